Context: an optimization exercise on an open-source flow, tuned for small area, a short achievable clock period and few clock cycles. The choices shown serve that exercise and are no tape-out recipe.
Where RTL was checked, it was by simulation tests only, not by an equivalence proof against the original.
Order is by start time. A run may have started before the one above it ended, and the first run may already hold edits.
Some runs may be left out. An edit can pass the tests and still lose a function that they never use.
Only the layout flow was run in runs 2 and 3; the RTL was not checked for function there.
Power and IR drop assume default switching activity.

==> design/flow/design.v <==
module fixed_point_mult(
     input wire signed [15:0] a,
     input wire signed [15:0] b,
     output wire signed [31:0] result
 );
     assign result = (a * b) >>> 6;
endmodule
module boundingbox(
    input wire signed [15:0] v0x, 
    input wire signed [15:0] v1x,
    input wire signed [15:0] v2x,
    input wire signed [15:0] v0y,
    input wire signed [15:0] v1y,
    input wire signed [15:0] v2y,
    output wire signed [15:0] XMIN,
    output wire signed [15:0] XMAX,
    output wire signed [15:0] YMIN,
    output wire signed [15:0] YMAX
);
    wire signed [15:0] xmax_unrounded, xmin_unrounded, ymax_unrounded, ymin_unrounded;
    maximum xmax_mod (.p1(v0x), .p2(v1x), .p3(v2x), .max(xmax_unrounded));
    minimum xmin_mod (.p1(v0x), .p2(v1x), .p3(v2x), .min(xmin_unrounded));
    maximum ymax_mod (.p1(v0y), .p2(v1y), .p3(v2y), .max(ymax_unrounded));
    minimum ymin_mod (.p1(v0y), .p2(v1y), .p3(v2y), .min(ymin_unrounded));
    round_fixed_point rounded_xmax (
        .unrounded(xmax_unrounded),
        .rounded(XMAX)
    );
    round_fixed_point rounded_xmin (
        .unrounded(xmin_unrounded),
        .rounded(XMIN)
    );
    round_fixed_point rounded_ymax (
        .unrounded(ymax_unrounded),
        .rounded(YMAX)
    );
    round_fixed_point rounded_ymin (
        .unrounded(ymin_unrounded),
        .rounded(YMIN)
    );
endmodule
module round_fixed_point(  
    input wire [15:0] unrounded,
    output wire [15:0] rounded
); 
    assign rounded = {unrounded[15:6], 6'b0} + 64*unrounded[5];
endmodule
    module maximum(
        input [15:0] p1,
        input [15:0] p2,
        input [15:0] p3,
        output reg [15:0] max
        );
        always @(*) begin
                if(p1[15:0] > p2[15:0]) begin
                    if(p1[15:0] > p3[15:0]) begin
                        max = p1;
                    end 
                    else begin
                        max = p3;
                    end 
                end
                else begin 
                    if(p2[15:0] > p3[15:0]) begin
                        max = p2;
                    end
                    else begin  
                        max = p3;
                    end
                end
            end
    endmodule
    module minimum(
        input [15:0] p1,
        input [15:0] p2,
        input [15:0] p3,
        output reg [15:0] min
        );
        always @(*) begin
                if(p1[15:0] < p2[15:0]) begin
                    if(p1[15:0] < p3[15:0]) begin
                        min = p1;
                    end 
                    else begin
                        min = p3;
                    end 
                end
                else begin 
                    if(p2[15:0] < p3[15:0]) begin
                        min = p2;
                    end
                    else begin  
                        min = p3;
                    end
                end
            end
    endmodule
module edge_function(
    input wire clk,
    input wire rst,
    input wire valid_data,
    input wire signed [15:0] v0x,
    input wire signed [15:0] v0y,
    input wire signed [15:0] v1x,
    input wire signed [15:0] v1y,
    input wire signed [15:0] v2x,
    input wire signed [15:0] v2y,
    input wire signed [15:0] px,
    input wire signed [15:0] py,
    input wire signed [15:0] a1,
    input wire signed [15:0] a2,
    input wire signed [15:0] a3,
    input wire signed [15:0] b1,
    input wire signed [15:0] b2,
    input wire signed [15:0] b3,
    output reg signed [31:0] e1,
    output reg signed [31:0] e2,
    output reg signed [31:0] e3,
    output reg edge_done
);
reg [2:0] count;
reg busy;
reg signed [15:0] A, B;
wire signed [31:0] mult_result;
reg signed [31:0] m1, m2;
fixed_point_mult mult (
    .a(A),
    .b(B),
    .result(mult_result)
);
always @(posedge clk) begin
    edge_done <= 0;
    if (rst) begin
        e1 <= 32'sd0;
        e2 <= 32'sd0;
        e3 <= 32'sd0;
        m1 <= 32'sd0;
        m2 <= 32'sd0;
        A <= 16'sd0;
        B <= 16'sd0;
        count <= 3'd0;
        busy <= 0;
    end else begin
        if (valid_data && !busy) begin
            count <= 3'd0;
            busy <= 1;
            A <= px - v0x;
            B <= a1;
        end
        else if (busy) begin
            if (count == 0) begin
                m1 <= mult_result;
                A <= py - v0y;
                B <= b1;
            end else if (count == 1) begin
                m2 <= mult_result;
                A <= px - v1x;
                B <= a2;
            end else if (count == 2) begin
                e1 <= m1 + m2;
                m1 <= mult_result;
                A <= py - v1y;
                B <= b2;
            end else if (count == 3) begin
                m2 <= mult_result;
                A <= px - v2x;
                B <= a3;
            end else if (count == 4) begin
                e2 <= m1 + m2;
                m1 <= mult_result;
                A <= py - v2y;
                B <= b3;
            end else if (count == 5) begin
                m2 <= mult_result;
            end else if (count == 6) begin
                e3 <= m1 + m2;
                count <= 3'd0;
                edge_done <= 1;
                busy <= 0;
            end 
            count <= count + 1;
        end  
    end
end
endmodule
module area(
    input wire clk,
    input wire rst,
    input wire valid_data,
    input [15:0] xspan_pix,
    input [15:0] yspan_pix,
    output reg [15:0] area_012,
    output wire area_done
 );
    wire [3:0] msbx, msby;
    wire [15:0] area_012_temp;
    wire x_done;
    wire y_done;
findMSB x(.valid_data(valid_data), .rst(rst), .span(xspan_pix[8:0]), .msb(msbx), .done(x_done));
findMSB y(.valid_data(valid_data), .rst(rst), .span(yspan_pix[8:0]), .msb(msby), .done(y_done));
findArea a(.rst(rst), .x_done(x_done), .y_done(y_done), .msbx(msbx), .msby(msby), .area_012(area_012_temp), .area_done(area_done));
always @(posedge clk) begin 
    if(area_done) begin
        area_012 <= area_012_temp;
    end
end
endmodule
module findArea(
input wire rst,
input wire x_done,
input wire y_done,
input [3:0] msbx,
input [3:0] msby,
output reg area_done,
output reg [15:0] area_012
);
always @(*) begin
    area_012 = msbx + msby;
    area_done = 0;
    if(rst) begin 
        area_012 = 1;
        area_done = 0;
    end else 
    if(x_done && y_done) begin 
        area_012 = msbx + msby;
        area_done = 1;
    end else begin 
        area_done = 0;
    end
end
endmodule
module findMSB(
    input wire valid_data,
    input wire rst,
    input wire [8:0] span,
    output reg [3:0] msb,
    output reg done
);
reg [8:0] temp;
always @(*) begin
    temp = span;
    done = 0;
    msb = 0;
    if(rst) begin 
        done = 0;
        msb = 0;
    end else if(valid_data) begin 
            temp = temp >> 1;  
            if(temp != 0) begin 
                msb = msb + 1;
            end else begin
                done = 1;
            end
            temp = temp >> 1;  
            if(temp != 0) begin 
                msb = msb + 1;
            end else begin
                done = 1;
            end
            temp = temp >> 1;  
            if(temp != 0) begin 
                msb = msb + 1;
            end else begin
                done = 1;
            end
            temp = temp >> 1;  
            if(temp != 0) begin 
                msb = msb + 1;
            end else begin
                done = 1;
            end
            temp = temp >> 1;  
            if(temp != 0) begin 
                msb = msb + 1;
            end else begin
                done = 1;
            end
            temp = temp >> 1;  
            if(temp != 0) begin 
                msb = msb + 1;
            end else begin
                done = 1;
            end
            temp = temp >> 1;  
            if(temp != 0) begin 
                msb = msb + 1;
            end else begin
                done = 1;
            end
            temp = temp >> 1;  
            if(temp != 0) begin 
                msb = msb + 1;
            end else begin
                done = 1;
            end
           temp = temp >> 1;  
            if(temp != 0) begin 
                msb = msb + 1;
            end
                done = 1;
    end 
end
endmodule
module interpolation_weights_old(
    input wire clk,
    input wire rst,
    input wire valid_data,
    input wire [15:0] area_012,
    input wire [15:0] area_p12,
    input wire [15:0] area_0p2,
    input wire [15:0] area_01p,
    output reg [31:0] w0,
    output reg [31:0] w1,
    output reg [31:0] w2,
    output reg interp_done
);
wire [15:0] divisor;
assign divisor = area_012;
always @(posedge clk) begin
    if(interp_done) begin 
        interp_done <= 0;
    end 
    else if (rst) begin
        w0 <= 32'sd0;
        w1 <= 32'sd0;
        w2 <= 32'sd0;
    end 
    else if (valid_data) begin
            w0 <= (area_p12 << 6) >> divisor;
            w1 <= (area_0p2 << 6) >> divisor;
            w2 <= (area_01p << 6) >> divisor;
            interp_done <= 1;
    end
end
endmodule
module rasterizer(
        input wire CLK,
        input wire RST,
        input wire START,        
        output wire READY,       
        input wire [15:0] V0X,   
        input wire [15:0] V0Y,
        input wire [15:0] C0,    
        input wire [15:0] V1X,
        input wire [15:0] V1Y,
        input wire [15:0] C1,
        input wire [15:0] V2X,
        input wire [15:0] V2Y,
        input wire [15:0] C2,
        output wire [15:0] COLOR,  
        output wire [9:0] PX,      
        output wire [7:0] PY,      
        output reg VALID,  
        output reg DONE  
);
    parameter FRAC = 6;  
    wire signed [15:0] v0x, v0y;  
    reg signed [15:0] v0x_reg, v0y_reg;
    wire signed [15:0] v1x, v1y;
    reg signed [15:0] v1x_reg, v1y_reg;
    wire signed [15:0] v2x, v2y;
    reg signed [15:0] v2x_reg, v2y_reg;
    wire [15:0] c0, c1, c2;
    reg [15:0] c0_reg, c1_reg, c2_reg;
        reg [15:0] v0x_reg_temp;  
        reg [15:0] v0y_reg_temp;
        reg [15:0] v1x_reg_temp;
        reg [15:0] v1y_reg_temp;
        reg [15:0] v2x_reg_temp;
        reg [15:0] v2y_reg_temp;
        reg [15:0] c0_reg_temp;  
        reg [15:0] c1_reg_temp;
        reg [15:0] c2_reg_temp;
        reg firstTriangle;
        reg siposFinished;
    reg [15:0] xspan_pix;   
    reg [15:0] yspan_pix;   
    reg [15:0] xrem;
    reg [15:0] yrem;
    wire [15:0] xmax;
    reg [8:0] xmax_reg;
    wire [15:0] xmin;
    reg [8:0] xmin_reg;
    wire [15:0] ymax;
    reg [7:0] ymax_reg;
    wire [15:0] ymin;
    reg [7:0] ymin_reg;
    reg signed [15:0] A1, A2, A3;
    reg signed [15:0] B1, B2, B3;
    wire signed [31:0] e1, e2, e3;
    reg signed [31:0] edge1, edge2, edge3;
    reg signed [31:0] e1_row0, e2_row0, e3_row0;  
    wire signed [15:0] area_012;
    wire signed [31:0] w0, w1, w2;
    wire [4:0] R0 = c0_reg[15:11];
    wire [4:0] G0 = c0_reg[10:6];
    wire [4:0] BL0 = c0_reg[5:1];
    wire       AL0 = c0_reg[0];
    wire [4:0] R1 = c1_reg[15:11];
    wire [4:0] G1 = c1_reg[10:6];
    wire [4:0] BL1 = c1_reg[5:1];
    wire       AL1 = c1_reg[0];
    wire [4:0] R2 = c2_reg[15:11];
    wire [4:0] G2 = c2_reg[10:6];
    wire [4:0] BL2 = c2_reg[5:1];
    wire       AL2 = c2_reg[0];
    wire [21:0] r0p = R0 * w0[15:0];
    wire [21:0] r1p = R1 * w1[15:0];
    wire [21:0] r2p = R2 * w2[15:0];
    wire [21:0] g0p = G0 * w0[15:0];
    wire [21:0] g1p = G1 * w1[15:0];
    wire [21:0] g2p = G2 * w2[15:0];
    wire [21:0] b0p = BL0 * w0[15:0];
    wire [21:0] b1p = BL1 * w1[15:0];
    wire [21:0] b2p = BL2 * w2[15:0];
    wire [22:0] Racc_full = r0p + r1p + r2p;
    wire [22:0] Gacc_full = g0p + g1p + g2p;
    wire [22:0] BLacc_full = b0p + b1p + b2p;
    wire [15:0] Racc_hi = Racc_full[22:6];
    wire [15:0] Gacc_hi = Gacc_full[22:6];
    wire [15:0] BLacc_hi = BLacc_full[22:6];
    wire [4:0] Rout = (Racc_hi > 16'd31) ? 5'd31 : Racc_hi[4:0];
    wire [4:0] Gout = (Gacc_hi > 16'd31) ? 5'd31 : Gacc_hi[4:0];
    wire [4:0] BLout = (BLacc_hi > 16'd31) ? 5'd31 : BLacc_hi[4:0];
    wire [15:0] ALacc = (AL0 ? w0[15:0] : 16'd0)
                    + (AL1 ? w1[15:0] : 16'd0)
                    + (AL2 ? w2[15:0] : 16'd0);
    wire        ALout = (ALacc >= 16'd32);
    wire sipos_done;
    reg area_start;
    wire area_done;
    reg ef_start;
    wire edge_done;
    reg iw_start;
    wire interp_done;
    reg coloring_ready;
    reg pixel_done;
    wire pisos_done;
    reg signed [15:0] xpos, ypos;  
    reg signed [15:0] xpos_out, ypos_out;
    reg [15:0] color;
assign v0x = V0X;
assign v0y = V0Y;
assign c0 = C0;
assign v1x = V1X;
assign v1y = V1Y;
assign c1 = C1;
assign v2x = V2X;
assign v2y = V2Y;
assign c2 = C2;
assign READY = !siposFinished;
assign sipos_done = START && !siposFinished;
boundingbox bb (
    .v0x(v0x_reg),
    .v0y(v0y_reg),
    .v1x(v1x_reg),
    .v1y(v1y_reg),
    .v2x(v2x_reg),
    .v2y(v2y_reg),
    .XMIN(xmin),
    .XMAX(xmax),
    .YMIN(ymin),
    .YMAX(ymax)
);
edge_function ef (
    .clk(CLK),
    .rst(RST),
    .valid_data(ef_start),
    .v0x(v0x_reg),
    .v0y(v0y_reg),
    .v1x(v1x_reg),
    .v1y(v1y_reg),
    .v2x(v2x_reg),
    .v2y(v2y_reg),
    .px(xpos + 16'd32),  
    .py(ypos + 16'd32),
    .a1(A1),
    .a2(A2),
    .a3(A3),
    .b1(B1),
    .b2(B2),
    .b3(B3),
    .e1(e1),
    .e2(e2),
    .e3(e3),
    .edge_done(edge_done)
);
area ar (
    .clk(CLK),
    .rst(RST),
    .valid_data(edge_done),
    .xspan_pix(xspan_pix),
    .yspan_pix(yspan_pix),
    .area_012(area_012),
    .area_done(area_done)
);
wire [15:0] area_p12 = (edge1 >>> FRAC);
wire [15:0] area_0p2 = (edge2 >>> FRAC);
wire [15:0] area_01p = (edge3 >>> FRAC);
interpolation_weights_old iw (
    .clk(CLK),
    .rst(RST),
    .valid_data(iw_start),
    .area_012(area_012),
    .area_p12(area_p12[15:0]),
    .area_0p2(area_0p2[15:0]),
    .area_01p(area_01p[15:0]),
    .w0(w0),
    .w1(w1),
    .w2(w2),
    .interp_done(interp_done)
);  
reg valid_d1, valid_d2;
always @(posedge CLK) begin
    if (RST) begin
        valid_d1 <= 0;
        valid_d2 <= 0;
    end else begin
        valid_d1 <= VALID;
        valid_d2 <= valid_d1;
    end
end
assign pisos_done = valid_d2;
assign PX = xpos_out[15:6];
assign PY = ypos_out[13:6];
assign COLOR = color;
always @(posedge CLK) begin
    VALID <= 0;  
    iw_start <= 0;
    if(RST) begin
        DONE <= 0;
        xspan_pix <= 0;
        yspan_pix <= 0;
        xrem <= 0;
        yrem <= 0;
        xpos <= 0;
        ypos <= 0;
        color <= 0;
        edge1 <= 0;
        edge2 <= 0;
        edge3 <= 0;
        e1_row0 <= 0;
        e2_row0 <= 0;
        e3_row0 <= 0;
        v0x_reg <= 0;
        v0y_reg <= 0;
        v1x_reg <= 0;  
        v1y_reg <= 0;
        v2x_reg <= 0;
        v2y_reg <= 0;
        c0_reg <= 0;
        c1_reg <= 0;
        c2_reg <= 0;
        A1 <= 0;
        A2 <= 0;
        A3 <= 0;
        B1 <= 0;
        B2 <= 0;
        B3 <= 0;
        area_start <= 0;
        ef_start <= 0;
        iw_start <= 0;
        coloring_ready <= 0;
        pixel_done <= 0;
        siposFinished <= 0;
        firstTriangle <= 1;
    end else if(sipos_done) begin
        v0x_reg_temp <= v0x;  
        v0y_reg_temp <= v0y;
        v1x_reg_temp <= v1x;
        v1y_reg_temp <= v1y;
        v2x_reg_temp <= v2x;
        v2y_reg_temp <= v2y;
        c0_reg_temp <= c0;  
        c1_reg_temp <= c1;
        c2_reg_temp <= c2;
        siposFinished <= 1;
    end 
    if((DONE || firstTriangle) && siposFinished) begin  
        DONE <= 0;
        v0x_reg <= v0x_reg_temp;  
        v0y_reg <= v0y_reg_temp;
        v1x_reg <= v1x_reg_temp;
        v1y_reg <= v1y_reg_temp;
        v2x_reg <= v2x_reg_temp;
        v2y_reg <= v2y_reg_temp;
        c0_reg <= c0_reg_temp;  
        c1_reg <= c1_reg_temp;
        c2_reg <= c2_reg_temp;
        siposFinished <= 0;
        firstTriangle <= 0;
        area_start <= 1;
    end else if(area_start) begin 
        A1 <= v0y_reg - v1y_reg;  
        A2 <= v1y_reg - v2y_reg;  
        A3 <= v2y_reg - v0y_reg;
        B1 <= v1x_reg - v0x_reg;
        B2 <= v2x_reg - v1x_reg;
        B3 <= v0x_reg - v2x_reg;
        xspan_pix <= ( (xmax - xmin) >>> FRAC ) + 10'd1;  
        yspan_pix <= ( (ymax - ymin) >>> FRAC ) + 9'd1;
        xrem <= ( (xmax - xmin) >>> FRAC );
        yrem <= ( (ymax - ymin) >>> FRAC );
        xpos <= xmin;
        ypos <= ymin;
        area_start <= 0;
        ef_start <= 1;
    end
    else if(edge_done) begin  
        edge1 <= e1;
        edge2 <= e2;
        edge3 <= e3;
        e1_row0 <= e1;
        e2_row0 <= e2;
        e3_row0 <= e3;
        ef_start <= 0;
        coloring_ready <= 1;
    end
    else if(VALID) begin 
        iw_start <= 1;
    end
    else if(coloring_ready && (pisos_done || !pixel_done || interp_done)) begin  
        if(yrem != 0) begin
            xpos_out <= xpos;
            ypos_out <= ypos;
            if(xrem != 0) begin
                if(edge1 >= 0 && edge2 >= 0 && edge3 >= 0) begin  
                    if(!pixel_done) begin
                    iw_start <= 1;
                    pixel_done <= 1;
                    end
                    if(interp_done) begin  
                        color <= {Rout, Gout, BLout, ALout};  
                        VALID <= 1;  
                        xpos <= xpos + 16'd64;
                        xrem <= xrem - 1;  
                        edge1 <= edge1 + A1;  
                        edge2 <= edge2 + A2;
                        edge3 <= edge3 + A3;
                    end
                end
                else begin
                    VALID <= 0;  
                    pixel_done <= 0;
                    xpos <= xpos + 16'd64;
                    xrem <= xrem - 1;  
                    edge1 <= edge1 + A1;  
                    edge2 <= edge2 + A2;
                    edge3 <= edge3 + A3;
                end
            end 
            else begin
                xpos <= xmin;
                pixel_done <= 0;
                ypos <= ypos + 16'd64;
                xrem <= xspan_pix;  
                yrem <= yrem - 1;  
                e1_row0 <= e1_row0 + B1;  
                e2_row0 <= e2_row0 + B2;
                e3_row0 <= e3_row0 + B3;
                edge1 <= e1_row0 + B1;  
                edge2 <= e2_row0 + B2;
                edge3 <= e3_row0 + B3;
            end
        end 
        else begin
            VALID <= 0;
            coloring_ready <= 0;
            DONE <= 1;
        end
    end
    else begin
        VALID <= 0;
        area_start <= 0;
        ef_start <= 0;
        iw_start <= 0;
    end
end
endmodule
==> design/flow/run.sh <==
#!/bin/bash
# synth_recipe.tcl (not shown) runs the flow's synth.tcl, then flattens the netlist and writes it again
# the make line also repeats each setting of config.mk as NAME=value (left out here)
make -C /OpenROAD-flow-scripts/flow DESIGN_CONFIG=/design/flow/config.mk WORK_HOME=/design/flow/orfs CLKGATE_MAP_FILE= SYNTH_SCRIPT=/design/flow/synth_recipe.tcl finish
==> design/flow/config.mk <==
export PLATFORM = sky130hd
export DESIGN_NAME = rasterizer
export DESIGN_NICKNAME = rasterizer
export VERILOG_FILES = /design/flow/design.v
export SDC_FILE = /design/flow/constraint.sdc
export NUM_CORES = 4
export LEC_CHECK = 0
export CAP_MARGIN = 20
export CORE_MARGIN = 2
export CORE_UTILIZATION = 40
export SLEW_MARGIN = 20
==> design/flow/constraint.sdc <==
create_clock -name core_clock -period 12.0 [get_ports {CLK}]
set_input_delay 2.4000 -clock core_clock [delete_from_list [all_inputs] [get_ports {CLK}]]
set_output_delay 2.4000 -clock core_clock [all_outputs]
set_load 0.01 [all_outputs]
==> results of run 1 <==
[layout make-up]
type                    count  area, um2  share of cell area
flip-flops and latches    948      22700               0.217
diodes                      2       5.00           0.0000479
clock inverters            69        753             0.00721
multi-input cells        8356      66400               0.636
well taps                3167       3960              0.0379
repair buffers            309       2840              0.0272
clock buffers             144       3140              0.0301
inverters                1236       4650              0.0445
[logic make-up (layout without fill, tap and decap cells)]
family	count (synthesis)	in the layout	synth area share
compound gates	2516	2516	0.167
xor+xnor	476	476	0.0438
fa+ha+maj	1651	1651	0.287
buf+inv	1740	1758	0.0686
flops	948	948	0.238
mux	138	138	0.0149
other cells	0	2	0
simple gates	3575	3575	0.181
[worst register-to-register path: stages (launching register included)]
cell       delay [ns]
edfxtp_1         0.42
inv_1            0.33
ha_1             0.37
nand4_1          0.17
a211oi_1         0.09
nor3_1           0.53
o21ba_1          0.28
nand4_1          0.49
and2_4           0.46
a21oi_1          0.19
ha_1             0.25
inv_1            0.06
a211oi_1         0.71
nand2_1          0.15
xor2_1           0.41
ha_1             0.32
ha_1             0.32
o21a_1           0.22
a2111oi_0        0.40
or3_1            0.21
xor2_1           0.32
nor3_1           0.13
and3_1           0.24
nand3_1          0.11
nor2_1           0.05
a2111oi_0        0.43
nand3_1          0.11
[cell usage after synthesis, types with 63 or more instances]
cell      count  share of area
nand2_1    1296          0.051
inv_1      1228          0.048
fa_1        892           0.19
ha_1        759          0.099
a21oi_1     720          0.038
and2_1      696          0.046
nor2_1      597          0.023
o21ai_0     589          0.031
dfxtp_1     577           0.12
clkbuf_1    459          0.018
edfxtp_1    371           0.12
xnor2_1     273          0.025
nand3_1     266          0.014
xor2_1      202          0.019
nor3_1      158         0.0083
a21o_1      145          0.011
nor2b_1     141         0.0092
a211oi_1    137          0.011
o22ai_1     128         0.0084
mux2i_1     116          0.012
nand2b_1     83         0.0054
a22oi_1      73         0.0057
and3_1       73         0.0048
a31oi_1      72         0.0047
a221oi_1     66         0.0061
o21a_1       65         0.0051
o211ai_1     63         0.0050
[power by group through the flow]
stage / clock, mW / sequential [mW] / combinational [mW]
after floorplan: 0 / 3.89 / 6.75
final: 3.71 / 4.22 / 9.39
after detailed placement: 0 / 4.25 / 9.31
after global routing: 3.88 / 4.23 / 10.5
after CTS: 3.76 / 4.19 / 9.37
after global placement: 0 / 4.25 / 9.12
[through the flow]
| stage | instance area [um2] | total power, mW |
|---|---|---|
| 2_1_floorplan | 95500 | 10.6 |
| 3_3_place_gp | 101000 | 13.4 |
| 3_5_place_dp | 101000 | 13.6 |
| 4_1_cts | 104000 | 17.3 |
| 5_1_grt | 104000 | 18.6 |
| 6_report | 104000 | 17.3 |
[layer usage]
layer / up-vias / part of all wire / track usage
met5: - / 0.00013 / 0
met4: 8 / 0.078 / 0.190
met3: 896 / 0.072 / 0.0437
met2: 3432 / 0.46 / 0.481
met1: 40600 / 0.39 / 0.360
li1: 37500 / - / -
[path summary, 6_finish.rpt]
path	startpoint	to	slack [ns]	depth (start not counted)
hold reg to reg	valid_d1$_SDFF_PP0_	valid_d2$_SDFF_PP0_	0.44	1
hold / removal	valid_d1$_SDFF_PP0_	valid_d2$_SDFF_PP0_	0.44	1
setup / recovery	v2x_reg[6]$_SDFFCE_PN0P_	xspan_pix[9]$_DFF_P_	4.13	26
setup reg to reg	v2x_reg[6]$_SDFFCE_PN0P_	xspan_pix[9]$_DFF_P_	4.13	26
==> results.json, run 1 <==
{
  "utilization": 0.440,
  "dr_total_vias": 82500,
  "dpl.hpwl_um": 279000,
  "final_cell_mix": "nand2_1 (1292), inv_1 (1226), fa_1 (892)",
  "clk-insertion-delay-late_ns": 0.81,
  "yosysSeqAreaShare": 0.238,
  "die_area_mm2": 0.243,
  "port_buffers": 183,
  "dp_slack_ns": 3.84,
  "area_growth_pct": 9.42,
  "wl_per_cell_um": 25.4,
  "clock_sinks": 948,
  "cts_max_level": 3,
  "finClkSkew_ns": 0.0510,
  "critPathTopFamily": "simple AND/OR/NAND/NOR gates",
  "ant_nets": 0,
  "status": "timing/DRC/antenna clean",
  "drc": 0,
  "clk_pin_slew_ns": 0.06,
  "place_congestion": 0.994,
  "grt_usage": 0.293,
  "critPathBufInv": 2,
  "synth_edf_count": 371,
  "netlist_area_mm2": 0.0955,
  "row_count": 179,
  "crit_type": "reg -> reg",
  "fmax_ghz": 0.127,
  "avgViaCountPerCell": 5.80,
  "syn_area_per_cell_um2": 8.64,
  "cts_max_path_buffers": 3,
  "cts_hold_buf": 0,
  "final_common_cell": "nand2_1",
  "drtPass1Iterations": 6,
  "combPwrFrac": 0.542,
  "cts_tree": "done",
  "cts_setup_buffers": 0,
  "n_fill_cell": 23300,
  "fin_ws_ns": 4.13,
  "cpMostUsedCell": "ha_1",
  "die_y_um": 493,
  "drtIter0Drc": 7383,
  "fin_nets": 12800,
  "timing_hold_violations_final": 0,
  "p_seq_frac": 0.244,
  "post-route-period-util": 0.656,
  "synth-async-reset-ratio": 0,
  "tns_ns": 0,
  "grt_pass1_wl_um": 536000,
  "whs_ns": 0.439,
  "arrival_ns": 8.55,
  "p_clk_frac": 0.214,
  "hold_class": "reg -> reg",
  "critPathSlowestCell": "a211oi_1",
  "p_int_mw": 9.35,
  "dp_cells": 14000,
  "grt-ovfl-total": 0,
  "io_pins": 184,
  "syn-num-nets": 12800,
  "drv_cap": 0,
  "max_slew_margin": 0.128,
  "worstMarginPinSlew_ns": 1.31,
  "grt_pass1_vias": 83200,
  "critPathRequiredTime_ns": 12.68,
  "netSwitchingPower_mw": 7.97,
  "p_leak_nw": 44.6,
  "wl_um": 361000,
  "cts_buffers": 113,
  "antenna_found_initial": 17,
  "power_density_mw_per_mm2": 166,
  "yosysWarnings": 8,
  "grt_setup_unrepaired": "no",
  "fp.dieW_um": 493,
  "synth_cell_types": 97,
  "core_mm2": 0.238,
  "cts_root_buf": "clkbuf_16",
  "layout.cells.non_filler": 14200,
  "min_period_ns": 7.87,
  "grt_max_degree": 185,
  "start_util": 0.402,
  "ys.flop_type": "dfxtp_1",
  "setup_viol": 0,
  "swShare": 0.460,
  "synth-seq-cells": 948,
  "finalMaxSlewViolations": 0,
  "cp-end-kind": "flop",
  "slowest_delay_ns": 0.71,
  "peakVddDrop_mv": 0.187,
  "drive_gt1_frac": 0.0405,
  "path_max_fanout": 12,
  "cp-start-kind": "flop",
  "syn_inst": 11000,
  "cts_resized": 0
}
Testbench counts, summed over its fixed seeds: cycles 104,207.
==> inputs of run 2 (changes only) <==
==> design/flow/design.v (replaced) <==
module rasterizer(
        input wire CLK,
        input wire RST,
        input wire START,
        output wire READY,
        input wire [15:0] V0X,
        input wire [15:0] V0Y,
        input wire [15:0] C0,
        input wire [15:0] V1X,
        input wire [15:0] V1Y,
        input wire [15:0] C1,
        input wire [15:0] V2X,
        input wire [15:0] V2Y,
        input wire [15:0] C2,
        output reg [15:0] COLOR,
        output reg [9:0] PX,
        output reg [7:0] PY,
        output reg VALID,
        output reg DONE
);
    reg full;
    reg [15:0] v0x, v0y, v1x, v1y, v2x, v2y, c0, c1, c2;
    assign READY = !full;
    localparam S_IDLE = 3'd0, S_BOX = 3'd1, S_MUL = 3'd2, S_WAIT = 3'd3, S_WALK = 3'd4;
    reg [2:0] state;
    reg [2:0] mcnt;         
    function [15:0] max3(input [15:0] a, input [15:0] b, input [15:0] c);
        max3 = (a > b) ? ((a > c) ? a : c) : ((b > c) ? b : c);
    endfunction
    function [15:0] min3(input [15:0] a, input [15:0] b, input [15:0] c);
        min3 = (a < b) ? ((a < c) ? a : c) : ((b < c) ? b : c);
    endfunction
    function [3:0] msb9(input [8:0] v);
        msb9 = v[8] ? 4'd8 : v[7] ? 4'd7 : v[6] ? 4'd6 : v[5] ? 4'd5 :
               v[4] ? 4'd4 : v[3] ? 4'd3 : v[2] ? 4'd2 : v[1] ? 4'd1 : 4'd0;
    endfunction
    wire [15:0] xmax_u = max3(v0x, v1x, v2x);
    wire [15:0] xmin_u = min3(v0x, v1x, v2x);
    wire [15:0] ymax_u = max3(v0y, v1y, v2y);
    wire [15:0] ymin_u = min3(v0y, v1y, v2y);
    wire [9:0] xmax_p = xmax_u[15:6] + xmax_u[5];
    wire [9:0] xmin_p = xmin_u[15:6] + xmin_u[5];
    wire [9:0] ymax_p = ymax_u[15:6] + ymax_u[5];
    wire [9:0] ymin_p = ymin_u[15:6] + ymin_u[5];
    reg [9:0] xmin_i;       
    reg [7:0] ymin_i;       
    reg [8:0] wbox;         
    reg [7:0] hbox;         
    reg [4:0] dsh;          
    reg signed [15:0] A1, A2, A3, B1, B2, B3;
    reg signed [17:0] A1x3, A2x3, A3x3;
    wire [15:0] X0 = {xmin_i, 6'd32};
    wire [15:0] Y0 = {ymin_i[7:0], 6'd32};
    reg signed [15:0] opa, opb;
    reg op_v;               
    reg [2:0] op_n;         
    always @(*) begin
        case (mcnt)
            3'd0: begin opa = X0 - v0x; opb = A1; end
            3'd1: begin opa = Y0 - v0y; opb = B1; end
            3'd2: begin opa = X0 - v1x; opb = A2; end
            3'd3: begin opa = Y0 - v1y; opb = B2; end
            3'd4: begin opa = X0 - v2x; opb = A3; end
            default: begin opa = Y0 - v2y; opb = B3; end
        endcase
    end
    reg signed [15:0] ma, mb;
    reg signed [23:0] plo, phi;
    reg m1_v;
    reg [2:0] m1_n;
    always @(posedge CLK) begin
        plo <= ma * $signed({1'b0, mb[7:0]});
        phi <= ma * $signed(mb[15:8]);
    end
    wire signed [24:0] pterm = (plo >>> 6) + (phi <<< 2);
    reg signed [24:0] e1, e2, e3;         
    reg signed [24:0] r1, r2, r3;         
    reg [8:0] rem;                        
    reg [7:0] rows;                       
    reg seen;                             
    reg [9:0] cx;                         
    reg [7:0] cy;                         
    reg [15:0] k0, k1, k2;                
    wire signed [24:0] e1a = e1 + A1, e1b = e1 + (A1 <<< 1), e1c = e1 + A1x3, e1d = e1 + (A1 <<< 2);
    wire signed [24:0] e2a = e2 + A2, e2b = e2 + (A2 <<< 1), e2c = e2 + A2x3, e2d = e2 + (A2 <<< 2);
    wire signed [24:0] e3a = e3 + A3, e3b = e3 + (A3 <<< 1), e3c = e3 + A3x3, e3d = e3 + (A3 <<< 2);
    wire in0 = (rem > 9'd0) && !e1[24] && !e2[24] && !e3[24];
    wire in1 = (rem > 9'd1) && !e1a[24] && !e2a[24] && !e3a[24];
    wire in2 = (rem > 9'd2) && !e1b[24] && !e2b[24] && !e3b[24];
    wire in3 = (rem > 9'd3) && !e1c[24] && !e2c[24] && !e3c[24];
    wire any_in = in0 | in1 | in2 | in3;
    wire [1:0] kf = in0 ? 2'd0 : in1 ? 2'd1 : in2 ? 2'd2 : 2'd3;
    wire span_end = kf == 2'd0 ? !in1 : kf == 2'd1 ? !in2 : kf == 2'd2 ? !in3 : (rem == 9'd4);
    wire leave_row = seen ? (!in0 || span_end) : (any_in ? span_end : (rem <= 9'd4));
    wire last_row = rows == 8'd1;
    reg pa_v, pa_done;
    reg [9:0] pa_x;
    reg [7:0] pa_y;
    reg [15:0] pa_e1, pa_e2, pa_e3;
    reg pb_v, pb_done;
    reg [9:0] pb_x;
    reg [7:0] pb_y;
    reg [7:0] w0, w1, w2;
    always @(posedge CLK) begin
        if (!full) begin
            v0x <= V0X; v0y <= V0Y; v1x <= V1X; v1y <= V1Y; v2x <= V2X; v2y <= V2Y;
            c0 <= C0; c1 <= C1; c2 <= C2;
        end
        pa_v <= 1'b0;
        pa_done <= 1'b0;
        ma <= opa;
        mb <= opb;
        m1_v <= op_v; m1_n <= op_n;
        op_v <= 1'b0;
        case (state)
            S_IDLE: if (full) state <= S_BOX;
            S_BOX: begin
                xmin_i <= xmin_p;
                ymin_i <= ymin_p[7:0];
                wbox <= xmax_p[8:0] - xmin_p[8:0];
                hbox <= ymax_p[7:0] - ymin_p[7:0];
                A1 <= v0y - v1y; A2 <= v1y - v2y; A3 <= v2y - v0y;
                B1 <= v1x - v0x; B2 <= v2x - v1x; B3 <= v0x - v2x;
                mcnt <= 3'd0;
                state <= S_MUL;
            end
            S_MUL: begin
                if (mcnt == 3'd0) begin
                    k0 <= c0; k1 <= c1; k2 <= c2;
                    dsh <= msb9(wbox + 9'd1) + msb9({1'b0, hbox} + 9'd1);
                    A1x3 <= A1 + (A1 <<< 1); A2x3 <= A2 + (A2 <<< 1); A3x3 <= A3 + (A3 <<< 1);
                    rows <= hbox;
                end
                if (hbox == 8'd0) begin
                    pa_done <= 1'b1;
                    state <= S_IDLE;
                end else begin
                    op_v <= 1'b1;
                    op_n <= mcnt;
                    mcnt <= mcnt + 3'd1;
                    if (mcnt == 3'd5) state <= S_WAIT;
                end
            end
            S_WAIT: if (m1_v && m1_n == 3'd5) begin
                state <= S_WALK;
                rem <= wbox;
                seen <= 1'b0;
                cx <= xmin_i;
                cy <= ymin_i;
            end
            S_WALK: begin
                if (!(seen && !in0) && any_in) begin
                    pa_v <= 1'b1;
                    pa_x <= cx + kf;
                    pa_y <= cy;
                    case (kf)
                        2'd0: begin pa_e1 <= e1[21:6];  pa_e2 <= e2[21:6];  pa_e3 <= e3[21:6];  end
                        2'd1: begin pa_e1 <= e1a[21:6]; pa_e2 <= e2a[21:6]; pa_e3 <= e3a[21:6]; end
                        2'd2: begin pa_e1 <= e1b[21:6]; pa_e2 <= e2b[21:6]; pa_e3 <= e3b[21:6]; end
                        default: begin pa_e1 <= e1c[21:6]; pa_e2 <= e2c[21:6]; pa_e3 <= e3c[21:6]; end
                    endcase
                end
                if (leave_row) begin
                    if (last_row) begin
                        pa_done <= 1'b1;
                        state <= full ? S_BOX : S_IDLE;
                    end
                    rows <= rows - 8'd1;
                    e1 <= r1 + B1; e2 <= r2 + B2; e3 <= r3 + B3;
                    r1 <= r1 + B1; r2 <= r2 + B2; r3 <= r3 + B3;
                    cx <= xmin_i;
                    cy <= cy + 8'd1;
                    rem <= wbox + 9'd1;
                    seen <= 1'b0;
                end else if (any_in) begin
                    seen <= 1'b1;
                    case (kf)
                        2'd0: begin e1 <= e1a; e2 <= e2a; e3 <= e3a; end
                        2'd1: begin e1 <= e1b; e2 <= e2b; e3 <= e3b; end
                        2'd2: begin e1 <= e1c; e2 <= e2c; e3 <= e3c; end
                        default: begin e1 <= e1d; e2 <= e2d; e3 <= e3d; end
                    endcase
                    cx <= cx + kf + 10'd1;
                    rem <= rem - kf - 9'd1;
                end else begin
                    e1 <= e1d; e2 <= e2d; e3 <= e3d;
                    cx <= cx + 10'd4;
                    rem <= rem - 9'd4;
                end
            end
            default: state <= S_IDLE;
        endcase
        if (m1_v) begin
            case (m1_n)
                3'd0: begin e1 <= pterm; r1 <= pterm; end
                3'd1: begin e1 <= e1 + pterm; r1 <= r1 + pterm; end
                3'd2: begin e2 <= pterm; r2 <= pterm; end
                3'd3: begin e2 <= e2 + pterm; r2 <= r2 + pterm; end
                3'd4: begin e3 <= pterm; r3 <= pterm; end
                default: begin e3 <= e3 + pterm; r3 <= r3 + pterm; end
            endcase
        end
        if (state == S_MUL && (mcnt == 3'd5 || hbox == 8'd0)) full <= 1'b0;
        else if (!full && START) full <= 1'b1;
        if (RST) begin
            full <= 1'b0;
            state <= S_IDLE;
            op_v <= 1'b0;
            m1_v <= 1'b0;
            pa_v <= 1'b0;
            pa_done <= 1'b0;
        end
    end
    function [7:0] wsh(input [15:0] a, input [4:0] d);
        reg [21:0] t;
        begin
            t = {a, 6'd0} >> d;
            wsh = t[7:0];
        end
    endfunction
    wire [4:0] R0 = k0[15:11], G0 = k0[10:6], L0 = k0[5:1];
    wire [4:0] R1 = k1[15:11], G1 = k1[10:6], L1 = k1[5:1];
    wire [4:0] R2 = k2[15:11], G2 = k2[10:6], L2 = k2[5:1];
    wire [14:0] racc = R0 * w0 + R1 * w1 + R2 * w2;
    wire [14:0] gacc = G0 * w0 + G1 * w1 + G2 * w2;
    wire [14:0] lacc = L0 * w0 + L1 * w1 + L2 * w2;
    wire [9:0] aacc = (k0[0] ? w0 : 8'd0) + (k1[0] ? w1 : 8'd0) + (k2[0] ? w2 : 8'd0);
    wire [4:0] rout = (racc[14:11] != 4'd0) ? 5'd31 : racc[10:6];
    wire [4:0] gout = (gacc[14:11] != 4'd0) ? 5'd31 : gacc[10:6];
    wire [4:0] lout = (lacc[14:11] != 4'd0) ? 5'd31 : lacc[10:6];
    always @(posedge CLK) begin
        pb_v <= pa_v;
        pb_done <= pa_done;
        pb_x <= pa_x;
        pb_y <= pa_y;
        w0 <= wsh(pa_e1, dsh);
        w1 <= wsh(pa_e2, dsh);
        w2 <= wsh(pa_e3, dsh);
        VALID <= pb_v;
        DONE <= pb_done;
        PX <= pb_x;
        PY <= pb_y;
        COLOR <= {rout, gout, lout, aacc >= 10'd32};
        if (RST) begin
            pb_v <= 1'b0;
            pb_done <= 1'b0;
            VALID <= 1'b0;
            DONE <= 1'b0;
        end
    end
endmodule
==> run 2 against run 1 <==
Area after synthesis down 10%. Fmax up 9.8%. Still clean. Setup slack better by 0.71 ns. Via count down 9.2%. Critical path type unchanged. Global-route usage down 0.61 points. Sequential cell count down 144. Non-clock buffer count up 2. Count of clock-buffer cells in the layout down 30. Register-to-register slack better by 0.71 ns.
==> results.json, run 2 <==
{
  "status": "timing/DRC/antenna clean",
  "drtIter0Drc": 7257,
  "cts_max_path_buffers": 3,
  "hold_class": "reg -> reg",
  "path_max_fanout": 55,
  "clk_pin_slew_ns": 0.06,
  "fin_nets": 11400,
  "timing_hold_violations_final": 0,
  "dp_slack_ns": 4.98,
  "synth_mux_area_frac": 0.0242,
  "synth_commonest_cells": "inv_1 (980), ha_1 (917), nand2_1 (887)",
  "synth_top_family_by_area": "adder cells",
  "setup_viol": 0,
  "ant_nets": 0,
  "synth_compound_gate_area_share": 0.198,
  "ys.flop_type": "edfxtp_1",
  "cts_max_level": 3,
  "top_layer_used": "met4",
  "critPathRequiredTime_ns": 12.51,
  "netlist_area_mm2": 0.0857,
  "synth_edf_count": 490,
  "wl_met3_um": 22900,
  "place_congestion": 1.01,
  "cts_root_buf": "clkbuf_16",
  "final_cell_mix": "inv_1 (979), ha_1 (917), nand2_1 (883)",
  "yosysWarnings": 1,
  "max_slew_margin": 0.137,
  "synth_top_area_cell": "edfxtp_1",
  "grt_setup_unrepaired": "no",
  "post-route-period-util": 0.597,
  "worstMarginPinSlew_ns": 1.29,
  "die_area_mm2": 0.218,
  "tns_ns": 0,
  "drtPass1Iterations": 6,
  "area_growth_pct": 10.1,
  "fp.dieW_um": 467,
  "wl_met1_um": 131000,
  "synth-seq-cells": 804,
  "clk-insertion-delay-late_ns": 0.82,
  "cp-start-kind": "flop",
  "port_buffers": 183,
  "synth_top_area_share": 0.172,
  "row_count": 169,
  "grt_max_degree": 82,
  "arrival_ns": 7.67,
  "cts_setup_buffers": 0,
  "syn_inst": 9725,
  "die_y_um": 467,
  "finalMaxSlewViolations": 0,
  "routed-wl-met2_um": 144000,
  "yosysSeqAreaShare": 0.245,
  "wl_per_cell_um": 25.1,
  "drv_cap": 0,
  "min_period_ns": 7.16,
  "finClkSkew_ns": 0.103,
  "drive_gt1_frac": 0.0479,
  "whs_ns": 0.325,
  "syn-num-nets": 11300,
  "synth-xor-area-share": 0.0677,
  "dpl.hpwl_um": 253000,
  "core_mm2": 0.213,
  "yosysMostFrequentCell": "inv_1",
  "grt-ovfl-total": 0,
  "dr_total_vias": 74900,
  "crit_type": "reg -> reg",
  "drc": 0,
  "synth-async-reset-ratio": 0,
  "cts_tree": "done",
  "yosys.area_share.simple": 0.151,
  "avgViaCountPerCell": 5.89,
  "grt_pass1_wl_um": 471000,
  "start_util": 0.403,
  "synthAdderAreaFrac": 0.256,
  "cp-end-kind": "flop",
  "fmax_ghz": 0.140,
  "fin_ws_ns": 4.84,
  "cts_hold_buf": 0,
  "cts_resized": 0,
  "synth.area.top_cells": "edfxtp_1 (17%), ha_1 (13%), fa_1 (12%)",
  "syn_area_per_cell_um2": 8.81,
  "clock_sinks": 804,
  "grt_usage": 0.287,
  "io_pins": 184,
  "cts_buffers": 97,
  "wl_um": 320000,
  "grt_pass1_vias": 73300,
  "final_common_cell": "inv_1",
  "antenna_found_initial": 14,
  "synth_cell_types": 103
}
run 2: cell types whose count changed in the layout (fill, tap and decap cells not counted), sizes merged, moves of 46 or more:
cell / change
a21o: +63
a31oi: +72
and2: -266
dfxtp: -263
edfxtp: +119
fa: -369
ha: +158
inv: -243
nand2: -408
nand3: -123
nor2b: -46
o21ai: -48
xnor2: +160
run 2: final timing paths:
| path | slack [ns] | start | cells past startpoint | end |
|---|---|---|---|---|
| max | 4.84 | A1[1]$_DFFE_PP_ | 16 | rows[2]$_DFFE_PP_ |
| min | 0.33 | pb_y[0]$_DFF_P_ | 0 | PY[0]$_DFF_P_ |
| max reg2reg | 4.84 | A1[1]$_DFFE_PP_ | 16 | rows[2]$_DFFE_PP_ |
| min reg2reg | 0.33 | pb_y[0]$_DFF_P_ | 0 | PY[0]$_DFF_P_ |
run 2: cells by family after synthesis:
group / count (synthesis)
buffers and inverters: 1313
muxes: 197
xor gates and xnor gates: 662
AOI/OAI and AO/OA: 2617
adders and majority gates: 1440
and+or+nand+nor: 2692
DFF: 804
run 2: area by class of cell:
class | instances | area, um2
Tap cell | 2821 | 3530
Antenna cell | 13 | 32.5
Multi-Input combinational cell | 7608 | 59900
Sequential cell | 804 | 21000
Clock buffer | 114 | 2620
Timing Repair Buffer | 311 | 2790
Clock inverter | 70 | 757
Fill cell | 20600 | 118000
Inverter | 982 | 3690
run 2: stage by stage:
step	utilization	area (um2)	std cells
floorplan	-	85700	9725
global placement	0.428	90900	12500
detailed placement	0.428	90900	12500
CTS	0.444	94300	12700
global route	0.444	94300	12700
finish	0.444	94300	12700
run 2: per-layer routing:
| metal | vias up | global-route usage |
|---|---|---|
| met5 | - | 0 |
| met4 | 0 | 0.171 |
| met1 | 36300 | 0.363 |
| li1 | 34600 | - |
| met3 | 779 | 0.0456 |
| met2 | 3193 | 0.461 |
run 2: critical path: stages, from the launching register on:
cell and delay [ns]:
edfxtp_1 0.54, inv_1 0.23, fa_1 0.50, nor2b_1 0.19, o31a_1 0.25, o22ai_1 0.21, o21ai_0 0.51, nand4_1 0.22
a21bo_2 0.24, nand4_1 0.46, buf_4 0.44, o2111ai_2 0.13, buf_4 0.27, or2_1 0.38, a31oi_4 0.83, buf_4 0.96
or2_2 0.37
Power of run 2 is not shown: default switching activity piles up to over one toggle a cycle in this logic, so the estimate is an artifact.
==> inputs of run 3 (changes only) <==
--- a/design/flow/design.v
+++ b/design/flow/design.v
@@ -24,20 +24,21 @@
     localparam S_IDLE = 3'd0, S_BOX = 3'd1, S_MUL = 3'd2, S_WAIT = 3'd3, S_WALK = 3'd4;
     reg [2:0] state;
     reg [2:0] mcnt;         
-    function [15:0] max3(input [15:0] a, input [15:0] b, input [15:0] c);
-        max3 = (a > b) ? ((a > c) ? a : c) : ((b > c) ? b : c);
-    endfunction
-    function [15:0] min3(input [15:0] a, input [15:0] b, input [15:0] c);
-        min3 = (a < b) ? ((a < c) ? a : c) : ((b < c) ? b : c);
+    function [31:0] maxmin3(input [15:0] a, input [15:0] b, input [15:0] c);
+        reg gab, gac, gbc;
+        begin
+            gab = a > b; gac = a > c; gbc = b > c;
+            maxmin3[31:16] = gab ? (gac ? a : c) : (gbc ? b : c);
+            maxmin3[15:0]  = gab ? (gbc ? c : b) : (gac ? c : a);
+        end
     endfunction
     function [3:0] msb9(input [8:0] v);
         msb9 = v[8] ? 4'd8 : v[7] ? 4'd7 : v[6] ? 4'd6 : v[5] ? 4'd5 :
                v[4] ? 4'd4 : v[3] ? 4'd3 : v[2] ? 4'd2 : v[1] ? 4'd1 : 4'd0;
     endfunction
-    wire [15:0] xmax_u = max3(v0x, v1x, v2x);
-    wire [15:0] xmin_u = min3(v0x, v1x, v2x);
-    wire [15:0] ymax_u = max3(v0y, v1y, v2y);
-    wire [15:0] ymin_u = min3(v0y, v1y, v2y);
+    wire [15:0] xmax_u, xmin_u, ymax_u, ymin_u;
+    assign {xmax_u, xmin_u} = maxmin3(v0x, v1x, v2x);
+    assign {ymax_u, ymin_u} = maxmin3(v0y, v1y, v2y);
     wire [9:0] xmax_p = xmax_u[15:6] + xmax_u[5];
     wire [9:0] xmin_p = xmin_u[15:6] + xmin_u[5];
     wire [9:0] ymax_p = ymax_u[15:6] + ymax_u[5];
@@ -73,6 +74,8 @@
         phi <= ma * $signed(mb[15:8]);
     end
     wire signed [24:0] pterm = (plo >>> 6) + (phi <<< 2);
+    reg signed [24:0] acc_in;
+    wire signed [24:0] acc_sum = acc_in + pterm;
     reg signed [24:0] e1, e2, e3;         
     reg signed [24:0] r1, r2, r3;         
     reg [8:0] rem;                        
@@ -93,6 +96,14 @@
     wire span_end = kf == 2'd0 ? !in1 : kf == 2'd1 ? !in2 : kf == 2'd2 ? !in3 : (rem == 9'd4);
     wire leave_row = seen ? (!in0 || span_end) : (any_in ? span_end : (rem <= 9'd4));
     wire last_row = rows == 8'd1;
+    always @(*) begin
+        case (m1_n)
+            3'd1: acc_in = e1;
+            3'd3: acc_in = e2;
+            3'd5: acc_in = e3;
+            default: acc_in = 25'sd0;
+        endcase
+    end
     reg pa_v, pa_done;
     reg [9:0] pa_x;
     reg [7:0] pa_y;
@@ -191,13 +202,10 @@
             default: state <= S_IDLE;
         endcase
         if (m1_v) begin
-            case (m1_n)
-                3'd0: begin e1 <= pterm; r1 <= pterm; end
-                3'd1: begin e1 <= e1 + pterm; r1 <= r1 + pterm; end
-                3'd2: begin e2 <= pterm; r2 <= pterm; end
-                3'd3: begin e2 <= e2 + pterm; r2 <= r2 + pterm; end
-                3'd4: begin e3 <= pterm; r3 <= pterm; end
-                default: begin e3 <= e3 + pterm; r3 <= r3 + pterm; end
+            case (m1_n[2:1])
+                2'd0: begin e1 <= acc_sum; r1 <= acc_sum; end
+                2'd1: begin e2 <= acc_sum; r2 <= acc_sum; end
+                default: begin e3 <= acc_sum; r3 <= acc_sum; end
             endcase
         end
         if (state == S_MUL && (mcnt == 3'd5 || hbox == 8'd0)) full <= 1'b0;
==> design/flow/flow/run.sh (new file) <==
#!/bin/bash
# Standard layout, with repair_timing aiming well below the 12 ns clock
# (the SDC is unchanged; only the optimisation target margin is raised).
set -euo pipefail
bash standard.sh SETUP_SLACK_MARGIN=8 finish > standard.log 2>&1
==> design/flow/standard.sh (new file) <==
#!/bin/bash
# synth_recipe.tcl (not shown) runs the flow's synth.tcl, then flattens the netlist and writes it again
# the make line also repeats each setting of config.mk as NAME=value (left out here)
make -C /OpenROAD-flow-scripts/flow DESIGN_CONFIG=/design/flow/config.mk WORK_HOME=/design/flow/orfs CLKGATE_MAP_FILE= SYNTH_SCRIPT=/design/flow/synth_recipe.tcl "${@:-finish}"
--- a/design/flow/config.mk
+++ b/design/flow/config.mk
@@ -5,6 +5,7 @@
 export SDC_FILE = /design/flow/constraint.sdc
 export NUM_CORES = 4
 export LEC_CHECK = 0
+export ABC_CLOCK_PERIOD_IN_PS = 4000
 export CAP_MARGIN = 20
 export CORE_MARGIN = 2
 export CORE_UTILIZATION = 40
removed: design/flow/run.sh
==> run 3 against run 2 <==
Critical path depth is 6 higher. Clock skew shrank 0.021 ns. Highest routed layer is now met5. Global-route usage grew 2.9 points. Still clean.
==> results.json, run 3 <==
{
  "drtPass1Iterations": 8,
  "ys.flop_type": "edfxtp_1",
  "die_y_um": 449,
  "post-route-period-util": 0.506,
  "avgViaCountPerCell": 5.98,
  "crit_type": "reg -> reg",
  "final_cell_mix": "inv_1 (843), nand2_1 (725), ha_1 (678)",
  "hold_depth": 0,
  "worstMarginPinSlew_ns": 1.23,
  "min_period_ns": 6.07,
  "clk-insertion-delay-late_ns": 0.83,
  "synth_edf_count": 490,
  "syn_inst": 8825,
  "layout.cells.non_filler": 12400,
  "cp-end-kind": "flop",
  "wl_um": 333000,
  "tns_ns": 0,
  "timing_hold_violations_final": 0,
  "critPathRequiredTime_ns": 12.62,
  "netlist_area_mm2": 0.0793,
  "cp-start-kind": "flop",
  "cts_max_path_buffers": 3,
  "drv_cap": 0,
  "clock_sinks": 804,
  "area_growth_pct": 30.1,
  "startpoint": "k0[2]$_DFFE_PP_",
  "core_mm2": 0.197,
  "die_area_mm2": 0.202,
  "whs_ns": 0.324,
  "cts_tree": "done",
  "fp.dieW_um": 449,
  "synth_commonest_cells": "inv_1 (901), nand2_1 (806), ha_1 (776)",
  "reg2reg_depth": 22,
  "synth_top_area_cell": "edfxtp_1",
  "hold_class": "reg -> reg",
  "port_buffers": 183,
  "syn-num-nets": 10300,
  "grt-ovfl-total": 0,
  "place_congestion": 1.00,
  "synth.area.top_cells": "edfxtp_1 (19%), fa_1 (14%), ha_1 (12%)",
  "r2r_slack_ns": 5.93,
  "grt_pass1_wl_um": 477000,
  "fin_nets": 11100,
  "finClkSkew_ns": 0.0819,
  "cts_buffers": 99,
  "grt_usage": 0.316,
  "io_pins": 184,
  "dp_cells": 11400,
  "fmax_ghz": 0.165,
  "grt_pass1_vias": 73000,
  "drtIter0Drc": 8423,
  "grt_setup_unrepaired": "yes",
  "dr_total_vias": 74100,
  "hold_start": "pb_x[1]$_DFF_P_",
  "synth_top_area_share": 0.186,
  "cts_hold_buf": 0,
  "cts_root_buf": "clkbuf_16",
  "max_slew_margin": 0.179,
  "drive_gt1_frac": 0.222,
  "ant_nets": 0,
  "synth-seq-cells": 804,
  "dpl.hpwl_um": 228000,
  "reg2reg_from": "k0[2]$_DFFE_PP_",
  "cts_max_level": 3,
  "regArea_mm2": 0.0212,
  "yosysMostFrequentCell": "inv_1",
  "arrival_ns": 6.69,
  "drc": 0,
  "multi_input_area_mm2": 0.0601,
  "synth-async-reset-ratio": 0,
  "clk_pin_slew_ns": 0.06,
  "path_max_fanout": 7,
  "finalMaxSlewViolations": 0,
  "n_fill_cell": 17600,
  "grt_max_degree": 121,
  "status": "timing/DRC/antenna clean",
  "synth_cell_types": 99,
  "start_util": 0.402,
  "row_count": 163,
  "syn_area_per_cell_um2": 8.98,
  "setup_viol": 0,
  "yosysSeqAreaShare": 0.265,
  "final_common_cell": "inv_1",
  "yosysWarnings": 1,
  "antenna_found_initial": 28,
  "wl_per_cell_um": 26.9,
  "utilization": 0.523
}
[run 3: cell types whose count changed after synthesis, sizes merged, moves of 45 or more]
cell and change:
a21o -59, nand2 -82, ha -141, xnor2 -69
xor2 -55, inv -80, o21ai -113, o221ai -45
[run 3: cell type report]
cell class                 instances  share of cell area
antenna                            8            0.000194
clock buffer                     138              0.0291
clock inverter                    50             0.00646
inverter                         902              0.0332
multi-input combinational       6804               0.583
sequential                       804               0.206
tap                             2640              0.0320
timing repair buffer            1044               0.110
[run 3: cells by family after synthesis]
family / share of synthesized area
flip-flops: 0.265
adder cells (fa/ha/maj): 0.259
XOR/XNOR: 0.0600
multiplexers: 0.0238
AO/OA/AOI/OAI: 0.180
AND/OR/NAND/NOR: 0.154
buffers and inverters: 0.0587
[run 3: path summary, 6_finish.rpt]
check | endpoint
worst min-delay path | PX[1]$_DFF_P_
worst max register to register | COLOR[3]$_SDFF_PP1_
worst max-delay path | COLOR[3]$_SDFF_PP1_
worst min register to register | PX[1]$_DFF_P_
[run 3: metal layers]
metal	vias up	share of wire	global-route usage
li1	32700	-	-
met1	36100	0.37	0.379
met2	4089	0.44	0.495
met3	1287	0.093	0.0693
met4	14	0.097	0.241
met5	-	0.00027	0
[run 3: stage by stage]
| stage | setup slack, ns | cell area (um2) |
|---|---|---|
| after floorplan | 6.17 | 80800 |
| after global placement | 5.37 | 85000 |
| after detailed placement | 5.34 | 85000 |
| after CTS | 5.95 | 99200 |
| after global routing | 5.62 | 103000 |
| final | 5.93 | 103000 |
[run 3: critical path: stages, from the launching register on]
cell and delay [ns]:
edfxtp_1 0.41, buf_4 0.16, buf_4 0.15, and2_1 0.17, fa_1 0.50, fa_1 0.59, fa_1 0.46, fa_1 0.50
fa_1 0.49, inv_1 0.05, fa_1 0.47, inv_1 0.04, ha_1 0.27, a21oi_2 0.15, nor2b_2 0.06, o21a_1 0.19
o21a_1 0.18, o21a_1 0.19, o21a_1 0.21, a2111oi_2 0.22, a21oi_1 0.09, a31oi_2 0.25, o21ai_1 0.11
[run 3: timing repair]
item / CTS / global route
buffers inserted: 512 / 209
resized for setup: 1168 / 470
endpoints found under the setup margin: 441 / 402
pin swaps: 394 / 357
gates cloned: 55 / 8
Power of run 3 is left out for the same reason.
==> inputs of run 4 (changes only) <==
--- a/design/flow/design.v
+++ b/design/flow/design.v
@@ -18,12 +18,9 @@
         output reg VALID,
         output reg DONE
 );
-    reg full;
+    reg full, full_d;
     reg [15:0] v0x, v0y, v1x, v1y, v2x, v2y, c0, c1, c2;
     assign READY = !full;
-    localparam S_IDLE = 3'd0, S_BOX = 3'd1, S_MUL = 3'd2, S_WAIT = 3'd3, S_WALK = 3'd4;
-    reg [2:0] state;
-    reg [2:0] mcnt;         
     function [31:0] maxmin3(input [15:0] a, input [15:0] b, input [15:0] c);
         reg gab, gac, gbc;
         begin
@@ -39,39 +36,67 @@
     wire [15:0] xmax_u, xmin_u, ymax_u, ymin_u;
     assign {xmax_u, xmin_u} = maxmin3(v0x, v1x, v2x);
     assign {ymax_u, ymin_u} = maxmin3(v0y, v1y, v2y);
-    wire [9:0] xmax_p = xmax_u[15:6] + xmax_u[5];
-    wire [9:0] xmin_p = xmin_u[15:6] + xmin_u[5];
-    wire [9:0] ymax_p = ymax_u[15:6] + ymax_u[5];
-    wire [9:0] ymin_p = ymin_u[15:6] + ymin_u[5];
-    reg [9:0] xmin_i;       
-    reg [7:0] ymin_i;       
-    reg [8:0] wbox;         
-    reg [7:0] hbox;         
-    reg [4:0] dsh;          
+    reg [9:0] bx_xmax, bx_xmin, bx_ymax, bx_ymin;
+    wire [8:0] bx_w = bx_xmax[8:0] - bx_xmin[8:0];
+    wire [7:0] bx_h = bx_ymax[7:0] - bx_ymin[7:0];
+    reg [9:0] bb_xmin;
+    reg [7:0] bb_ymin;
+    reg [8:0] bb_w;
+    reg [7:0] bb_h;
+    reg [4:0] bb_d;
+    always @(posedge CLK) begin
+        bx_xmax <= xmax_u[15:6] + xmax_u[5];
+        bx_xmin <= xmin_u[15:6] + xmin_u[5];
+        bx_ymax <= ymax_u[15:6] + ymax_u[5];
+        bx_ymin <= ymin_u[15:6] + ymin_u[5];
+        bb_xmin <= bx_xmin;
+        bb_ymin <= bx_ymin[7:0];
+        bb_w <= bx_w;
+        bb_h <= bx_h;
+        bb_d <= msb9(bx_w + 9'd1) + msb9({1'b0, bx_h} + 9'd1);
+    end
+    localparam S_IDLE = 2'd0, S_MUL = 2'd1, S_WAIT = 2'd2, S_WALK = 2'd3;
+    reg [1:0] state;
+    reg [2:0] mcnt;         
+    wire go = full && full_d;    
+    reg [9:0] xmin_i;
+    reg [7:0] ymin_i;
+    reg [8:0] wbox;
+    reg [4:0] dsh;
     reg signed [15:0] A1, A2, A3, B1, B2, B3;
     reg signed [17:0] A1x3, A2x3, A3x3;
-    wire [15:0] X0 = {xmin_i, 6'd32};
-    wire [15:0] Y0 = {ymin_i[7:0], 6'd32};
-    reg signed [15:0] opa, opb;
-    reg op_v;               
-    reg [2:0] op_n;         
+    reg [15:0] vsel, cp, cq;
     always @(*) begin
         case (mcnt)
-            3'd0: begin opa = X0 - v0x; opb = A1; end
-            3'd1: begin opa = Y0 - v0y; opb = B1; end
-            3'd2: begin opa = X0 - v1x; opb = A2; end
-            3'd3: begin opa = Y0 - v1y; opb = B2; end
-            3'd4: begin opa = X0 - v2x; opb = A3; end
-            default: begin opa = Y0 - v2y; opb = B3; end
+            3'd0: begin vsel = v0x; cp = v0y; cq = v1y; end    
+            3'd1: begin vsel = v0y; cp = v1x; cq = v0x; end    
+            3'd2: begin vsel = v1x; cp = v1y; cq = v2y; end    
+            3'd3: begin vsel = v1y; cp = v2x; cq = v1x; end    
+            3'd4: begin vsel = v2x; cp = v2y; cq = v0y; end    
+            default: begin vsel = v2y; cp = v0x; cq = v2x; end    
         endcase
     end
+    wire [15:0] corner = mcnt[0] ? {bb_ymin, 6'd32} : {bb_xmin, 6'd32};
+    wire signed [15:0] opa = corner - vsel;
+    wire signed [15:0] coef = cp - cq;
+    reg signed [15:0] a3sel;
+    always @(*) begin
+        case (mcnt[2:1])
+            2'd0: a3sel = A1;
+            2'd1: a3sel = A2;
+            default: a3sel = A3;
+        endcase
+    end
+    wire signed [17:0] a3sum = a3sel + (a3sel <<< 1);
     reg signed [15:0] ma, mb;
     reg signed [23:0] plo, phi;
-    reg m1_v;
-    reg [2:0] m1_n;
+    reg op_v, m1_v;
+    reg [2:0] op_n, m1_n;
+    wire signed [8:0] mb_lo = {1'b0, mb[7:0]};
+    wire signed [7:0] mb_hi = mb[15:8];
     always @(posedge CLK) begin
-        plo <= ma * $signed({1'b0, mb[7:0]});
-        phi <= ma * $signed(mb[15:8]);
+        plo <= ma * mb_lo;
+        phi <= ma * mb_hi;
     end
     wire signed [24:0] pterm = (plo >>> 6) + (phi <<< 2);
     reg signed [24:0] acc_in;
@@ -84,6 +109,14 @@
     reg [9:0] cx;                         
     reg [7:0] cy;                         
     reg [15:0] k0, k1, k2;                
+    always @(*) begin
+        case (m1_n)
+            3'd1: acc_in = e1;
+            3'd3: acc_in = e2;
+            3'd5: acc_in = e3;
+            default: acc_in = 25'sd0;
+        endcase
+    end
     wire signed [24:0] e1a = e1 + A1, e1b = e1 + (A1 <<< 1), e1c = e1 + A1x3, e1d = e1 + (A1 <<< 2);
     wire signed [24:0] e2a = e2 + A2, e2b = e2 + (A2 <<< 1), e2c = e2 + A2x3, e2d = e2 + (A2 <<< 2);
     wire signed [24:0] e3a = e3 + A3, e3b = e3 + (A3 <<< 1), e3c = e3 + A3x3, e3d = e3 + (A3 <<< 2);
@@ -96,53 +129,63 @@
     wire span_end = kf == 2'd0 ? !in1 : kf == 2'd1 ? !in2 : kf == 2'd2 ? !in3 : (rem == 9'd4);
     wire leave_row = seen ? (!in0 || span_end) : (any_in ? span_end : (rem <= 9'd4));
     wire last_row = rows == 8'd1;
-    always @(*) begin
-        case (m1_n)
-            3'd1: acc_in = e1;
-            3'd3: acc_in = e2;
-            3'd5: acc_in = e3;
-            default: acc_in = 25'sd0;
-        endcase
-    end
-    reg pa_v, pa_done;
+    reg pa_v, pa_done;                    
     reg [9:0] pa_x;
     reg [7:0] pa_y;
     reg [15:0] pa_e1, pa_e2, pa_e3;
-    reg pb_v, pb_done;
+    reg pb_v, pb_done;                    
     reg [9:0] pb_x;
     reg [7:0] pb_y;
     reg [7:0] w0, w1, w2;
+    reg pc_v, pc_done;                    
+    reg [9:0] pc_x;
+    reg [7:0] pc_y;
+    reg [13:0] rs01, gs01, ls01;
+    reg [12:0] rs2, gs2, ls2;
+    reg pc_al;
     always @(posedge CLK) begin
         if (!full) begin
             v0x <= V0X; v0y <= V0Y; v1x <= V1X; v1y <= V1Y; v2x <= V2X; v2y <= V2Y;
             c0 <= C0; c1 <= C1; c2 <= C2;
         end
+        full_d <= full;
         pa_v <= 1'b0;
         pa_done <= 1'b0;
         ma <= opa;
-        mb <= opb;
+        mb <= coef;
         m1_v <= op_v; m1_n <= op_n;
         op_v <= 1'b0;
         case (state)
-            S_IDLE: if (full) state <= S_BOX;
-            S_BOX: begin
-                xmin_i <= xmin_p;
-                ymin_i <= ymin_p[7:0];
-                wbox <= xmax_p[8:0] - xmin_p[8:0];
-                hbox <= ymax_p[7:0] - ymin_p[7:0];
-                A1 <= v0y - v1y; A2 <= v1y - v2y; A3 <= v2y - v0y;
-                B1 <= v1x - v0x; B2 <= v2x - v1x; B3 <= v0x - v2x;
+            S_IDLE: if (go) begin
                 mcnt <= 3'd0;
                 state <= S_MUL;
             end
             S_MUL: begin
+                case (mcnt)
+                    3'd0: A1 <= coef;
+                    3'd1: B1 <= coef;
+                    3'd2: A2 <= coef;
+                    3'd3: B2 <= coef;
+                    3'd4: A3 <= coef;
+                    default: B3 <= coef;
+                endcase
+                case (mcnt)
+                    3'd1: A1x3 <= a3sum;
+                    3'd3: A2x3 <= a3sum;
+                    3'd5: A3x3 <= a3sum;
+                    default: ;
+                endcase
                 if (mcnt == 3'd0) begin
+                    xmin_i <= bb_xmin;
+                    ymin_i <= bb_ymin;
+                    wbox <= bb_w;
+                    rows <= bb_h;
+                    dsh <= bb_d;
+                end
+                if (mcnt == 3'd1) begin
                     k0 <= c0; k1 <= c1; k2 <= c2;
-                    dsh <= msb9(wbox + 9'd1) + msb9({1'b0, hbox} + 9'd1);
-                    A1x3 <= A1 + (A1 <<< 1); A2x3 <= A2 + (A2 <<< 1); A3x3 <= A3 + (A3 <<< 1);
-                    rows <= hbox;
-                end
-                if (hbox == 8'd0) begin
+                end
+                if (mcnt == 3'd1 && bb_h == 8'd0) begin
                     pa_done <= 1'b1;
                     state <= S_IDLE;
                 end else begin
@@ -159,7 +202,7 @@
                 cx <= xmin_i;
                 cy <= ymin_i;
             end
-            S_WALK: begin
+            default: begin   
                 if (!(seen && !in0) && any_in) begin
                     pa_v <= 1'b1;
                     pa_x <= cx + kf;
@@ -174,7 +217,12 @@
                 if (leave_row) begin
                     if (last_row) begin
                         pa_done <= 1'b1;
-                        state <= full ? S_BOX : S_IDLE;
+                        if (go) begin
+                            mcnt <= 3'd0;
+                            state <= S_MUL;
+                        end else begin
+                            state <= S_IDLE;
+                        end
                     end
                     rows <= rows - 8'd1;
                     e1 <= r1 + B1; e2 <= r2 + B2; e3 <= r3 + B3;
@@ -199,7 +247,6 @@
                     rem <= rem - 9'd4;
                 end
             end
-            default: state <= S_IDLE;
         endcase
         if (m1_v) begin
             case (m1_n[2:1])
@@ -208,10 +255,11 @@
                 default: begin e3 <= acc_sum; r3 <= acc_sum; end
             endcase
         end
-        if (state == S_MUL && (mcnt == 3'd5 || hbox == 8'd0)) full <= 1'b0;
+        if (state == S_MUL && (mcnt == 3'd5 || (mcnt == 3'd1 && bb_h == 8'd0))) full <= 1'b0;
         else if (!full && START) full <= 1'b1;
         if (RST) begin
             full <= 1'b0;
+            full_d <= 1'b0;
             state <= S_IDLE;
             op_v <= 1'b0;
             m1_v <= 1'b0;
@@ -229,10 +277,10 @@
     wire [4:0] R0 = k0[15:11], G0 = k0[10:6], L0 = k0[5:1];
     wire [4:0] R1 = k1[15:11], G1 = k1[10:6], L1 = k1[5:1];
     wire [4:0] R2 = k2[15:11], G2 = k2[10:6], L2 = k2[5:1];
-    wire [14:0] racc = R0 * w0 + R1 * w1 + R2 * w2;
-    wire [14:0] gacc = G0 * w0 + G1 * w1 + G2 * w2;
-    wire [14:0] lacc = L0 * w0 + L1 * w1 + L2 * w2;
     wire [9:0] aacc = (k0[0] ? w0 : 8'd0) + (k1[0] ? w1 : 8'd0) + (k2[0] ? w2 : 8'd0);
+    wire [14:0] racc = rs01 + rs2;
+    wire [14:0] gacc = gs01 + gs2;
+    wire [14:0] lacc = ls01 + ls2;
     wire [4:0] rout = (racc[14:11] != 4'd0) ? 5'd31 : racc[10:6];
     wire [4:0] gout = (gacc[14:11] != 4'd0) ? 5'd31 : gacc[10:6];
     wire [4:0] lout = (lacc[14:11] != 4'd0) ? 5'd31 : lacc[10:6];
@@ -244,14 +292,27 @@
         w0 <= wsh(pa_e1, dsh);
         w1 <= wsh(pa_e2, dsh);
         w2 <= wsh(pa_e3, dsh);
-        VALID <= pb_v;
-        DONE <= pb_done;
-        PX <= pb_x;
-        PY <= pb_y;
-        COLOR <= {rout, gout, lout, aacc >= 10'd32};
+        pc_v <= pb_v;
+        pc_done <= pb_done;
+        pc_x <= pb_x;
+        pc_y <= pb_y;
+        rs01 <= R0 * w0 + R1 * w1;
+        gs01 <= G0 * w0 + G1 * w1;
+        ls01 <= L0 * w0 + L1 * w1;
+        rs2 <= R2 * w2;
+        gs2 <= G2 * w2;
+        ls2 <= L2 * w2;
+        pc_al <= aacc >= 10'd32;
+        VALID <= pc_v;
+        DONE <= pc_done;
+        PX <= pc_x;
+        PY <= pc_y;
+        COLOR <= {rout, gout, lout, pc_al};
         if (RST) begin
             pb_v <= 1'b0;
             pb_done <= 1'b0;
+            pc_v <= 1'b0;
+            pc_done <= 1'b0;
             VALID <= 1'b0;
             DONE <= 1'b0;
         end
==> design/flow/run.sh (new file) <==
#!/bin/bash
# synth_recipe.tcl (not shown) runs the flow's synth.tcl, then flattens the netlist and writes it again
# the make line also repeats each setting of config.mk as NAME=value (left out here)
make -C /OpenROAD-flow-scripts/flow DESIGN_CONFIG=/design/flow/config.mk WORK_HOME=/design/flow/orfs CLKGATE_MAP_FILE= SYNTH_SCRIPT=/design/flow/synth_recipe.tcl finish
--- a/design/flow/config.mk
+++ b/design/flow/config.mk
@@ -5,7 +5,6 @@
 export SDC_FILE = /design/flow/constraint.sdc
 export NUM_CORES = 4
 export LEC_CHECK = 0
-export ABC_CLOCK_PERIOD_IN_PS = 4000
 export CAP_MARGIN = 20
 export CORE_MARGIN = 2
 export CORE_UTILIZATION = 40
removed: design/flow/flow/run.sh
removed: design/flow/standard.sh
==> run 4 against run 3 <==
Still clean. Non-clock buffer count down 773. Sequential cell count is 169 higher. Global-route usage shrank 5.3 points. Core utilization decreased by 7.8 points. Routed wire length fell by 18%. Final cell count decreased by 8.0%. Worst hold slack got worse by 0.0026 ns. Setup slack lost 1.0 ns. Area after synthesis up 1.1%. Via count down 10%. First-iteration DRC count shrank 27%. Cell area is 14% lower. Largest cell class unchanged. Highest routed layer unchanged.
==> results.json, run 4 <==
{
  "status": "timing/DRC/antenna clean",
  "crit_type": "reg -> reg",
  "drtPass1Iterations": 7,
  "fin_nets": 10100,
  "cts_resized": 0,
  "cts_max_path_buffers": 3,
  "grt-ovfl-total": 0,
  "grt_max_degree": 84,
  "drc": 0,
  "avgViaCountPerCell": 5.82,
  "synth_cell_types": 110,
  "drive_gt1_frac": 0.0483,
  "row_count": 164,
  "wl_per_cell_um": 24.0,
  "cp-end-kind": "flop",
  "cp-start-kind": "flop",
  "cts_root_buf": "clkbuf_16",
  "synth.area.top_cells": "edfxtp_1 (18%), ha_1 (13%), dfxtp_1 (12%)",
  "cts_hold_buf": 0,
  "synth-seq-cells": 973,
  "die_y_um": 452,
  "synth_commonest_cells": "ha_1 (809), nand2_1 (791), inv_1 (740)",
  "cts_max_level": 3,
  "wl_um": 274000,
  "yosysWarnings": 1,
  "area_growth_pct": 10.7,
  "drv_cap": 0,
  "antenna_found_initial": 13,
  "synth-async-reset-ratio": 0,
  "arrival_ns": 7.74,
  "port_buffers": 183,
  "dpl.hpwl_um": 210000,
  "dr_total_vias": 66400,
  "max_slew_margin": 0.128,
  "io_pins": 184,
  "path_max_fanout": 15,
  "fmax_ghz": 0.141,
  "cts_buffers": 110,
  "ant_nets": 0,
  "tns_ns": 0,
  "finalMaxSlewViolations": 0,
  "yosysSeqAreaShare": 0.303,
  "setup_viol": 0,
  "worstMarginPinSlew_ns": 1.29,
  "grt_pass1_wl_um": 410000,
  "clk_pin_slew_ns": 0.06,
  "start_util": 0.402,
  "clock_sinks": 973,
  "netlist_area_mm2": 0.0801,
  "final_common_cell": "ha_1",
  "timing_hold_violations_final": 0,
  "final_cell_mix": "ha_1 (807), nand2_1 (789), inv_1 (739)",
  "fp.dieW_um": 452,
  "yosysMostFrequentCell": "ha_1",
  "place_congestion": 0.989,
  "synth_top_area_cell": "edfxtp_1",
  "clk-insertion-delay-late_ns": 0.81,
  "finClkSkew_ns": 0.0581,
  "ys.flop_type": "dfxtp_1",
  "drtIter0Drc": 6167,
  "post-route-period-util": 0.593,
  "syn_inst": 8588,
  "grt_usage": 0.263,
  "cts_tree": "done",
  "synth_edf_count": 482,
  "die_area_mm2": 0.204,
  "synth_top_area_share": 0.181,
  "core_mm2": 0.199,
  "syn_area_per_cell_um2": 9.33,
  "critPathRequiredTime_ns": 12.62,
  "hold_class": "reg -> reg",
  "grt_pass1_vias": 65600,
  "syn-num-nets": 10000,
  "grt_setup_unrepaired": "no",
  "min_period_ns": 7.11,
  "cts_setup_buffers": 0
}
run 4: cell types whose count changed after synthesis, sizes merged, moves of 27 or more:
cell | previous run | this run
buf | 58 | 96
a22oi | 61 | 107
fa | 539 | 472
inv | 901 | 742
a21oi | 650 | 601
a31oi | 135 | 106
ha | 776 | 809
dfxtp | 314 | 491
or3 | 58 | 31
nor3 | 158 | 131
clkbuf | 266 | 229
o21bai | 57 | 84
nor2 | 573 | 506
run 4: path summary, 6_finish.rpt:
kind / from / endpoint / slack, ns / cells past startpoint
max: A2[0]$_DFFE_PP_ / cx[9]$_DFFE_PP_ / 4.89 / 25
min reg2reg: pb_y[6]$_DFF_P_ / pc_y[6]$_DFF_P_ / 0.32 / 0
min: pb_y[6]$_DFF_P_ / pc_y[6]$_DFF_P_ / 0.32 / 0
max reg2reg: A2[0]$_DFFE_PP_ / cx[9]$_DFFE_PP_ / 4.89 / 25
run 4: stage by stage:
stage | hold slack (ns) | util | instance area (um2) | worst slack [ns] | std cells
after floorplan | 0.310 | - | 80100 | 3.53 | 8588
after global placement | 0.315 | 0.425 | 84800 | 5.08 | 11200
after detailed placement | 0.312 | 0.425 | 84800 | 5.13 | 11200
after CTS | 0.315 | 0.444 | 88600 | 5.11 | 11400
after global routing | 0.325 | 0.444 | 88600 | 4.54 | 11400
final | 0.322 | 0.444 | 88700 | 4.89 | 11400
run 4: critical path: stages, from the launching register on:
cell	delay (ns)
edfxtp_1	0.43
ha_1	0.23
inv_1	0.07
fa_1	0.41
nand2b_1	0.19
a21oi_1	0.29
o21ai_1	0.25
a211oi_1	0.58
o21ai_0	0.15
a221oi_1	0.93
o211ai_4	0.25
buf_4	0.32
nor2_4	0.11
buf_4	0.32
nor2_1	0.13
inv_1	0.12
ha_1	0.20
fa_1	0.32
xor2_1	0.28
and3_1	0.25
nand3_1	0.13
nor3_1	0.26
and3_1	0.22
xnor2_1	0.07
mux2_2	0.26
o21ai_0	0.15
run 4: routing by layer:
| layer | global-route usage | share of wire | up-vias |
|---|---|---|---|
| met5 | 0 | 0.00035 | - |
| met4 | 0.150 | 0.067 | 14 |
| met3 | 0.0517 | 0.081 | 724 |
| met2 | 0.418 | 0.44 | 2842 |
| met1 | 0.335 | 0.41 | 32300 |
| li1 | - | - | 30500 |
run 4: cell families (layout without fill, tap and decap cells):
kind of cell	after synthesis	count (layout)	synth area share
other	0	4	0
buffers and inverters	1067	1223	0.0515
flip-flops	973	973	0.303
multiplexers	136	136	0.0180
adder cells (fa/ha/maj)	1281	1281	0.244
AND/OR/NAND/NOR	2356	2356	0.142
AO/OA/AOI/OAI	2242	2242	0.183
XOR/XNOR	533	533	0.0584
run 4: area by class of cell:
cell class / count / area (um2)
fillers: 19200 / 111000
diodes: 4 / 10.0
well taps: 2656 / 3320
flip-flops and latches: 973 / 24300
inverters: 742 / 2790
clock inverters: 61 / 627
multi-input cells: 6548 / 51900
clock buffers: 149 / 3210
repair buffers: 271 / 2510
Testbench counts for the RTL of run 4, summed over its fixed seeds: cycles 25,516.
Power of run 4 is not shown: the default activity estimate is doubtful for this run.
==> inputs of run 5 (changes only) <==
--- a/design/flow/design.v
+++ b/design/flow/design.v
@@ -89,18 +89,27 @@
     end
     wire signed [17:0] a3sum = a3sel + (a3sel <<< 1);
     reg signed [15:0] ma, mb;
-    reg signed [23:0] plo, phi;
-    reg op_v, m1_v;
-    reg [2:0] op_n, m1_n;
-    wire signed [8:0] mb_lo = {1'b0, mb[7:0]};
-    wire signed [7:0] mb_hi = mb[15:8];
+    reg signed [19:0] q0, q1, q2, q3;
+    reg op_v, m1_v, m2_v;
+    reg [2:0] op_n, m1_n, m2_n;
+    wire signed [4:0] mb0 = {1'b0, mb[3:0]};
+    wire signed [4:0] mb1 = {1'b0, mb[7:4]};
+    wire signed [4:0] mb2 = {1'b0, mb[11:8]};
+    wire signed [3:0] mb3 = mb[15:12];
     always @(posedge CLK) begin
-        plo <= ma * mb_lo;
-        phi <= ma * mb_hi;
+        q0 <= ma * mb0;
+        q1 <= ma * mb1;
+        q2 <= ma * mb2;
+        q3 <= ma * mb3;
     end
-    wire signed [24:0] pterm = (plo >>> 6) + (phi <<< 2);
-    reg signed [24:0] acc_in;
-    wire signed [24:0] acc_sum = acc_in + pterm;
+    wire [6:0] low6 = q0[5:0] + {q1[1:0], 4'd0};
+    wire signed [24:0] t0 = q0 >>> 6;
+    wire signed [24:0] t1 = q1 >>> 2;
+    wire signed [24:0] t2 = q2 <<< 2;
+    wire signed [24:0] t3 = q3 <<< 6;
+    wire signed [24:0] t4 = {24'd0, low6[6]};
+    reg signed [24:0] pt;                 
+    always @(posedge CLK) pt <= t0 + t1 + t2 + t3 + t4;
     reg signed [24:0] e1, e2, e3;         
     reg signed [24:0] r1, r2, r3;         
     reg [8:0] rem;                        
@@ -109,14 +118,10 @@
     reg [9:0] cx;                         
     reg [7:0] cy;                         
     reg [15:0] k0, k1, k2;                
-    always @(*) begin
-        case (m1_n)
-            3'd1: acc_in = e1;
-            3'd3: acc_in = e2;
-            3'd5: acc_in = e3;
-            default: acc_in = 25'sd0;
-        endcase
-    end
+    wire walking = state == S_WALK;
+    wire signed [24:0] rs1 = r1 + (walking ? {{9{B1[15]}}, B1} : pt);
+    wire signed [24:0] rs2 = r2 + (walking ? {{9{B2[15]}}, B2} : pt);
+    wire signed [24:0] rs3 = r3 + (walking ? {{9{B3[15]}}, B3} : pt);
     wire signed [24:0] e1a = e1 + A1, e1b = e1 + (A1 <<< 1), e1c = e1 + A1x3, e1d = e1 + (A1 <<< 2);
     wire signed [24:0] e2a = e2 + A2, e2b = e2 + (A2 <<< 1), e2c = e2 + A2x3, e2d = e2 + (A2 <<< 2);
     wire signed [24:0] e3a = e3 + A3, e3b = e3 + (A3 <<< 1), e3c = e3 + A3x3, e3d = e3 + (A3 <<< 2);
@@ -129,6 +134,8 @@
     wire span_end = kf == 2'd0 ? !in1 : kf == 2'd1 ? !in2 : kf == 2'd2 ? !in3 : (rem == 9'd4);
     wire leave_row = seen ? (!in0 || span_end) : (any_in ? span_end : (rem <= 9'd4));
     wire last_row = rows == 8'd1;
+    wire [9:0] cx1 = cx + 10'd1, cx2 = cx + 10'd2, cx3 = cx + 10'd3, cx4 = cx + 10'd4;
+    wire [8:0] rm1 = rem - 9'd1, rm2 = rem - 9'd2, rm3 = rem - 9'd3, rm4 = rem - 9'd4;
     reg pa_v, pa_done;                    
     reg [9:0] pa_x;
     reg [7:0] pa_y;
@@ -140,8 +147,7 @@
     reg pc_v, pc_done;                    
     reg [9:0] pc_x;
     reg [7:0] pc_y;
-    reg [13:0] rs01, gs01, ls01;
-    reg [12:0] rs2, gs2, ls2;
+    reg [12:0] rp0, rp1, rp2, gp0, gp1, gp2, lp0, lp1, lp2;
     reg pc_al;
     always @(posedge CLK) begin
         if (!full) begin
@@ -154,6 +160,7 @@
         ma <= opa;
         mb <= coef;
         m1_v <= op_v; m1_n <= op_n;
+        m2_v <= m1_v; m2_n <= m1_n;
         op_v <= 1'b0;
         case (state)
             S_IDLE: if (go) begin
@@ -195,7 +202,7 @@
                     if (mcnt == 3'd5) state <= S_WAIT;
                 end
             end
-            S_WAIT: if (m1_v && m1_n == 3'd5) begin
+            S_WAIT: if (m2_v && m2_n == 3'd5) begin
                 state <= S_WALK;
                 rem <= wbox;
                 seen <= 1'b0;
@@ -205,7 +212,12 @@
             default: begin   
                 if (!(seen && !in0) && any_in) begin
                     pa_v <= 1'b1;
-                    pa_x <= cx + kf;
+                    case (kf)
+                        2'd0: pa_x <= cx;
+                        2'd1: pa_x <= cx1;
+                        2'd2: pa_x <= cx2;
+                        default: pa_x <= cx3;
+                    endcase
                     pa_y <= cy;
                     case (kf)
                         2'd0: begin pa_e1 <= e1[21:6];  pa_e2 <= e2[21:6];  pa_e3 <= e3[21:6];  end
@@ -225,8 +237,8 @@
                         end
                     end
                     rows <= rows - 8'd1;
-                    e1 <= r1 + B1; e2 <= r2 + B2; e3 <= r3 + B3;
-                    r1 <= r1 + B1; r2 <= r2 + B2; r3 <= r3 + B3;
+                    e1 <= rs1; e2 <= rs2; e3 <= rs3;
+                    r1 <= rs1; r2 <= rs2; r3 <= rs3;
                     cx <= xmin_i;
                     cy <= cy + 8'd1;
                     rem <= wbox + 9'd1;
@@ -239,20 +251,27 @@
                         2'd2: begin e1 <= e1c; e2 <= e2c; e3 <= e3c; end
                         default: begin e1 <= e1d; e2 <= e2d; e3 <= e3d; end
                     endcase
-                    cx <= cx + kf + 10'd1;
-                    rem <= rem - kf - 9'd1;
+                    case (kf)
+                        2'd0: begin cx <= cx1; rem <= rm1; end
+                        2'd1: begin cx <= cx2; rem <= rm2; end
+                        2'd2: begin cx <= cx3; rem <= rm3; end
+                        default: begin cx <= cx4; rem <= rm4; end
+                    endcase
                 end else begin
                     e1 <= e1d; e2 <= e2d; e3 <= e3d;
-                    cx <= cx + 10'd4;
-                    rem <= rem - 9'd4;
+                    cx <= cx4;
+                    rem <= rm4;
                 end
             end
         endcase
-        if (m1_v) begin
-            case (m1_n[2:1])
-                2'd0: begin e1 <= acc_sum; r1 <= acc_sum; end
-                2'd1: begin e2 <= acc_sum; r2 <= acc_sum; end
-                default: begin e3 <= acc_sum; r3 <= acc_sum; end
+        if (state == S_MUL && mcnt == 3'd0) begin
+            r1 <= 25'sd0; r2 <= 25'sd0; r3 <= 25'sd0;
+        end
+        if (m2_v) begin
+            case (m2_n[2:1])
+                2'd0: begin e1 <= rs1; r1 <= rs1; end
+                2'd1: begin e2 <= rs2; r2 <= rs2; end
+                default: begin e3 <= rs3; r3 <= rs3; end
             endcase
         end
         if (state == S_MUL && (mcnt == 3'd5 || (mcnt == 3'd1 && bb_h == 8'd0))) full <= 1'b0;
@@ -263,6 +282,7 @@
             state <= S_IDLE;
             op_v <= 1'b0;
             m1_v <= 1'b0;
+            m2_v <= 1'b0;
             pa_v <= 1'b0;
             pa_done <= 1'b0;
         end
@@ -278,9 +298,9 @@
     wire [4:0] R1 = k1[15:11], G1 = k1[10:6], L1 = k1[5:1];
     wire [4:0] R2 = k2[15:11], G2 = k2[10:6], L2 = k2[5:1];
     wire [9:0] aacc = (k0[0] ? w0 : 8'd0) + (k1[0] ? w1 : 8'd0) + (k2[0] ? w2 : 8'd0);
-    wire [14:0] racc = rs01 + rs2;
-    wire [14:0] gacc = gs01 + gs2;
-    wire [14:0] lacc = ls01 + ls2;
+    wire [14:0] racc = rp0 + rp1 + rp2;
+    wire [14:0] gacc = gp0 + gp1 + gp2;
+    wire [14:0] lacc = lp0 + lp1 + lp2;
     wire [4:0] rout = (racc[14:11] != 4'd0) ? 5'd31 : racc[10:6];
     wire [4:0] gout = (gacc[14:11] != 4'd0) ? 5'd31 : gacc[10:6];
     wire [4:0] lout = (lacc[14:11] != 4'd0) ? 5'd31 : lacc[10:6];
@@ -296,12 +316,9 @@
         pc_done <= pb_done;
         pc_x <= pb_x;
         pc_y <= pb_y;
-        rs01 <= R0 * w0 + R1 * w1;
-        gs01 <= G0 * w0 + G1 * w1;
-        ls01 <= L0 * w0 + L1 * w1;
-        rs2 <= R2 * w2;
-        gs2 <= G2 * w2;
-        ls2 <= L2 * w2;
+        rp0 <= R0 * w0; rp1 <= R1 * w1; rp2 <= R2 * w2;
+        gp0 <= G0 * w0; gp1 <= G1 * w1; gp2 <= G2 * w2;
+        lp0 <= L0 * w0; lp1 <= L1 * w1; lp2 <= L2 * w2;
         pc_al <= aacc >= 10'd32;
         VALID <= pc_v;
         DONE <= pc_done;
==> design/flow/flow/run.sh (new file) <==
#!/bin/bash
set -euo pipefail
bash standard.sh SETUP_SLACK_MARGIN=7.5 finish > standard.log 2>&1
==> design/flow/standard.sh (new file) <==
#!/bin/bash
# synth_recipe.tcl (not shown) runs the flow's synth.tcl, then flattens the netlist and writes it again
# the make line also repeats each setting of config.mk as NAME=value (left out here)
make -C /OpenROAD-flow-scripts/flow DESIGN_CONFIG=/design/flow/config.mk WORK_HOME=/design/flow/orfs CLKGATE_MAP_FILE= SYNTH_SCRIPT=/design/flow/synth_recipe.tcl "${@:-finish}"
removed: design/flow/run.sh
==> run 5 against run 4 <==
Final cell count grew 6.3%. Count of clock-buffer cells in the layout increased by 31. Clock skew is 0.019 ns lower. Fmax increased by 36%. Die area grew 3.2%. Critical path type unchanged. Still clean. Critical path depth shrank 3. Core utilization increased by 5.0 points. Cell area up 14%.
==> results.json, run 5 <==
{
  "clk-insertion-delay-late_ns": 0.82,
  "wl_um": 286000,
  "p_int_mw": 14.1,
  "syn-num-nets": 10300,
  "grt_usage": 0.264,
  "fp.dieW_um": 459,
  "finClkSkew_ns": 0.0387,
  "critPathRequiredTime_ns": 12.55,
  "tns_ns": 0,
  "syn_inst": 8833,
  "avgViaCountPerCell": 5.78,
  "power_density_mw_per_mm2": 253,
  "combPwrFrac": 0.629,
  "synth_top_area_cell": "edfxtp_1",
  "area_growth_pct": 22.5,
  "netlist_area_mm2": 0.0827,
  "core_mm2": 0.205,
  "ys.flop_type": "dfxtp_1",
  "cp-start-kind": "flop",
  "cts_max_path_buffers": 3,
  "p_seq_frac": 0.206,
  "synth_commonest_cells": "ha_1 (903), nand2_1 (847), inv_1 (770)",
  "yosysMostFrequentCell": "ha_1",
  "post-route-period-util": 0.436,
  "cts_tree": "done",
  "r2r_end": "rem[6]$_DFFE_PP_",
  "synth_cell_types": 105,
  "synth_edf_count": 482,
  "synth_top_area_share": 0.175,
  "path_max_fanout": 5,
  "row_count": 166,
  "dpl.hpwl_um": 197000,
  "cts_buffers": 130,
  "grt_max_degree": 63,
  "fmax_ghz": 0.191,
  "grt-ovfl-total": 0,
  "drtPass1Iterations": 8,
  "worstPathCellList": "ha_4, o211ai_1, o211ai_2, a311oi_4, o41ai_4, buf_4, mux2i_4, or4_4, nor4_4, a21oi_4, ha_4, buf_16, nor4_4, nor2_2, o21ai_2, a32o_4, o22ai_4, buf_12, nand2_8, inv_8, or3_4, o211a_1",
  "dr_total_vias": 70100,
  "die_y_um": 459,
  "swShare": 0.450,
  "clock_sinks": 1072,
  "hold_class": "reg -> reg",
  "netSwitchingPower_mw": 11.5,
  "grt_setup_unrepaired": "yes",
  "status": "timing/DRC/antenna clean",
  "peakVddDrop_mv": 0.402,
  "slowest_delay_ns": 0.50,
  "p_clk_frac": 0.165,
  "min_period_ns": 5.24,
  "die_area_mm2": 0.210,
  "fin_nets": 10800,
  "start_util": 0.404,
  "place_congestion": 0.966,
  "setup_viol": 0,
  "grt_pass1_wl_um": 424000,
  "yosysWarnings": 1,
  "cp-end-kind": "flop",
  "final_cell_mix": "ha_1 (868), nand2_1 (832), inv_1 (757)",
  "synth-seq-cells": 1072,
  "wl_per_cell_um": 23.6,
  "ant_nets": 0,
  "hold_start": "pc_y[3]$_DFF_P_",
  "port_buffers": 183,
  "drv_cap": 0,
  "drive_gt1_frac": 0.138,
  "final_common_cell": "ha_1",
  "synth-async-reset-ratio": 0,
  "grt_pass1_vias": 68600,
  "crit_type": "reg -> reg",
  "finalMaxSlewViolations": 0,
  "drc": 0,
  "worstMarginPinSlew_ns": 1.19,
  "critPathSlowestCell": "or4_4",
  "r2r_slack_ns": 6.76,
  "timing_hold_violations_final": 0,
  "reg2reg_from": "A1[2]$_DFFE_PP_",
  "syn_area_per_cell_um2": 9.37,
  "hold_depth": 0,
  "drtIter0Drc": 6847,
  "antenna_found_initial": 14,
  "reg2reg_depth": 22,
  "cts_max_level": 4,
  "clk_pin_slew_ns": 0.06,
  "arrival_ns": 5.79,
  "cts_hold_buf": 0,
  "max_slew_margin": 0.210,
  "synth.area.top_cells": "edfxtp_1 (17%), dfxtp_1 (14%), ha_1 (14%)",
  "cts_root_buf": "clkbuf_16",
  "hold_end": "PY[3]$_DFF_P_",
  "whs_ns": 0.324,
  "io_pins": 184,
  "p_leak_nw": 44.3,
  "yosysSeqAreaShare": 0.318
}
## run 5: changes by cell type in the layout (fill, tap and decap cells not counted), sizes merged, moves of 42 or more
cell	delta
fa	-78
nand2	+58
dfxtp	+99
xnor2	+69
nor2	-67
a31oi	-52
ha	+94
a222oi	+42
buf	+388
## run 5: what timing repair did
action	4_1_cts	5_1_grt
gates cloned	69	6
endpoints found under the setup margin	477	464
pin swaps	233	159
buffers inserted	262	90
gates resized for setup	725	271
## run 5: critical path, delay by kind of cell, from the launching register on
kind	cells	cell delay, ns
AND/OR/NAND/NOR	6	1.59
multiplexers	1	0.19
adder cells (fa/ha/maj)	2	0.53
buffers and inverters	4	0.54
AO/OA/AOI/OAI	9	1.64
flip-flops	1	0.47
## run 5: cell families (layout without fill, tap and decap cells)
family | Yosys count | in the layout | synth area share
simple gates | 2368 | 2374 | 0.138
xor+xnor | 586 | 586 | 0.0620
buf+inv | 1106 | 1698 | 0.0509
flops | 1072 | 1072 | 0.318
other cells | 0 | 3 | 0
compound gates | 2291 | 2294 | 0.185
fa+ha+maj | 1297 | 1297 | 0.232
mux | 113 | 113 | 0.0146
## run 5: routing by layer
layer  global-route usage  part of all wire
met5                    0           0.00020
met4                0.139             0.062
met3               0.0496             0.078
met2                0.427              0.46
met1                0.333              0.40
## run 5: per-stage QoR
step	setup WS [ns]	util	instances	cell area (um2)	power [mW]
4_1_cts	6.90	0.485	12000	99400	24.9
2_1_floorplan	7.35	-	8833	83100	15.2
6_report	6.76	0.494	12100	101000	25.6
3_5_place_dp	4.48	0.427	11500	87600	18.8
3_3_place_gp	4.61	0.427	11500	87600	18.6
5_1_grt	6.64	0.494	12100	101000	27.5
## run 5: worst max-delay path by stage
stage                      from          endpoint  slack [ns]
2_1_floorplan   A1[3]$_DFFE_PP_  rem[6]$_DFFE_PP_        7.35
3_3_place_gp   A2[15]$_DFFE_PP_    e1[18]$_DFF_P_        4.61
3_5_place_dp   A2[15]$_DFFE_PP_    e1[18]$_DFF_P_        4.48
4_1_cts         A1[1]$_DFFE_PP_  rem[6]$_DFFE_PP_        6.90
5_1_grt         A1[2]$_DFFE_PP_     r2[2]$_DFF_P_        6.64
6_report        A1[2]$_DFFE_PP_  rem[6]$_DFFE_PP_        6.76
## run 5: power by group through the flow
stage                     Sequential (mW)  Clock, mW  Combinational [mW]
final                                5.26       4.23                16.1
after global routing                 5.33       4.45                17.7
after CTS                            5.26       4.31                15.3
after detailed placement             5.35          0                13.4
after global placement               5.34          0                13.2
after floorplan                      4.97          0                10.2
## run 5: layout make-up
type | count | area (um2)
Fill cell | 18600 | 104000
Clock inverter | 62 | 857
Multi-Input combinational cell | 6664 | 55500
Inverter | 773 | 2980
Clock buffer | 180 | 3800
Antenna cell | 3 | 7.51
Timing Repair Buffer | 682 | 8420
Sequential cell | 1072 | 26400
Timing Repair inverter | 1 | 11.3
Tap cell | 2688 | 3360
Testbench counts for the RTL of run 5, summed over its fixed seeds: cycles 25,990.
==> inputs of run 6 (changes only) <==
--- a/design/flow/design.v
+++ b/design/flow/design.v
@@ -1,3 +1,37 @@
+module edge_step(
+    input wire signed [24:0] e,
+    input wire signed [15:0] a,
+    input wire signed [17:0] a3,
+    output wire [24:0] s1,
+    output wire [24:0] s2,
+    output wire [24:0] s3,
+    output wire [24:0] s4,
+    output wire n1,
+    output wire n2,
+    output wire n3
+);
+    wire [17:0] k1 = {{2{a[15]}}, a};
+    wire [17:0] k2 = {a[15], a, 1'b0};
+    wire [17:0] k3 = a3;
+    wire [17:0] k4 = {a, 2'b00};
+    wire [8:0] h0 = e[24:16];
+    wire [8:0] hm = h0 - 9'd1;
+    wire [8:0] hp = h0 + 9'd1;
+    wire n0 = e[24];
+    wire nm = e[24] | (h0 == 9'd0);         
+    wire np = e[24] & (h0 != 9'h1ff);       
+    wire [16:0] l1 = {1'b0, e[15:0]} + {1'b0, k1[15:0]};
+    wire [16:0] l2 = {1'b0, e[15:0]} + {1'b0, k2[15:0]};
+    wire [16:0] l3 = {1'b0, e[15:0]} + {1'b0, k3[15:0]};
+    wire [16:0] l4 = {1'b0, e[15:0]} + {1'b0, k4[15:0]};
+    assign s1 = {k1[17] ? (l1[16] ? h0 : hm) : (l1[16] ? hp : h0), l1[15:0]};
+    assign s2 = {k2[17] ? (l2[16] ? h0 : hm) : (l2[16] ? hp : h0), l2[15:0]};
+    assign s3 = {k3[17] ? (l3[16] ? h0 : hm) : (l3[16] ? hp : h0), l3[15:0]};
+    assign s4 = {k4[17] ? (l4[16] ? h0 : hm) : (l4[16] ? hp : h0), l4[15:0]};
+    assign n1 = k1[17] ? (l1[16] ? n0 : nm) : (l1[16] ? np : n0);
+    assign n2 = k2[17] ? (l2[16] ? n0 : nm) : (l2[16] ? np : n0);
+    assign n3 = k3[17] ? (l3[16] ? n0 : nm) : (l3[16] ? np : n0);
+endmodule
 module rasterizer(
         input wire CLK,
         input wire RST,
@@ -65,18 +99,14 @@
     reg [4:0] dsh;
     reg signed [15:0] A1, A2, A3, B1, B2, B3;
     reg signed [17:0] A1x3, A2x3, A3x3;
-    reg [15:0] vsel, cp, cq;
-    always @(*) begin
-        case (mcnt)
-            3'd0: begin vsel = v0x; cp = v0y; cq = v1y; end    
-            3'd1: begin vsel = v0y; cp = v1x; cq = v0x; end    
-            3'd2: begin vsel = v1x; cp = v1y; cq = v2y; end    
-            3'd3: begin vsel = v1y; cp = v2x; cq = v1x; end    
-            3'd4: begin vsel = v2x; cp = v2y; cq = v0y; end    
-            default: begin vsel = v2y; cp = v0x; cq = v2x; end    
-        endcase
-    end
-    wire [15:0] corner = mcnt[0] ? {bb_ymin, 6'd32} : {bb_xmin, 6'd32};
+    reg [5:0] msel;         
+    wire [15:0] vsel = ({16{msel[0]}} & v0x) | ({16{msel[1]}} & v0y) | ({16{msel[2]}} & v1x)
+                     | ({16{msel[3]}} & v1y) | ({16{msel[4]}} & v2x) | ({16{msel[5]}} & v2y);
+    wire [15:0] cp = ({16{msel[0]}} & v0y) | ({16{msel[1]}} & v1x) | ({16{msel[2]}} & v1y)
+                   | ({16{msel[3]}} & v2x) | ({16{msel[4]}} & v2y) | ({16{msel[5]}} & v0x);
+    wire [15:0] cq = ({16{msel[0]}} & v1y) | ({16{msel[1]}} & v0x) | ({16{msel[2]}} & v2y)
+                   | ({16{msel[3]}} & v1x) | ({16{msel[4]}} & v0y) | ({16{msel[5]}} & v2x);
+    wire [15:0] corner = (msel[1] | msel[3] | msel[5]) ? {bb_ymin, 6'd32} : {bb_xmin, 6'd32};
     wire signed [15:0] opa = corner - vsel;
     wire signed [15:0] coef = cp - cq;
     reg signed [15:0] a3sel;
@@ -122,17 +152,38 @@
     wire signed [24:0] rs1 = r1 + (walking ? {{9{B1[15]}}, B1} : pt);
     wire signed [24:0] rs2 = r2 + (walking ? {{9{B2[15]}}, B2} : pt);
     wire signed [24:0] rs3 = r3 + (walking ? {{9{B3[15]}}, B3} : pt);
-    wire signed [24:0] e1a = e1 + A1, e1b = e1 + (A1 <<< 1), e1c = e1 + A1x3, e1d = e1 + (A1 <<< 2);
-    wire signed [24:0] e2a = e2 + A2, e2b = e2 + (A2 <<< 1), e2c = e2 + A2x3, e2d = e2 + (A2 <<< 2);
-    wire signed [24:0] e3a = e3 + A3, e3b = e3 + (A3 <<< 1), e3c = e3 + A3x3, e3d = e3 + (A3 <<< 2);
+    wire signed [24:0] e1a, e1b, e1c, e1d, e2a, e2b, e2c, e2d, e3a, e3b, e3c, e3d;
+    wire n1a, n1b, n1c, n2a, n2b, n2c, n3a, n3b, n3c;
+    edge_step es1(.e(e1), .a(A1), .a3(A1x3), .s1(e1a), .s2(e1b), .s3(e1c), .s4(e1d), .n1(n1a), .n2(n1b), .n3(n1c));
+    edge_step es2(.e(e2), .a(A2), .a3(A2x3), .s1(e2a), .s2(e2b), .s3(e2c), .s4(e2d), .n1(n2a), .n2(n2b), .n3(n2c));
+    edge_step es3(.e(e3), .a(A3), .a3(A3x3), .s1(e3a), .s2(e3b), .s3(e3c), .s4(e3d), .n1(n3a), .n2(n3b), .n3(n3c));
     wire in0 = (rem > 9'd0) && !e1[24] && !e2[24] && !e3[24];
-    wire in1 = (rem > 9'd1) && !e1a[24] && !e2a[24] && !e3a[24];
-    wire in2 = (rem > 9'd2) && !e1b[24] && !e2b[24] && !e3b[24];
-    wire in3 = (rem > 9'd3) && !e1c[24] && !e2c[24] && !e3c[24];
-    wire any_in = in0 | in1 | in2 | in3;
-    wire [1:0] kf = in0 ? 2'd0 : in1 ? 2'd1 : in2 ? 2'd2 : 2'd3;
-    wire span_end = kf == 2'd0 ? !in1 : kf == 2'd1 ? !in2 : kf == 2'd2 ? !in3 : (rem == 9'd4);
-    wire leave_row = seen ? (!in0 || span_end) : (any_in ? span_end : (rem <= 9'd4));
+    wire in1 = (rem > 9'd1) && !n1a && !n2a && !n3a;
+    wire in2 = (rem > 9'd2) && !n1b && !n2b && !n3b;
+    wire in3 = (rem > 9'd3) && !n1c && !n2c && !n3c;
+    wire p0 = in0;
+    wire p1 = !in0 & in1;
+    wire p2 = !in0 & !in1 & in2;
+    wire p3 = !in0 & !in1 & !in2 & in3;
+    wire pn = !in0 & !in1 & !in2 & !in3;
+    wire v4 = rem > 9'd4;
+    wire leave_row = seen ? !(in0 & in1)
+                          : (p0 & !in1) | (p1 & !in2) | (p2 & !in3) | ((p3 | pn) & !v4);
+    wire emit = walking & (seen ? in0 : !pn);
+    wire st1 = walking & !leave_row & p0;
+    wire st2 = walking & !leave_row & !seen & p1;
+    wire st3 = walking & !leave_row & !seen & p2;
+    wire st4 = walking & !leave_row & !seen & (p3 | pn);
+    wire acc1 = m2_v & (m2_n[2:1] == 2'd0);
+    wire acc2 = m2_v & (m2_n[2:1] == 2'd1);
+    wire acc3 = m2_v & (m2_n[2:1] == 2'd2);
+    wire strow = walking & leave_row;
+    wire [24:0] e1n = ({25{strow | acc1}} & rs1) | ({25{st1}} & e1a) | ({25{st2}} & e1b)
+                    | ({25{st3}} & e1c) | ({25{st4}} & e1d);
+    wire [24:0] e2n = ({25{strow | acc2}} & rs2) | ({25{st1}} & e2a) | ({25{st2}} & e2b)
+                    | ({25{st3}} & e2c) | ({25{st4}} & e2d);
+    wire [24:0] e3n = ({25{strow | acc3}} & rs3) | ({25{st1}} & e3a) | ({25{st2}} & e3b)
+                    | ({25{st3}} & e3c) | ({25{st4}} & e3d);
     wire last_row = rows == 8'd1;
     wire [9:0] cx1 = cx + 10'd1, cx2 = cx + 10'd2, cx3 = cx + 10'd3, cx4 = cx + 10'd4;
     wire [8:0] rm1 = rem - 9'd1, rm2 = rem - 9'd2, rm3 = rem - 9'd3, rm4 = rem - 9'd4;
@@ -165,17 +216,16 @@
         case (state)
             S_IDLE: if (go) begin
                 mcnt <= 3'd0;
+                msel <= 6'd1;
                 state <= S_MUL;
             end
             S_MUL: begin
-                case (mcnt)
-                    3'd0: A1 <= coef;
-                    3'd1: B1 <= coef;
-                    3'd2: A2 <= coef;
-                    3'd3: B2 <= coef;
-                    3'd4: A3 <= coef;
-                    default: B3 <= coef;
-                endcase
+                if (msel[0]) A1 <= coef;
+                if (msel[1]) B1 <= coef;
+                if (msel[2]) A2 <= coef;
+                if (msel[3]) B2 <= coef;
+                if (msel[4]) A3 <= coef;
+                if (msel[5]) B3 <= coef;
                 case (mcnt)
                     3'd1: A1x3 <= a3sum;
                     3'd3: A2x3 <= a3sum;
@@ -199,6 +249,7 @@
                     op_v <= 1'b1;
                     op_n <= mcnt;
                     mcnt <= mcnt + 3'd1;
+                    msel <= {msel[4:0], 1'b0};
                     if (mcnt == 3'd5) state <= S_WAIT;
                 end
             end
@@ -210,70 +261,46 @@
                 cy <= ymin_i;
             end
             default: begin   
-                if (!(seen && !in0) && any_in) begin
+                if (emit) begin
                     pa_v <= 1'b1;
-                    case (kf)
-                        2'd0: pa_x <= cx;
-                        2'd1: pa_x <= cx1;
-                        2'd2: pa_x <= cx2;
-                        default: pa_x <= cx3;
-                    endcase
+                    pa_x <= ({10{p0}} & cx) | ({10{p1}} & cx1) | ({10{p2}} & cx2) | ({10{p3}} & cx3);
                     pa_y <= cy;
-                    case (kf)
-                        2'd0: begin pa_e1 <= e1[21:6];  pa_e2 <= e2[21:6];  pa_e3 <= e3[21:6];  end
-                        2'd1: begin pa_e1 <= e1a[21:6]; pa_e2 <= e2a[21:6]; pa_e3 <= e3a[21:6]; end
-                        2'd2: begin pa_e1 <= e1b[21:6]; pa_e2 <= e2b[21:6]; pa_e3 <= e3b[21:6]; end
-                        default: begin pa_e1 <= e1c[21:6]; pa_e2 <= e2c[21:6]; pa_e3 <= e3c[21:6]; end
-                    endcase
+                    pa_e1 <= ({16{p0}} & e1[21:6]) | ({16{p1}} & e1a[21:6]) | ({16{p2}} & e1b[21:6]) | ({16{p3}} & e1c[21:6]);
+                    pa_e2 <= ({16{p0}} & e2[21:6]) | ({16{p1}} & e2a[21:6]) | ({16{p2}} & e2b[21:6]) | ({16{p3}} & e2c[21:6]);
+                    pa_e3 <= ({16{p0}} & e3[21:6]) | ({16{p1}} & e3a[21:6]) | ({16{p2}} & e3b[21:6]) | ({16{p3}} & e3c[21:6]);
                 end
                 if (leave_row) begin
                     if (last_row) begin
                         pa_done <= 1'b1;
                         if (go) begin
                             mcnt <= 3'd0;
+                            msel <= 6'd1;
                             state <= S_MUL;
                         end else begin
                             state <= S_IDLE;
                         end
                     end
                     rows <= rows - 8'd1;
-                    e1 <= rs1; e2 <= rs2; e3 <= rs3;
-                    r1 <= rs1; r2 <= rs2; r3 <= rs3;
                     cx <= xmin_i;
                     cy <= cy + 8'd1;
                     rem <= wbox + 9'd1;
                     seen <= 1'b0;
-                end else if (any_in) begin
-                    seen <= 1'b1;
-                    case (kf)
-                        2'd0: begin e1 <= e1a; e2 <= e2a; e3 <= e3a; end
-                        2'd1: begin e1 <= e1b; e2 <= e2b; e3 <= e3b; end
-                        2'd2: begin e1 <= e1c; e2 <= e2c; e3 <= e3c; end
-                        default: begin e1 <= e1d; e2 <= e2d; e3 <= e3d; end
-                    endcase
-                    case (kf)
-                        2'd0: begin cx <= cx1; rem <= rm1; end
-                        2'd1: begin cx <= cx2; rem <= rm2; end
-                        2'd2: begin cx <= cx3; rem <= rm3; end
-                        default: begin cx <= cx4; rem <= rm4; end
-                    endcase
                 end else begin
-                    e1 <= e1d; e2 <= e2d; e3 <= e3d;
-                    cx <= cx4;
-                    rem <= rm4;
+                    if (!pn) seen <= 1'b1;
+                    cx <= ({10{st1}} & cx1) | ({10{st2}} & cx2) | ({10{st3}} & cx3) | ({10{st4}} & cx4);
+                    rem <= ({9{st1}} & rm1) | ({9{st2}} & rm2) | ({9{st3}} & rm3) | ({9{st4}} & rm4);
                 end
             end
         endcase
+        if (walking | acc1) e1 <= e1n;
+        if (walking | acc2) e2 <= e2n;
+        if (walking | acc3) e3 <= e3n;
+        if (strow | acc1) r1 <= rs1;
+        if (strow | acc2) r2 <= rs2;
+        if (strow | acc3) r3 <= rs3;
         if (state == S_MUL && mcnt == 3'd0) begin
             r1 <= 25'sd0; r2 <= 25'sd0; r3 <= 25'sd0;
         end
-        if (m2_v) begin
-            case (m2_n[2:1])
-                2'd0: begin e1 <= rs1; r1 <= rs1; end
-                2'd1: begin e2 <= rs2; r2 <= rs2; end
-                default: begin e3 <= rs3; r3 <= rs3; end
-            endcase
-        end
         if (state == S_MUL && (mcnt == 3'd5 || (mcnt == 3'd1 && bb_h == 8'd0))) full <= 1'b0;
         else if (!full && START) full <= 1'b1;
         if (RST) begin
==> run 6 against run 5 <==
Largest cell class unchanged. Global-route usage fell by 1.7 points. Total power fell by 22%. Cell area fell by 5.3%.
==> results.json, run 6 <==
{
  "worstMarginPinSlew_ns": 1.11,
  "whs_ns": 0.306,
  "synth-seq-cells": 1075,
  "min_period_ns": 4.72,
  "grt_max_degree": 80,
  "syn_area_per_cell_um2": 9.47,
  "fmax_ghz": 0.212,
  "status": "timing/DRC/antenna clean",
  "yosys.area_share.simple": 0.144,
  "wl_per_cell_um": 22.7,
  "hold_class": "reg -> reg",
  "syn-num-nets": 9931,
  "ant_nets": 0,
  "synth_compound_gate_area_share": 0.162,
  "synth_top_family_by_area": "adder cells",
  "netlist_area_mm2": 0.0808,
  "drc": 0,
  "synth_commonest_cells": "nand2_1 (992), ha_1 (854), inv_1 (745)",
  "syn_inst": 8536,
  "critPathRequiredTime_ns": 12.52,
  "cts_max_level": 4,
  "grt_setup_unrepaired": "yes",
  "grt_pass1_wl_um": 390000,
  "wl_met1_um": 108000,
  "core_mm2": 0.200,
  "synth_edf_count": 560,
  "die_area_mm2": 0.206,
  "synthAdderAreaFrac": 0.231,
  "top_layer_used": "met5",
  "grt_pass1_vias": 64900,
  "dpl.hpwl_um": 187000,
  "max_slew_margin": 0.255,
  "wl_met3_um": 19300,
  "cts_root_buf": "clkbuf_16",
  "finalPower_mw": 20.0,
  "avgViaCountPerCell": 5.70,
  "yosysSeqAreaShare": 0.336,
  "area_growth_pct": 18.7,
  "start_util": 0.403,
  "power_density_mw_per_mm2": 209,
  "timing_hold_violations_final": 0,
  "finClkSkew_ns": 0.0566,
  "drv_cap": 0,
  "ys.flop_type": "edfxtp_1",
  "cts_hold_buf": 0,
  "row_count": 164,
  "synth_cell_types": 95,
  "utilization": 0.479,
  "fp.dieW_um": 453,
  "peakVddDrop_mv": 0.390,
  "clk_pin_slew_ns": 0.08,
  "cp-start-kind": "flop",
  "cts_tree": "done",
  "synth-async-reset-ratio": 0,
  "place_congestion": 0.945,
  "io_pins": 184,
  "fin_nets": 10300,
  "drtPass1Iterations": 9,
  "synth_top_area_share": 0.208,
  "grt_usage": 0.246,
  "post-route-period-util": 0.393,
  "arrival_ns": 5.24,
  "cp-end-kind": "flop",
  "p_leak_nw": 42.0,
  "synth-xor-area-share": 0.0606,
  "clk-insertion-delay-late_ns": 0.83,
  "grt-ovfl-total": 0,
  "crit_type": "reg -> reg",
  "drive_gt1_frac": 0.122,
  "synth_mux_area_frac": 0.0179,
  "antenna_found_initial": 8,
  "die_y_um": 453,
  "final_common_cell": "nand2_1",
  "cts_max_path_buffers": 3,
  "yosysMostFrequentCell": "nand2_1",
  "synth.area.top_cells": "edfxtp_1 (21%), ha_1 (13%), dfxtp_1 (13%)",
  "synth_top_area_cell": "edfxtp_1",
  "setup_viol": 0,
  "tns_ns": 0,
  "dr_total_vias": 66500,
  "port_buffers": 183,
  "final_cell_mix": "nand2_1 (868), ha_1 (841), inv_1 (735)",
  "yosysWarnings": 1,
  "drtIter0Drc": 6170,
  "finalMaxSlewViolations": 0,
  "wl_um": 265000,
  "cts_buffers": 131,
  "clock_sinks": 1075,
  "routed-wl-met2_um": 126000,
  "path_max_fanout": 8
}
run 6: changes by cell type in the layout (fill, tap and decap cells not counted), moves of 41 or more:
cell | before | now
a22oi_1 | 99 | 199
edfxtp_1 | 482 | 560
nand2_4 | 5 | 72
dfxtp_1 | 559 | 493
a222oi_1 | 76 | 11
a21o_1 | 195 | 134
o21ai_0 | 319 | 270
o211ai_1 | 102 | 59
nand2_2 | 7 | 48
run 6: final timing paths:
kind	startpoint	end	slack (ns)	cells after the start
max reg2reg	e1[17]$_DFFE_PP_	mcnt[0]$_SDFFCE_PN0P_	7.28	19
min reg2reg	op_n[0]$_DFFE_PP_	m1_n[0]$_DFF_P_	0.31	0
max	e1[17]$_DFFE_PP_	mcnt[0]$_SDFFCE_PN0P_	7.28	19
min	op_n[0]$_DFFE_PP_	m1_n[0]$_DFF_P_	0.31	0
run 6: stage by stage:
stage | worst slack, ns | cells | cell area, um2
6_report | 7.28 | 11700 | 95900
5_1_grt | 7.21 | 11700 | 95900
3_3_place_gp | 5.58 | 11200 | 85600
2_1_floorplan | 7.50 | 8536 | 80800
4_1_cts | 7.37 | 11500 | 92900
3_5_place_dp | 5.36 | 11200 | 85600
run 6: layout make-up:
type | instances | area (um2)
diodes | 6 | 15.0
clock buffers | 183 | 3790
clock inverters | 58 | 717
fillers | 18700 | 104000
inverters | 748 | 2820
multi-input cells | 6405 | 52100
flip-flops and latches | 1075 | 27200
well taps | 2656 | 3320
repair buffers | 551 | 5970
run 6: kinds of logic after synthesis:
group | Yosys count
AND/OR/NAND/NOR | 2467
AO/OA/AOI/OAI | 1983
adder cells (fa/ha/maj) | 1255
flip-flops | 1075
buffers and inverters | 1060
XOR/XNOR | 559
multiplexers | 137
run 6: critical path, cell delays in order (launching register included):
cell and delay, ns:
edfxtp_1 0.41, ha_4 0.18, nand3_4 0.08, or2_4 0.26, inv_2 0.06, nand3_2 0.09
ha_4 0.20, nor2b_4 0.13, a222oi_1 0.63, o31ai_1 0.22, nand3b_1 0.21, and4bb_4 0.45
and2_4 0.21, nor3_4 0.06, o211ai_4 0.33, buf_6 0.16, and4b_2 0.24, a21o_1 0.16
a21boi_4 0.20, buf_12 0.14
run 6: metal layers:
layer / up-vias / global-route usage
li1: 30900 / -
met1: 32600 / 0.317
met2: 2538 / 0.411
met3: 577 / 0.0419
met4: 2 / 0.0950
met5: - / 0
run 6: repair_timing:
item / CTS / global route
endpoints found under the setup margin: 381 / 410
cloned: 20 / 17
pin swaps: 82 / 192
gates resized for setup: 311 / 465
buffers inserted: 126 / 115
run 6: power by group:
part           switching, mW  internal (mW)
logic                   6.22           4.67
clock network           1.70           2.48
registers              0.415           4.55
total                   8.34           11.7
Testbench counts for the RTL of run 6, summed over its fixed seeds: cycles 25,990.
==> inputs of run 7 (changes only) <==
==> design/flow/flow/run.sh (replaced) <==
#!/bin/bash
set -euo pipefail
bash standard.sh SETUP_SLACK_MARGIN=8 finish > standard.log 2>&1
--- a/design/flow/config.mk
+++ b/design/flow/config.mk
@@ -7,5 +7,5 @@
 export LEC_CHECK = 0
 export CAP_MARGIN = 20
 export CORE_MARGIN = 2
-export CORE_UTILIZATION = 40
+export CORE_UTILIZATION = 60
 export SLEW_MARGIN = 20
==> run 7 against run 6 <==
Routed wire length grew 3.9%. Setup slack better by 0.18 ns. First-iteration DRC count increased by 29%. Sequential share of layout area decreased by 0.91 points. Non-clock buffer count increased by 227. Clock power decreased by 7.6%. Worst hold slack better by 0.017 ns. Critical path depth is 6 lower. Fmax increased by 3.9%. Core utilization rose by 26 points. Area after synthesis is the same. Critical endpoint is now rem[4]$_DFFE_PP_. Largest power group unchanged.
==> results.json, run 7 <==
{
  "status": "timing/DRC/antenna clean",
  "finClkSkew_ns": 0.0305,
  "die_y_um": 371,
  "drive_gt1_frac": 0.185,
  "final_common_cell": "ha_1",
  "cts_hold_buf": 0,
  "dp_slack_ns": 5.73,
  "fin_nets": 10500,
  "synth_commonest_cells": "nand2_1 (992), ha_1 (854), inv_1 (745)",
  "p_leak_nw": 43.6,
  "syn_area_per_cell_um2": 9.47,
  "synth_edf_count": 560,
  "top_layer_used": "met5",
  "io_pins": 184,
  "row_count": 134,
  "yosysSeqAreaShare": 0.336,
  "synth_top_area_share": 0.208,
  "grt_pass1_vias": 66500,
  "grt_usage": 0.384,
  "cp-start-kind": "flop",
  "dr_total_vias": 69900,
  "port_buffers": 183,
  "synth_top_area_cell": "edfxtp_1",
  "wl_met1_um": 106000,
  "grt_setup_unrepaired": "yes",
  "whs_ns": 0.323,
  "wl_per_cell_um": 25.0,
  "hold_class": "reg -> reg",
  "max_slew_margin": 0.154,
  "cp-end-kind": "flop",
  "critPathRequiredTime_ns": 12.62,
  "final_cell_mix": "ha_1 (823), nand2_1 (820), inv_1 (726)",
  "slowest_delay_ns": 0.93,
  "core_mm2": 0.134,
  "utilization": 0.743,
  "worstMarginPinSlew_ns": 1.26,
  "worstPathCellList": "inv_1, ha_1, nor2b_2, nand2_1, nor3b_2, or4_1, buf_4, nor2_2, nand2_8, nor2_2, o221ai_1, nand4_1, a21boi_2",
  "n_fill_cell": 9443,
  "fin_ws_ns": 7.45,
  "drv_cap": 0,
  "post-route-period-util": 0.379,
  "r2r_slack_ns": 7.45,
  "grt_pass1_wl_um": 400000,
  "syn-num-nets": 9931,
  "path_max_fanout": 18,
  "yosysMostFrequentCell": "nand2_1",
  "tns_ns": 0,
  "yosysWarnings": 1,
  "critPathTopFamily": "simple AND/OR/NAND/NOR gates",
  "cts_max_level": 3,
  "place_area_mm2": 0.0848,
  "synth.area.top_cells": "edfxtp_1 (21%), ha_1 (13%), dfxtp_1 (13%)",
  "synth_cell_types": 95,
  "clk_pin_slew_ns": 0.06,
  "place_congestion": 1.00,
  "wl_met3_um": 31600,
  "synth-async-reset-ratio": 0,
  "die_area_mm2": 0.138,
  "arrival_ns": 5.17,
  "syn_inst": 8536,
  "start_util": 0.605,
  "synth-seq-cells": 1075,
  "dpl.hpwl_um": 186000,
  "routed-wl-met2_um": 120000,
  "avgViaCountPerCell": 6.35,
  "ys.flop_type": "edfxtp_1",
  "power_density_mw_per_mm2": 208,
  "netlist_area_mm2": 0.0808,
  "drc": 0,
  "ant_nets": 0,
  "peakVddDrop_mv": 0.408,
  "stdcell_area_mm2": 0.0992,
  "cts_max_path_buffers": 3,
  "setup_viol": 0,
  "timing_hold_violations_final": 0,
  "drtPass1Iterations": 14,
  "drtIter0Drc": 7949,
  "antenna_found_initial": 13,
  "area_growth_pct": 22.8,
  "cts_tree": "done",
  "grt_max_degree": 145,
  "wl_um": 275000,
  "clk-insertion-delay-late_ns": 0.79,
  "cpMostUsedCell": "nor2_2",
  "critPathBufInv": 2,
  "clock_sinks": 1075,
  "fmax_ghz": 0.220,
  "cts_buffers": 115,
  "min_period_ns": 4.55,
  "grt-ovfl-total": 0,
  "cts_root_buf": "clkbuf_16",
  "finalMaxSlewViolations": 0,
  "crit_type": "reg -> reg",
  "critPathSlowestCell": "nor2_2",
  "fp.dieW_um": 371
}
run 7: cell type report:
class	instances	area, um2	area share
Clock inverter	69	782	0.00788
Sequential cell	1075	27200	0.274
Antenna cell	5	12.5	0.000126
Timing Repair Buffer	778	8330	0.0840
Tap cell	1768	2210	0.0223
Multi-Input combinational cell	6410	54500	0.549
Inverter	748	2820	0.0284
Clock buffer	150	3370	0.0340
run 7: kinds of logic (layout without fill, tap and decap cells):
kind of cell,after synthesis,in the layout,share of synthesized area
flops,1075,1075,0.336
fa+ha+maj,1255,1255,0.231
compound gates,1983,1987,0.162
buf+inv,1060,1745,0.0497
mux,137,137,0.0179
xor+xnor,559,559,0.0606
other cells,0,5,0
simple gates,2467,2472,0.144
run 7: per-layer routing:
layer / up-vias / global-route usage
met3: 990 / 0.105
met2: 3806 / 0.586
li1: 31300 / -
met1: 33800 / 0.501
met5: - / 0
met4: 10 / 0.193
run 7: metrics by stage:
stage / power (mW) / std cells
after floorplan: 12.3 / 8536
after global placement: 14.8 / 10300
after detailed placement: 15.0 / 10300
after CTS: 19.8 / 10800
after global routing: 22.0 / 11000
final: 20.6 / 11000
run 7: worst register-to-register path: stages (launching register included):
cell      delay, ns
edfxtp_1       0.55
inv_1          0.23
ha_1           0.30
nor2b_2        0.21
nand2_1        0.18
nor3b_2        0.11
or4_1          0.43
buf_4          0.27
nor2_2         0.94
nand2_8        0.35
nor2_2         0.26
o221ai_1       0.20
nand4_1        0.20
a21boi_2       0.19
run 7: worst paths after layout:
path,cells after the start,startpoint,to
setup / recovery,13,rem[2]$_DFFE_PP_,rem[4]$_DFFE_PP_
hold / removal,0,pb_y[6]$_DFF_P_,pc_y[6]$_DFF_P_
setup reg to reg,13,rem[2]$_DFFE_PP_,rem[4]$_DFFE_PP_
hold reg to reg,0,pb_y[6]$_DFF_P_,pc_y[6]$_DFF_P_
run 7: timing repair:
item / 4_1_cts / 5_1_grt
pin swaps: 283 / 278
setup endpoints to repair: 511 / 455
cloned: 40 / 9
setup buffers: 279 / 180
resized for setup: 851 / 552
run 7: power by group:
| group | switching (mW) | internal [mW] | leakage [nW] |
|---|---|---|---|
| Sequential | 0.409 | 4.55 | 9.62 |
| Combinational | 6.68 | 5.09 | 32.0 |
| Clock | 1.64 | 2.22 | 2.03 |
| Total | 8.74 | 11.9 | 43.6 |
==> inputs of run 8 (changes only) <==
--- a/design/flow/design.v
+++ b/design/flow/design.v
@@ -167,8 +167,10 @@
     wire p3 = !in0 & !in1 & !in2 & in3;
     wire pn = !in0 & !in1 & !in2 & !in3;
     wire v4 = rem > 9'd4;
+    wire past = (n1c & (A1[15] | (A1 == 16'sd0))) | (n2c & (A2[15] | (A2 == 16'sd0)))
+              | (n3c & (A3[15] | (A3 == 16'sd0)));
     wire leave_row = seen ? !(in0 & in1)
-                          : (p0 & !in1) | (p1 & !in2) | (p2 & !in3) | ((p3 | pn) & !v4);
+                          : (p0 & !in1) | (p1 & !in2) | (p2 & !in3) | (p3 & !v4) | (pn & (!v4 | past));
     wire emit = walking & (seen ? in0 : !pn);
     wire st1 = walking & !leave_row & p0;
     wire st2 = walking & !leave_row & !seen & p1;
@@ -261,8 +263,8 @@
                 cy <= ymin_i;
             end
             default: begin   
-                if (emit) begin
-                    pa_v <= 1'b1;
+                pa_v <= emit;
+                begin
                     pa_x <= ({10{p0}} & cx) | ({10{p1}} & cx1) | ({10{p2}} & cx2) | ({10{p3}} & cx3);
                     pa_y <= cy;
                     pa_e1 <= ({16{p0}} & e1[21:6]) | ({16{p1}} & e1a[21:6]) | ({16{p2}} & e1b[21:6]) | ({16{p3}} & e1c[21:6]);
==> design/flow/flow/run.sh (replaced) <==
#!/bin/bash
set -euo pipefail
bash standard.sh SETUP_SLACK_MARGIN=7.5 finish > standard.log 2>&1
--- a/design/flow/config.mk
+++ b/design/flow/config.mk
@@ -7,5 +7,5 @@
 export LEC_CHECK = 0
 export CAP_MARGIN = 20
 export CORE_MARGIN = 2
-export CORE_UTILIZATION = 60
+export CORE_UTILIZATION = 40
 export SLEW_MARGIN = 20
==> run 8 against run 7 <==
Combinational power decreased by 5%. Cell area decreased by 3.8%. Setup slack got worse by 0.075 ns. Critical path type unchanged. Sequential power increased by 3%.
==> results.json, run 8 <==
{
  "status": "timing/DRC/antenna clean",
  "clk_pin_slew_ns": 0.06,
  "drtIter0Drc": 5984,
  "final_common_cell": "nand2_1",
  "io_pins": 184,
  "multi_input_area_mm2": 0.0520,
  "dpl.hpwl_um": 193000,
  "syn-num-nets": 10000,
  "critPathRequiredTime_ns": 12.72,
  "grt_usage": 0.254,
  "synth_top_area_share": 0.207,
  "reg2reg_depth": 21,
  "synth_cell_types": 94,
  "timing_hold_violations_final": 0,
  "cp-start-kind": "flop",
  "area_growth_pct": 17.5,
  "worstPathCellList": "and2_4, fa_1, inv_1, fa_1, fa_2, inv_2, ha_4, inv_2, fa_2, nor2b_1, o21ai_1, a21boi_1, o21ai_1, a21boi_1, o21ai_1, a21boi_1, o21ai_1, a21boi_1, o21ai_1, a211o_1, o211ai_1",
  "yosysWarnings": 1,
  "synth_top_area_cell": "edfxtp_1",
  "drc": 0,
  "whs_ns": 0.318,
  "drive_gt1_frac": 0.106,
  "arrival_ns": 5.34,
  "setup_viol": 0,
  "netlist_area_mm2": 0.0813,
  "wl_um": 270000,
  "yosysSeqAreaShare": 0.334,
  "worstMarginPinSlew_ns": 1.18,
  "peakVddDrop_mv": 0.258,
  "drv_cap": 0,
  "clock_sinks": 1075,
  "finClkSkew_ns": 0.0422,
  "grt-ovfl-total": 0,
  "synth_edf_count": 560,
  "antenna_found_initial": 22,
  "syn_area_per_cell_um2": 9.45,
  "yosysMostFrequentCell": "nand2_1",
  "critPathSlowestCell": "fa_1",
  "finalPower_mw": 20.5,
  "crit_cells": 21,
  "hold_depth": 0,
  "cpMostUsedCell": "o21ai_1",
  "utilization": 0.472,
  "critPathBufInv": 3,
  "start_util": 0.402,
  "slowest_delay_ns": 0.53,
  "cts_max_level": 4,
  "synth_commonest_cells": "nand2_1 (988), ha_1 (854), inv_1 (755)",
  "regArea_mm2": 0.0272,
  "grt_setup_unrepaired": "yes",
  "fmax_ghz": 0.216,
  "cts_buffers": 132,
  "reg2reg_from": "ma[2]$_DFF_P_",
  "max_slew_margin": 0.213,
  "grt_pass1_wl_um": 403000,
  "p_leak_nw": 41.1,
  "grt_pass1_vias": 67100,
  "path_max_fanout": 7,
  "layout.cells.non_filler": 11800,
  "synth-seq-cells": 1075,
  "hold_start": "m1_n[0]$_DFF_P_",
  "avgViaCountPerCell": 5.73,
  "ys.flop_type": "edfxtp_1",
  "min_period_ns": 4.62,
  "dp_slack_ns": 5.00,
  "tns_ns": 0,
  "die_area_mm2": 0.207,
  "place_congestion": 0.955,
  "cts_max_path_buffers": 3,
  "dr_total_vias": 67300,
  "place_area_mm2": 0.0862,
  "fin_nets": 10400,
  "grt_max_degree": 67,
  "synth.area.top_cells": "edfxtp_1 (21%), ha_1 (13%), dfxtp_1 (13%)",
  "syn_inst": 8606,
  "post-route-period-util": 0.385,
  "critPathTopFamily": "adder cells",
  "final_cell_mix": "nand2_1 (967), ha_1 (838), inv_1 (747)",
  "drtPass1Iterations": 7,
  "stdcell_area_mm2": 0.0955,
  "hold_class": "reg -> reg",
  "crit_type": "reg -> reg",
  "port_buffers": 183,
  "cts_tree": "done",
  "synth-async-reset-ratio": 0,
  "cts_root_buf": "clkbuf_16",
  "startpoint": "ma[2]$_DFF_P_",
  "n_fill_cell": 18800,
  "ant_nets": 0,
  "fp.dieW_um": 455,
  "clk-insertion-delay-late_ns": 0.83,
  "power_density_mw_per_mm2": 215,
  "dp_cells": 11300,
  "finalMaxSlewViolations": 0,
  "row_count": 165,
  "die_y_um": 455,
  "core_mm2": 0.202,
  "wl_per_cell_um": 23.0,
  "fin_ws_ns": 7.38,
  "cp-end-kind": "flop"
}
==> run 8: cell count changes in the layout (fill, tap and decap cells not counted), moves of 22 or more <==
cell / previous run / this run
o211ai_1: 59 / 83
nand2_1: 820 / 967
a21oi_2: 156 / 42
a21oi_1: 387 / 496
clkdlybuf4s50_1: 146 / 182
buf_6: 113 / 39
o21ai_2: 39 / 17
nor2_1: 392 / 427
nand2_4: 91 / 8
buf_12: 61 / 33
nand2_2: 65 / 8
buf_4: 365 / 243
a22oi_2: 29 / 0
dlygate4sd2_1: 36 / 1
==> run 8: metal layers <==
| layer | wire (um) | part of all wire | track usage | vias up |
|---|---|---|---|---|
| met5 | 45 | 0.00017 | 0 | - |
| met4 | 15000 | 0.055 | 0.121 | 6 |
| met3 | 20300 | 0.075 | 0.0460 | 790 |
| met2 | 128000 | 0.47 | 0.431 | 2680 |
| met1 | 107000 | 0.40 | 0.311 | 32700 |
| li1 | - | - | - | 31100 |
==> run 8: kinds of logic after synthesis <==
family | Yosys count | share of synthesized area
and+or+nand+nor | 2507 | 0.145
AOI/OAI and AO/OA | 1990 | 0.163
adders and majority gates | 1248 | 0.228
buffers and inverters | 1075 | 0.0502
DFF | 1075 | 0.334
xor gates and xnor gates | 561 | 0.0604
muxes | 150 | 0.0195
==> run 8: cell type report <==
cell class,count,area share
tap,2672,0.0350
clock buffer,183,0.0406
antenna,8,0.000210
clock inverter,62,0.00697
timing repair buffer,529,0.0575
inverter,760,0.0301
multi-input combinational,6461,0.545
sequential,1075,0.285
==> run 8: path summary, 6_finish.rpt <==
| check | slack (ns) | endpoint |
|---|---|---|
| min | 0.32 | m2_n[0]$_DFF_P_ |
| min reg2reg | 0.32 | m2_n[0]$_DFF_P_ |
| max | 7.38 | q3[17]$_DFF_P_ |
| max reg2reg | 7.38 | q3[17]$_DFF_P_ |
==> run 8: report_power, final <==
part	switching [mW]	leakage [nW]	total, mW	internal (mW)
clock	1.76	2.23	4.19	2.43
sequential	0.510	9.42	5.10	4.59
combinational	6.23	29.5	11.2	4.97
total	8.50	41.1	20.5	12.0
==> run 8: repair_timing <==
item                       CTS  global route
setup endpoints to repair  358           282
cloned                      12             8
resized for setup          318           255
hold buffers                 0             0
buffers inserted           121           106
pin swaps                   70           105
Testbench counts for the RTL of run 8, summed over its fixed seeds: cycles 25,312.
==> inputs of run 9 (changes only) <==
--- a/design/flow/config.mk
+++ b/design/flow/config.mk
@@ -7,5 +7,7 @@
 export LEC_CHECK = 0
 export CAP_MARGIN = 20
 export CORE_MARGIN = 2
-export CORE_UTILIZATION = 40
+export CORE_UTILIZATION = 55
+export CTS_BUF_LIST = sky130_fd_sc_hd__clkbuf_8
+export CTS_CLUSTER_SIZE = 24
 export SLEW_MARGIN = 20
==> run 9 against run 8 <==
Clock power decreased by 12%. Critical path depth fell by 4. Count of clock-buffer cells in the layout grew 43. Worst hold slack better by 0.0024 ns. Setup slack worse by 0.047 ns. Final cell count shrank 5.5%. Critical path type unchanged. Critical endpoint is now e3[23]$_DFFE_PP_. Highest routed layer unchanged.
==> results.json, run 9 <==
{
  "status": "timing/DRC/antenna clean",
  "synth_top_area_cell": "edfxtp_1",
  "io_pins": 184,
  "clock_sinks": 1075,
  "multi_input_area_mm2": 0.0526,
  "core_mm2": 0.147,
  "fin_nets": 10400,
  "final_common_cell": "nand2_1",
  "antenna_found_initial": 15,
  "finalPower_mw": 20.1,
  "yosysSeqAreaShare": 0.334,
  "area_growth_pct": 16.4,
  "peakVddDrop_mv": 0.268,
  "hold_class": "reg -> reg",
  "reg2reg_depth": 17,
  "path_max_fanout": 7,
  "start_util": 0.552,
  "grt_max_degree": 60,
  "setup_viol": 0,
  "worstMarginPinSlew_ns": 1.23,
  "dr_total_vias": 68000,
  "wl_per_cell_um": 25.1,
  "n_fill_cell": 12200,
  "grt_setup_unrepaired": "yes",
  "crit_type": "reg -> reg",
  "wl_met1_um": 109000,
  "yosysMostFrequentCell": "nand2_1",
  "syn_inst": 8606,
  "ys.flop_type": "edfxtp_1",
  "regArea_mm2": 0.0272,
  "fp.dieW_um": 388,
  "synth-seq-cells": 1075,
  "cts_tree": "done",
  "cts_buffers": 191,
  "wl_met3_um": 26600,
  "final_cell_mix": "nand2_1 (930), ha_1 (844), inv_1 (793)",
  "drive_gt1_frac": 0.124,
  "grt_pass1_vias": 66300,
  "p_leak_nw": 41.2,
  "avgViaCountPerCell": 6.12,
  "drc": 0,
  "cp-end-kind": "flop",
  "routed-wl-met2_um": 123000,
  "place_congestion": 0.980,
  "die_area_mm2": 0.151,
  "stdcell_area_mm2": 0.0946,
  "cts_hold_buf": 0,
  "wl_um": 278000,
  "arrival_ns": 5.41,
  "synth_cell_types": 94,
  "ant_nets": 0,
  "synth.area.top_cells": "edfxtp_1 (21%), ha_1 (13%), dfxtp_1 (13%)",
  "dpl.hpwl_um": 198000,
  "fin_ws_ns": 7.33,
  "power_density_mw_per_mm2": 213,
  "cp-start-kind": "flop",
  "syn-num-nets": 10000,
  "top_layer_used": "met5",
  "finalMaxSlewViolations": 0,
  "synth_top_area_share": 0.207,
  "timing_hold_violations_final": 0,
  "cts_max_level": 4,
  "post-route-period-util": 0.389,
  "grt_pass1_wl_um": 406000,
  "die_y_um": 388,
  "clk_pin_slew_ns": 0.06,
  "synth_edf_count": 560,
  "yosysWarnings": 1,
  "synth_commonest_cells": "nand2_1 (988), ha_1 (854), inv_1 (755)",
  "max_slew_margin": 0.179,
  "cts_max_path_buffers": 3,
  "drtIter0Drc": 6182,
  "drv_cap": 0,
  "syn_area_per_cell_um2": 9.45,
  "netlist_area_mm2": 0.0813,
  "tns_ns": 0,
  "clk-insertion-delay-late_ns": 0.95,
  "port_buffers": 183,
  "grt-ovfl-total": 0,
  "finClkSkew_ns": 0.0596,
  "drtPass1Iterations": 7,
  "cts_root_buf": "clkbuf_8",
  "row_count": 141,
  "place_area_mm2": 0.0851,
  "dp_slack_ns": 5.71,
  "min_period_ns": 4.67,
  "grt_usage": 0.356,
  "fmax_ghz": 0.214,
  "synth-async-reset-ratio": 0,
  "hold_depth": 0,
  "critPathRequiredTime_ns": 12.74
}
==> run 9: metal layers <==
metal,vias to the layer above,global-route usage
met5,-,0
met3,853,0.0816
met4,16,0.211
met2,3145,0.559
li1,31200,-
met1,32700,0.449
==> run 9: kinds of logic after synthesis <==
| group | count (synthesis) | share of synthesized area |
|---|---|---|
| flops | 1075 | 0.334 |
| buf+inv | 1075 | 0.0502 |
| simple gates | 2507 | 0.145 |
| xor+xnor | 561 | 0.0604 |
| mux | 150 | 0.0195 |
| fa+ha+maj | 1248 | 0.228 |
| compound gates | 1990 | 0.163 |
==> run 9: report_power, final <==
part	internal [mW]	switching, mW	total, mW
combinational	5.00	6.32	11.3
sequential	4.59	0.539	5.13
clock	1.94	1.72	3.67
total	11.5	8.58	20.1
==> run 9: final cells by class <==
type                    instances  area share
well taps                    1930      0.0255
clock buffers                 226      0.0329
multi-input cells            6461       0.556
repair buffers                503      0.0567
flip-flops and latches       1075       0.288
diodes                          8    0.000212
inverters                     760      0.0303
clock inverters               135      0.0104
==> run 9: final timing paths <==
kind	slack (ns)	start	end
setup reg to reg	7.33	e3[0]$_DFFE_PP_	e3[23]$_DFFE_PP_
hold reg to reg	0.32	pb_x[4]$_DFF_P_	pc_x[4]$_DFF_P_
hold / removal	0.32	pb_x[4]$_DFF_P_	pc_x[4]$_DFF_P_
setup / recovery	7.33	e3[0]$_DFFE_PP_	e3[23]$_DFFE_PP_
==> run 9: timing repair <==
action,CTS,global route
gates cloned,15,11
setup buffers,129,89
pin swaps,80,239
endpoints found under the setup margin,364,323
resized for setup,318,393
==> run 9: worst max-delay path, stage by stage (launching register included) <==
cell and delay [ns]:
edfxtp_1 0.39, ha_2 0.21, inv_2 0.04, fa_2 0.36, nor2b_4 0.18, o2111ai_4 0.14
o211a_1 0.19, o31ai_4 0.36, a221o_1 0.30, buf_12 0.14, mux2_4 0.31, and3_4 0.21
or4_4 0.52, or3_4 0.45, buf_12 0.19, o2111ai_4 0.19, mux2i_1 0.10, o221ai_1 0.17
==> run 9: metrics by stage <==
step | util | hold WS [ns] | std cells
final | 0.642 | 0.321 | 11100
after global routing | 0.642 | 0.330 | 11100
after global placement | 0.578 | 0.310 | 10500
after CTS | 0.624 | 0.323 | 11000
after floorplan | - | 0.310 | 8606
after detailed placement | 0.578 | 0.312 | 10500
==> inputs of run 10 (changes only) <==
--- a/design/flow/design.v
+++ b/design/flow/design.v
@@ -52,7 +52,7 @@
         output reg VALID,
         output reg DONE
 );
-    reg full, full_d;
+    reg full, full_d, full_d2, taken;
     reg [15:0] v0x, v0y, v1x, v1y, v2x, v2y, c0, c1, c2;
     assign READY = !full;
     function [31:0] maxmin3(input [15:0] a, input [15:0] b, input [15:0] c);
@@ -89,35 +89,22 @@
         bb_h <= bx_h;
         bb_d <= msb9(bx_w + 9'd1) + msb9({1'b0, bx_h} + 9'd1);
     end
-    localparam S_IDLE = 2'd0, S_MUL = 2'd1, S_WAIT = 2'd2, S_WALK = 2'd3;
-    reg [1:0] state;
-    reg [2:0] mcnt;         
-    wire go = full && full_d;    
-    reg [9:0] xmin_i;
-    reg [7:0] ymin_i;
-    reg [8:0] wbox;
-    reg [4:0] dsh;
-    reg signed [15:0] A1, A2, A3, B1, B2, B3;
-    reg signed [17:0] A1x3, A2x3, A3x3;
+    wire signed [15:0] cA1 = v0y - v1y, cA2 = v1y - v2y, cA3 = v2y - v0y;
+    wire signed [15:0] cB1 = v1x - v0x, cB2 = v2x - v1x, cB3 = v0x - v2x;
+    localparam U_IDLE = 2'd0, U_MUL = 2'd1, U_WAIT = 2'd2, U_RDY = 2'd3;
+    reg [1:0] ustate;
     reg [5:0] msel;         
+    reg empty;              
+    wire go = full && !taken && ustate == U_IDLE;
     wire [15:0] vsel = ({16{msel[0]}} & v0x) | ({16{msel[1]}} & v0y) | ({16{msel[2]}} & v1x)
                      | ({16{msel[3]}} & v1y) | ({16{msel[4]}} & v2x) | ({16{msel[5]}} & v2y);
     wire [15:0] cp = ({16{msel[0]}} & v0y) | ({16{msel[1]}} & v1x) | ({16{msel[2]}} & v1y)
                    | ({16{msel[3]}} & v2x) | ({16{msel[4]}} & v2y) | ({16{msel[5]}} & v0x);
     wire [15:0] cq = ({16{msel[0]}} & v1y) | ({16{msel[1]}} & v0x) | ({16{msel[2]}} & v2y)
                    | ({16{msel[3]}} & v1x) | ({16{msel[4]}} & v0y) | ({16{msel[5]}} & v2x);
-    wire [15:0] corner = (msel[1] | msel[3] | msel[5]) ? {bb_ymin, 6'd32} : {bb_xmin, 6'd32};
+    wire [15:0] corner = (msel[1] | msel[3] | msel[5]) ? {bx_ymin[7:0], 6'd32} : {bx_xmin, 6'd32};
     wire signed [15:0] opa = corner - vsel;
     wire signed [15:0] coef = cp - cq;
-    reg signed [15:0] a3sel;
-    always @(*) begin
-        case (mcnt[2:1])
-            2'd0: a3sel = A1;
-            2'd1: a3sel = A2;
-            default: a3sel = A3;
-        endcase
-    end
-    wire signed [17:0] a3sum = a3sel + (a3sel <<< 1);
     reg signed [15:0] ma, mb;
     reg signed [19:0] q0, q1, q2, q3;
     reg op_v, m1_v, m2_v;
@@ -140,6 +127,25 @@
     wire signed [24:0] t4 = {24'd0, low6[6]};
     reg signed [24:0] pt;                 
     always @(posedge CLK) pt <= t0 + t1 + t2 + t3 + t4;
+    reg signed [24:0] se1, se2, se3;      
+    reg signed [24:0] acc_in;
+    always @(*) begin
+        case (m2_n)
+            3'd1: acc_in = se1;
+            3'd3: acc_in = se2;
+            3'd5: acc_in = se3;
+            default: acc_in = 25'sd0;
+        endcase
+    end
+    wire signed [24:0] acc_sum = acc_in + pt;
+    localparam W_IDLE = 2'd0, W_WALK = 2'd1, W_EMPTY = 2'd2;
+    reg [1:0] wstate;
+    reg [1:0] rel;                        
+    reg signed [15:0] A1, A2, A3, B1, B2, B3;
+    reg signed [17:0] A1x3, A2x3, A3x3;
+    reg [9:0] xmin_i;
+    reg [8:0] wbox;
+    reg [4:0] dsh;
     reg signed [24:0] e1, e2, e3;         
     reg signed [24:0] r1, r2, r3;         
     reg [8:0] rem;                        
@@ -148,10 +154,12 @@
     reg [9:0] cx;                         
     reg [7:0] cy;                         
     reg [15:0] k0, k1, k2;                
-    wire walking = state == S_WALK;
-    wire signed [24:0] rs1 = r1 + (walking ? {{9{B1[15]}}, B1} : pt);
-    wire signed [24:0] rs2 = r2 + (walking ? {{9{B2[15]}}, B2} : pt);
-    wire signed [24:0] rs3 = r3 + (walking ? {{9{B3[15]}}, B3} : pt);
+    reg [15:0] sk0, sk1, sk2;             
+    wire walking = wstate == W_WALK;
+    wire take = wstate == W_IDLE && ustate == U_RDY;
+    wire signed [24:0] rs1 = r1 + B1;
+    wire signed [24:0] rs2 = r2 + B2;
+    wire signed [24:0] rs3 = r3 + B3;
     wire signed [24:0] e1a, e1b, e1c, e1d, e2a, e2b, e2c, e2d, e3a, e3b, e3c, e3d;
     wire n1a, n1b, n1c, n2a, n2b, n2c, n3a, n3b, n3c;
     edge_step es1(.e(e1), .a(A1), .a3(A1x3), .s1(e1a), .s2(e1b), .s3(e1c), .s4(e1d), .n1(n1a), .n2(n1b), .n3(n1c));
@@ -171,22 +179,19 @@
               | (n3c & (A3[15] | (A3 == 16'sd0)));
     wire leave_row = seen ? !(in0 & in1)
                           : (p0 & !in1) | (p1 & !in2) | (p2 & !in3) | (p3 & !v4) | (pn & (!v4 | past));
+    wire last_row = rows == 8'd1;
     wire emit = walking & (seen ? in0 : !pn);
     wire st1 = walking & !leave_row & p0;
     wire st2 = walking & !leave_row & !seen & p1;
     wire st3 = walking & !leave_row & !seen & p2;
     wire st4 = walking & !leave_row & !seen & (p3 | pn);
-    wire acc1 = m2_v & (m2_n[2:1] == 2'd0);
-    wire acc2 = m2_v & (m2_n[2:1] == 2'd1);
-    wire acc3 = m2_v & (m2_n[2:1] == 2'd2);
     wire strow = walking & leave_row;
-    wire [24:0] e1n = ({25{strow | acc1}} & rs1) | ({25{st1}} & e1a) | ({25{st2}} & e1b)
-                    | ({25{st3}} & e1c) | ({25{st4}} & e1d);
-    wire [24:0] e2n = ({25{strow | acc2}} & rs2) | ({25{st1}} & e2a) | ({25{st2}} & e2b)
-                    | ({25{st3}} & e2c) | ({25{st4}} & e2d);
-    wire [24:0] e3n = ({25{strow | acc3}} & rs3) | ({25{st1}} & e3a) | ({25{st2}} & e3b)
-                    | ({25{st3}} & e3c) | ({25{st4}} & e3d);
-    wire last_row = rows == 8'd1;
+    wire [24:0] e1n = ({25{strow}} & rs1) | ({25{st1}} & e1a) | ({25{st2}} & e1b)
+                    | ({25{st3}} & e1c) | ({25{st4}} & e1d) | ({25{take}} & se1);
+    wire [24:0] e2n = ({25{strow}} & rs2) | ({25{st1}} & e2a) | ({25{st2}} & e2b)
+                    | ({25{st3}} & e2c) | ({25{st4}} & e2d) | ({25{take}} & se2);
+    wire [24:0] e3n = ({25{strow}} & rs3) | ({25{st1}} & e3a) | ({25{st2}} & e3b)
+                    | ({25{st3}} & e3c) | ({25{st4}} & e3d) | ({25{take}} & se3);
     wire [9:0] cx1 = cx + 10'd1, cx2 = cx + 10'd2, cx3 = cx + 10'd3, cx4 = cx + 10'd4;
     wire [8:0] rm1 = rem - 9'd1, rm2 = rem - 9'd2, rm3 = rem - 9'd3, rm4 = rem - 9'd4;
     reg pa_v, pa_done;                    
@@ -208,6 +213,7 @@
             c0 <= C0; c1 <= C1; c2 <= C2;
         end
         full_d <= full;
+        full_d2 <= full_d & full;
         pa_v <= 1'b0;
         pa_done <= 1'b0;
         ma <= opa;
@@ -215,100 +221,102 @@
         m1_v <= op_v; m1_n <= op_n;
         m2_v <= m1_v; m2_n <= m1_n;
         op_v <= 1'b0;
-        case (state)
-            S_IDLE: if (go) begin
-                mcnt <= 3'd0;
+        case (ustate)
+            U_IDLE: if (go) begin
                 msel <= 6'd1;
-                state <= S_MUL;
+                taken <= 1'b1;
+                ustate <= U_MUL;
             end
-            S_MUL: begin
-                if (msel[0]) A1 <= coef;
-                if (msel[1]) B1 <= coef;
-                if (msel[2]) A2 <= coef;
-                if (msel[3]) B2 <= coef;
-                if (msel[4]) A3 <= coef;
-                if (msel[5]) B3 <= coef;
-                case (mcnt)
-                    3'd1: A1x3 <= a3sum;
-                    3'd3: A2x3 <= a3sum;
-                    3'd5: A3x3 <= a3sum;
-                    default: ;
-                endcase
-                if (mcnt == 3'd0) begin
-                    xmin_i <= bb_xmin;
-                    ymin_i <= bb_ymin;
-                    wbox <= bb_w;
-                    rows <= bb_h;
-                    dsh <= bb_d;
+            U_MUL: begin
+                if (msel[1]) begin
+                    empty <= bb_h == 8'd0;
+                    if (bb_h == 8'd0) ustate <= U_RDY;
                 end
-                if (mcnt == 3'd1) begin
-                    k0 <= c0; k1 <= c1; k2 <= c2;
-                end
-                if (mcnt == 3'd1 && bb_h == 8'd0) begin
+                op_v <= 1'b1;
+                op_n <= msel[0] ? 3'd0 : msel[1] ? 3'd1 : msel[2] ? 3'd2 :
+                        msel[3] ? 3'd3 : msel[4] ? 3'd4 : 3'd5;
+                msel <= {msel[4:0], 1'b0};
+                if (msel[5]) ustate <= U_WAIT;
+                if (msel[1] && bb_h == 8'd0) ustate <= U_RDY;
+            end
+            U_WAIT: if (m2_v && m2_n == 3'd5) ustate <= U_RDY;
+            default: if (take) ustate <= U_IDLE;    
+        endcase
+        if (m2_v) begin
+            case (m2_n[2:1])
+                2'd0: se1 <= acc_sum;
+                2'd1: se2 <= acc_sum;
+                default: se3 <= acc_sum;
+            endcase
+        end
+        if (take) begin
+            A1 <= cA1; A2 <= cA2; A3 <= cA3;
+            B1 <= cB1; B2 <= cB2; B3 <= cB3;
+            A1x3 <= cA1 + (cA1 <<< 1); A2x3 <= cA2 + (cA2 <<< 1); A3x3 <= cA3 + (cA3 <<< 1);
+            xmin_i <= bb_xmin;
+            wbox <= bb_w;
+            rows <= bb_h;
+            dsh <= bb_d;
+            rem <= bb_w;
+            seen <= 1'b0;
+            cx <= bb_xmin;
+            cy <= bb_ymin;
+            rel <= 2'd1;
+            sk0 <= c0; sk1 <= c1; sk2 <= c2;
+            wstate <= empty ? W_EMPTY : W_WALK;
+        end
+        if (rel == 2'd1) rel <= 2'd2;
+        if (rel == 2'd2) begin
+            k0 <= sk0; k1 <= sk1; k2 <= sk2;
+            rel <= 2'd0;
+        end
+        if (wstate == W_EMPTY) begin
+            pa_done <= 1'b1;
+            wstate <= W_IDLE;
+        end
+        if (walking) begin
+            pa_v <= emit;
+            pa_x <= ({10{p0}} & cx) | ({10{p1}} & cx1) | ({10{p2}} & cx2) | ({10{p3}} & cx3);
+            pa_y <= cy;
+            pa_e1 <= ({16{p0}} & e1[21:6]) | ({16{p1}} & e1a[21:6]) | ({16{p2}} & e1b[21:6]) | ({16{p3}} & e1c[21:6]);
+            pa_e2 <= ({16{p0}} & e2[21:6]) | ({16{p1}} & e2a[21:6]) | ({16{p2}} & e2b[21:6]) | ({16{p3}} & e2c[21:6]);
+            pa_e3 <= ({16{p0}} & e3[21:6]) | ({16{p1}} & e3a[21:6]) | ({16{p2}} & e3b[21:6]) | ({16{p3}} & e3c[21:6]);
+            if (leave_row) begin
+                if (last_row) begin
                     pa_done <= 1'b1;
-                    state <= S_IDLE;
-                end else begin
-                    op_v <= 1'b1;
-                    op_n <= mcnt;
-                    mcnt <= mcnt + 3'd1;
-                    msel <= {msel[4:0], 1'b0};
-                    if (mcnt == 3'd5) state <= S_WAIT;
+                    wstate <= W_IDLE;
                 end
-            end
-            S_WAIT: if (m2_v && m2_n == 3'd5) begin
-                state <= S_WALK;
-                rem <= wbox;
-                seen <= 1'b0;
+                rows <= rows - 8'd1;
                 cx <= xmin_i;
-                cy <= ymin_i;
-            end
-            default: begin   
-                pa_v <= emit;
-                begin
-                    pa_x <= ({10{p0}} & cx) | ({10{p1}} & cx1) | ({10{p2}} & cx2) | ({10{p3}} & cx3);
-                    pa_y <= cy;
-                    pa_e1 <= ({16{p0}} & e1[21:6]) | ({16{p1}} & e1a[21:6]) | ({16{p2}} & e1b[21:6]) | ({16{p3}} & e1c[21:6]);
-                    pa_e2 <= ({16{p0}} & e2[21:6]) | ({16{p1}} & e2a[21:6]) | ({16{p2}} & e2b[21:6]) | ({16{p3}} & e2c[21:6]);
-                    pa_e3 <= ({16{p0}} & e3[21:6]) | ({16{p1}} & e3a[21:6]) | ({16{p2}} & e3b[21:6]) | ({16{p3}} & e3c[21:6]);
-                end
-                if (leave_row) begin
-                    if (last_row) begin
-                        pa_done <= 1'b1;
-                        if (go) begin
-                            mcnt <= 3'd0;
-                            msel <= 6'd1;
-                            state <= S_MUL;
-                        end else begin
-                            state <= S_IDLE;
-                        end
-                    end
-                    rows <= rows - 8'd1;
-                    cx <= xmin_i;
-                    cy <= cy + 8'd1;
-                    rem <= wbox + 9'd1;
-                    seen <= 1'b0;
-                end else begin
-                    if (!pn) seen <= 1'b1;
-                    cx <= ({10{st1}} & cx1) | ({10{st2}} & cx2) | ({10{st3}} & cx3) | ({10{st4}} & cx4);
-                    rem <= ({9{st1}} & rm1) | ({9{st2}} & rm2) | ({9{st3}} & rm3) | ({9{st4}} & rm4);
-                end
+                cy <= cy + 8'd1;
+                rem <= wbox + 9'd1;
+                seen <= 1'b0;
+            end else begin
+                if (!pn) seen <= 1'b1;
+                cx <= ({10{st1}} & cx1) | ({10{st2}} & cx2) | ({10{st3}} & cx3) | ({10{st4}} & cx4);
+                rem <= ({9{st1}} & rm1) | ({9{st2}} & rm2) | ({9{st3}} & rm3) | ({9{st4}} & rm4);
             end
-        endcase
-        if (walking | acc1) e1 <= e1n;
-        if (walking | acc2) e2 <= e2n;
-        if (walking | acc3) e3 <= e3n;
-        if (strow | acc1) r1 <= rs1;
-        if (strow | acc2) r2 <= rs2;
-        if (strow | acc3) r3 <= rs3;
-        if (state == S_MUL && mcnt == 3'd0) begin
-            r1 <= 25'sd0; r2 <= 25'sd0; r3 <= 25'sd0;
         end
-        if (state == S_MUL && (mcnt == 3'd5 || (mcnt == 3'd1 && bb_h == 8'd0))) full <= 1'b0;
-        else if (!full && START) full <= 1'b1;
+        if (walking | take) begin
+            e1 <= e1n; e2 <= e2n; e3 <= e3n;
+        end
+        if (strow | take) begin
+            r1 <= take ? se1 : rs1;
+            r2 <= take ? se2 : rs2;
+            r3 <= take ? se3 : rs3;
+        end
+        if (take) begin
+            full <= 1'b0;
+            taken <= 1'b0;
+        end else if (!full && START) full <= 1'b1;
         if (RST) begin
             full <= 1'b0;
             full_d <= 1'b0;
-            state <= S_IDLE;
+            full_d2 <= 1'b0;
+            taken <= 1'b0;
+            ustate <= U_IDLE;
+            wstate <= W_IDLE;
+            rel <= 2'd0;
             op_v <= 1'b0;
             m1_v <= 1'b0;
             m2_v <= 1'b0;
--- a/design/flow/config.mk
+++ b/design/flow/config.mk
@@ -7,7 +7,5 @@
 export LEC_CHECK = 0
 export CAP_MARGIN = 20
 export CORE_MARGIN = 2
-export CORE_UTILIZATION = 55
-export CTS_BUF_LIST = sky130_fd_sc_hd__clkbuf_8
-export CTS_CLUSTER_SIZE = 24
+export CORE_UTILIZATION = 40
 export SLEW_MARGIN = 20
==> run 10 against run 9 <==
Total power increased by 19%. Fmax grew 4.0%. Die area increased by 51%. Critical endpoint is now A2x3[14]$_DFFE_PP_. Via count increased by 7.6%. First-iteration DRC count rose by 9.0%. Count of clock-buffer cells in the layout is 38 lower. Global-route usage shrank 9.6 points.
==> results.json, run 10 <==
{
  "dr_total_vias": 73100,
  "dpl.hpwl_um": 228000,
  "drtPass1Iterations": 10,
  "cts_max_level": 4,
  "finalPower_mw": 23.9,
  "synthAdderAreaFrac": 0.217,
  "grt-ovfl-total": 0,
  "cp-start-kind": "flop",
  "drc": 0,
  "utilization": 0.465,
  "crit_type": "reg -> reg",
  "die_area_mm2": 0.228,
  "post-route-period-util": 0.374,
  "syn-num-nets": 10700,
  "synth.area.top_cells": "edfxtp_1 (24%), ha_1 (13%), dfxtp_1 (10%)",
  "worstMarginPinSlew_ns": 1.04,
  "yosysSeqAreaShare": 0.346,
  "cts_max_path_buffers": 3,
  "synth_compound_gate_area_share": 0.166,
  "final_cell_mix": "ha_1 (893), nand2_1 (877), inv_1 (818)",
  "start_util": 0.403,
  "path_max_fanout": 4,
  "status": "timing/DRC/antenna clean",
  "grt_setup_unrepaired": "yes",
  "ant_nets": 0,
  "drive_gt1_frac": 0.0899,
  "timing_hold_violations_final": 0,
  "cts_tree": "done",
  "power_density_mw_per_mm2": 231,
  "clk-insertion-delay-late_ns": 0.82,
  "finalMaxSlewViolations": 0,
  "area_growth_pct": 15.4,
  "drtIter0Drc": 6740,
  "grt_pass1_vias": 71700,
  "drv_cap": 0,
  "synth_top_family_by_area": "adder cells",
  "cts_hold_buf": 0,
  "synth_mux_area_frac": 0.0217,
  "finClkSkew_ns": 0.0457,
  "p_leak_nw": 43.9,
  "peakVddDrop_mv": 0.403,
  "arrival_ns": 5.02,
  "hold_class": "reg -> reg",
  "fin_nets": 11000,
  "tns_ns": 0,
  "ys.flop_type": "edfxtp_1",
  "synth-xor-area-share": 0.0671,
  "avgViaCountPerCell": 5.78,
  "synth_cell_types": 99,
  "n_fill_cell": 20800,
  "syn_area_per_cell_um2": 9.69,
  "synth-async-reset-ratio": 0,
  "grt_pass1_wl_um": 452000,
  "clk_pin_slew_ns": 0.07,
  "clock_sinks": 1186,
  "min_period_ns": 4.49,
  "synth_edf_count": 725,
  "grt_max_degree": 163,
  "synth-seq-cells": 1186,
  "critPathRequiredTime_ns": 12.53,
  "yosys.area_share.simple": 0.134,
  "hold_start": "pb_x[5]$_DFF_P_",
  "synth_top_area_cell": "edfxtp_1",
  "fp.dieW_um": 478,
  "netlist_area_mm2": 0.0897,
  "antenna_found_initial": 17,
  "grt_usage": 0.260,
  "port_buffers": 183,
  "io_pins": 184,
  "row_count": 173,
  "reg2reg_from": "v1y[1]$_DFFE_PN_",
  "syn_inst": 9253,
  "startpoint": "v1y[1]$_DFFE_PN_",
  "die_y_um": 478,
  "yosysMostFrequentCell": "ha_1",
  "final_common_cell": "ha_1",
  "setup_viol": 0,
  "synth_commonest_cells": "ha_1 (904), nand2_1 (885), inv_1 (825)",
  "wl_um": 305000,
  "core_mm2": 0.223,
  "synth_top_area_share": 0.243,
  "cts_root_buf": "clkbuf_16",
  "whs_ns": 0.325,
  "fmax_ghz": 0.223,
  "cts_buffers": 141,
  "wl_per_cell_um": 24.1,
  "max_slew_margin": 0.305,
  "yosysWarnings": 1,
  "cp-end-kind": "flop",
  "place_congestion": 0.951
}
[run 10: routing by layer]
metal  GRT usage  vias to the layer above  routed length [um]
met5           0                        -                  70
met3      0.0473                      648               23500
met1       0.340                    35900              128000
met4       0.112                       10               14600
met2       0.421                     2987              139000
li1            -                    33500                   -
[run 10: cells by family after synthesis]
group / after synthesis
flip-flops: 1186
buffers and inverters: 1143
AND/OR/NAND/NOR: 2524
adder cells (fa/ha/maj): 1313
multiplexers: 186
XOR/XNOR: 687
AO/OA/AOI/OAI: 2214
[run 10: repair_timing]
action,CTS,global route
pin swaps,40,75
endpoints found under the setup margin,336,289
resized for setup,236,191
setup buffers,91,83
cloned,9,4
[run 10: path summary, 6_finish.rpt]
path | to | slack, ns | cells past startpoint
hold / removal | pc_x[5]$_DFF_P_ | 0.33 | 0
setup / recovery | A2x3[14]$_DFFE_PP_ | 7.51 | 18
hold reg to reg | pc_x[5]$_DFF_P_ | 0.33 | 0
setup reg to reg | A2x3[14]$_DFFE_PP_ | 7.51 | 18
[run 10: per-stage QoR]
stage	cell area (um2)	cells	setup WS, ns
floorplan	89900	9253	7.29
global placement	95000	12200	5.83
detailed placement	95000	12200	5.69
CTS	102000	12600	7.50
global route	103000	12600	7.28
finish	103000	12600	7.51
[run 10: worst max-delay path: stages (launching register included)]
cell and delay (ns):
edfxtp_1 0.51, buf_4 0.20, ha_1 0.32, nor2b_1 0.16, o21ai_1 0.18, a21boi_1 0.13
o21ai_1 0.15, nand2b_1 0.15, a21o_1 0.23, a31o_2 0.28, o21ai_2 0.20, o21bai_1 0.10
a211oi_2 0.27, nor3_4 0.11, ha_1 0.35, inv_1 0.10, and3_1 0.17, a2111oi_1 0.38
o311ai_1 0.20
[run 10: power by group]
part | switching, mW | internal [mW]
Sequential | 0.676 | 5.23
Clock | 1.91 | 2.77
Combinational | 7.64 | 5.68
[run 10: area by class of cell]
cell class                 instances  area, um2  share of cell area
antenna                            4       10.0           0.0000967
clock buffer                     188       4060              0.0392
clock inverter                    74        966             0.00933
inverter                         826       3120              0.0301
multi-input combinational       6927      56000               0.541
sequential                      1186      31100               0.300
tap                             2975       3720              0.0360
timing repair buffer             467       4590              0.0444
Testbench counts for the RTL of run 10, summed over its fixed seeds: cycles 22,647.
==> inputs of run 11 (changes only) <==
==> design/flow/design.v: back to that of run 8 <==
==> design/flow/flow/run.sh (replaced) <==
#!/bin/bash
set -euo pipefail
bash standard.sh SETUP_SLACK_MARGIN=7 finish > standard.log 2>&1
==> run 11 against run 10 <==
Global-route usage down 0.77 points. Area after synthesis down 9.4%. Fmax down 9.0%. Final cell count down 8.6%. Sequential share of layout area down 0.68 points. Clock power down 7.1%. Non-clock buffer count down 121.
==> results.json, run 11 <==
{
  "status": "timing/DRC/antenna clean",
  "reg2reg_depth": 15,
  "synth-async-reset-ratio": 0,
  "cp-end-kind": "flop",
  "critPathTopFamily": "compound AO/OA/AOI/OAI gates",
  "multi_input_area_mm2": 0.0509,
  "grt_max_degree": 70,
  "fmax_ghz": 0.203,
  "slowest_delay_ns": 0.49,
  "die_y_um": 455,
  "ant_nets": 0,
  "finClkSkew_ns": 0.0524,
  "crit_type": "reg -> reg",
  "drtPass1Iterations": 6,
  "utilization": 0.458,
  "r2r_slack_ns": 7.07,
  "fin_nets": 10200,
  "dp_cells": 11200,
  "critPathSlowestCell": "edfxtp_1",
  "finalMaxSlewViolations": 0,
  "synth_top_area_cell": "edfxtp_1",
  "critPathBufInv": 2,
  "final_common_cell": "nand2_1",
  "clock_sinks": 1075,
  "synth_top_area_share": 0.207,
  "grt_usage": 0.252,
  "cts_max_level": 4,
  "startpoint": "e1[2]$_DFFE_PP_",
  "arrival_ns": 5.47,
  "syn_inst": 8606,
  "min_period_ns": 4.93,
  "dpl.hpwl_um": 195000,
  "wl_um": 266000,
  "area_growth_pct": 13.9,
  "synth.area.top_cells": "edfxtp_1 (21%), ha_1 (13%), dfxtp_1 (13%)",
  "regArea_mm2": 0.0272,
  "grt_pass1_wl_um": 399000,
  "cts_max_path_buffers": 3,
  "syn_area_per_cell_um2": 9.45,
  "drive_gt1_frac": 0.0675,
  "reg2reg_from": "e1[2]$_DFFE_PP_",
  "tns_ns": 0,
  "drc": 0,
  "antenna_found_initial": 17,
  "core_mm2": 0.202,
  "cts_tree": "done",
  "port_buffers": 183,
  "place_congestion": 0.957,
  "max_slew_margin": 0.215,
  "synth_commonest_cells": "nand2_1 (988), ha_1 (854), inv_1 (755)",
  "n_fill_cell": 19100,
  "die_area_mm2": 0.207,
  "cts_root_buf": "clkbuf_16",
  "row_count": 165,
  "ys.flop_type": "edfxtp_1",
  "post-route-period-util": 0.411,
  "worstSetupEndpoint": "msel[2]$_DFFE_PP_",
  "clk-insertion-delay-late_ns": 0.84,
  "r2r_end": "msel[2]$_DFFE_PP_",
  "netlist_area_mm2": 0.0813,
  "cp-start-kind": "flop",
  "synth_edf_count": 560,
  "drtIter0Drc": 5731,
  "critPathRequiredTime_ns": 12.54,
  "peakVddDrop_mv": 0.207,
  "worstPathCellList": "ha_1, a211oi_1, o21ai_1, o2111ai_2, nand4b_1, and2_4, a2111oi_4, a31o_2, a31oi_2, o21a_1, buf_6, or3_1, a21oi_2, a21boi_4, buf_4",
  "hold_class": "reg -> reg",
  "synth-seq-cells": 1075,
  "io_pins": 184,
  "setup_viol": 0,
  "synth_cell_types": 94,
  "fin_ws_ns": 7.07,
  "dp_slack_ns": 5.18,
  "grt-ovfl-total": 0,
  "layout.cells.non_filler": 11600,
  "final_cell_mix": "nand2_1 (977), ha_1 (853), inv_1 (753)",
  "crit_cells": 15,
  "cts_buffers": 132,
  "worstMarginPinSlew_ns": 1.17,
  "drv_cap": 0,
  "wl_per_cell_um": 23.0,
  "power_density_mw_per_mm2": 215,
  "yosysMostFrequentCell": "nand2_1",
  "fp.dieW_um": 455,
  "grt_pass1_vias": 65800,
  "timing_hold_violations_final": 0,
  "syn-num-nets": 10000,
  "dr_total_vias": 66100,
  "path_max_fanout": 18,
  "start_util": 0.402,
  "avgViaCountPerCell": 5.72,
  "clk_pin_slew_ns": 0.06,
  "p_leak_nw": 39.9,
  "yosysSeqAreaShare": 0.334,
  "yosysWarnings": 1,
  "grt_setup_unrepaired": "yes",
  "whs_ns": 0.321
}
run 11: stage by stage:
| stage | power, mW | instance area, um2 |
|---|---|---|
| final | 19.9 | 92600 |
| after global routing | 21.7 | 92500 |
| after CTS | 20.0 | 91900 |
| after detailed placement | 15.5 | 86200 |
| after global placement | 15.2 | 86200 |
| after floorplan | 12.8 | 81300 |
run 11: where the power goes:
group	internal [mW]	leakage (nW)	total, mW	switching [mW]
Clock	2.56	2.30	4.35	1.79
Combinational	4.55	28.2	10.5	5.92
Sequential	4.59	9.41	5.11	0.520
Total	11.7	39.9	19.9	8.23
run 11: worst min-delay path by stage:
stage                     from          endpoint  slack [ns]  depth (start not counted)
6_report       pc_y[1]$_DFF_P_     PY[1]$_DFF_P_        0.32                          0
5_1_grt        pc_y[1]$_DFF_P_     PY[1]$_DFF_P_        0.32                          0
4_1_cts        pc_y[1]$_DFF_P_     PY[1]$_DFF_P_        0.32                          0
3_5_place_dp   pc_x[8]$_DFF_P_     PX[8]$_DFF_P_        0.31                          0
3_3_place_gp   m1_n[2]$_DFF_P_   m2_n[2]$_DFF_P_        0.31                          0
2_1_floorplan    pc_al$_DFF_P_  COLOR[0]$_DFF_P_        0.31                          0
run 11: final cells by class:
cell class,instances,area share
timing repair buffer,346,0.0378
tap,2672,0.0361
sequential,1075,0.293
inverter,760,0.0311
antenna,6,0.000162
clock buffer,171,0.0394
clock inverter,75,0.0117
multi-input combinational,6459,0.550
run 11: cells by family after synthesis:
family,count (synthesis),synth area share
and+or+nand+nor,2507,0.145
AOI/OAI and AO/OA,1990,0.163
adders and majority gates,1248,0.228
buffers and inverters,1075,0.0502
DFF,1075,0.334
xor gates and xnor gates,561,0.0604
muxes,150,0.0195
run 11: per-layer routing:
| metal | share of wire | up-vias | global-route usage |
|---|---|---|---|
| met2 | 0.48 | 2536 | 0.432 |
| met1 | 0.40 | 32300 | 0.310 |
| met4 | 0.051 | 4 | 0.113 |
| met5 | 0.000087 | - | 0 |
| li1 | - | 30700 | - |
| met3 | 0.069 | 626 | 0.0428 |
run 11: what timing repair did:
| item | CTS | global route |
|---|---|---|
| gates cloned | 7 | 3 |
| setup endpoints to repair | 294 | 166 |
| hold endpoints to repair | 0 | 0 |
| pin swaps | 18 | 22 |
| gates resized for setup | 131 | 94 |
| buffers inserted | 27 | 28 |
| hold buffers | 0 | 0 |
Testbench counts for the RTL of run 11, summed over its fixed seeds: cycles 25,312.
==> inputs of run 12 (changes only) <==
==> design/flow/flow/run.sh (replaced) <==
#!/bin/bash
set -euo pipefail
bash standard.sh SETUP_SLACK_MARGIN=7.5 finish > standard.log 2>&1
--- a/design/flow/config.mk
+++ b/design/flow/config.mk
@@ -9,3 +9,4 @@
 export CORE_MARGIN = 2
 export CORE_UTILIZATION = 40
 export SLEW_MARGIN = 20
+export TNS_END_PERCENT = 10
==> run 12 against run 11 <==
Clock skew is 0.050 ns higher. Largest cell class unchanged. Still clean. Register-to-register slack better by 0.29 ns. Total power is 0.53% higher. Sequential share of layout area is 0.33 points lower. Critical path type unchanged.
==> results.json, run 12 <==
{
  "synth.area.top_cells": "edfxtp_1 (21%), ha_1 (13%), dfxtp_1 (13%)",
  "drtIter0Drc": 5685,
  "worstMarginPinSlew_ns": 1.22,
  "synth_commonest_cells": "nand2_1 (988), ha_1 (854), inv_1 (755)",
  "clk_pin_slew_ns": 0.07,
  "syn_inst": 8606,
  "power_density_mw_per_mm2": 214,
  "ys.flop_type": "edfxtp_1",
  "area_growth_pct": 15.3,
  "critPathBufInv": 7,
  "dr_total_vias": 66500,
  "timing_hold_violations_final": 0,
  "startpoint": "A3[0]$_DFFE_PP_",
  "n_fill_cell": 18900,
  "critPathRequiredTime_ns": 12.62,
  "yosysSeqAreaShare": 0.334,
  "crit_type": "reg -> reg",
  "grt_usage": 0.254,
  "whs_ns": 0.325,
  "syn-num-nets": 10000,
  "antenna_found_initial": 19,
  "dp_cells": 11200,
  "cts_hold_buf": 0,
  "cts_max_level": 3,
  "yosysMostFrequentCell": "nand2_1",
  "fin_ws_ns": 7.36,
  "grt_setup_unrepaired": "yes",
  "final_cell_mix": "nand2_1 (973), ha_1 (838), inv_1 (747)",
  "finalMaxSlewViolations": 0,
  "cts_root_buf": "clkbuf_16",
  "dpl.hpwl_um": 195000,
  "clk-insertion-delay-late_ns": 0.86,
  "synth_top_area_cell": "edfxtp_1",
  "clock_sinks": 1075,
  "row_count": 165,
  "r2r_slack_ns": 7.36,
  "grt-ovfl-total": 0,
  "reg2reg_from": "A3[0]$_DFFE_PP_",
  "yosysWarnings": 1,
  "status": "timing/DRC/antenna clean",
  "wl_um": 268000,
  "finClkSkew_ns": 0.103,
  "drv_cap": 0,
  "cp-end-kind": "flop",
  "routed-wl-met2_um": 127000,
  "hold_class": "reg -> reg",
  "netlist_area_mm2": 0.0813,
  "cts_tree": "done",
  "fmax_ghz": 0.215,
  "grt_pass1_vias": 66100,
  "arrival_ns": 5.26,
  "synth-seq-cells": 1075,
  "io_pins": 184,
  "core_mm2": 0.202,
  "drtPass1Iterations": 7,
  "wl_met1_um": 108000,
  "ant_nets": 0,
  "cp-start-kind": "flop",
  "wl_per_cell_um": 23.0,
  "max_slew_margin": 0.173,
  "p_leak_nw": 40.4,
  "avgViaCountPerCell": 5.71,
  "synth_cell_types": 94,
  "place_congestion": 0.930,
  "fp.dieW_um": 455,
  "layout.cells.non_filler": 11600,
  "critPathTopFamily": "buffers and inverters",
  "top_layer_used": "met5",
  "fin_nets": 10300,
  "post-route-period-util": 0.387,
  "min_period_ns": 4.64,
  "dp_slack_ns": 5.55,
  "setup_viol": 0,
  "finalPower_mw": 20.0,
  "tns_ns": 0,
  "worstPathCellList": "ha_2, inv_2, fa_2, nor2b_4, o2111ai_2, o211a_1, o31ai_4, a221o_1, buf_12, mux2_4, buf_4, nand3_4, buf_12, buf_16, nand2_8, buf_4, nor3_2, buf_6, a221o_1",
  "die_area_mm2": 0.207,
  "critPathSlowestCell": "buf_6",
  "slowest_delay_ns": 0.51,
  "drive_gt1_frac": 0.0898,
  "path_max_fanout": 46,
  "hold_start": "pc_y[0]$_DFF_P_",
  "die_y_um": 455,
  "place_area_mm2": 0.0862,
  "stdcell_area_mm2": 0.0937,
  "peakVddDrop_mv": 0.254,
  "cts_max_path_buffers": 3,
  "port_buffers": 183,
  "grt_pass1_wl_um": 402000,
  "drc": 0,
  "wl_met3_um": 18200,
  "synth_edf_count": 560,
  "final_common_cell": "nand2_1",
  "cts_buffers": 121,
  "utilization": 0.464,
  "synth-async-reset-ratio": 0,
  "start_util": 0.402,
  "grt_max_degree": 98,
  "syn_area_per_cell_um2": 9.45,
  "synth_top_area_share": 0.207
}
==> run 12: cell counts after synthesis <==
No cell type changed its count.
==> run 12: timing repair <==
item | 4_1_cts | 5_1_grt
gates resized for setup | 232 | 190
pin swaps | 53 | 88
setup endpoints to repair | 343 | 374
gates cloned | 11 | 2
setup buffers | 76 | 79
==> run 12: worst register-to-register path, cell delays in order (launching register included) <==
cell and delay, ns:
edfxtp_1 0.38, ha_2 0.21, inv_2 0.05, fa_2 0.37
nor2b_4 0.16, o2111ai_2 0.13, o211a_1 0.18, o31ai_4 0.30
a221o_1 0.24, buf_12 0.14, mux2_4 0.33, buf_4 0.16
nand3_4 0.10, buf_12 0.14, buf_16 0.20, nand2_8 0.12
buf_4 0.15, nor3_2 0.12, buf_6 0.51, a221o_1 0.45
==> run 12: worst paths after layout <==
path,to,cells after the start
worst max-delay path,pa_e2[8]$_DFFE_PP_,19
worst min-delay path,PY[0]$_DFF_P_,0
worst max register to register,pa_e2[8]$_DFFE_PP_,19
worst min register to register,PY[0]$_DFF_P_,0
==> run 12: per-layer routing <==
metal | vias to the layer above | track usage
met3 | 641 | 0.0404
li1 | 30900 | -
met1 | 32500 | 0.314
met5 | - | 0
met2 | 2459 | 0.433
met4 | 2 | 0.117
==> run 12: cell type report <==
| class | count | area, um2 | area share |
|---|---|---|---|
| repair buffers | 447 | 4480 | 0.0478 |
| clock buffers | 163 | 3530 | 0.0377 |
| diodes | 4 | 10.0 | 0.000107 |
| multi-input cells | 6458 | 51500 | 0.550 |
| flip-flops and latches | 1075 | 27200 | 0.290 |
| inverters | 760 | 2880 | 0.0307 |
| clock inverters | 69 | 788 | 0.00841 |
| well taps | 2672 | 3340 | 0.0357 |
==> run 12: cells by family after synthesis <==
kind of cell / after synthesis / share of synthesized area
muxes: 150 / 0.0195
xor gates and xnor gates: 561 / 0.0604
buffers and inverters: 1075 / 0.0502
adders and majority gates: 1248 / 0.228
and+or+nand+nor: 2507 / 0.145
AOI/OAI and AO/OA: 1990 / 0.163
DFF: 1075 / 0.334
==> run 12: report_power, final <==
| part | leakage [nW] | internal [mW] | switching [mW] | total, mW |
|---|---|---|---|---|
| clock | 2.12 | 2.27 | 1.71 | 3.98 |
| combinational | 28.9 | 4.81 | 6.15 | 11.0 |
| sequential | 9.42 | 4.59 | 0.497 | 5.09 |
==> inputs of run 13 (changes only) <==
--- a/design/flow/design.v
+++ b/design/flow/design.v
@@ -52,7 +52,7 @@
         output reg VALID,
         output reg DONE
 );
-    reg full, full_d;
+    reg full, full_d, full_d2, taken;
     reg [15:0] v0x, v0y, v1x, v1y, v2x, v2y, c0, c1, c2;
     assign READY = !full;
     function [31:0] maxmin3(input [15:0] a, input [15:0] b, input [15:0] c);
@@ -89,35 +89,19 @@
         bb_h <= bx_h;
         bb_d <= msb9(bx_w + 9'd1) + msb9({1'b0, bx_h} + 9'd1);
     end
-    localparam S_IDLE = 2'd0, S_MUL = 2'd1, S_WAIT = 2'd2, S_WALK = 2'd3;
-    reg [1:0] state;
-    reg [2:0] mcnt;         
-    wire go = full && full_d;    
-    reg [9:0] xmin_i;
-    reg [7:0] ymin_i;
-    reg [8:0] wbox;
-    reg [4:0] dsh;
-    reg signed [15:0] A1, A2, A3, B1, B2, B3;
-    reg signed [17:0] A1x3, A2x3, A3x3;
+    wire signed [15:0] cA1 = v0y - v1y, cA2 = v1y - v2y, cA3 = v2y - v0y;
+    wire signed [15:0] cB1 = v1x - v0x, cB2 = v2x - v1x, cB3 = v0x - v2x;
+    localparam U_IDLE = 2'd0, U_MUL = 2'd1, U_WAIT = 2'd2, U_RDY = 2'd3;
+    reg [1:0] ustate;
     reg [5:0] msel;         
+    reg empty;              
+    wire go = full && !taken && ustate == U_IDLE;
     wire [15:0] vsel = ({16{msel[0]}} & v0x) | ({16{msel[1]}} & v0y) | ({16{msel[2]}} & v1x)
                      | ({16{msel[3]}} & v1y) | ({16{msel[4]}} & v2x) | ({16{msel[5]}} & v2y);
-    wire [15:0] cp = ({16{msel[0]}} & v0y) | ({16{msel[1]}} & v1x) | ({16{msel[2]}} & v1y)
-                   | ({16{msel[3]}} & v2x) | ({16{msel[4]}} & v2y) | ({16{msel[5]}} & v0x);
-    wire [15:0] cq = ({16{msel[0]}} & v1y) | ({16{msel[1]}} & v0x) | ({16{msel[2]}} & v2y)
-                   | ({16{msel[3]}} & v1x) | ({16{msel[4]}} & v0y) | ({16{msel[5]}} & v2x);
-    wire [15:0] corner = (msel[1] | msel[3] | msel[5]) ? {bb_ymin, 6'd32} : {bb_xmin, 6'd32};
+    wire [15:0] corner = (msel[1] | msel[3] | msel[5]) ? {bx_ymin[7:0], 6'd32} : {bx_xmin, 6'd32};
     wire signed [15:0] opa = corner - vsel;
-    wire signed [15:0] coef = cp - cq;
-    reg signed [15:0] a3sel;
-    always @(*) begin
-        case (mcnt[2:1])
-            2'd0: a3sel = A1;
-            2'd1: a3sel = A2;
-            default: a3sel = A3;
-        endcase
-    end
-    wire signed [17:0] a3sum = a3sel + (a3sel <<< 1);
+    wire signed [15:0] coef = ({16{msel[0]}} & cA1) | ({16{msel[1]}} & cB1) | ({16{msel[2]}} & cA2)
+                            | ({16{msel[3]}} & cB2) | ({16{msel[4]}} & cA3) | ({16{msel[5]}} & cB3);
     reg signed [15:0] ma, mb;
     reg signed [19:0] q0, q1, q2, q3;
     reg op_v, m1_v, m2_v;
@@ -140,6 +124,25 @@
     wire signed [24:0] t4 = {24'd0, low6[6]};
     reg signed [24:0] pt;                 
     always @(posedge CLK) pt <= t0 + t1 + t2 + t3 + t4;
+    reg signed [24:0] se1, se2, se3;      
+    reg signed [24:0] acc_in;
+    always @(*) begin
+        case (m2_n)
+            3'd1: acc_in = se1;
+            3'd3: acc_in = se2;
+            3'd5: acc_in = se3;
+            default: acc_in = 25'sd0;
+        endcase
+    end
+    wire signed [24:0] acc_sum = acc_in + pt;
+    localparam W_IDLE = 2'd0, W_WALK = 2'd1, W_EMPTY = 2'd2;
+    reg [1:0] wstate;
+    reg [1:0] rel;                        
+    reg signed [15:0] A1, A2, A3, B1, B2, B3;
+    reg signed [17:0] A1x3, A2x3, A3x3;
+    reg [9:0] xmin_i;
+    reg [8:0] wbox;
+    reg [4:0] dsh;
     reg signed [24:0] e1, e2, e3;         
     reg signed [24:0] r1, r2, r3;         
     reg [8:0] rem;                        
@@ -148,10 +151,12 @@
     reg [9:0] cx;                         
     reg [7:0] cy;                         
     reg [15:0] k0, k1, k2;                
-    wire walking = state == S_WALK;
-    wire signed [24:0] rs1 = r1 + (walking ? {{9{B1[15]}}, B1} : pt);
-    wire signed [24:0] rs2 = r2 + (walking ? {{9{B2[15]}}, B2} : pt);
-    wire signed [24:0] rs3 = r3 + (walking ? {{9{B3[15]}}, B3} : pt);
+    reg [15:0] sk0, sk1, sk2;             
+    wire walking = wstate == W_WALK;
+    wire take = wstate == W_IDLE && ustate == U_RDY;
+    wire signed [24:0] rs1 = r1 + B1;
+    wire signed [24:0] rs2 = r2 + B2;
+    wire signed [24:0] rs3 = r3 + B3;
     wire signed [24:0] e1a, e1b, e1c, e1d, e2a, e2b, e2c, e2d, e3a, e3b, e3c, e3d;
     wire n1a, n1b, n1c, n2a, n2b, n2c, n3a, n3b, n3c;
     edge_step es1(.e(e1), .a(A1), .a3(A1x3), .s1(e1a), .s2(e1b), .s3(e1c), .s4(e1d), .n1(n1a), .n2(n1b), .n3(n1c));
@@ -171,22 +176,19 @@
               | (n3c & (A3[15] | (A3 == 16'sd0)));
     wire leave_row = seen ? !(in0 & in1)
                           : (p0 & !in1) | (p1 & !in2) | (p2 & !in3) | (p3 & !v4) | (pn & (!v4 | past));
+    wire last_row = rows == 8'd1;
     wire emit = walking & (seen ? in0 : !pn);
     wire st1 = walking & !leave_row & p0;
     wire st2 = walking & !leave_row & !seen & p1;
     wire st3 = walking & !leave_row & !seen & p2;
     wire st4 = walking & !leave_row & !seen & (p3 | pn);
-    wire acc1 = m2_v & (m2_n[2:1] == 2'd0);
-    wire acc2 = m2_v & (m2_n[2:1] == 2'd1);
-    wire acc3 = m2_v & (m2_n[2:1] == 2'd2);
     wire strow = walking & leave_row;
-    wire [24:0] e1n = ({25{strow | acc1}} & rs1) | ({25{st1}} & e1a) | ({25{st2}} & e1b)
-                    | ({25{st3}} & e1c) | ({25{st4}} & e1d);
-    wire [24:0] e2n = ({25{strow | acc2}} & rs2) | ({25{st1}} & e2a) | ({25{st2}} & e2b)
-                    | ({25{st3}} & e2c) | ({25{st4}} & e2d);
-    wire [24:0] e3n = ({25{strow | acc3}} & rs3) | ({25{st1}} & e3a) | ({25{st2}} & e3b)
-                    | ({25{st3}} & e3c) | ({25{st4}} & e3d);
-    wire last_row = rows == 8'd1;
+    wire [24:0] e1n = ({25{strow}} & rs1) | ({25{st1}} & e1a) | ({25{st2}} & e1b)
+                    | ({25{st3}} & e1c) | ({25{st4}} & e1d) | ({25{take}} & se1);
+    wire [24:0] e2n = ({25{strow}} & rs2) | ({25{st1}} & e2a) | ({25{st2}} & e2b)
+                    | ({25{st3}} & e2c) | ({25{st4}} & e2d) | ({25{take}} & se2);
+    wire [24:0] e3n = ({25{strow}} & rs3) | ({25{st1}} & e3a) | ({25{st2}} & e3b)
+                    | ({25{st3}} & e3c) | ({25{st4}} & e3d) | ({25{take}} & se3);
     wire [9:0] cx1 = cx + 10'd1, cx2 = cx + 10'd2, cx3 = cx + 10'd3, cx4 = cx + 10'd4;
     wire [8:0] rm1 = rem - 9'd1, rm2 = rem - 9'd2, rm3 = rem - 9'd3, rm4 = rem - 9'd4;
     reg pa_v, pa_done;                    
@@ -208,6 +210,7 @@
             c0 <= C0; c1 <= C1; c2 <= C2;
         end
         full_d <= full;
+        full_d2 <= full_d & full;
         pa_v <= 1'b0;
         pa_done <= 1'b0;
         ma <= opa;
@@ -215,100 +218,102 @@
         m1_v <= op_v; m1_n <= op_n;
         m2_v <= m1_v; m2_n <= m1_n;
         op_v <= 1'b0;
-        case (state)
-            S_IDLE: if (go) begin
-                mcnt <= 3'd0;
+        case (ustate)
+            U_IDLE: if (go) begin
                 msel <= 6'd1;
-                state <= S_MUL;
+                taken <= 1'b1;
+                ustate <= U_MUL;
             end
-            S_MUL: begin
-                if (msel[0]) A1 <= coef;
-                if (msel[1]) B1 <= coef;
-                if (msel[2]) A2 <= coef;
-                if (msel[3]) B2 <= coef;
-                if (msel[4]) A3 <= coef;
-                if (msel[5]) B3 <= coef;
-                case (mcnt)
-                    3'd1: A1x3 <= a3sum;
-                    3'd3: A2x3 <= a3sum;
-                    3'd5: A3x3 <= a3sum;
-                    default: ;
-                endcase
-                if (mcnt == 3'd0) begin
-                    xmin_i <= bb_xmin;
-                    ymin_i <= bb_ymin;
-                    wbox <= bb_w;
-                    rows <= bb_h;
-                    dsh <= bb_d;
+            U_MUL: begin
+                if (msel[1]) begin
+                    empty <= bb_h == 8'd0;
+                    if (bb_h == 8'd0) ustate <= U_RDY;
                 end
-                if (mcnt == 3'd1) begin
-                    k0 <= c0; k1 <= c1; k2 <= c2;
-                end
-                if (mcnt == 3'd1 && bb_h == 8'd0) begin
+                op_v <= 1'b1;
+                op_n <= msel[0] ? 3'd0 : msel[1] ? 3'd1 : msel[2] ? 3'd2 :
+                        msel[3] ? 3'd3 : msel[4] ? 3'd4 : 3'd5;
+                msel <= {msel[4:0], 1'b0};
+                if (msel[5]) ustate <= U_WAIT;
+                if (msel[1] && bb_h == 8'd0) ustate <= U_RDY;
+            end
+            U_WAIT: if (m2_v && m2_n == 3'd5) ustate <= U_RDY;
+            default: if (take) ustate <= U_IDLE;    
+        endcase
+        if (m2_v) begin
+            case (m2_n[2:1])
+                2'd0: se1 <= acc_sum;
+                2'd1: se2 <= acc_sum;
+                default: se3 <= acc_sum;
+            endcase
+        end
+        if (take) begin
+            A1 <= cA1; A2 <= cA2; A3 <= cA3;
+            B1 <= cB1; B2 <= cB2; B3 <= cB3;
+            A1x3 <= cA1 + (cA1 <<< 1); A2x3 <= cA2 + (cA2 <<< 1); A3x3 <= cA3 + (cA3 <<< 1);
+            xmin_i <= bb_xmin;
+            wbox <= bb_w;
+            rows <= bb_h;
+            dsh <= bb_d;
+            rem <= bb_w;
+            seen <= 1'b0;
+            cx <= bb_xmin;
+            cy <= bb_ymin;
+            rel <= 2'd1;
+            sk0 <= c0; sk1 <= c1; sk2 <= c2;
+            wstate <= empty ? W_EMPTY : W_WALK;
+        end
+        if (rel == 2'd1) rel <= 2'd2;
+        if (rel == 2'd2) begin
+            k0 <= sk0; k1 <= sk1; k2 <= sk2;
+            rel <= 2'd0;
+        end
+        if (wstate == W_EMPTY) begin
+            pa_done <= 1'b1;
+            wstate <= W_IDLE;
+        end
+        if (walking) begin
+            pa_v <= emit;
+            pa_x <= ({10{p0}} & cx) | ({10{p1}} & cx1) | ({10{p2}} & cx2) | ({10{p3}} & cx3);
+            pa_y <= cy;
+            pa_e1 <= ({16{p0}} & e1[21:6]) | ({16{p1}} & e1a[21:6]) | ({16{p2}} & e1b[21:6]) | ({16{p3}} & e1c[21:6]);
+            pa_e2 <= ({16{p0}} & e2[21:6]) | ({16{p1}} & e2a[21:6]) | ({16{p2}} & e2b[21:6]) | ({16{p3}} & e2c[21:6]);
+            pa_e3 <= ({16{p0}} & e3[21:6]) | ({16{p1}} & e3a[21:6]) | ({16{p2}} & e3b[21:6]) | ({16{p3}} & e3c[21:6]);
+            if (leave_row) begin
+                if (last_row) begin
                     pa_done <= 1'b1;
-                    state <= S_IDLE;
-                end else begin
-                    op_v <= 1'b1;
-                    op_n <= mcnt;
-                    mcnt <= mcnt + 3'd1;
-                    msel <= {msel[4:0], 1'b0};
-                    if (mcnt == 3'd5) state <= S_WAIT;
+                    wstate <= W_IDLE;
                 end
-            end
-            S_WAIT: if (m2_v && m2_n == 3'd5) begin
-                state <= S_WALK;
-                rem <= wbox;
-                seen <= 1'b0;
+                rows <= rows - 8'd1;
                 cx <= xmin_i;
-                cy <= ymin_i;
-            end
-            default: begin   
-                pa_v <= emit;
-                begin
-                    pa_x <= ({10{p0}} & cx) | ({10{p1}} & cx1) | ({10{p2}} & cx2) | ({10{p3}} & cx3);
-                    pa_y <= cy;
-                    pa_e1 <= ({16{p0}} & e1[21:6]) | ({16{p1}} & e1a[21:6]) | ({16{p2}} & e1b[21:6]) | ({16{p3}} & e1c[21:6]);
-                    pa_e2 <= ({16{p0}} & e2[21:6]) | ({16{p1}} & e2a[21:6]) | ({16{p2}} & e2b[21:6]) | ({16{p3}} & e2c[21:6]);
-                    pa_e3 <= ({16{p0}} & e3[21:6]) | ({16{p1}} & e3a[21:6]) | ({16{p2}} & e3b[21:6]) | ({16{p3}} & e3c[21:6]);
-                end
-                if (leave_row) begin
-                    if (last_row) begin
-                        pa_done <= 1'b1;
-                        if (go) begin
-                            mcnt <= 3'd0;
-                            msel <= 6'd1;
-                            state <= S_MUL;
-                        end else begin
-                            state <= S_IDLE;
-                        end
-                    end
-                    rows <= rows - 8'd1;
-                    cx <= xmin_i;
-                    cy <= cy + 8'd1;
-                    rem <= wbox + 9'd1;
-                    seen <= 1'b0;
-                end else begin
-                    if (!pn) seen <= 1'b1;
-                    cx <= ({10{st1}} & cx1) | ({10{st2}} & cx2) | ({10{st3}} & cx3) | ({10{st4}} & cx4);
-                    rem <= ({9{st1}} & rm1) | ({9{st2}} & rm2) | ({9{st3}} & rm3) | ({9{st4}} & rm4);
-                end
+                cy <= cy + 8'd1;
+                rem <= wbox + 9'd1;
+                seen <= 1'b0;
+            end else begin
+                if (!pn) seen <= 1'b1;
+                cx <= ({10{st1}} & cx1) | ({10{st2}} & cx2) | ({10{st3}} & cx3) | ({10{st4}} & cx4);
+                rem <= ({9{st1}} & rm1) | ({9{st2}} & rm2) | ({9{st3}} & rm3) | ({9{st4}} & rm4);
             end
-        endcase
-        if (walking | acc1) e1 <= e1n;
-        if (walking | acc2) e2 <= e2n;
-        if (walking | acc3) e3 <= e3n;
-        if (strow | acc1) r1 <= rs1;
-        if (strow | acc2) r2 <= rs2;
-        if (strow | acc3) r3 <= rs3;
-        if (state == S_MUL && mcnt == 3'd0) begin
-            r1 <= 25'sd0; r2 <= 25'sd0; r3 <= 25'sd0;
         end
-        if (state == S_MUL && (mcnt == 3'd5 || (mcnt == 3'd1 && bb_h == 8'd0))) full <= 1'b0;
-        else if (!full && START) full <= 1'b1;
+        if (walking | take) begin
+            e1 <= e1n; e2 <= e2n; e3 <= e3n;
+        end
+        if (strow | take) begin
+            r1 <= take ? se1 : rs1;
+            r2 <= take ? se2 : rs2;
+            r3 <= take ? se3 : rs3;
+        end
+        if (take) begin
+            full <= 1'b0;
+            taken <= 1'b0;
+        end else if (!full && START) full <= 1'b1;
         if (RST) begin
             full <= 1'b0;
             full_d <= 1'b0;
-            state <= S_IDLE;
+            full_d2 <= 1'b0;
+            taken <= 1'b0;
+            ustate <= U_IDLE;
+            wstate <= W_IDLE;
+            rel <= 2'd0;
             op_v <= 1'b0;
             m1_v <= 1'b0;
             m2_v <= 1'b0;
--- a/design/flow/config.mk
+++ b/design/flow/config.mk
@@ -9,4 +9,3 @@
 export CORE_MARGIN = 2
 export CORE_UTILIZATION = 40
 export SLEW_MARGIN = 20
-export TNS_END_PERCENT = 10
==> run 13 against run 12 <==
Critical endpoint is now r2[1]$_DFFE_PP_. Core utilization grew 0.75 points. Register-to-register slack gained 0.03 ns. Setup slack gained 0.027 ns. Clock power grew 16%. First-iteration DRC count grew 31%. Die area grew 8.3%. Largest cell class unchanged.
==> results.json, run 13 <==
{
  "cts_tree": "done",
  "drive_gt1_frac": 0.108,
  "finClkSkew_ns": 0.0473,
  "cts_buffers": 143,
  "grt_pass1_vias": 70700,
  "place_congestion": 1.01,
  "area_growth_pct": 17.3,
  "port_buffers": 183,
  "finalMaxSlewViolations": 0,
  "syn_area_per_cell_um2": 9.75,
  "grt_pass1_wl_um": 452000,
  "p_leak_nw": 43.9,
  "post-route-period-util": 0.385,
  "cts_max_level": 4,
  "timing_hold_violations_final": 0,
  "wl_um": 315000,
  "antenna_found_initial": 16,
  "cts_max_path_buffers": 3,
  "io_pins": 184,
  "hold_class": "reg -> reg",
  "syn_inst": 9037,
  "syn-num-nets": 10500,
  "max_slew_margin": 0.230,
  "yosysSeqAreaShare": 0.352,
  "yosysWarnings": 1,
  "synth_cell_types": 103,
  "drtIter0Drc": 7442,
  "status": "timing/DRC/antenna clean",
  "grt_usage": 0.269,
  "grt-ovfl-total": 0,
  "synth_mux_area_frac": 0.0209,
  "fp.dieW_um": 473,
  "fin_nets": 10900,
  "tns_ns": 0,
  "final_common_cell": "ha_1",
  "netlist_area_mm2": 0.0881,
  "synth-async-reset-ratio": 0,
  "dr_total_vias": 72100,
  "synth_top_area_share": 0.247,
  "arrival_ns": 5.19,
  "clk-insertion-delay-late_ns": 0.83,
  "yosys.area_share.simple": 0.132,
  "synth-xor-area-share": 0.0686,
  "wl_per_cell_um": 25.3,
  "min_period_ns": 4.62,
  "crit_type": "reg -> reg",
  "synth.area.top_cells": "edfxtp_1 (25%), ha_1 (13%), dfxtp_1 (10%)",
  "path_max_fanout": 6,
  "core_mm2": 0.219,
  "yosysMostFrequentCell": "ha_1",
  "start_util": 0.402,
  "cts_root_buf": "clkbuf_16",
  "row_count": 172,
  "die_area_mm2": 0.224,
  "clock_sinks": 1186,
  "synth_top_area_cell": "edfxtp_1",
  "dpl.hpwl_um": 226000,
  "avgViaCountPerCell": 5.79,
  "drtPass1Iterations": 10,
  "fmax_ghz": 0.217,
  "cp-start-kind": "flop",
  "peakVddDrop_mv": 0.495,
  "ys.flop_type": "edfxtp_1",
  "cp-end-kind": "flop",
  "synth_compound_gate_area_share": 0.160,
  "critPathRequiredTime_ns": 12.58,
  "grt_max_degree": 127,
  "synth-seq-cells": 1186,
  "drc": 0,
  "cts_hold_buf": 0,
  "synth_commonest_cells": "ha_1 (889), nand2_1 (852), inv_1 (799)",
  "whs_ns": 0.324,
  "worstMarginPinSlew_ns": 1.15,
  "clk_pin_slew_ns": 0.06,
  "synth_edf_count": 725,
  "die_y_um": 473,
  "drv_cap": 0,
  "ant_nets": 0,
  "grt_setup_unrepaired": "yes",
  "setup_viol": 0,
  "synth_top_family_by_area": "adder cells",
  "final_cell_mix": "ha_1 (865), nand2_1 (840), inv_1 (789)",
  "synthAdderAreaFrac": 0.218,
  "power_density_mw_per_mm2": 254
}
run 13: changes by cell type after synthesis, sizes merged, moves of 57 or more:
cell / previous run / this run
o21ai: 293 / 494
a22oi: 184 / 122
nand2: 988 / 852
xnor2: 399 / 471
edfxtp: 560 / 725
xor2: 162 / 219
run 13: area by class of cell:
class / instances / area [um2]
Fill cell: 20300 / 116000
Multi-Input combinational cell: 6741 / 54800
Sequential cell: 1186 / 31100
Timing Repair Buffer: 569 / 5890
Clock buffer: 182 / 3960
Tap cell: 2871 / 3590
Inverter: 802 / 3050
Clock inverter: 84 / 962
Timing Repair inverter: 4 / 38.8
Antenna cell: 5 / 12.5
run 13: what timing repair did:
item                       4_1_cts  5_1_grt
pin swaps                       51      157
buffers inserted                96      152
cloned                          16       22
gates resized for setup        233      284
setup endpoints to repair      337      277
run 13: per-stage QoR:
stage	power [mW]	instances	area [um2]	utilization	setup WS [ns]
CTS	25.2	12300	100000	0.457	7.38
detailed placement	19.9	11900	93200	0.425	5.69
finish	26.3	12400	103000	0.471	7.38
global route	28.4	12400	103000	0.471	7.22
floorplan	16.2	9037	88100	-	7.50
global placement	19.6	11900	93200	0.425	5.77
run 13: where the power goes:
part	internal, mW	leakage [nW]	switching [mW]
clock network	2.64	2.38	1.96
logic	7.04	31.0	8.71
registers	5.30	10.6	0.636
run 13: cells by family after synthesis:
group | count (synthesis)
AOI/OAI and AO/OA | 2158
xor gates and xnor gates | 690
adders and majority gates | 1291
buffers and inverters | 1115
DFF | 1186
muxes | 177
and+or+nand+nor | 2420
run 13: path summary, 6_finish.rpt:
path                          end  cells past startpoint             from  slack (ns)
setup / recovery  r2[1]$_DFFE_PP_                     17  e2[0]$_DFFE_PP_        7.38
hold reg to reg   pc_x[2]$_DFF_P_                      0  pb_x[2]$_DFF_P_        0.32
hold / removal    pc_x[2]$_DFF_P_                      0  pb_x[2]$_DFF_P_        0.32
setup reg to reg  r2[1]$_DFFE_PP_                     17  e2[0]$_DFFE_PP_        7.38
run 13: per-layer routing:
metal,track usage,part of all wire,up-vias
li1,-,-,32800
met1,0.346,0.40,35200
met2,0.426,0.44,3229
met3,0.0492,0.086,854
met4,0.147,0.069,4
met5,0,0.000086,-
run 13: critical path: stages (launching register included):
cell	delay (ns)
edfxtp_1	0.49
ha_4	0.23
fa_2	0.42
a211oi_2	0.25
o21ai_2	0.13
a2111oi_4	0.44
nor3_2	0.09
or3_4	0.43
a21o_4	0.27
nand4_4	0.15
buf_6	0.12
buf_6	0.09
a21oi_4	0.07
o31a_4	0.41
nor2_4	0.18
bufinv_16	0.23
buf_4	0.14
clkbuf_16	0.17
Testbench counts for the RTL of run 13, summed over its fixed seeds: cycles 22,647.
==> inputs of run 14 (changes only) <==
--- a/design/flow/design.v
+++ b/design/flow/design.v
@@ -153,7 +153,9 @@
     reg [15:0] k0, k1, k2;                
     reg [15:0] sk0, sk1, sk2;             
     wire walking = wstate == W_WALK;
-    wire take = wstate == W_IDLE && ustate == U_RDY;
+    wire last_acc = ustate == U_WAIT && m2_v && m2_n == 3'd5;
+    wire take = wstate == W_IDLE && (ustate == U_RDY || last_acc);
+    wire signed [24:0] se3_now = last_acc ? acc_sum : se3;
     wire signed [24:0] rs1 = r1 + B1;
     wire signed [24:0] rs2 = r2 + B2;
     wire signed [24:0] rs3 = r3 + B3;
@@ -188,7 +190,7 @@
     wire [24:0] e2n = ({25{strow}} & rs2) | ({25{st1}} & e2a) | ({25{st2}} & e2b)
                     | ({25{st3}} & e2c) | ({25{st4}} & e2d) | ({25{take}} & se2);
     wire [24:0] e3n = ({25{strow}} & rs3) | ({25{st1}} & e3a) | ({25{st2}} & e3b)
-                    | ({25{st3}} & e3c) | ({25{st4}} & e3d) | ({25{take}} & se3);
+                    | ({25{st3}} & e3c) | ({25{st4}} & e3d) | ({25{take}} & se3_now);
     wire [9:0] cx1 = cx + 10'd1, cx2 = cx + 10'd2, cx3 = cx + 10'd3, cx4 = cx + 10'd4;
     wire [8:0] rm1 = rem - 9'd1, rm2 = rem - 9'd2, rm3 = rem - 9'd3, rm4 = rem - 9'd4;
     reg pa_v, pa_done;                    
@@ -236,7 +238,7 @@
                 if (msel[5]) ustate <= U_WAIT;
                 if (msel[1] && bb_h == 8'd0) ustate <= U_RDY;
             end
-            U_WAIT: if (m2_v && m2_n == 3'd5) ustate <= U_RDY;
+            U_WAIT: if (m2_v && m2_n == 3'd5) ustate <= take ? U_IDLE : U_RDY;
             default: if (take) ustate <= U_IDLE;    
         endcase
         if (m2_v) begin
@@ -300,7 +302,7 @@
         if (strow | take) begin
             r1 <= take ? se1 : rs1;
             r2 <= take ? se2 : rs2;
-            r3 <= take ? se3 : rs3;
+            r3 <= take ? se3_now : rs3;
         end
         if (take) begin
             full <= 1'b0;
--- a/design/flow/config.mk
+++ b/design/flow/config.mk
@@ -9,3 +9,4 @@
 export CORE_MARGIN = 2
 export CORE_UTILIZATION = 40
 export SLEW_MARGIN = 20
+export TNS_END_PERCENT = 10
==> run 14 against run 13 <==
Still clean on timing, DRC and antenna. Area after synthesis grew 1.8%. Final cell count grew 1.9%. Sequential share of layout area down 0.28 points. Global-route usage fell by 0.26 points. Critical path type unchanged.
==> results.json, run 14 <==
{
  "status": "timing/DRC/antenna clean",
  "synth_top_area_cell": "edfxtp_1",
  "drtPass1Iterations": 8,
  "cp-start-kind": "flop",
  "syn_area_per_cell_um2": 9.73,
  "n_fill_cell": 21000,
  "drtIter0Drc": 7271,
  "start_util": 0.403,
  "ant_nets": 0,
  "synth_cell_types": 104,
  "synth_edf_count": 725,
  "syn-num-nets": 10700,
  "fp.dieW_um": 477,
  "fmax_ghz": 0.215,
  "hold_class": "reg -> reg",
  "cts_hold_buf": 0,
  "synth_compound_gate_area_share": 0.166,
  "tns_ns": 0,
  "die_area_mm2": 0.228,
  "yosysSeqAreaShare": 0.346,
  "setup_viol": 0,
  "port_buffers": 183,
  "synth-seq-cells": 1186,
  "dpl.hpwl_um": 229000,
  "area_growth_pct": 16.3,
  "crit_type": "reg -> reg",
  "worstMarginPinSlew_ns": 1.18,
  "die_y_um": 477,
  "drc": 0,
  "max_slew_margin": 0.213,
  "post-route-period-util": 0.387,
  "grt_max_degree": 108,
  "yosysWarnings": 1,
  "cts_buffers": 146,
  "startpoint": "e3[0]$_DFFE_PP_",
  "hold_start": "pc_y[4]$_DFF_P_",
  "grt_pass1_vias": 72200,
  "min_period_ns": 4.64,
  "synth_top_area_share": 0.243,
  "avgViaCountPerCell": 5.80,
  "synth_mux_area_frac": 0.0224,
  "place_congestion": 0.967,
  "netlist_area_mm2": 0.0897,
  "syn_inst": 9214,
  "synth_top_family_by_area": "adder cells",
  "fin_nets": 11000,
  "final_cell_mix": "ha_1 (873), nand2_1 (859), inv_1 (792)",
  "synth-async-reset-ratio": 0,
  "timing_hold_violations_final": 0,
  "ys.flop_type": "edfxtp_1",
  "grt_usage": 0.266,
  "synthAdderAreaFrac": 0.214,
  "dr_total_vias": 73600,
  "critPathRequiredTime_ns": 12.55,
  "grt_setup_unrepaired": "yes",
  "clock_sinks": 1186,
  "cts_root_buf": "clkbuf_16",
  "reg2reg_from": "e3[0]$_DFFE_PP_",
  "synth-xor-area-share": 0.0670,
  "wl_um": 316000,
  "core_mm2": 0.223,
  "path_max_fanout": 8,
  "clk-insertion-delay-late_ns": 0.83,
  "synth_commonest_cells": "ha_1 (889), nand2_1 (869), inv_1 (802)",
  "yosysMostFrequentCell": "ha_1",
  "finClkSkew_ns": 0.0489,
  "drive_gt1_frac": 0.102,
  "yosys.area_share.simple": 0.137,
  "grt_pass1_wl_um": 458000,
  "cts_max_level": 4,
  "finalMaxSlewViolations": 0,
  "wl_per_cell_um": 24.9,
  "cts_tree": "done",
  "row_count": 173,
  "cp-end-kind": "flop",
  "final_common_cell": "ha_1",
  "io_pins": 184,
  "drv_cap": 0,
  "arrival_ns": 5.19,
  "antenna_found_initial": 21,
  "grt-ovfl-total": 0,
  "clk_pin_slew_ns": 0.06,
  "synth.area.top_cells": "edfxtp_1 (24%), ha_1 (12%), dfxtp_1 (10%)",
  "cts_max_path_buffers": 3
}
## run 14: changes by cell type in the layout (fill, tap and decap cells not counted), moves of 16 or more
cell,previous run,this run
nor2_1,449,499
o21bai_1,114,98
nand3_1,151,175
o21ai_0,439,340
o22a_1,11,36
a211oi_1,59,76
o21a_1,64,88
nand2_1,840,859
buf_4,292,271
a21oi_1,499,478
a211o_1,19,45
xnor2_1,442,467
## run 14: area by class of cell
cell class | instances | area [um2] | share of cell area
clock buffers | 185 | 4090 | 0.0392
multi-input cells | 6903 | 56100 | 0.537
repair buffers | 538 | 5330 | 0.0511
diodes | 7 | 17.5 | 0.000168
inverters | 805 | 3050 | 0.0293
clock inverters | 87 | 987 | 0.00946
well taps | 2975 | 3720 | 0.0357
flip-flops and latches | 1186 | 31100 | 0.298
## run 14: stage by stage
| stage | area [um2] | std cells | setup WS, ns | util | hold WS, ns |
|---|---|---|---|---|---|
| 6_report | 104000 | 12700 | 7.36 | 0.469 | 0.307 |
| 2_1_floorplan | 89700 | 9214 | 6.62 | - | 0.310 |
| 5_1_grt | 104000 | 12700 | 7.27 | 0.469 | 0.323 |
| 4_1_cts | 102000 | 12500 | 7.37 | 0.458 | 0.309 |
| 3_5_place_dp | 95000 | 12200 | 5.22 | 0.427 | 0.312 |
| 3_3_place_gp | 95000 | 12200 | 5.25 | 0.427 | 0.313 |
## run 14: worst max-delay path, cell delays in order, from the launching register on
cell	delay, ns
edfxtp_1	0.46
ha_4	0.23
fa_2	0.41
a211oi_2	0.27
o21ai_2	0.13
o211ai_2	0.18
o211ai_1	0.26
o41ai_4	0.40
buf_6	0.17
mux2_4	0.31
nand4_1	0.15
buf_6	0.16
buf_8	0.12
or2_2	0.21
buf_12	0.17
buf_4	0.23
o32ai_1	0.12
a211oi_1	0.26
o211ai_1	0.12
## run 14: timing repair
item	CTS	global route
setup endpoints to repair	416	341
pin swaps	45	89
cloned	13	11
buffers inserted	87	130
gates resized for setup	222	257
## run 14: final timing paths
kind / end / slack (ns) / depth (start not counted)
hold / removal: PY[4]$_DFF_P_ / 0.31 / 0
setup reg to reg: e3[15]$_DFFE_PP_ / 7.36 / 18
hold reg to reg: PY[4]$_DFF_P_ / 0.31 / 0
setup / recovery: e3[15]$_DFFE_PP_ / 7.36 / 18
## run 14: metal layers
metal / vias up / share of wire / GRT usage
met4: 2 / 0.063 / 0.134
li1: 33600 / - / -
met2: 3251 / 0.44 / 0.423
met5: - / 0.000035 / 0
met1: 36000 / 0.41 / 0.344
met3: 789 / 0.088 / 0.0512
## run 14: cell families (layout without fill, tap and decap cells)
logic type | after synthesis | in the layout
buffers and inverters | 1133 | 1615
xor gates and xnor gates | 686 | 686
muxes | 191 | 191
adders and majority gates | 1291 | 1291
AOI/OAI and AO/OA | 2181 | 2182
DFF | 1186 | 1186
and+or+nand+nor | 2546 | 2553
other | 0 | 7
Testbench counts for the RTL of run 14, summed over its fixed seeds: cycles 22,438.
Power of run 14 is not shown: the default activity estimate is doubtful for this run.
==> inputs of run 15 (changes only) <==
--- a/design/flow/design.v
+++ b/design/flow/design.v
@@ -185,12 +185,16 @@
     wire st3 = walking & !leave_row & !seen & p2;
     wire st4 = walking & !leave_row & !seen & (p3 | pn);
     wire strow = walking & leave_row;
+    wire ehold = !walking & !take;
     wire [24:0] e1n = ({25{strow}} & rs1) | ({25{st1}} & e1a) | ({25{st2}} & e1b)
-                    | ({25{st3}} & e1c) | ({25{st4}} & e1d) | ({25{take}} & se1);
+                    | ({25{st3}} & e1c) | ({25{st4}} & e1d) | ({25{take}} & se1)
+                    | ({25{ehold}} & e1);
     wire [24:0] e2n = ({25{strow}} & rs2) | ({25{st1}} & e2a) | ({25{st2}} & e2b)
-                    | ({25{st3}} & e2c) | ({25{st4}} & e2d) | ({25{take}} & se2);
+                    | ({25{st3}} & e2c) | ({25{st4}} & e2d) | ({25{take}} & se2)
+                    | ({25{ehold}} & e2);
     wire [24:0] e3n = ({25{strow}} & rs3) | ({25{st1}} & e3a) | ({25{st2}} & e3b)
-                    | ({25{st3}} & e3c) | ({25{st4}} & e3d) | ({25{take}} & se3_now);
+                    | ({25{st3}} & e3c) | ({25{st4}} & e3d) | ({25{take}} & se3_now)
+                    | ({25{ehold}} & e3);
     wire [9:0] cx1 = cx + 10'd1, cx2 = cx + 10'd2, cx3 = cx + 10'd3, cx4 = cx + 10'd4;
     wire [8:0] rm1 = rem - 9'd1, rm2 = rem - 9'd2, rm3 = rem - 9'd3, rm4 = rem - 9'd4;
     reg pa_v, pa_done;                    
@@ -273,13 +277,15 @@
             pa_done <= 1'b1;
             wstate <= W_IDLE;
         end
-        if (walking) begin
-            pa_v <= emit;
+        pa_v <= emit;
+        begin
             pa_x <= ({10{p0}} & cx) | ({10{p1}} & cx1) | ({10{p2}} & cx2) | ({10{p3}} & cx3);
             pa_y <= cy;
             pa_e1 <= ({16{p0}} & e1[21:6]) | ({16{p1}} & e1a[21:6]) | ({16{p2}} & e1b[21:6]) | ({16{p3}} & e1c[21:6]);
             pa_e2 <= ({16{p0}} & e2[21:6]) | ({16{p1}} & e2a[21:6]) | ({16{p2}} & e2b[21:6]) | ({16{p3}} & e2c[21:6]);
             pa_e3 <= ({16{p0}} & e3[21:6]) | ({16{p1}} & e3a[21:6]) | ({16{p2}} & e3b[21:6]) | ({16{p3}} & e3c[21:6]);
+        end
+        if (walking) begin
             if (leave_row) begin
                 if (last_row) begin
                     pa_done <= 1'b1;
@@ -296,9 +302,7 @@
                 rem <= ({9{st1}} & rm1) | ({9{st2}} & rm2) | ({9{st3}} & rm3) | ({9{st4}} & rm4);
             end
         end
-        if (walking | take) begin
-            e1 <= e1n; e2 <= e2n; e3 <= e3n;
-        end
+        e1 <= e1n; e2 <= e2n; e3 <= e3n;
         if (strow | take) begin
             r1 <= take ? se1 : rs1;
             r2 <= take ? se2 : rs2;
==> run 15 against run 14 <==
Fmax is 1.7% lower. Highest routed layer unchanged. Sequential cell count unchanged. Sequential share of layout area fell by 0.30 points.
==> results.json, run 15 <==
{
  "status": "timing/DRC/antenna clean",
  "grt_max_degree": 83,
  "worstMarginPinSlew_ns": 1.14,
  "final_cell_mix": "nand2_1 (915), ha_1 (876), inv_1 (791)",
  "r2r_slack_ns": 7.28,
  "fmax_ghz": 0.212,
  "whs_ns": 0.323,
  "clock_sinks": 1186,
  "synth-seq-cells": 1186,
  "cts_max_path_buffers": 3,
  "min_period_ns": 4.72,
  "netlist_area_mm2": 0.0872,
  "crit_type": "reg -> reg",
  "hold_class": "reg -> reg",
  "fin_nets": 10900,
  "cts_root_buf": "clkbuf_16",
  "reg2reg_from": "A3[0]$_DFFE_PP_",
  "die_y_um": 471,
  "io_pins": 184,
  "dpl.hpwl_um": 220000,
  "arrival_ns": 5.42,
  "antenna_found_initial": 7,
  "start_util": 0.402,
  "utilization": 0.464,
  "yosysWarnings": 1,
  "ys.flop_type": "dfxtp_1",
  "max_slew_margin": 0.239,
  "ant_nets": 0,
  "critPathRequiredTime_ns": 12.70,
  "multi_input_area_mm2": 0.0547,
  "regArea_mm2": 0.0296,
  "finalMaxSlewViolations": 0,
  "n_fill_cell": 20400,
  "syn-num-nets": 10600,
  "synth_edf_count": 584,
  "cts_tree": "done",
  "hold_depth": 0,
  "tns_ns": 0,
  "core_mm2": 0.217,
  "grt-ovfl-total": 0,
  "wl_um": 295000,
  "port_buffers": 183,
  "drv_cap": 0,
  "syn_inst": 9123,
  "synth_top_area_share": 0.201,
  "grt_usage": 0.258,
  "wl_per_cell_um": 23.8,
  "synth_top_area_cell": "edfxtp_1",
  "synth.area.top_cells": "edfxtp_1 (20%), dfxtp_1 (14%), ha_1 (13%)",
  "clk-insertion-delay-late_ns": 0.84,
  "hold_end": "PX[5]$_DFF_P_",
  "place_congestion": 0.980,
  "row_count": 171,
  "grt_pass1_wl_um": 437000,
  "cp-end-kind": "flop",
  "synth_cell_types": 98,
  "dr_total_vias": 71600,
  "clk_pin_slew_ns": 0.07,
  "drive_gt1_frac": 0.0878,
  "die_area_mm2": 0.222,
  "cts_max_level": 4,
  "grt_pass1_vias": 70900,
  "cts_hold_buf": 0,
  "hold_start": "pc_x[5]$_DFF_P_",
  "drtPass1Iterations": 9,
  "drtIter0Drc": 6897,
  "final_common_cell": "nand2_1",
  "grt_setup_unrepaired": "yes",
  "yosysMostFrequentCell": "nand2_1",
  "syn_area_per_cell_um2": 9.56,
  "avgViaCountPerCell": 5.77,
  "synth-async-reset-ratio": 0,
  "cts_buffers": 144,
  "path_max_fanout": 22,
  "r2r_end": "e2[0]$_DFF_P_",
  "timing_hold_violations_final": 0,
  "cp-start-kind": "flop",
  "fp.dieW_um": 471,
  "reg2reg_depth": 15,
  "synth_commonest_cells": "nand2_1 (920), ha_1 (889), inv_1 (794)",
  "drc": 0,
  "area_growth_pct": 15.4,
  "post-route-period-util": 0.393,
  "finClkSkew_ns": 0.0569,
  "setup_viol": 0,
  "yosysSeqAreaShare": 0.339
}
## run 15: changes by cell type after synthesis, sizes merged, moves of 23 or more
cell	before	now
a211o	46	19
a211oi	90	63
a21oi	508	544
a222oi	39	62
a22oi	130	187
dfxtp	461	602
edfxtp	725	584
nand2	870	920
nand3	178	135
nor2	512	452
o21ai	385	445
## run 15: metrics by stage
stage,cells,instance area (um2),setup WS [ns]
final,12400,101000,7.28
after global routing,12400,101000,7.21
after CTS,12300,98500,7.24
after detailed placement,12000,92300,5.47
after global placement,12000,92300,5.56
after floorplan,9123,87200,6.45
## run 15: area by class of cell
| type | instances | share of cell area |
|---|---|---|
| Sequential cell | 1186 | 0.295 |
| Timing Repair inverter | 1 | 0.0000871 |
| Tap cell | 2854 | 0.0355 |
| Clock buffer | 194 | 0.0406 |
| Multi-Input combinational cell | 6815 | 0.543 |
| Clock inverter | 76 | 0.00950 |
| Timing Repair Buffer | 481 | 0.0461 |
| Antenna cell | 1 | 0.0000249 |
| Inverter | 798 | 0.0301 |
## run 15: what timing repair did
item | in CTS | in global routing
pin swaps | 29 | 70
gates cloned | 7 | 7
buffers inserted | 37 | 128
gates resized for setup | 152 | 241
endpoints found under the hold margin | 0 | 0
endpoints found under the setup margin | 406 | 378
## run 15: logic make-up (layout without fill, tap and decap cells)
family / count (synthesis) / in the layout / share of synthesized area
buffers and inverters: 1123 / 1550 / 0.0490
muxes: 185 / 185 / 0.0221
AOI/OAI and AO/OA: 2193 / 2193 / 0.166
DFF: 1186 / 1186 / 0.339
and+or+nand+nor: 2465 / 2466 / 0.135
xor gates and xnor gates: 674 / 674 / 0.0677
other: 0 / 1 / 0
adders and majority gates: 1297 / 1297 / 0.221
## run 15: worst max path at each step
stage                      end       startpoint  slack, ns  cells after the start
3_5_place_dp   r2[2]$_DFFE_PP_  A1[0]$_DFFE_PP_       5.47                     16
3_3_place_gp   r2[0]$_DFFE_PP_  A1[0]$_DFFE_PP_       5.56                     16
4_1_cts         q1[18]$_DFF_P_    mb[6]$_DFF_P_       7.24                     19
5_1_grt        lp2[12]$_DFF_P_    w2[1]$_DFF_P_       7.21                     15
6_report         e2[0]$_DFF_P_  A3[0]$_DFFE_PP_       7.28                     15
2_1_floorplan  r1[0]$_DFFE_PP_  A1[0]$_DFFE_PP_       6.45                     16
## run 15: critical path: stages (launching register included)
cell      delay, ns
edfxtp_1       0.39
ha_1           0.29
fa_1           0.45
a211oi_2       0.26
o211ai_1       0.22
a211oi_2       0.45
buf_4          0.18
nor3_1         0.05
a2111o_1       0.36
or2_4          0.29
buf_6          0.19
nand4_1        0.12
buf_4          0.40
nand3_2        0.38
a222oi_1       0.44
nand2_1        0.09
## run 15: layer usage
metal	vias up	share of wire	wire length, um	track usage
li1	32900	-	-	-
met1	35100	0.41	121000	0.332
met2	2913	0.45	131000	0.412
met3	696	0.080	23600	0.0446
met4	4	0.064	18800	0.138
met5	-	0.000088	26	0
Testbench counts for the RTL of run 15, summed over its fixed seeds: cycles 22,438.
Power of run 15 is not shown: the default activity estimate is doubtful for this run.
==> inputs of run 16 (changes only) <==
--- a/design/flow/config.mk
+++ b/design/flow/config.mk
@@ -8,5 +8,6 @@
 export CAP_MARGIN = 20
 export CORE_MARGIN = 2
 export CORE_UTILIZATION = 40
+export GPL_TIMING_DRIVEN = 0
 export SLEW_MARGIN = 20
 export TNS_END_PERCENT = 10
==> run 16 against run 15 <==
Fmax is 4.6% lower. Area after synthesis stayed put. Final cell count is 2.1% higher. Die area stayed put. Register-to-register slack worse by 0.23 ns. Global-route usage is 5.1 points higher. Via count is 3.5% higher. Synthesized cell count stayed put. Critical path type unchanged. Largest cell class unchanged. Core utilization is 0.92 points higher. Still clean on timing, DRC and antenna. Worst hold slack better by 0.0020 ns.
==> results.json, run 16 <==
{
  "grt_setup_unrepaired": "yes",
  "post-route-period-util": 0.412,
  "cp-start-kind": "flop",
  "ant_nets": 0,
  "fmax_ghz": 0.202,
  "core_mm2": 0.217,
  "clk-insertion-delay-late_ns": 0.83,
  "finalMaxSlewViolations": 0,
  "synth-xor-area-share": 0.0677,
  "fin_nets": 11100,
  "synth_cell_types": 98,
  "reg2reg_from": "msel[2]$_SDFFCE_PN0P_",
  "syn_area_per_cell_um2": 9.56,
  "synth-seq-cells": 1186,
  "crit_type": "reg -> reg",
  "hold_class": "reg -> reg",
  "finClkSkew_ns": 0.0467,
  "dr_total_vias": 74100,
  "layout.cells.non_filler": 12700,
  "hold_start": "pc_al$_DFF_P_",
  "synth-async-reset-ratio": 0,
  "wl_per_cell_um": 28.0,
  "ys.flop_type": "dfxtp_1",
  "synth.area.top_cells": "edfxtp_1 (20%), dfxtp_1 (14%), ha_1 (13%)",
  "fp.dieW_um": 471,
  "drc": 0,
  "wl_um": 354000,
  "dpl.hpwl_um": 278000,
  "synth_compound_gate_area_share": 0.166,
  "grt_pass1_wl_um": 498000,
  "status": "timing/DRC/antenna clean",
  "grt_max_degree": 60,
  "start_util": 0.402,
  "cts_buffers": 145,
  "synth_mux_area_frac": 0.0221,
  "startpoint": "msel[2]$_SDFFCE_PN0P_",
  "place_congestion": 1.05,
  "synth_commonest_cells": "nand2_1 (920), ha_1 (889), inv_1 (794)",
  "synth_top_family_by_area": "adder cells",
  "drv_cap": 0,
  "cts_max_level": 4,
  "synthAdderAreaFrac": 0.221,
  "path_max_fanout": 10,
  "drive_gt1_frac": 0.0989,
  "area_growth_pct": 17.7,
  "utilization": 0.473,
  "yosysMostFrequentCell": "nand2_1",
  "synth_edf_count": 584,
  "synth_top_area_share": 0.201,
  "syn-num-nets": 10600,
  "yosys.area_share.simple": 0.135,
  "setup_viol": 0,
  "port_buffers": 182,
  "antenna_found_initial": 22,
  "syn_inst": 9123,
  "drtPass1Iterations": 10,
  "cp-end-kind": "flop",
  "cts_tree": "done",
  "dp_cells": 12200,
  "yosysSeqAreaShare": 0.339,
  "drtIter0Drc": 7991,
  "arrival_ns": 5.57,
  "clk_pin_slew_ns": 0.06,
  "synth_top_area_cell": "edfxtp_1",
  "tns_ns": 0,
  "cts_max_path_buffers": 3,
  "timing_hold_violations_final": 0,
  "worstMarginPinSlew_ns": 1.28,
  "yosysWarnings": 1,
  "final_common_cell": "nand2_1",
  "final_cell_mix": "nand2_1 (911), ha_1 (867), inv_1 (789)",
  "netlist_area_mm2": 0.0872,
  "grt_usage": 0.309,
  "die_area_mm2": 0.222,
  "min_period_ns": 4.95,
  "avgViaCountPerCell": 5.85,
  "n_fill_cell": 20300,
  "cts_root_buf": "clkbuf_16",
  "clock_sinks": 1186,
  "grt_pass1_vias": 71500,
  "grt-ovfl-total": 0,
  "io_pins": 184,
  "die_y_um": 471,
  "critPathRequiredTime_ns": 12.63,
  "row_count": 171,
  "max_slew_margin": 0.141
}
-- run 16: path summary, 6_finish.rpt --
check	slack, ns	endpoint	cells after the start
min	0.32	COLOR[0]$_DFF_P_	0
max	7.05	ma[14]$_DFF_P_	13
max reg2reg	7.05	ma[14]$_DFF_P_	13
min reg2reg	0.32	COLOR[0]$_DFF_P_	0
-- run 16: metrics by stage --
stage / instance area [um2] / worst slack, ns / hold WS (ns)
after detailed placement: 93200 / 5.38 / 0.312
after CTS: 100000 / 7.18 / 0.323
final: 103000 / 7.05 / 0.325
after floorplan: 87200 / 6.45 / 0.310
after global placement: 92600 / 3.03 / 0.313
after global routing: 103000 / 7.11 / 0.328
-- run 16: final cells by class --
class	instances	area, um2	area share
Antenna cell	31	77.6	0.000756
Buffer	325	2160	0.0211
Clock buffer	189	4020	0.0392
Clock inverter	81	1020	0.00996
Inverter	798	3030	0.0295
Multi-Input combinational cell	6815	55100	0.537
Sequential cell	1186	29600	0.289
Tap cell	2854	3570	0.0348
Timing Repair Buffer	384	3990	0.0388
Timing Repair inverter	1	5.00	0.0000488
-- run 16: worst max-delay path, stage by stage (launching register included) --
cell and delay [ns]:
edfxtp_1 0.38, clkbuf_1 0.33, clkbuf_1 0.74, buf_1 0.66, a221oi_1 0.21, ha_1 0.38, a21o_1 0.12, a21o_1 0.28
a21oi_1 0.11, o21ai_0 0.33, nor2b_1 0.26, or3_1 0.13, a21oi_1 0.09, xnor2_2 0.72
-- run 16: per-layer routing --
layer / GRT usage / vias to the layer above / routed length, um
met3: 0.0554 / 870 / 28700
li1: - / 33400 / -
met5: 0 / - / 21
met4: 0.207 / 4 / 29200
met2: 0.489 / 3540 / 157000
met1: 0.385 / 36200 / 140000
-- run 16: what timing repair did --
| item | in CTS | in global routing |
|---|---|---|
| endpoints found under the setup margin | 686 | 382 |
| hold buffers | 0 | 0 |
| cloned | 7 | 6 |
| pin swaps | 51 | 99 |
| setup buffers | 70 | 97 |
| gates resized for setup | 328 | 475 |
-- run 16: kinds of logic (layout without fill, tap and decap cells) --
logic type,count (synthesis),after routing
and+or+nand+nor,2465,2466
buffers and inverters,1123,1778
xor gates and xnor gates,674,674
DFF,1186,1186
AOI/OAI and AO/OA,2193,2193
other,0,31
adders and majority gates,1297,1297
muxes,185,185
Power of run 16 is not shown: the default activity estimate is doubtful for this run.
==> inputs of run 17 (changes only) <==
--- a/design/flow/design.v
+++ b/design/flow/design.v
@@ -1,3 +1,26 @@
+module booth_nibble(
+    input wire signed [15:0] ma,
+    input wire b3,
+    input wire b2,
+    input wire b1,
+    input wire b0,
+    input wire bm,
+    output wire signed [19:0] q
+);
+    wire one0 = b0 ^ bm;
+    wire two0 = (b1 & !b0 & !bm) | (!b1 & b0 & bm);
+    wire one1 = b2 ^ b1;
+    wire two1 = (b3 & !b2 & !b1) | (!b3 & b2 & b1);
+    wire [17:0] m1 = {{2{ma[15]}}, ma};
+    wire [17:0] m2 = {ma[15], ma, 1'b0};
+    wire [17:0] mag0 = ({18{one0}} & m1) | ({18{two0}} & m2);
+    wire [17:0] mag1 = ({18{one1}} & m1) | ({18{two1}} & m2);
+    wire [17:0] row0 = mag0 ^ {18{b1}};
+    wire [17:0] row1 = mag1 ^ {18{b3}};
+    wire [19:0] r0 = {{2{row0[17]}}, row0};
+    wire [19:0] r1 = {row1, 2'b00};
+    assign q = r0 + r1 + {17'd0, b3, 1'b0, b1};
+endmodule
 module edge_step(
     input wire signed [24:0] e,
     input wire signed [15:0] a,
@@ -106,15 +129,16 @@
     reg signed [19:0] q0, q1, q2, q3;
     reg op_v, m1_v, m2_v;
     reg [2:0] op_n, m1_n, m2_n;
-    wire signed [4:0] mb0 = {1'b0, mb[3:0]};
-    wire signed [4:0] mb1 = {1'b0, mb[7:4]};
-    wire signed [4:0] mb2 = {1'b0, mb[11:8]};
-    wire signed [3:0] mb3 = mb[15:12];
+    wire signed [19:0] bq0, bq1, bq2, bq3;
+    booth_nibble bn0(.ma(ma), .b3(mb[3]), .b2(mb[2]), .b1(mb[1]), .b0(mb[0]), .bm(1'b0), .q(bq0));
+    booth_nibble bn1(.ma(ma), .b3(mb[7]), .b2(mb[6]), .b1(mb[5]), .b0(mb[4]), .bm(mb[3]), .q(bq1));
+    booth_nibble bn2(.ma(ma), .b3(mb[11]), .b2(mb[10]), .b1(mb[9]), .b0(mb[8]), .bm(mb[7]), .q(bq2));
+    booth_nibble bn3(.ma(ma), .b3(mb[15]), .b2(mb[14]), .b1(mb[13]), .b0(mb[12]), .bm(mb[11]), .q(bq3));
     always @(posedge CLK) begin
-        q0 <= ma * mb0;
-        q1 <= ma * mb1;
-        q2 <= ma * mb2;
-        q3 <= ma * mb3;
+        q0 <= bq0;
+        q1 <= bq1;
+        q2 <= bq2;
+        q3 <= bq3;
     end
     wire [6:0] low6 = q0[5:0] + {q1[1:0], 4'd0};
     wire signed [24:0] t0 = q0 >>> 6;
--- a/design/flow/config.mk
+++ b/design/flow/config.mk
@@ -8,6 +8,5 @@
 export CAP_MARGIN = 20
 export CORE_MARGIN = 2
 export CORE_UTILIZATION = 40
-export GPL_TIMING_DRIVEN = 0
 export SLEW_MARGIN = 20
 export TNS_END_PERCENT = 10
==> run 17 against run 16 <==
Still clean. First-iteration DRC count shrank 2.5%. Register-to-register slack gained 0.25 ns. Die area is essentially flat. Critical path type unchanged. Critical endpoint is now cx[8]$_DFFE_PP_. Largest cell class unchanged.
==> results.json, run 17 <==
{
  "status": "timing/DRC/antenna clean",
  "place_congestion": 0.988,
  "synth-xor-area-share": 0.0679,
  "synthAdderAreaFrac": 0.194,
  "setup_viol": 0,
  "crit_type": "reg -> reg",
  "wl_um": 314000,
  "worstMarginPinSlew_ns": 1.27,
  "finClkSkew_ns": 0.0380,
  "port_buffers": 183,
  "yosysSeqAreaShare": 0.339,
  "grt_setup_unrepaired": "yes",
  "fp.dieW_um": 471,
  "cts_max_level": 4,
  "synth-async-reset-ratio": 0,
  "drive_gt1_frac": 0.0907,
  "tns_ns": 0,
  "drtIter0Drc": 7794,
  "final_common_cell": "nand2_1",
  "drv_cap": 0,
  "drc": 0,
  "synth_compound_gate_area_share": 0.192,
  "clk-insertion-delay-late_ns": 0.84,
  "path_max_fanout": 6,
  "netlist_area_mm2": 0.0872,
  "drtPass1Iterations": 12,
  "dpl.hpwl_um": 230000,
  "synth_commonest_cells": "nand2_1 (981), ha_1 (882), a21oi_1 (706)",
  "post-route-period-util": 0.392,
  "wl_per_cell_um": 24.9,
  "syn_inst": 9415,
  "cp-start-kind": "flop",
  "yosysWarnings": 1,
  "hold_class": "reg -> reg",
  "grt-ovfl-total": 0,
  "fin_nets": 10900,
  "grt_pass1_wl_um": 458000,
  "dr_total_vias": 74400,
  "clk_pin_slew_ns": 0.06,
  "area_growth_pct": 15.4,
  "io_pins": 184,
  "grt_pass1_vias": 71700,
  "worstPathCellList": "ha_4, buf_4, fa_2, a211oi_4, o211ai_1, a221oi_2, buf_4, o21a_4, mux2i_1, or4_1, a311o_1, a211o_1, o21a_4, buf_6, clkbuf_16, a222oi_1, o211ai_1",
  "timing_hold_violations_final": 0,
  "grt_max_degree": 100,
  "synth_top_family_by_area": "adder cells",
  "slowest_delay_ns": 0.44,
  "grt_usage": 0.272,
  "clock_sinks": 1186,
  "core_mm2": 0.217,
  "avgViaCountPerCell": 5.90,
  "final_cell_mix": "nand2_1 (972), ha_1 (874), a21oi_1 (679)",
  "critPathRequiredTime_ns": 12.55,
  "synth_top_area_cell": "edfxtp_1",
  "critPathSlowestCell": "edfxtp_1",
  "syn-num-nets": 10700,
  "cts_root_buf": "clkbuf_16",
  "start_util": 0.402,
  "yosys.area_share.simple": 0.137,
  "cts_max_path_buffers": 3,
  "synth-seq-cells": 1186,
  "cts_hold_buf": 0,
  "synth.area.top_cells": "edfxtp_1 (20%), dfxtp_1 (14%), ha_1 (13%)",
  "ant_nets": 0,
  "yosysMostFrequentCell": "nand2_1",
  "cts_tree": "done",
  "synth_top_area_share": 0.201,
  "die_area_mm2": 0.222,
  "cts_buffers": 143,
  "synth_edf_count": 584,
  "finalMaxSlewViolations": 0,
  "row_count": 171,
  "arrival_ns": 5.25,
  "cp-end-kind": "flop",
  "ys.flop_type": "dfxtp_1",
  "fmax_ghz": 0.213,
  "min_period_ns": 4.70,
  "max_slew_margin": 0.150,
  "die_y_um": 471,
  "syn_area_per_cell_um2": 9.26,
  "synth_cell_types": 89,
  "synth_mux_area_frac": 0.0250,
  "antenna_found_initial": 21
}
run 17: changes by cell type after synthesis, sizes merged, moves of 54 or more:
| cell | before | now |
|---|---|---|
| inv | 795 | 576 |
| o21ai | 445 | 499 |
| fa | 402 | 275 |
| a221oi | 47 | 137 |
| nand2 | 920 | 981 |
| clkbuf | 252 | 337 |
| a22oi | 187 | 96 |
| nor2 | 452 | 606 |
| and2 | 408 | 273 |
| a21oi | 544 | 707 |
run 17: kinds of logic after synthesis:
family / Yosys count
flops: 1186
simple gates: 2590
fa+ha+maj: 1198
mux: 209
xor+xnor: 676
buf+inv: 1013
compound gates: 2543
run 17: cell type report:
class	instances	area (um2)
Fill cell	20400	116000
Multi-Input combinational cell	7224	55200
Sequential cell	1186	29600
Timing Repair Buffer	490	5040
Clock buffer	195	4080
Tap cell	2854	3570
Inverter	578	2220
Clock inverter	73	818
Antenna cell	16	40.0
Timing Repair inverter	2	17.5
run 17: final timing paths:
kind              startpoint              end  slack (ns)  cells after the start
min reg2reg  pb_x[5]$_DFF_P_  pc_x[5]$_DFF_P_        0.32                      0
max reg2reg  A3[0]$_DFFE_PP_  cx[8]$_DFFE_PP_        7.30                     17
min          pb_x[5]$_DFF_P_  pc_x[5]$_DFF_P_        0.32                      0
max          A3[0]$_DFFE_PP_  cx[8]$_DFFE_PP_        7.30                     17
run 17: metrics by stage:
stage	util	worst slack [ns]	area (um2)	hold WS, ns	instances
floorplan	-	7.05	87200	0.310	9415
global placement	0.424	5.41	92000	0.311	12200
detailed placement	0.424	5.37	92000	0.312	12200
CTS	0.455	7.34	98700	0.325	12500
global route	0.464	7.26	101000	0.328	12600
finish	0.464	7.30	101000	0.324	12600
run 17: critical path, delay by kind of cell, from the launching register on:
kind | cells | cell delay (ns)
compound gates | 9 | 2.30
buf+inv | 4 | 0.61
fa+ha+maj | 2 | 0.56
flops | 1 | 0.44
simple gates | 1 | 0.41
mux | 1 | 0.09
run 17: per-layer routing:
layer | up-vias | global-route usage | part of all wire
met4 | 12 | 0.156 | 0.065
li1 | 34400 | - | -
met5 | - | 0 | 0.00032
met3 | 761 | 0.0510 | 0.081
met1 | 36000 | 0.345 | 0.41
met2 | 3238 | 0.433 | 0.45
run 17: timing repair:
item | CTS | global route
endpoints found under the setup margin | 480 | 329
pin swaps | 39 | 82
buffers inserted | 68 | 87
gates resized for setup | 181 | 219
gates cloned | 17 | 11
Testbench counts for the RTL of run 17, summed over its fixed seeds: cycles 22,438.
Power of run 17 is not shown: the default activity estimate is doubtful for this run.
==> inputs of run 18 (changes only) <==
--- a/design/flow/design.v
+++ b/design/flow/design.v
@@ -1,26 +1,3 @@
-module booth_nibble(
-    input wire signed [15:0] ma,
-    input wire b3,
-    input wire b2,
-    input wire b1,
-    input wire b0,
-    input wire bm,
-    output wire signed [19:0] q
-);
-    wire one0 = b0 ^ bm;
-    wire two0 = (b1 & !b0 & !bm) | (!b1 & b0 & bm);
-    wire one1 = b2 ^ b1;
-    wire two1 = (b3 & !b2 & !b1) | (!b3 & b2 & b1);
-    wire [17:0] m1 = {{2{ma[15]}}, ma};
-    wire [17:0] m2 = {ma[15], ma, 1'b0};
-    wire [17:0] mag0 = ({18{one0}} & m1) | ({18{two0}} & m2);
-    wire [17:0] mag1 = ({18{one1}} & m1) | ({18{two1}} & m2);
-    wire [17:0] row0 = mag0 ^ {18{b1}};
-    wire [17:0] row1 = mag1 ^ {18{b3}};
-    wire [19:0] r0 = {{2{row0[17]}}, row0};
-    wire [19:0] r1 = {row1, 2'b00};
-    assign q = r0 + r1 + {17'd0, b3, 1'b0, b1};
-endmodule
 module edge_step(
     input wire signed [24:0] e,
     input wire signed [15:0] a,
@@ -129,16 +106,15 @@
     reg signed [19:0] q0, q1, q2, q3;
     reg op_v, m1_v, m2_v;
     reg [2:0] op_n, m1_n, m2_n;
-    wire signed [19:0] bq0, bq1, bq2, bq3;
-    booth_nibble bn0(.ma(ma), .b3(mb[3]), .b2(mb[2]), .b1(mb[1]), .b0(mb[0]), .bm(1'b0), .q(bq0));
-    booth_nibble bn1(.ma(ma), .b3(mb[7]), .b2(mb[6]), .b1(mb[5]), .b0(mb[4]), .bm(mb[3]), .q(bq1));
-    booth_nibble bn2(.ma(ma), .b3(mb[11]), .b2(mb[10]), .b1(mb[9]), .b0(mb[8]), .bm(mb[7]), .q(bq2));
-    booth_nibble bn3(.ma(ma), .b3(mb[15]), .b2(mb[14]), .b1(mb[13]), .b0(mb[12]), .bm(mb[11]), .q(bq3));
+    wire signed [4:0] mb0 = {1'b0, mb[3:0]};
+    wire signed [4:0] mb1 = {1'b0, mb[7:4]};
+    wire signed [4:0] mb2 = {1'b0, mb[11:8]};
+    wire signed [3:0] mb3 = mb[15:12];
     always @(posedge CLK) begin
-        q0 <= bq0;
-        q1 <= bq1;
-        q2 <= bq2;
-        q3 <= bq3;
+        q0 <= ma * mb0;
+        q1 <= ma * mb1;
+        q2 <= ma * mb2;
+        q3 <= ma * mb3;
     end
     wire [6:0] low6 = q0[5:0] + {q1[1:0], 4'd0};
     wire signed [24:0] t0 = q0 >>> 6;
--- a/design/flow/config.mk
+++ b/design/flow/config.mk
@@ -9,4 +9,4 @@
 export CORE_MARGIN = 2
 export CORE_UTILIZATION = 40
 export SLEW_MARGIN = 20
-export TNS_END_PERCENT = 10
+export TNS_END_PERCENT = 0
==> run 18 against run 17 <==
Sequential share of layout area up 0.53 points. Die area about the same. Core utilization down 0.79 points. Clock skew down 0.0025 ns. Highest routed layer unchanged. Sequential cell count unchanged. Synthesized cell count down 3.1%. Critical endpoint is now rem[2]$_DFFE_PP_.
==> results.json, run 18 <==
{
  "dp_slack_ns": 5.69,
  "synth_commonest_cells": "nand2_1 (920), ha_1 (889), inv_1 (794)",
  "cts_hold_buf": 0,
  "wl_per_cell_um": 23.6,
  "place_congestion": 0.980,
  "area_growth_pct": 13.5,
  "fp.dieW_um": 471,
  "post-route-period-util": 0.395,
  "cts_buffers": 143,
  "synth_top_area_share": 0.201,
  "synth_edf_count": 584,
  "io_pins": 184,
  "status": "timing/DRC/antenna clean",
  "synth.area.top_cells": "edfxtp_1 (20%), dfxtp_1 (14%), ha_1 (13%)",
  "grt-ovfl-total": 0,
  "drtPass1Iterations": 10,
  "drc": 0,
  "syn-num-nets": 10600,
  "synthAdderAreaFrac": 0.221,
  "finClkSkew_ns": 0.0355,
  "core_mm2": 0.217,
  "clk_pin_slew_ns": 0.06,
  "cp-start-kind": "flop",
  "min_period_ns": 4.74,
  "critPathRequiredTime_ns": 12.67,
  "yosys.area_share.simple": 0.135,
  "antenna_found_initial": 11,
  "start_util": 0.402,
  "hold_class": "reg -> reg",
  "ys.flop_type": "dfxtp_1",
  "path_max_fanout": 31,
  "synth_compound_gate_area_share": 0.166,
  "dpl.hpwl_um": 219000,
  "synth_cell_types": 98,
  "final_cell_mix": "nand2_1 (917), ha_1 (883), inv_1 (792)",
  "cts_root_buf": "clkbuf_16",
  "crit_type": "reg -> reg",
  "grt_setup_unrepaired": "yes",
  "grt_pass1_vias": 70200,
  "drtIter0Drc": 6910,
  "synth_top_area_cell": "edfxtp_1",
  "grt_max_degree": 103,
  "yosysMostFrequentCell": "nand2_1",
  "fmax_ghz": 0.211,
  "ant_nets": 0,
  "avgViaCountPerCell": 5.78,
  "clk-insertion-delay-late_ns": 0.82,
  "cts_max_level": 4,
  "grt_pass1_wl_um": 433000,
  "worstMarginPinSlew_ns": 1.11,
  "dr_total_vias": 71000,
  "cp-end-kind": "flop",
  "synth_top_family_by_area": "adder cells",
  "die_y_um": 471,
  "cts_tree": "done",
  "synth_mux_area_frac": 0.0221,
  "clock_sinks": 1186,
  "drive_gt1_frac": 0.0704,
  "cts_max_path_buffers": 3,
  "finalMaxSlewViolations": 0,
  "arrival_ns": 5.40,
  "yosysWarnings": 1,
  "row_count": 171,
  "syn_inst": 9123,
  "tns_ns": 0,
  "netlist_area_mm2": 0.0872,
  "port_buffers": 183,
  "die_area_mm2": 0.222,
  "syn_area_per_cell_um2": 9.56,
  "timing_hold_violations_final": 0,
  "synth-xor-area-share": 0.0677,
  "final_common_cell": "nand2_1",
  "drv_cap": 0,
  "synth-seq-cells": 1186,
  "wl_um": 290000,
  "grt_usage": 0.255,
  "setup_viol": 0,
  "synth-async-reset-ratio": 0,
  "fin_nets": 10700,
  "yosysSeqAreaShare": 0.339,
  "fin_ws_ns": 7.26,
  "max_slew_margin": 0.257
}
run 18: cell types whose count changed after synthesis, moves of 91 or more:
cell | previous run | this run
inv_1 | 574 | 794
a21oi_1 | 706 | 544
nor2_1 | 606 | 450
and2_1 | 269 | 407
fa_1 | 275 | 402
a22oi_1 | 96 | 187
run 18: cell type report:
cell class / instances / area, um2
Timing Repair Buffer: 365 / 3520
Antenna cell: 4 / 10.0
Tap cell: 2854 / 3570
Fill cell: 20500 / 118000
Clock inverter: 70 / 813
Timing Repair inverter: 1 / 5.00
Sequential cell: 1186 / 29700
Clock buffer: 192 / 4040
Inverter: 798 / 3020
Multi-Input combinational cell: 6816 / 54300
run 18: what timing repair did:
item                                    in CTS  in global routing
pin swaps                                   23                 32
setup buffers                               35                 35
endpoints found under the setup margin     407                405
gates resized for setup                    149                119
gates cloned                                 6                  2
run 18: per-layer routing:
layer	up-vias	routed length, um	GRT usage
li1	32600	-	-
met1	34600	119000	0.327
met2	2999	129000	0.406
met3	719	22300	0.0450
met4	4	18900	0.142
met5	-	34	0
run 18: path summary, 6_finish.rpt:
| kind | start | end | slack (ns) | depth (start not counted) |
|---|---|---|---|---|
| hold reg to reg | pb_x[9]$_DFF_P_ | pc_x[9]$_DFF_P_ | 0.32 | 0 |
| setup reg to reg | rem[6]$_DFFE_PP_ | rem[2]$_DFFE_PP_ | 7.26 | 11 |
| hold / removal | pb_x[9]$_DFF_P_ | pc_x[9]$_DFF_P_ | 0.32 | 0 |
| setup / recovery | rem[6]$_DFFE_PP_ | rem[2]$_DFFE_PP_ | 7.26 | 11 |
run 18: cells by family (layout without fill, tap and decap cells):
kind of cell / Yosys count / in the layout
mux: 185 / 185
other cells: 0 / 4
simple gates: 2465 / 2466
fa+ha+maj: 1297 / 1297
flops: 1186 / 1186
compound gates: 2193 / 2194
buf+inv: 1123 / 1426
xor+xnor: 674 / 674
run 18: through the flow:
step,cell area (um2),instances,hold WS (ns),util
2_1_floorplan,87200,9123,0.310,-
3_3_place_gp,92200,11900,0.310,0.425
3_5_place_dp,92200,11900,0.312,0.425
4_1_cts,98100,12200,0.326,0.452
5_1_grt,98900,12300,0.326,0.456
6_report,98900,12300,0.324,0.456
run 18: worst max-delay path, stage by stage (launching register included):
cell and delay, ns:
edfxtp_1 0.50, or4_1 0.69, nor2_1 0.89, a2111oi_2 0.20, buf_4 0.32, or3_1 0.54, or4_4 0.57, buf_12 0.22
nor2_1 0.19, a2111oi_2 0.07, o22a_1 0.23, a21oi_1 0.15
Testbench counts for the RTL of run 18, summed over its fixed seeds: cycles 22,438.
Power of run 18 is not shown: the default activity estimate is doubtful for this run.
==> inputs of run 19 (changes only) <==
==> design/flow/flow/run.sh (replaced) <==
#!/bin/bash
set -euo pipefail
bash standard.sh SETUP_SLACK_MARGIN=8 finish > standard.log 2>&1
--- a/design/flow/config.mk
+++ b/design/flow/config.mk
@@ -9,4 +9,4 @@
 export CORE_MARGIN = 2
 export CORE_UTILIZATION = 40
 export SLEW_MARGIN = 20
-export TNS_END_PERCENT = 0
+export TNS_END_PERCENT = 10
==> run 19 against run 18 <==
Clock skew rose by 0.011 ns. Final cell count is 2.2% higher. Routed wire length up 4.9%. Setup slack improved by 0.12 ns. Sequential share of layout area is 1.4 points lower. Sequential cell count stayed put. Critical path depth is 7 higher. Area after synthesis unchanged. Non-clock buffer count up 260. Worst hold slack got worse by 0.014 ns. Core utilization grew 2.3 points. Count of clock-buffer cells in the layout increased by 10.
==> results.json, run 19 <==
{
  "netlist_area_mm2": 0.0872,
  "critPathSlowestCell": "a2111o_1",
  "clk_pin_slew_ns": 0.06,
  "dp_cells": 11900,
  "yosysMostFrequentCell": "nand2_1",
  "clk-insertion-delay-late_ns": 0.82,
  "yosysSeqAreaShare": 0.339,
  "grt-ovfl-total": 0,
  "drive_gt1_frac": 0.124,
  "drtIter0Drc": 7398,
  "wl_um": 304000,
  "yosysWarnings": 1,
  "port_buffers": 183,
  "final_cell_mix": "nand2_1 (909), ha_1 (838), inv_1 (777)",
  "synth_edf_count": 584,
  "drc": 0,
  "core_mm2": 0.217,
  "die_area_mm2": 0.222,
  "path_max_fanout": 9,
  "finalMaxSlewViolations": 0,
  "worstMarginPinSlew_ns": 1.26,
  "fmax_ghz": 0.217,
  "drtPass1Iterations": 9,
  "layout.cells.non_filler": 12600,
  "finClkSkew_ns": 0.0460,
  "cp-end-kind": "flop",
  "post-route-period-util": 0.385,
  "stdcell_area_mm2": 0.104,
  "place_congestion": 1.00,
  "hold_class": "reg -> reg",
  "grt_max_degree": 139,
  "dr_total_vias": 72900,
  "avgViaCountPerCell": 5.80,
  "cp-start-kind": "flop",
  "synth_top_area_share": 0.201,
  "cts_root_buf": "clkbuf_16",
  "syn_inst": 9123,
  "status": "timing/DRC/antenna clean",
  "wl_per_cell_um": 24.2,
  "fp.dieW_um": 471,
  "cts_tree": "done",
  "synth_commonest_cells": "nand2_1 (920), ha_1 (889), inv_1 (794)",
  "slowest_delay_ns": 0.53,
  "syn-num-nets": 10600,
  "synth_top_area_cell": "edfxtp_1",
  "place_area_mm2": 0.0923,
  "whs_ns": 0.310,
  "cts_buffers": 144,
  "worstPathCellList": "ha_4, fa_2, a211oi_2, o21ai_2, o31ai_4, o31a_1, o31a_1, buf_12, mux2i_2, a2111o_1, buf_6, nor4_4, o2bb2ai_4, o21a_4, nor2_4, clkinvlp_4, buf_12, clkbuf_16",
  "drv_cap": 0,
  "ys.flop_type": "dfxtp_1",
  "fin_nets": 11000,
  "synth-async-reset-ratio": 0,
  "tns_ns": 0,
  "die_y_um": 471,
  "synth.area.top_cells": "edfxtp_1 (20%), dfxtp_1 (14%), ha_1 (13%)",
  "crit_type": "reg -> reg",
  "critPathBufInv": 5,
  "min_period_ns": 4.62,
  "setup_viol": 0,
  "ant_nets": 0,
  "grt_setup_unrepaired": "yes",
  "critPathRequiredTime_ns": 12.52,
  "clock_sinks": 1186,
  "grt_pass1_wl_um": 444000,
  "row_count": 171,
  "synth_cell_types": 98,
  "grt_usage": 0.263,
  "cts_max_level": 4,
  "grt_pass1_vias": 70600,
  "final_common_cell": "nand2_1",
  "synth-seq-cells": 1186,
  "max_slew_margin": 0.156,
  "timing_hold_violations_final": 0,
  "antenna_found_initial": 10,
  "arrival_ns": 5.14,
  "dpl.hpwl_um": 218000,
  "critPathTopFamily": "compound AO/OA/AOI/OAI gates",
  "io_pins": 184,
  "syn_area_per_cell_um2": 9.56,
  "area_growth_pct": 19.1,
  "start_util": 0.402,
  "cts_max_path_buffers": 3
}
[run 19: area by class of cell]
class / count / area [um2]
flip-flops and latches: 1186 / 29700
clock inverters: 65 / 781
clock buffers: 202 / 4290
well taps: 2854 / 3570
repair buffers: 625 / 6330
multi-input cells: 6819 / 56200
fillers: 20000 / 113000
diodes: 9 / 22.5
inverters: 798 / 3020
repair inverters: 1 / 7.51
[run 19: layer usage]
metal	vias up	track usage	part of all wire
met5	-	0	0.000082
met4	4	0.140	0.067
met3	830	0.0466	0.084
met2	3200	0.421	0.45
met1	35600	0.338	0.40
li1	33200	-	-
[run 19: worst paths after layout]
path	start	to	slack, ns	cells after the start
setup / recovery	A1[0]$_DFFE_PP_	r3[0]$_DFFE_PP_	7.38	18
hold / removal	pc_y[3]$_DFF_P_	PY[3]$_DFF_P_	0.31	0
setup reg to reg	A1[0]$_DFFE_PP_	r3[0]$_DFFE_PP_	7.38	18
hold reg to reg	pc_y[3]$_DFF_P_	PY[3]$_DFF_P_	0.31	0
[run 19: timing repair]
action,4_1_cts,5_1_grt
setup buffers,112,199
hold buffers,0,0
pin swaps,66,240
resized for setup,307,415
cloned,21,11
endpoints found under the setup margin,737,668
[run 19: logic make-up after synthesis]
| kind of cell | after synthesis | share of synthesized area |
|---|---|---|
| buffers and inverters | 1123 | 0.0490 |
| adder cells (fa/ha/maj) | 1297 | 0.221 |
| multiplexers | 185 | 0.0221 |
| flip-flops | 1186 | 0.339 |
| AO/OA/AOI/OAI | 2193 | 0.166 |
| XOR/XNOR | 674 | 0.0677 |
| AND/OR/NAND/NOR | 2465 | 0.135 |
[run 19: stage by stage]
step	utilization	worst slack [ns]
finish	0.479	7.38
global route	0.479	7.32
CTS	0.462	7.52
detailed placement	0.425	5.31
global placement	0.425	5.42
floorplan	-	6.98
Power of run 19 is not shown: the default activity estimate is doubtful for this run.
==> inputs of run 20 (changes only) <==
--- a/design/flow/design.v
+++ b/design/flow/design.v
@@ -1,3 +1,26 @@
+module booth_nibble(
+    input wire signed [15:0] ma,
+    input wire b3,
+    input wire b2,
+    input wire b1,
+    input wire b0,
+    input wire bm,
+    output wire signed [19:0] q
+);
+    wire one0 = b0 ^ bm;
+    wire two0 = (b1 & !b0 & !bm) | (!b1 & b0 & bm);
+    wire one1 = b2 ^ b1;
+    wire two1 = (b3 & !b2 & !b1) | (!b3 & b2 & b1);
+    wire [17:0] m1 = {{2{ma[15]}}, ma};
+    wire [17:0] m2 = {ma[15], ma, 1'b0};
+    wire [17:0] mag0 = ({18{one0}} & m1) | ({18{two0}} & m2);
+    wire [17:0] mag1 = ({18{one1}} & m1) | ({18{two1}} & m2);
+    wire [17:0] row0 = mag0 ^ {18{b1}};
+    wire [17:0] row1 = mag1 ^ {18{b3}};
+    wire [19:0] r0 = {{2{row0[17]}}, row0};
+    wire [19:0] r1 = {row1, 2'b00};
+    assign q = r0 + r1 + {17'd0, b3, 1'b0, b1};
+endmodule
 module edge_step(
     input wire signed [24:0] e,
     input wire signed [15:0] a,
@@ -106,15 +129,16 @@
     reg signed [19:0] q0, q1, q2, q3;
     reg op_v, m1_v, m2_v;
     reg [2:0] op_n, m1_n, m2_n;
-    wire signed [4:0] mb0 = {1'b0, mb[3:0]};
-    wire signed [4:0] mb1 = {1'b0, mb[7:4]};
-    wire signed [4:0] mb2 = {1'b0, mb[11:8]};
-    wire signed [3:0] mb3 = mb[15:12];
+    wire signed [19:0] bq0, bq1, bq2, bq3;
+    booth_nibble bn0(.ma(ma), .b3(mb[3]), .b2(mb[2]), .b1(mb[1]), .b0(mb[0]), .bm(1'b0), .q(bq0));
+    booth_nibble bn1(.ma(ma), .b3(mb[7]), .b2(mb[6]), .b1(mb[5]), .b0(mb[4]), .bm(mb[3]), .q(bq1));
+    booth_nibble bn2(.ma(ma), .b3(mb[11]), .b2(mb[10]), .b1(mb[9]), .b0(mb[8]), .bm(mb[7]), .q(bq2));
+    booth_nibble bn3(.ma(ma), .b3(mb[15]), .b2(mb[14]), .b1(mb[13]), .b0(mb[12]), .bm(mb[11]), .q(bq3));
     always @(posedge CLK) begin
-        q0 <= ma * mb0;
-        q1 <= ma * mb1;
-        q2 <= ma * mb2;
-        q3 <= ma * mb3;
+        q0 <= bq0;
+        q1 <= bq1;
+        q2 <= bq2;
+        q3 <= bq3;
     end
     wire [6:0] low6 = q0[5:0] + {q1[1:0], 4'd0};
     wire signed [24:0] t0 = q0 >>> 6;
==> design/flow/flow/run.sh (replaced) <==
#!/bin/bash
set -euo pipefail
bash standard.sh SETUP_SLACK_MARGIN=7.5 finish > standard.log 2>&1
--- a/design/flow/config.mk
+++ b/design/flow/config.mk
@@ -9,4 +9,4 @@
 export CORE_MARGIN = 2
 export CORE_UTILIZATION = 40
 export SLEW_MARGIN = 20
-export TNS_END_PERCENT = 10
+export TNS_END_PERCENT = 0
==> run 20 against run 19 <==
Still clean. Register-to-register slack worse by 0.11 ns. Sequential share of layout area rose by 1.3 points. First-iteration DRC count fell by 8.9%. Critical path depth is 3 lower. Area after synthesis hardly changed. Worst hold slack better by 0.0089 ns. Setup slack got worse by 0.11 ns. Die area barely moved. Sequential cell count unchanged. Global-route usage is 0.59 points higher. Synthesized cell count rose by 3.2%. Count of clock-buffer cells in the layout is 15 lower.
==> results.json, run 20 <==
{
  "hold_class": "reg -> reg",
  "grt_pass1_wl_um": 454000,
  "syn-num-nets": 10700,
  "grt_setup_unrepaired": "yes",
  "drive_gt1_frac": 0.0742,
  "synth-seq-cells": 1186,
  "io_pins": 184,
  "clock_sinks": 1186,
  "wl_um": 309000,
  "synth-async-reset-ratio": 0,
  "finalMaxSlewViolations": 0,
  "globalRouteMet2Util": 0.432,
  "ant_nets": 0,
  "stdcell_area_mm2": 0.0991,
  "timing_hold_violations_final": 0,
  "worstMarginPinSlew_ns": 1.19,
  "row_count": 171,
  "grt-busiest-layer": "met2",
  "critPathBufInv": 2,
  "tns_ns": 0,
  "cts_tree": "done",
  "grt_pass1_vias": 72300,
  "die_y_um": 471,
  "slowest_delay_ns": 0.54,
  "cp-end-kind": "flop",
  "path_max_fanout": 9,
  "min_period_ns": 4.73,
  "clk-insertion-delay-late_ns": 0.84,
  "drc": 0,
  "area_growth_pct": 13.7,
  "place_congestion": 0.989,
  "fp.dieW_um": 471,
  "port_buffers": 183,
  "synth_cell_types": 89,
  "start_util": 0.402,
  "synth_top_area_share": 0.201,
  "status": "timing/DRC/antenna clean",
  "drtPass1Iterations": 9,
  "dr_total_vias": 74000,
  "synth.area.top_cells": "edfxtp_1 (20%), dfxtp_1 (14%), ha_1 (13%)",
  "drtIter0Drc": 6737,
  "setup_viol": 0,
  "antenna_found_initial": 31,
  "cts_buffers": 144,
  "post-route-period-util": 0.394,
  "syn_area_per_cell_um2": 9.26,
  "yosysMostFrequentCell": "nand2_1",
  "die_area_mm2": 0.222,
  "crit_type": "reg -> reg",
  "hold_start": "m1_n[1]$_DFF_P_",
  "grt_use_met1": 0.337,
  "fin_nets": 10800,
  "grt-ovfl-total": 0,
  "drv_cap": 0,
  "grt_usage": 0.269,
  "grt_max_degree": 96,
  "fmax_ghz": 0.212,
  "synth_top_area_cell": "edfxtp_1",
  "core_mm2": 0.217,
  "finClkSkew_ns": 0.0628,
  "cts_max_path_buffers": 3,
  "max_slew_margin": 0.200,
  "critPathTopFamily": "compound AO/OA/AOI/OAI gates",
  "r2r_slack_ns": 7.27,
  "place_area_mm2": 0.0920,
  "clk_pin_slew_ns": 0.06,
  "cts_hold_buf": 0,
  "reg2reg_from": "A1[0]$_DFFE_PP_",
  "netlist_area_mm2": 0.0872,
  "synth_commonest_cells": "nand2_1 (981), ha_1 (882), a21oi_1 (706)",
  "cp-start-kind": "flop",
  "ys.flop_type": "dfxtp_1",
  "cpMostUsedCell": "o211ai_1",
  "met3_usage": 0.0534,
  "critPathSlowestCell": "or4_1",
  "final_cell_mix": "nand2_1 (973), ha_1 (878), a21oi_1 (694)",
  "avgViaCountPerCell": 5.91,
  "yosysSeqAreaShare": 0.339,
  "critPathRequiredTime_ns": 12.53,
  "final_common_cell": "nand2_1",
  "synth_edf_count": 584,
  "wl_per_cell_um": 24.6,
  "worstPathCellList": "ha_4, fa_2, a211oi_2, o211ai_1, nor4bb_4, buf_6, nor3_4, o211ai_1, or4_1, a311o_1, a211o_4, o21a_4, buf_12, a222oi_1, o211ai_1",
  "cts_root_buf": "clkbuf_16",
  "syn_inst": 9415,
  "cts_max_level": 4,
  "dpl.hpwl_um": 226000,
  "startpoint": "A1[0]$_DFFE_PP_",
  "yosysWarnings": 1,
  "arrival_ns": 5.26
}
run 20: cell types whose count changed after synthesis, sizes merged, moves of 34 or more:
cell / before / now
a21oi: 544 / 707
a221oi: 47 / 137
a22oi: 187 / 96
and2: 408 / 273
clkbuf: 252 / 337
fa: 402 / 275
inv: 795 / 576
maj3: 6 / 41
nand2: 920 / 981
nor2: 452 / 606
o21ai: 445 / 499
o22ai: 63 / 106
xor2: 193 / 227
run 20: worst paths after layout:
| path | endpoint | cells past startpoint |
|---|---|---|
| setup reg to reg | cx[3]$_DFFE_PP_ | 15 |
| hold reg to reg | m2_n[1]$_DFF_P_ | 0 |
| hold / removal | m2_n[1]$_DFF_P_ | 0 |
| setup / recovery | cx[3]$_DFFE_PP_ | 15 |
run 20: final cells by class:
class | instances | area [um2]
repair inverters | 4 | 27.5
flip-flops and latches | 1186 | 29600
diodes | 15 | 37.5
inverters | 578 | 2210
repair buffers | 400 | 4020
clock buffers | 187 | 3910
clock inverters | 82 | 923
multi-input cells | 7222 | 54800
well taps | 2854 | 3570
fillers | 20700 | 118000
run 20: cell families after synthesis:
kind of cell               share of synthesized area
buffers and inverters                         0.0443
and+or+nand+nor                                0.137
DFF                                            0.339
AOI/OAI and AO/OA                              0.192
adders and majority gates                      0.194
muxes                                         0.0250
xor gates and xnor gates                      0.0679
run 20: through the flow:
stage                      util  setup WS, ns  hold slack [ns]  std cells
final                     0.457          7.27            0.319      12500
after global routing      0.457          7.19            0.328      12500
after CTS                 0.453          7.29            0.321      12500
after detailed placement  0.424          4.99            0.312      12100
after global placement    0.424          5.10            0.311      12100
after floorplan               -          7.02            0.310       9415
run 20: routing by layer:
layer	wire (um)	share of wire
met1	125000	0.41
met2	139000	0.45
met3	24900	0.081
met4	19900	0.064
met5	40	0.00013
run 20: repair_timing:
item                       CTS  global route
buffers inserted            50            30
setup endpoints to repair  530           370
pin swaps                   37            33
gates cloned                14             9
resized for setup          182           105
Testbench counts for the RTL of run 20, summed over its fixed seeds: cycles 22,438.
Power of run 20 is not shown: the default activity estimate is doubtful for this run.
==> inputs of run 21 (changes only) <==
--- a/design/flow/design.v
+++ b/design/flow/design.v
@@ -327,11 +327,9 @@
             end
         end
         e1 <= e1n; e2 <= e2n; e3 <= e3n;
-        if (strow | take) begin
-            r1 <= take ? se1 : rs1;
-            r2 <= take ? se2 : rs2;
-            r3 <= take ? se3_now : rs3;
-        end
+        r1 <= ({25{strow & !take}} & rs1) | ({25{take}} & se1) | ({25{!strow & !take}} & r1);
+        r2 <= ({25{strow & !take}} & rs2) | ({25{take}} & se2) | ({25{!strow & !take}} & r2);
+        r3 <= ({25{strow & !take}} & rs3) | ({25{take}} & se3_now) | ({25{!strow & !take}} & r3);
         if (take) begin
             full <= 1'b0;
             taken <= 1'b0;
==> run 21 against run 20 <==
Highest routed layer unchanged. Routed wire length hardly changed. Still clean on timing, DRC and antenna. Non-clock buffer count is 1 higher. Synthesized cell count is 0.31% lower. Register-to-register slack better by 0.10 ns. Critical endpoint is now e3[3]$_DFF_P_. Largest cell class unchanged. Clock skew is 0.018 ns lower. Count of clock-buffer cells in the layout is 2 higher. Fmax is 2.2% higher. Sequential share of layout area is 0.48 points lower. Cell area is 0.97% lower.
==> results.json, run 21 <==
{
  "final_common_cell": "nand2_1",
  "worstSetupEndpoint": "e3[3]$_DFF_P_",
  "cp-end-kind": "flop",
  "core_mm2": 0.215,
  "grt_pass1_wl_um": 453000,
  "fin_nets": 10800,
  "hold_depth": 0,
  "cts_root_buf": "clkbuf_16",
  "syn_inst": 9386,
  "critPathBufInv": 1,
  "yosysMostFrequentCell": "nand2_1",
  "row_count": 170,
  "grt_max_degree": 82,
  "startpoint": "A2[1]$_DFFE_PP_",
  "arrival_ns": 5.29,
  "tns_ns": 0,
  "place_area_mm2": 0.0912,
  "whs_ns": 0.312,
  "drive_gt1_frac": 0.0783,
  "timing_hold_violations_final": 0,
  "synth-async-reset-ratio": 0,
  "crit_type": "reg -> reg",
  "drc": 0,
  "dr_total_vias": 73900,
  "ys.flop_type": "dfxtp_1",
  "stdcell_area_mm2": 0.0982,
  "synth_top_area_share": 0.177,
  "min_period_ns": 4.62,
  "critPathSlowestCell": "or4_4",
  "clk_pin_slew_ns": 0.06,
  "syn-num-nets": 10700,
  "cts_max_level": 4,
  "clk-insertion-delay-late_ns": 0.82,
  "cp-start-kind": "flop",
  "place_congestion": 0.999,
  "r2r_end": "e3[3]$_DFF_P_",
  "cts_tree": "done",
  "critPathTopFamily": "simple AND/OR/NAND/NOR gates",
  "clock_sinks": 1186,
  "yosysWarnings": 1,
  "dpl.hpwl_um": 229000,
  "regArea_mm2": 0.0289,
  "synth_commonest_cells": "nand2_1 (1011), ha_1 (882), a21oi_1 (681)",
  "drtIter0Drc": 6730,
  "critPathRequiredTime_ns": 12.67,
  "r2r_slack_ns": 7.38,
  "setup_viol": 0,
  "post-route-period-util": 0.385,
  "synth.area.top_cells": "edfxtp_1 (18%), dfxtp_1 (16%), ha_1 (13%)",
  "ant_nets": 0,
  "finalMaxSlewViolations": 0,
  "die_area_mm2": 0.220,
  "syn_area_per_cell_um2": 9.21,
  "area_growth_pct": 13.6,
  "cts_max_path_buffers": 3,
  "grt_setup_unrepaired": "yes",
  "fp.dieW_um": 469,
  "synth_edf_count": 509,
  "worstPathCellList": "ha_1, a211oi_1, o21ai_0, and4_1, o21ai_4, nand2_4, a221oi_4, nand3_2, or4_4, buf_4, and4_4, a21oi_1, nand3_1",
  "synth-seq-cells": 1186,
  "multi_input_area_mm2": 0.0549,
  "hold_class": "reg -> reg",
  "finClkSkew_ns": 0.0449,
  "cts_buffers": 140,
  "die_y_um": 469,
  "final_cell_mix": "nand2_1 (999), ha_1 (879), a21oi_1 (667)",
  "grt_pass1_vias": 70800,
  "antenna_found_initial": 11,
  "start_util": 0.403,
  "io_pins": 184,
  "path_max_fanout": 27,
  "port_buffers": 183,
  "avgViaCountPerCell": 5.92,
  "netlist_area_mm2": 0.0864,
  "slowest_delay_ns": 0.61,
  "worstMarginPinSlew_ns": 1.21,
  "max_slew_margin": 0.195,
  "fmax_ghz": 0.216,
  "reg2reg_from": "A2[1]$_DFFE_PP_",
  "reg2reg_depth": 13,
  "drv_cap": 0,
  "synth_top_area_cell": "edfxtp_1",
  "wl_um": 309000,
  "synth_cell_types": 103,
  "status": "timing/DRC/antenna clean",
  "wl_per_cell_um": 24.8,
  "drtPass1Iterations": 6,
  "n_fill_cell": 20200,
  "grt-ovfl-total": 0,
  "crit_cells": 13,
  "grt_usage": 0.273,
  "yosysSeqAreaShare": 0.334
}
## run 21: cell count changes after synthesis, moves of 30 or more
cell,before,now
o21ai_0,487,371
dfxtp_1,602,677
edfxtp_1,584,509
a22oi_1,96,161
nor3_1,161,207
xor2_1,227,182
xnor2_1,449,492
nand2_1,981,1011
## run 21: worst min-delay path by stage
stage,startpoint,slack [ns],endpoint
2_1_floorplan,pc_al$_DFF_P_,0.31,COLOR[0]$_DFF_P_
4_1_cts,pc_x[0]$_DFF_P_,0.32,PX[0]$_DFF_P_
5_1_grt,pc_x[0]$_DFF_P_,0.32,PX[0]$_DFF_P_
3_5_place_dp,m1_n[2]$_DFF_P_,0.31,m2_n[2]$_DFF_P_
6_report,pc_x[0]$_DFF_P_,0.31,PX[0]$_DFF_P_
3_3_place_gp,pa_y[7]$_DFF_P_,0.31,pb_y[7]$_DFF_P_
## run 21: cell families (layout without fill, tap and decap cells)
| family | Yosys count | count (layout) | share of synthesized area |
|---|---|---|---|
| and+or+nand+nor | 2715 | 2720 | 0.147 |
| xor gates and xnor gates | 674 | 674 | 0.0683 |
| muxes | 202 | 202 | 0.0245 |
| other | 0 | 6 | 0 |
| AOI/OAI and AO/OA | 2447 | 2447 | 0.189 |
| adders and majority gates | 1179 | 1179 | 0.194 |
| DFF | 1186 | 1186 | 0.334 |
| buffers and inverters | 983 | 1226 | 0.0438 |
## run 21: worst reg2reg max path, delay by kind of cell, from the launching register on
kind / cells / cell delay (ns)
AND/OR/NAND/NOR: 6 / 1.82
AO/OA/AOI/OAI: 5 / 1.62
flip-flops: 1 / 0.50
adder cells (fa/ha/maj): 1 / 0.36
buffers and inverters: 1 / 0.20
## run 21: layer usage
layer / vias up / track usage / share of wire
met3: 684 / 0.0404 / 0.070
met5: - / 0 / 0.000042
met4: 2 / 0.146 / 0.064
li1: 34300 / - / -
met2: 3027 / 0.433 / 0.44
met1: 35900 / 0.359 / 0.43
## run 21: cell type report
cell class | count | share of cell area
multi-input combinational | 7222 | 0.559
sequential | 1186 | 0.294
clock buffer | 189 | 0.0405
timing repair buffer | 401 | 0.0395
tap | 2838 | 0.0362
inverter | 566 | 0.0218
clock inverter | 69 | 0.00831
antenna | 6 | 0.000153
timing repair inverter | 1 | 0.0000510
## run 21: repair_timing
item	4_1_cts	5_1_grt
buffers inserted	33	53
endpoints found under the setup margin	386	396
hold buffers	0	0
gates resized for setup	127	164
cloned	8	5
pin swaps	21	40
## run 21: per-stage QoR
stage | utilization | setup WS (ns) | std cells
global placement | 0.425 | 5.68 | 12100
floorplan | - | 7.37 | 9386
global route | 0.457 | 7.24 | 12500
finish | 0.457 | 7.38 | 12500
detailed placement | 0.425 | 5.59 | 12100
CTS | 0.452 | 7.22 | 12400
Testbench counts for the RTL of run 21, summed over its fixed seeds: cycles 22,438.
Power of run 21 is not shown: the default activity estimate is doubtful for this run.

-- static timing again, ports no longer ideal --
In the flow no input, the clock included, has a driving cell. The finished layouts below were timed again as built, in two steps. Step 1 (the two cells are an assumption about what drives the block):
set clk [get_ports {CLK}]
set_driving_cell -lib_cell sky130_fd_sc_hd__clkbuf_16 $clk
set_driving_cell -lib_cell sky130_fd_sc_hd__buf_2 [delete_from_list [all_inputs] $clk]
Step 2, shift: input delay + t, output delay - t, t = (earliest + latest rising clock arrival at the registers) / 2. This alone moves slack from input paths to output paths. Slacks: no drivers / after step 1 / after step 2; pairs: no drivers / after step 1.
run	shift t [ns]	slack for setup (ns)	pins driven straight from the clock port
run 1	0.879	4.131 / 4.131 / 4.131	1
run 2	0.857	4.836 / 4.836 / 4.836	1
run 3	0.874	5.933 / 5.933 / 5.933	1
run 4	0.865	4.885 / 4.885 / 4.885	1
run 5	0.887	6.765 / 6.765 / 6.765	1
run 6	0.891	7.279 / 7.279 / 7.279	1
run 7	0.855	7.455 / 7.455 / 7.455	1
run 8	0.897	7.380 / 7.380 / 7.380	1
run 9	1.003	7.333 / 7.333 / 7.333	1
run 10	0.887	7.514 / 7.514 / 7.514	1
run 11	0.897	7.069 / 7.069 / 7.069	1
run 12	0.896	7.358 / 7.358 / 7.358	1
run 13	0.898	7.384 / 7.384 / 7.384	1
run 14	0.893	7.357 / 7.357 / 7.357	1
run 15	0.899	7.278 / 7.278 / 7.278	1
run 16	0.897	7.051 / 7.051 / 7.051	1
run 17	0.910	7.299 / 7.299 / 7.299	1
run 18	0.899	7.264 / 7.264 / 7.264	1
run 19	0.885	7.383 / 7.383 / 7.383	1
run 20	0.895	7.274 / 7.274 / 7.274	1
run 21	0.887	7.375 / 7.375 / 7.375	1
After both steps setup and hold are still met in every run listed.
